From an optimization exercise on the open Yosys and OpenROAD flow, aimed at small area; shortcuts taken in it are not production practice.
At most, simulation tests tie the RTL to the original design; equivalence was not proved.
The runs stand in the order in which they began. Some may have run side by side, so a run need not build on the results above it, and the first need not be the original design.
Not every run is shown, and edits may drop behaviour that the tests do not exercise.
For run 2, only the layout was checked, not whether the RTL still works.
No activity file was given, so power comes from the tool's default toggle rates.

[config.mk]
export PLATFORM = sky130hd
export DESIGN_NAME = FloatingPointAdder
export DESIGN_NICKNAME = FloatingPointAdder
export VERILOG_FILES = /design/flow/design.v
export SDC_FILE = /design/flow/constraint.sdc
export NUM_CORES = 4
export LEC_CHECK = 0
export CAP_MARGIN = 20
export CORE_MARGIN = 2
export CORE_UTILIZATION = 40
export SLEW_MARGIN = 20
[constraint.sdc]
create_clock -name core_clock -period 5.5 [get_ports {clk_pll}]
set_input_delay 1.1000 -clock core_clock [delete_from_list [all_inputs] [get_ports {clk_pll}]]
set_output_delay 1.1000 -clock core_clock [all_outputs]
set_load 0.01 [all_outputs]
[design.v]
`timescale 1ns / 1ps
module FPExpAdder(
	input wire [7 : 0] in,
	input wire [7 : 0] change,
	output reg [7 : 0] out
    );
	reg [8 : 0] res;
	always @(*)
	begin
		res = in + change;
		out = res[7:0];
		if(in[7] == 1'b0 && change[7] == 1'b0)
		begin
			if(res[7]) 
			begin
				out = 127;
			end
		end
		else if(in[7] == 1'b1 && change[7] == 1'b1)
		begin
			if(!res[7]) 
			begin
				out = -128;
			end
		end
	end
endmodule
`timescale 1ns / 1ps
module ShiftLeft(
	input wire [17 : 0] fraction,
	input wire [7 : 0] shift,
	output reg [17 : 0] out
    );
	always @(*)
	begin
		case (shift)
			0: out = fraction;
			1: out = {fraction[16: 0], 1'b0};
			2: out = {fraction[15: 0], 2'b00};
			3: out = {fraction[14: 0], 3'b000};
			4: out = {fraction[13: 0], 4'b0000};
			5: out = {fraction[12: 0], 5'b00000};
			6: out = {fraction[11: 0], 6'b000000};
			7: out = {fraction[10: 0], 7'b0000000};
			8: out = {fraction[9: 0], 8'b00000000};
			9: out = {fraction[8: 0], 9'b000000000};
			10: out = {fraction[7: 0], 10'b0000000000};
			11: out = {fraction[6: 0], 11'b00000000000};
			12: out = {fraction[5: 0], 12'b000000000000};
			13: out = {fraction[4: 0], 13'b0000000000000};
			14: out = {fraction[3: 0], 14'b00000000000000};
			15: out = {fraction[2: 0], 15'b000000000000000};
			16: out = {fraction[1: 0], 16'b0000000000000000};
			17: out = {fraction[0: 0], 17'b00000000000000000};
			default: out = 18'b000000000000000000;
		endcase
	end
endmodule
`timescale 1ns / 1ps
module ShiftRight(
	input wire [17 : 0] fraction,
	input wire [7 : 0] shift,
	output reg [17 : 0] out
    );
	always @(*)
	begin
		case (shift)
			0: out = fraction;
			1: out = {1'b0, fraction[17: 1]};
			2: out = {2'b00, fraction[17: 2]};
			3: out = {3'b000, fraction[17: 3]};
			4: out = {4'b0000, fraction[17: 4]};
			5: out = {5'b00000, fraction[17: 5]};
			6: out = {6'b000000, fraction[17: 6]};
			7: out = {7'b0000000, fraction[17: 7]};
			8: out = {8'b00000000, fraction[17: 8]};
			9: out = {9'b000000000, fraction[17: 9]};
			10: out = {10'b0000000000, fraction[17: 10]};
			11: out = {11'b00000000000, fraction[17: 11]};
			12: out = {12'b000000000000, fraction[17: 12]};
			13: out = {13'b0000000000000, fraction[17: 13]};
			14: out = {14'b00000000000000, fraction[17: 14]};
			15: out = {15'b000000000000000, fraction[17: 15]};
			16: out = {16'b0000000000000000, fraction[17: 16]};
			17: out = {17'b00000000000000000, fraction[17: 17]};
			default: out = 18'b000000000000000000;
		endcase
	end
endmodule
`timescale 1ns / 1ps
module FPNormal(
	input wire [26 : 0] in_1,
	input wire [26 : 0] in_2,
	output wire [26 : 0] out_1,
	output wire [26 : 0] out_2
    );
	wire in_1_sign;
	wire signed [7 : 0] in_1_exp;
	wire [17 : 0] in_1_fraction;
	wire in_2_sign;
	wire signed [7 : 0] in_2_exp;
	wire [17 : 0] in_2_fraction;
	reg out_1_sign;
	reg out_2_sign;
	reg [7 : 0] out_exp;
	reg [17 : 0] out_1_fraction;
	reg [17 : 0] out_2_fraction;
	assign in_1_sign = in_1[26];
	assign in_1_exp = in_1[25 : 18];
	assign in_1_fraction = in_1[17 : 0];
	assign in_2_sign = in_2[26];
	assign in_2_exp = in_2[25 : 18];
	assign in_2_fraction = in_2[17 : 0];
	assign out_1[26] = out_1_sign;
	assign out_2[26] = out_2_sign;
	assign out_1[25 : 18] = out_exp;
	assign out_2[25 : 18] = out_exp;
	assign out_1[17 : 0] = out_1_fraction;
	assign out_2[17 : 0] = out_2_fraction;
	reg [17 : 0] shifter_fraction;
	reg [7 : 0] shifter_shift;
	wire [17 : 0] shifter_out;
	ShiftRight shifter(.fraction(shifter_fraction), .shift(shifter_shift), .out(shifter_out));
	always @(*)
	begin
		out_1_sign = in_1_sign;
		out_2_sign = in_2_sign;
		if(in_1_exp < in_2_exp)
		begin
			out_exp = in_2_exp;
			out_2_fraction = in_2_fraction;
			shifter_fraction = in_1_fraction;
			shifter_shift = in_2_exp - in_1_exp;
			out_1_fraction = shifter_out;
		end
		else
		begin
			out_exp = in_1_exp;
			out_1_fraction = in_1_fraction;
			shifter_fraction = in_2_fraction;
			shifter_shift = in_1_exp - in_2_exp;
			out_2_fraction = shifter_out;
		end
	end
endmodule
`timescale 1ns / 1ps
module FPSubAdder(
	input wire [26 : 0] in_1,
	input wire [26 : 0] in_2,
	output wire [26 : 0] out,
	output reg carry
    );
	localparam negative = 1'b1;
	localparam possetive = 1'b0;
	wire in_1_sign;
	wire [17 : 0] in_1_fraction;
	wire in_2_sign;
	wire [17 : 0] in_2_fraction;
	wire [7 : 0] in_exp;
	reg out_sign;
	reg [7 : 0] out_exp;
	reg [17 : 0] out_fraction;
	assign in_1_sign = in_1[26];
	assign in_1_fraction = in_1[17 : 0];
	assign in_2_sign = in_2[26];
	assign in_2_fraction = in_2[17 : 0];
	assign in_exp = in_1[25 : 18];
	assign out[26] = out_sign;
	assign out[25 : 18] = out_exp;
	assign out[17 : 0] = out_fraction;
	reg [18 : 0] op_1;
	reg [18 : 0] op_2;
	reg signed [18 : 0] res;
	always @(*)
	begin
		out_exp = in_exp;
		if(in_1_sign == possetive)
		begin
			op_1 = {1'b0, in_1_fraction};
		end
		else
		begin
			op_1 = -{1'b0, in_1_fraction};
		end
		if(in_2_sign == possetive)
		begin
			op_2 = {1'b0, in_2_fraction};
		end
		else
		begin
			op_2 = -{1'b0, in_2_fraction};
		end
		res = op_1 + op_2;
		if(in_1_sign ^ in_2_sign)
		begin
			out_sign = res[18];
			if(out_sign == negative)
			begin
				res = -res;
			end
			out_fraction = res[17:0];
			carry = 0;
		end
		else if(in_1_sign == possetive)
		begin
			out_sign = possetive;
			out_fraction = res[17:0];
			carry = res[18];
		end
		else
		begin
			out_sign = negative;
			res = -res;
			out_fraction = res[17:0];
			carry = res[18];
		end
	end
endmodule
`timescale 1ns / 1ps
module FPShiftNormal(
	input wire [26:0] in,
	input wire carry,
	output wire [26:0] out
    );
	reg out_sign;
	reg [7 : 0] out_exp;
	reg [17 : 0] out_fraction;	
	assign out[26] = out_sign;
	assign out[25 : 18] = out_exp;
	assign out[17 : 0] = out_fraction;
	wire in_sign;
	wire [7 : 0] in_exp;
	wire [17 : 0] in_fraction;
	assign in_sign = in[26];
	assign in_exp = in[25 : 18];
	assign in_fraction = in[17 : 0];
	reg [7 : 0] f_p_exp_adder_in;
	reg [7 : 0] f_p_exp_adder_change;
	wire [7 : 0] f_p_exp_adder_out;
	FPExpAdder f_p_exp_adder (
		.in(f_p_exp_adder_in),
		.change(f_p_exp_adder_change),
		.out(f_p_exp_adder_out)
	);
	reg [17 : 0] shift_left_fraction;
	reg [7 : 0] shift_left_shift;
	wire [17 : 0] shift_left_out;
	ShiftLeft shift_left (
		.fraction(shift_left_fraction),
		.shift(shift_left_shift), 
		.out(shift_left_out)
	);
	reg [5 : 0] highest_set_bit;
	integer i;
	always @(*)
	begin
		out_sign = in_sign;
		f_p_exp_adder_in = in_exp;
		out_exp = f_p_exp_adder_out;
		shift_left_fraction = in_fraction;
		shift_left_shift = 0;
		highest_set_bit = 0;
		if(carry)
		begin
			f_p_exp_adder_change = 1;
			out_fraction = {1'b1, in_fraction[17 : 1]};
		end
		else
		begin
			highest_set_bit = 18;
			for (i=0; i<=17; i=i+1)
			begin
				if (in[i]) highest_set_bit = (17 - i);
			end
			shift_left_shift = highest_set_bit;
			f_p_exp_adder_change = -highest_set_bit;
			out_fraction = shift_left_out | (18'b1000_0000_0000_0000_00);
		end
	end
endmodule
`timescale 1ns / 1ps
module FloatingPointAdder( 
	input wire [26 : 0] in_1,
	input wire [26 : 0] in_2,
	input wire clk_pll,
	output wire [26 : 0] out
    );
	localparam negative = 1'b1;
	localparam possetive = 1'b0;
	wire [26:0] f_p_normal_out_1;
	wire [26:0] f_p_normal_out_2;
	FPNormal f_p_normal (
		.in_1(in_1), 
		.in_2(in_2), 
		.out_1(f_p_normal_out_1), 
		.out_2(f_p_normal_out_2)
	);
	reg [26:0] pipe_1_out_1;
	reg [26:0] pipe_1_out_2;
	always @(posedge clk_pll)
	begin
		pipe_1_out_1 <= f_p_normal_out_1;
		pipe_1_out_2 <= f_p_normal_out_2;
	end
	wire [26:0] f_p_sub_adder_out;
	wire f_p_sub_adder_carry;
	FPSubAdder f_p_sub_adder (
		.in_1(pipe_1_out_1),
		.in_2(pipe_1_out_2),
		.out(f_p_sub_adder_out),
		.carry(f_p_sub_adder_carry)
	);
	reg [26:0] pipe_2_out;
	reg pipe_2_carry;
	always @(posedge clk_pll)
	begin
		pipe_2_out <= f_p_sub_adder_out;
		pipe_2_carry <= f_p_sub_adder_carry;
	end
	FPShiftNormal f_p_shift_normal (
		.in(pipe_2_out),
		.carry(pipe_2_carry),
		.out(out)
	);
endmodule
[run.sh]
#!/bin/bash
# synth_recipe.tcl (not shown) runs the flow's synth.tcl, then flattens the netlist and writes it again
# the make line also repeats each setting of config.mk as NAME=value (left out here)
make -C /OpenROAD-flow-scripts/flow DESIGN_CONFIG=/design/flow/config.mk WORK_HOME=/design/flow/orfs CLKGATE_MAP_FILE= SYNTH_SCRIPT=/design/flow/synth_recipe.tcl finish
==> flow_metrics.env, run 1 <==
export IMPL_synth_seq_area_share_pct=17.1
export IMPL_drive_gt1_share_pct=12.3
export IMPL_routabilityCongestion=1.00
export IMPL_first_global_vias=8889
export IMPL_ios=82
export IMPL_drtAntennaViolNets=0
export IMPL_dp_hpwl_mm=23.0
export IMPL_die_y_um=151
export IMPL_fillCellCount=2162
export IMPL_skew_ps=6.34
export IMPL_final_setup_viol_count=0
export IMPL_avgSynthCellArea_um2=7.24
export IMPL_synth_edf_count=0
export IMPL_portBuffers=80
export IMPL_synthCells=1199
export IMPL_sw_frac_of_total_pct=47.1
export IMPL_core_mm2=0.0212
export IMPL_worstPathRequired_ps=4400
export IMPL_worstHoldEndpoint="pipe_2_out[18]$_DFF_P_"
export IMPL_synthArstFlopShare_pct=0
export IMPL_worst_setup_path_type="flip-flop to output port"
export IMPL_cts_root_buf="clkbuf_16"
export IMPL_endpoint_kind="output port"
export IMPL_path_cells="or4b_4 -> o21ai_2 -> a21oi_1 -> a211o_1 -> inv_1 -> ha_1 -> nor2b_1 -> ha_1 -> a21o_1 -> a21oi_2 -> o21bai_1 -> a21oi_2 -> nor2b_1 -> o21ai_1 -> nand2b_1 -> fa_2 -> nand2_2 -> nand2_1 -> dlygate4sd2_1"
export IMPL_synth_ff_type="dfxtp_1"
export IMPL_cap_viol_max_count=0
export IMPL_outcome="complete, no violations"
export IMPL_place_ws_ps=-140
export IMPL_synth_area_top_cells="dfxtp_1 (17%), ha_1 (6.6%), xnor2_1 (5.7%)"
export IMPL_hold_violations=0
export IMPL_r2r_end="pipe_2_out[1]$_DFF_P_"
export IMPL_clockBufferDepth=2
export IMPL_rsz0062_at_grt="false"
export IMPL_leakagePower_nw=4.25
export IMPL_pwr_share_clk_pct=10.8
export IMPL_max_slew_margin_pct=48.3
export IMPL_drv_slew=0
export IMPL_tightest_slew_ps=774
export IMPL_internal_power_mw=3.02
export IMPL_htree_levels=3
export IMPL_finalPower_mw=5.70
export IMPL_synth_area_mm2=0.00868
export IMPL_insertion_delay_ps=330
export IMPL_ys_ff_latch=74
export IMPL_synth_cell_type_count=86
export IMPL_crit_path_max_fanout=5
export IMPL_wl_mm=29.6
export IMPL_track_usage_pct=25.6
export IMPL_numCtsBuffers=9
export IMPL_yosys_area_top_type_share_pct=17.1
export IMPL_wire_per_inst_um=18.8
export IMPL_r2r_setup_slack_ps=750
export IMPL_seq_power_share_pct=14.3
export IMPL_cp_startpoint="pipe_2_out[12]$_DFF_P_"
export IMPL_ir_drop_mv=0.221
export IMPL_r2r_start="pipe_1_out_2[0]$_DFF_P_"
export IMPL_grt_pass1_wl_mm=46.7
export IMPL_drt_iter0_drc=761
export IMPL_cp_slowest_cell="fa_2"
export IMPL_hold_buffers=0
export IMPL_initial_core_util_pct=41.0
export IMPL_fin_cells=1578
export IMPL_whs_ps=323
export IMPL_clock_sinks=74
export IMPL_clk_pin_slew_worst_paths_ps=60
export IMPL_grt_start_max_net_pins=38
export IMPL_fin_ws_ps=219
export IMPL_finalCritPeriodShare_pct=96.0
export IMPL_clock_fmax_mhz=189
export IMPL_grt_ovfl_total=0
export IMPL_p_switching_mw=2.69
export IMPL_finalCriticalPeriod_ps=5280
export IMPL_viasPerCell=6.08
export IMPL_cts_tree="yes"
export IMPL_nets=1404
export IMPL_synthesis_nets=1305
export IMPL_drcViolationCount=0
export IMPL_fp_dieArea_mm2=0.0229
export IMPL_antenna_found_initial=0
export IMPL_rows=53
export IMPL_holdPathStages=0
export IMPL_diodes=0
export IMPL_synth_largest_area_cell="dfxtp_1"
export IMPL_worstPathArrival_ps=4180
export IMPL_powerDensity_mw_per_mm2=541
export IMPL_reg2regPathDepth=15
export IMPL_cp_start_kind="flip-flop"
export IMPL_hold_path_class="flip-flop to flip-flop"
export IMPL_tns_ps=0
export IMPL_dr_pass1_iters=5
export IMPL_post_place_cells=1555
export IMPL_ys_warn_count=7
export IMPL_die_w_um=151
export IMPL_comb_power_share_pct=74.8
export IMPL_area_growth_pct=21.4
export IMPL_via_count=9593
export IMPL_hold_path_startpoint="pipe_1_out_2[18]$_DFF_P_"
export IMPL_worst_path_largest_cell_delay_ps=590
==> per-layer routing <==
layer  part of all wire (%)  track usage (%)  vias up
met3                    6.5             2.71       83
met1                     43             33.3     4416
met2                     46             43.1      442
met5                      0                0        -
met4                    3.9             10.6        0
li1                       -                -     4652
==> area by class of cell <==
| cell class | instances | area (µm²) | share of cell area, % |
|---|---|---|---|
| Inverter | 47 | 176 | 1.67 |
| Tap cell | 275 | 344 | 3.27 |
| Clock buffer | 10 | 229 | 2.17 |
| Clock inverter | 6 | 88.8 | 0.843 |
| Sequential cell | 74 | 1480 | 14.1 |
| Multi-Input combinational cell | 995 | 6730 | 63.9 |
| Timing Repair Buffer | 171 | 1490 | 14.1 |
==> registers in the layout, indices dropped and copies added, names as in the netlist <==
| signal | cells |
|---|---|
| pipe_2_out | 27 |
| pipe_1_out_1 | 19 |
| pipe_2_carry | 1 |
| pipe_1_out_2 | 27 |
==> placed cells by master, fill, tap and decap left out, types with 8 or more instances in the layout <==
cell             count
clkbuf_16            9
clkdlybuf4s50_1     73
mux2_2              16
a211oi_1            21
a22oi_1             23
nor2b_1             10
nand2b_1            20
nor2_1             100
dfxtp_1             74
a31oi_1             17
inv_1               46
nand2_1            128
a221o_1             12
mux2i_1             39
or4_1               11
o31ai_1             13
or2_2                9
xor2_1              14
a21o_1               9
a21oi_1             81
a221oi_1            19
nand3_1             25
ha_1                46
o21ai_0             73
or3_1               19
xnor2_1             56
nor4_1              21
buf_4               88
and3_1              18
nor3_1              40
o211ai_1             8
==> synth_stat cells, types with 7 or more instances <==
library cell / n
mux2_2: 16
ha_1: 46
o32ai_1: 7
or3_1: 19
nor4_1: 22
a21oi_1: 84
a31oi_1: 17
a221oi_1: 19
dfxtp_1: 74
a21o_1: 9
o211ai_1: 8
xnor2_1: 56
o31ai_1: 13
nor2_1: 101
a221o_1: 12
nor3_1: 40
or2_2: 9
mux2i_1: 39
a22oi_1: 23
xor2_1: 14
clkbuf_1: 71
nand3_1: 25
inv_1: 46
a211oi_1: 22
and3_1: 18
o21ai_0: 76
and2_1: 7
or4_1: 11
nor2b_1: 10
nand2_1: 129
nand2b_1: 20
==> worst max-delay path by stage <==
stage,end
final,out[24]
after global routing,out[22]
after CTS,out[24]
after detailed placement,out[21]
after global placement,out[23]
after floorplan,out[20]
==> through the flow <==
stage	util, %	instance area [µm²]
2_1_floorplan	-	8680
4_1_cts	49.7	10500
5_1_grt	49.8	10500
3_3_place_gp	48.0	10100
6_report	49.8	10500
3_5_place_dp	48.0	10100
==> repair_timing <==
| item | 4_1_cts | 5_1_grt |
|---|---|---|
| gates resized for setup | 32 | 5 |
| pin swaps | 5 | 2 |
| buffers inserted | 7 | 0 |
| setup endpoints to repair | 8 | 8 |
==> power by group through the flow <==
stage | registers, mW | logic [mW] | clock network, mW
floorplan | 0.778 | 2.71 | 0
global placement | 0.825 | 4.15 | 0
detailed placement | 0.827 | 4.16 | 0
CTS | 0.817 | 4.21 | 0.629
global route | 0.839 | 4.66 | 0.655
finish | 0.818 | 4.27 | 0.618
==> critical path, delay by kind of cell (launching register included) <==
| family | cells | cell delay, ps |
|---|---|---|
| AO/OA/AOI/OAI | 8 | 1100 |
| buffers and inverters | 2 | 330 |
| AND/OR/NAND/NOR | 6 | 990 |
| flip-flops | 1 | 310 |
| adder cells (fa/ha/maj) | 3 | 1100 |
==> kinds of logic (layout without fill, tap and decap cells) <==
group	count (synthesis)	in the layout	synth area share (%)
AND/OR/NAND/NOR	440	440	24.9
AO/OA/AOI/OAI	373	373	29.4
buffers and inverters	130	234	5.97
flip-flops	74	74	17.1
XOR/XNOR	71	71	7.25
multiplexers	59	59	7.61
adder cells (fa/ha/maj)	51	51	7.79
other	1	1	0.0432
==> run 2: changes to the inputs <==
==> design.v (replaced) <==
`timescale 1ns / 1ps
module FloatingPointAdder(
	input wire [26 : 0] in_1,
	input wire [26 : 0] in_2,
	input wire clk_pll,
	output wire [26 : 0] out
    );
	wire s1 = in_1[26];
	wire s2 = in_2[26];
	wire [7:0] e1 = in_1[25:18];
	wire [7:0] e2 = in_2[25:18];
	wire [17:0] f1 = in_1[17:0];
	wire [17:0] f2 = in_2[17:0];
	wire [8:0] ediff = {e1[7], e1} - {e2[7], e2};
	wire elt = ediff[8];
	wire eeq = (e1 == e2);
	wire flt = (f1 < f2);
	wire swap = elt | (eeq & flt);
	wire [7:0] d = elt ? (e2 - e1) : ediff[7:0];
	wire sb = swap ? s2 : s1;
	wire [7:0] eb = swap ? e2 : e1;
	wire [17:0] fb = swap ? f2 : f1;
	wire [17:0] fs = swap ? f1 : f2;
	wire [17:0] sh = fs >> d;
	wire sub = s1 ^ s2;
	wire [18:0] sum = {1'b0, fb} + ({19{sub}} ^ {1'b0, sh}) + {18'd0, sub};
	reg p1_sign;
	reg [7:0] p1_exp;
	reg [18:0] p1_sum;
	always @(posedge clk_pll)
	begin
		p1_sign <= sb;
		p1_exp <= eb;
		p1_sum <= sum;
	end
	wire z16 = ~|p1_sum[18:3];
	wire [18:0] n16 = z16 ? {p1_sum[2:0], 16'd0} : p1_sum;
	wire z8 = ~|n16[18:11];
	wire [18:0] n8 = z8 ? {n16[10:0], 8'd0} : n16;
	wire z4 = ~|n8[18:15];
	wire [18:0] n4 = z4 ? {n8[14:0], 4'd0} : n8;
	wire z2 = ~|n4[18:17];
	wire [18:0] n2 = z2 ? {n4[16:0], 2'd0} : n4;
	wire z1 = ~n2[18];
	wire [18:0] n1 = z1 ? {n2[17:0], 1'b0} : n2;
	wire zero = ~|p1_sum;
	wire [4:0] lz = zero ? 5'd19 : {z16, z8, z4, z2, z1};
	wire [9:0] ex = {{2{p1_exp[7]}}, p1_exp} + 10'd1 - {5'd0, lz};
	wire [7:0] exs = (ex[9] & ~&ex[8:7]) ? 8'h80 :
	                 (~ex[9] & |ex[8:7]) ? 8'h7f : ex[7:0];
	reg p2_sign;
	reg [7:0] p2_exp;
	reg [16:0] p2_frac;
	always @(posedge clk_pll)
	begin
		p2_sign <= p1_sign & ~zero;
		p2_exp <= exs;
		p2_frac <= n1[17:1];
	end
	assign out = {p2_sign, p2_exp, 1'b1, p2_frac};
endmodule
==> run 2 against run 1 <==
Effect of this change: now fails the layout checks on negative setup slack; non-clock buffer count up 151; die area down 29%; critical path type is now input pin to flip-flop; cell count down 19%; hold slack better by 150 ps; global-route usage down 3.2 points; critical path depth up 10; synthesized area down 30%; largest power group unchanged; sequential power down 14%; synthesized cell count down 34%; core utilization up 15 points; clock-buffer cell count down 5.
==> flow_metrics.env, run 2 <==
export IMPL_first_global_vias=6496
export IMPL_synth_ff_type="dfxtp_1"
export IMPL_numCtsBuffers=5
export IMPL_dp_hpwl_mm=14.0
export IMPL_synth_cell_type_count=73
export IMPL_area_growth_pct=60.2
export IMPL_diodes=0
export IMPL_finalCriticalPeriod_ps=6160
export IMPL_largest_register="p1_sum"
export IMPL_grt_ovfl_total=0
export IMPL_largest_register_ffs=19
export IMPL_tns_ps=-3250
export IMPL_portBuffers=80
export IMPL_nets=1206
export IMPL_drtAntennaViolNets=0
export IMPL_finalPower_mw=3.51
export IMPL_grt_pass1_wl_mm=30.3
export IMPL_synth_edf_count=0
export IMPL_cp_start_kind="input pin"
export IMPL_rsz0062_at_grt="true"
export IMPL_yosysMostFrequentCell="nand2_1"
export IMPL_hold_path_class="flip-flop to flip-flop"
export IMPL_placedInstanceArea_mm2=0.00846
export IMPL_antenna_found_initial=0
export IMPL_ys_ff_latch=54
export IMPL_avgSynthCellArea_um2=7.69
export IMPL_seq_area_mm2=0.00108
export IMPL_synth_seq_area_share_pct=17.7
export IMPL_routabilityCongestion=0.938
export IMPL_cts_root_buf="clkbuf_16"
export IMPL_worst_setup_path_type="input pin to flip-flop"
export IMPL_htree_levels=2
export IMPL_grt_start_max_net_pins=27
export IMPL_core_mm2=0.0150
export IMPL_final_area_mm2=0.00978
export IMPL_place_ws_ps=-1510
export IMPL_top_regs="p1_sum (19), p2_frac (17)"
export IMPL_cts_tree="yes"
export IMPL_layout_common_cells="buf_4 (210), nand2_1 (91), dfxtp_1 (54)"
export IMPL_synth_largest_area_cell="dfxtp_1"
export IMPL_worstPathArrival_ps=6330
export IMPL_fp_dieArea_mm2=0.0163
export IMPL_clockBufferDepth=2
export IMPL_cap_viol_max_count=0
export IMPL_fin_ws_ps=-662
export IMPL_tightest_slew_ps=621
export IMPL_hold_violations=0
export IMPL_ios=82
export IMPL_track_usage_pct=22.5
export IMPL_drv_slew=0
export IMPL_initial_core_util_pct=40.6
export IMPL_worst_path_largest_cell_delay_ps=460
export IMPL_rows=45
export IMPL_whs_ps=469
export IMPL_drcViolationCount=0
export IMPL_drt_iter0_drc=309
export IMPL_via_count=6673
export IMPL_cp_slowest_cell="mux4_2"
export IMPL_yosys_area_top_type_share_pct=17.7
export IMPL_dr_pass1_iters=4
export IMPL_synthCells=794
export IMPL_powerDensity_mw_per_mm2=359
export IMPL_so_faults="negative setup slack"
export IMPL_crit_path_max_fanout=8
export IMPL_clock_fmax_mhz=162
export IMPL_synth_area_mm2=0.00611
export IMPL_skew_ps=11.7
export IMPL_outcome="failed layout checks"
export IMPL_drive_gt1_share_pct=40.9
export IMPL_viasPerCell=5.24
export IMPL_synthArstFlopShare_pct=0
export IMPL_ir_drop_mv=0.187
export IMPL_fin_cells=1274
export IMPL_postLayoutCoreUtil_pct=65.1
export IMPL_post_place_cells=1213
export IMPL_clock_sinks=54
export IMPL_hold_buffers=0
export IMPL_leakagePower_nw=4.52
export IMPL_fillCellCount=1264
export IMPL_synthesis_nets=914
export IMPL_clk_pin_slew_worst_paths_ps=70
export IMPL_cp_common_cell="o21ai_2"
export IMPL_wire_per_inst_um=14.6
export IMPL_die_w_um=128
export IMPL_synth_area_top_cells="dfxtp_1 (18%), ha_1 (13%), mux2i_1 (9.3%)"
export IMPL_final_common_cell="buf_4"
export IMPL_max_slew_margin_pct=58.6
export IMPL_multiInputGateArea_mm2=0.00530
export IMPL_final_setup_viol_count=9
export IMPL_ys_warn_count=1
export IMPL_synth_cells_most_frequent="nand2_1 (96), a21oi_1 (69), inv_1 (64)"
export IMPL_finalCritPeriodShare_pct=112
export IMPL_wl_mm=18.6
export IMPL_insertion_delay_ps=300
export IMPL_worstPathRequired_ps=5670
export IMPL_endpoint_kind="flip-flop"
export IMPL_die_y_um=128
## run 2: cell types whose count changed after synthesis, moves of 19 or more
cell / change
clkbuf_1: -53
nor2_1: -45
nand2_1: -33
nor3_1: -28
o21ai_0: -23
xnor2_1: -23
dfxtp_1: -20
a22oi_1: -19
nor4_1: -19
## run 2: report_power, final
part	internal [mW]	switching (mW)
logic	1.30	1.20
clock network	0.169	0.136
registers	0.584	0.117
total	2.05	1.46
## run 2: cell families (layout without fill, tap and decap cells)
kind of cell / Yosys count / in the layout / synth area share, %
simple gates: 239 / 239 / 18.2
compound gates: 205 / 205 / 20.9
buf+inv: 102 / 394 / 6.93
mux: 88 / 88 / 16.6
fa+ha+maj: 65 / 65 / 13.8
flops: 54 / 54 / 17.7
xor+xnor: 40 / 40 / 5.74
other cells: 1 / 1 / 0.0614
## run 2: worst max-delay path: cells and delay by family
kind | cells | cell delay, ps
simple gates | 3 | 460
compound gates | 14 | 2010
fa+ha+maj | 3 | 870
buf+inv | 4 | 400
mux | 5 | 1490
## run 2: final cells by class
class	instances	area share, %
multi-input cells	638	54.2
repair buffers	322	28.3
flip-flops and latches	54	11.1
inverters	65	2.62
well taps	188	2.41
clock buffers	5	1.28
clock inverters	2	0.179
## run 2: routing by layer
| layer | vias up | part of all wire (%) | track usage (%) |
|---|---|---|---|
| met2 | 150 | 50 | 40.8 |
| li1 | 3401 | - | - |
| met4 | 0 | 2.7 | 7.56 |
| met3 | 41 | 2.4 | 1.51 |
| met1 | 3081 | 45 | 28.1 |
| met5 | - | 0 | 0 |
## run 2: what timing repair did
| action | 4_1_cts | 5_1_grt |
|---|---|---|
| resized for setup | 141 | 138 |
| endpoints found under the setup margin | 15 | 23 |
| gates cloned | 2 | 0 |
| pin swaps | 57 | 51 |
| setup buffers | 49 | 19 |
## run 2: path summary, 6_finish.rpt
| kind | startpoint | to | slack [ps] | cells past startpoint |
|---|---|---|---|---|
| worst max-delay path | in_1[18] | p1_sum[18]$_DFF_P_ | -660 | 29 |
| worst min-delay path | p1_sign$_DFF_P_ | p2_sign$_DFF_P_ | 470 | 1 |
| worst max register to register | p1_sum[7]$_DFF_P_ | p2_exp[1]$_SDFF_PP0_ | 520 | 22 |
| worst min register to register | p1_sign$_DFF_P_ | p2_sign$_DFF_P_ | 470 | 1 |
==> run 3: changes to the inputs <==
==> design.v (replaced) <==
`timescale 1ns / 1ps
module FloatingPointAdder(
	input wire [26 : 0] in_1,
	input wire [26 : 0] in_2,
	input wire clk_pll,
	output wire [26 : 0] out
    );
	wire s1 = in_1[26];
	wire s2 = in_2[26];
	wire [7:0] e1 = in_1[25:18];
	wire [7:0] e2 = in_2[25:18];
	wire [17:0] f1 = in_1[17:0];
	wire [17:0] f2 = in_2[17:0];
	wire [8:0] ediff = {e1[7], e1} - {e2[7], e2};
	wire elt = ediff[8];
	wire swap = elt | ((e1 == e2) & (f1 < f2));
	wire [7:0] d = elt ? (e2 - e1) : ediff[7:0];
	reg p1_sign;
	reg p1_sub;
	reg [7:0] p1_exp;
	reg [17:0] p1_big;
	reg [17:0] p1_small;
	always @(posedge clk_pll)
	begin
		p1_sign <= swap ? s2 : s1;
		p1_sub <= s1 ^ s2;
		p1_exp <= swap ? e2 : e1;
		p1_big <= swap ? f2 : f1;
		p1_small <= (swap ? f1 : f2) >> d;
	end
	wire [18:0] sum = {1'b0, p1_big} + ({19{p1_sub}} ^ {1'b0, p1_small}) + {18'd0, p1_sub};
	reg [4:0] lz;
	integer i;
	always @(*)
	begin
		lz = 5'd19;
		for (i = 0; i <= 18; i = i + 1)
			if (sum[i]) lz = 18 - i;
	end
	wire zero = ~|sum;
	reg p2_sign;
	reg [7:0] p2_exp;
	reg [17:0] p2_sum;
	reg [4:0] p2_lz;
	always @(posedge clk_pll)
	begin
		p2_sign <= p1_sign & ~zero;
		p2_exp <= p1_exp;
		p2_sum <= sum[17:0];
		p2_lz <= lz;
	end
	wire [18:0] nrm = {1'b0, p2_sum} << p2_lz;
	wire [16:0] frac = nrm[17:1];
	wire [9:0] ex = {{2{p2_exp[7]}}, p2_exp} + 10'd1 - {5'd0, p2_lz};
	wire [7:0] exs = (ex[9] & ~&ex[8:7]) ? 8'h80 :
	                 (~ex[9] & |ex[8:7]) ? 8'h7f : ex[7:0];
	assign out = {p2_sign, exs, 1'b1, frac};
endmodule
==> run 3 against run 2 <==
Effect of this change: the run now finishes clean; synthesized area increased by 15%; sequential power increased by 11%; power grew 5.8%; routed wire length grew 0.52%; clock power rose by 110%; flip-flop and latch count rose by 24; hold slack worse by 140 ps; highest routed layer unchanged.
==> flow_metrics.env, run 3 <==
export IMPL_clk_pin_slew_worst_paths_ps=60
export IMPL_worstPathRequired_ps=5780
export IMPL_holdPathStages=0
export IMPL_rows=48
export IMPL_dp_hpwl_mm=15.2
export IMPL_drt_iter0_drc=350
export IMPL_diodes=0
export IMPL_core_mm2=0.0172
export IMPL_drtAntennaViolNets=0
export IMPL_clockBufferDepth=2
export IMPL_r2r_setup_slack_ps=1770
export IMPL_insertion_delay_ps=340
export IMPL_post_cts_resized=0
export IMPL_clock_sinks=78
export IMPL_fp_dieArea_mm2=0.0187
export IMPL_tightest_slew_ps=753
export IMPL_drive_gt1_share_pct=9.95
export IMPL_portBuffers=80
export IMPL_drv_slew=0
export IMPL_synthCells=842
export IMPL_finalCriticalPeriod_ps=4870
export IMPL_synth_cells_most_frequent="dfxtp_1 (78), nor2_1 (71), inv_1 (70)"
export IMPL_area_growth_pct=20.1
export IMPL_powerDensity_mw_per_mm2=440
export IMPL_worstPathArrival_ps=5150
export IMPL_synthArstFlopShare_pct=0
export IMPL_synth_area_mm2=0.00703
export IMPL_finalCritPeriodShare_pct=88.5
export IMPL_r2r_start="p1_sub$_DFF_P_"
export IMPL_via_count=6336
export IMPL_cts_root_buf="clkbuf_16"
export IMPL_hold_violations=0
export IMPL_synthesis_nets=962
export IMPL_synth_largest_area_cell="dfxtp_1"
export IMPL_ys_ff_latch=78
export IMPL_dr_pass1_iters=5
export IMPL_layout_common_cells="clkdlybuf4s50_1 (80), dfxtp_1 (78), inv_1 (70), nor2_1 (70), nand2_1 (66)"
export IMPL_worst_setup_path_type="input pin to flip-flop"
export IMPL_numCtsBuffers=9
export IMPL_yosys_area_top_type_share_pct=22.2
export IMPL_wl_mm=18.7
export IMPL_synth_edf_count=0
export IMPL_hold_path_startpoint="p1_exp[1]$_DFF_P_"
export IMPL_die_w_um=137
export IMPL_ir_drop_mv=0.298
export IMPL_postLayoutCoreUtil_pct=49.0
export IMPL_nets=1040
export IMPL_skew_ps=5.36
export IMPL_grt_ovfl_total=0
export IMPL_rsz0062_at_grt="false"
export IMPL_synth_cell_type_count=84
export IMPL_clock_fmax_mhz=205
export IMPL_ys_warn_count=1
export IMPL_cts_tree="yes"
export IMPL_grt_start_max_net_pins=53
export IMPL_routabilityCongestion=0.938
export IMPL_ios=82
export IMPL_outcome="complete, no violations"
export IMPL_post_cts_buffers=0
export IMPL_leakagePower_nw=3.67
export IMPL_grt_pass1_wl_mm=30.5
export IMPL_track_usage_pct=20.5
export IMPL_worstHoldEndpoint="p2_exp[1]$_DFF_P_"
export IMPL_max_slew_margin_pct=49.8
export IMPL_r2r_end="p2_sign$_DFF_P_"
export IMPL_yosysMostFrequentCell="dfxtp_1"
export IMPL_top_regs="p1_big (18), p1_small (18), p2_sum (18)"
export IMPL_synth_seq_area_share_pct=22.2
export IMPL_wire_per_inst_um=16.3
export IMPL_reg2regPathDepth=12
export IMPL_cp_start_kind="input pin"
export IMPL_final_setup_viol_count=0
export IMPL_die_y_um=137
export IMPL_hold_buffers=0
export IMPL_antenna_found_initial=0
export IMPL_endpoint_kind="flip-flop"
export IMPL_initial_core_util_pct=40.8
export IMPL_cap_viol_max_count=0
export IMPL_viasPerCell=5.51
export IMPL_drcViolationCount=0
export IMPL_synth_area_top_cells="dfxtp_1 (22%), ha_1 (11%), mux2i_1 (5.7%)"
export IMPL_avgSynthCellArea_um2=8.35
export IMPL_hold_path_class="flip-flop to flip-flop"
export IMPL_crit_path_max_fanout=15
export IMPL_first_global_vias=6047
export IMPL_synth_ff_type="dfxtp_1"
export IMPL_tns_ps=0
export IMPL_htree_levels=3
export IMPL_final_common_cell="clkdlybuf4s50_1"
[run 3: cell count changes after synthesis, sizes merged, moves of 15 or more]
| cell | before | now |
|---|---|---|
| nand2 | 97 | 67 |
| a211oi | 6 | 24 |
| a21oi | 70 | 43 |
| o211ai | 4 | 23 |
| mux2i | 58 | 43 |
| dfxtp | 54 | 78 |
| xnor2 | 33 | 17 |
| xor2 | 7 | 29 |
[run 3: worst max-delay path: stages]
cell	delay, ps
clkdlybuf4s50_1	460
inv_1	80
ha_1	180
inv_1	60
fa_1	440
a211oi_1	400
o31ai_4	110
buf_4	230
o211ai_1	260
a21boi_0	440
nand2_1	130
xnor2_1	570
a211oi_1	200
a311oi_1	300
o311a_1	200
[run 3: logic make-up (layout without fill, tap and decap cells)]
group	after synthesis	count (layout)	share of synthesized area, %
and+or+nand+nor	221	221	15.3
adders and majority gates	65	65	12.0
AOI/OAI and AO/OA	250	250	24.9
muxes	71	71	13.1
buffers and inverters	110	193	6.51
xor gates and xnor gates	46	46	6.00
other	1	1	0.0533
DFF	78	78	22.2
[run 3: routing by layer]
metal	GRT usage, %	share of wire (%)	wire (µm)	vias up
met4	8.10	2.4	442	0
met2	35.2	48	9020	162
li1	-	-	-	3232
met1	26.6	46	8650	2911
met5	0	0	0	-
met3	1.74	3.2	608	31
[run 3: power breakdown]
group	internal, mW	switching [mW]
Clock	0.398	0.230
Sequential	0.706	0.0698
Combinational	1.11	1.20
Total	2.21	1.50
[run 3: cell type report]
class,count,area (µm²)
well taps,225,282
flip-flops and latches,78,1560
fillers,1709,8790
repair buffers,106,996
clock buffers,9,225
clock inverters,7,97.6
multi-input cells,654,5020
inverters,71,267
[run 3: per-stage QoR]
stage	area (µm²)	worst slack, ps	hold slack (ps)	total power [mW]	std cells
after floorplan	7030	1370	310	2.32	842
after global placement	8130	301	313	3.09	1134
after detailed placement	8130	322	312	3.10	1134
after CTS	8450	635	326	3.73	1150
after global routing	8450	370	334	4.01	1150
final	8450	631	325	3.71	1150
[run 3: how the worst max path moves through the flow]
stage                     cells past startpoint           startpoint                endpoint  slack, ps
after floorplan                              14  p2_lz[0]$_SDFF_PP0_                 out[22]       1370
after global placement                       15             in_1[18]  p1_small[0]$_SDFF_PP0_        300
after detailed placement                     15             in_1[18]  p1_small[1]$_SDFF_PP0_        320
after CTS                                    13  p2_lz[2]$_SDFF_PP0_                 out[22]        640
after global routing                         13  p2_lz[4]$_SDFF_PP0_                 out[22]        370
final                                        15             in_1[18]  p1_small[0]$_SDFF_PP0_        630
==> run 4: changes to the inputs <==
==> flow/run.sh (new file) <==
#!/bin/bash
# Standard ORFS layout with two changes: port buffers use the smallest
# buffer cell, and adders are mapped with Yosys's default (Brent-Kung)
# carry network instead of Kogge-Stone.
export BUFFER_PORTS_ARGS="-buffer_cell sky130_fd_sc_hd__buf_1"
export SYNTH_OPERATIONS_ARGS="-nofsm"
bash standard.sh > standard.log 2>&1
==> standard.sh (new file) <==
#!/bin/bash
# synth_recipe.tcl (not shown) runs the flow's synth.tcl, then flattens the netlist and writes it again
# the make line also repeats each setting of config.mk as NAME=value (left out here)
make -C /OpenROAD-flow-scripts/flow DESIGN_CONFIG=/design/flow/config.mk WORK_HOME=/design/flow/orfs CLKGATE_MAP_FILE= SYNTH_SCRIPT=/design/flow/synth_recipe.tcl "${@:-finish}"
removed: run.sh
==> run 4 against run 3 <==
Effect of this change: worst setup slack got worse by 130 ps; power fell by 19%; hold slack hardly changed; first-iteration DRC count is 43% lower; largest power group unchanged; clock-buffer cell count grew 4; largest cell class unchanged; highest routed layer unchanged.
==> flow_metrics.env, run 4 <==
export IMPL_outcome="complete, no violations"
export IMPL_post_cts_resized=0
export IMPL_insertion_delay_ps=330
export IMPL_drive_gt1_share_pct=7.92
export IMPL_cts_root_buf="clkbuf_16"
export IMPL_reg2regPathDepth=17
export IMPL_synth_cells_most_frequent="nand2_1 (85), dfxtp_1 (78), inv_1 (66)"
export IMPL_synth_edf_count=0
export IMPL_htree_levels=3
export IMPL_hold_path_startpoint="p1_exp[3]$_DFF_P_"
export IMPL_powerDensity_mw_per_mm2=432
export IMPL_worstPathRequired_ps=4400
export IMPL_die_y_um=128
export IMPL_ys_ff_latch=78
export IMPL_post_place_cells=942
export IMPL_layout_common_cells="nand2_1 (85), buf_1 (80), dfxtp_1 (78)"
export IMPL_placedInstanceArea_mm2=0.00665
export IMPL_hold_buffers=0
export IMPL_wl_met1_mm=6.76
export IMPL_core_mm2=0.0151
export IMPL_fillCellCount=1490
export IMPL_final_area_mm2=0.00697
export IMPL_worstPathArrival_ps=3900
export IMPL_synthCells=693
export IMPL_ir_drop_mv=0.154
export IMPL_clock_fmax_mhz=200
export IMPL_worst_setup_path_type="flip-flop to output port"
export IMPL_synth_ff_type="dfxtp_1"
export IMPL_track_usage_pct=18.8
export IMPL_initial_core_util_pct=40.7
export IMPL_cp_start_kind="flip-flop"
export IMPL_cap_viol_max_count=0
export IMPL_finalPower_mw=3.01
export IMPL_ios=82
export IMPL_dr_pass1_iters=5
export IMPL_wire_per_inst_um=15.4
export IMPL_wl_mm=14.8
export IMPL_ys_warn_count=1
export IMPL_drtAntennaViolNets=0
export IMPL_grt_ovfl_total=0
export IMPL_synth_area_mm2=0.00615
export IMPL_avgSynthCellArea_um2=8.87
export IMPL_fp_dieArea_mm2=0.0164
export IMPL_dp_hpwl_mm=12.5
export IMPL_first_global_vias=5053
export IMPL_skew_ps=5.19
export IMPL_wl_met2_mm=7.20
export IMPL_finalCriticalPeriod_ps=5000
export IMPL_hold_violations=0
export IMPL_final_setup_viol_count=0
export IMPL_cts_tree="yes"
export IMPL_r2r_start="p1_sub$_DFF_P_"
export IMPL_area_growth_pct=13.3
export IMPL_grt_start_max_net_pins=43
export IMPL_fin_cells=958
export IMPL_max_slew_margin_pct=33.7
export IMPL_synthesis_nets=827
export IMPL_rows=45
export IMPL_rsz0062_at_grt="false"
export IMPL_drcViolationCount=0
export IMPL_r2r_end="p2_sign$_DFF_P_"
export IMPL_clockBufferDepth=2
export IMPL_endpoint_kind="output port"
export IMPL_leakagePower_nw=3.09
export IMPL_portBuffers=80
export IMPL_worstHoldEndpoint="p2_exp[3]$_DFF_P_"
export IMPL_synth_area_top_cells="dfxtp_1 (25%), ha_1 (12%), mux4_2 (8.1%)"
export IMPL_crit_path_max_fanout=17
export IMPL_drv_slew=0
export IMPL_hold_path_class="flip-flop to flip-flop"
export IMPL_clk_pin_slew_worst_paths_ps=50
export IMPL_tns_ps=0
export IMPL_viasPerCell=5.36
export IMPL_synthArstFlopShare_pct=0
export IMPL_clock_sinks=78
export IMPL_grt_pass1_wl_mm=24.7
export IMPL_routabilityCongestion=0.884
export IMPL_antenna_found_initial=0
export IMPL_synth_cell_type_count=58
export IMPL_synth_seq_area_share_pct=25.4
export IMPL_top_regs="p1_big (18), p1_small (18), p2_sum (18)"
export IMPL_synth_largest_area_cell="dfxtp_1"
export IMPL_finalCritPeriodShare_pct=91.0
export IMPL_holdPathStages=0
export IMPL_via_count=5132
export IMPL_final_common_cell="nand2_1"
export IMPL_diodes=0
export IMPL_wl_met3_um=526
export IMPL_yosys_area_top_type_share_pct=25.4
export IMPL_numCtsBuffers=9
export IMPL_die_w_um=128
export IMPL_yosysMostFrequentCell="nand2_1"
export IMPL_nets=899
export IMPL_post_cts_buffers=0
export IMPL_tightest_slew_ps=991
export IMPL_top_layer_used="met4"
export IMPL_drt_iter0_drc=200
export IMPL_r2r_setup_slack_ps=1260
-- run 4: cell count changes after synthesis, moves of 11 or more --
| cell | before | now |
|---|---|---|
| nand2_1 | 66 | 85 |
| a2111oi_0 | 12 | 1 |
| o211ai_1 | 22 | 2 |
| fa_1 | 4 | 20 |
| mux2i_1 | 40 | 28 |
| nor2_1 | 71 | 40 |
| o22ai_1 | 15 | 4 |
| a21oi_1 | 43 | 31 |
-- run 4: power by group --
| part | switching, mW | leakage, nW | internal (mW) |
|---|---|---|---|
| Clock | 0.202 | 0.162 | 0.398 |
| Combinational | 0.964 | 2.28 | 0.682 |
| Sequential | 0.0696 | 0.650 | 0.692 |
-- run 4: cell families (layout without fill, tap and decap cells) --
group                    Yosys count  in the layout  synth area share, %
AO/OA/AOI/OAI                    162            162                 17.3
other                              1              1               0.0610
AND/OR/NAND/NOR                  186            186                 13.7
multiplexers                      56             56                 13.7
adder cells (fa/ha/maj)           79             79                 18.5
XOR/XNOR                          35             35                 4.99
flip-flops                        78             78                 25.4
buffers and inverters             96            173                 6.27
-- run 4: stage by stage --
stage | setup WS, ps | util [%] | hold WS [ps]
global placement | 883 | 44.1 | 315
detailed placement | 815 | 44.1 | 312
finish | 497 | 46.2 | 325
CTS | 505 | 46.2 | 324
global route | 274 | 46.2 | 336
floorplan | 1150 | - | 310
-- run 4: worst max path at each step --
| stage | cells past startpoint | end | start |
|---|---|---|---|
| after floorplan | 14 | out[22] | p2_lz[2]$_SDFF_PP0_ |
| after global placement | 18 | p1_small[3]$_SDFF_PP0_ | in_1[18] |
| after detailed placement | 11 | p1_small[5]$_SDFF_PP0_ | in_1[22] |
| after CTS | 13 | out[21] | p2_lz[2]$_SDFF_PP0_ |
| after global routing | 13 | out[21] | p2_lz[2]$_SDFF_PP0_ |
| final | 13 | out[21] | p2_lz[2]$_SDFF_PP0_ |
-- run 4: layout make-up --
| cell class | instances | area, µm² | share of cell area, % |
|---|---|---|---|
| clock inverter | 3 | 40.0 | 0.575 |
| clock buffer | 13 | 280 | 4.02 |
| tap | 188 | 235 | 3.38 |
| sequential | 78 | 1560 | 22.4 |
| multi-input combinational | 519 | 4210 | 60.4 |
| timing repair buffer | 90 | 388 | 5.57 |
| inverter | 67 | 251 | 3.61 |
-- run 4: layer usage --
layer	global-route usage, %	vias to the layer above
met4	7.05	0
met3	2.05	19
met5	0	-
li1	-	2579
met1	24.5	2411
met2	32.1	123
-- run 4: worst max-delay path, stage by stage (launching register included) --
cell and delay (ps):
dfxtp_1 550, inv_2 250, ha_1 390, ha_1 320, a21o_1 160, a21oi_1 250
nor2b_1 80, o21ai_0 150, nand2b_1 110, fa_1 380, xnor2_1 170, nor2_1 400
o21a_1 200, buf_1 170
==> run 5: changes to the inputs <==
--- a/config.mk
+++ b/config.mk
@@ -8,4 +8,5 @@
 export CAP_MARGIN = 20
 export CORE_MARGIN = 2
-export CORE_UTILIZATION = 40
+export CORE_UTILIZATION = 60
+export CTS_BUF_LIST = sky130_fd_sc_hd__clkbuf_4 sky130_fd_sc_hd__clkbuf_8
 export SLEW_MARGIN = 20
==> run 5 against run 4 <==
Effect of this change: cell count decreased by 5.8%; clock skew up 3.4 ps; largest power group unchanged; hold slack better by 5.5 ps; flip-flop and latch count unchanged; largest cell class unchanged; clock-buffer cell count is 4 lower; via count rose by 0.37%; clock power is 29% lower; first-iteration DRC count rose by 65%; register-to-register slack worse by 30 ps.
==> flow_metrics.env, run 5 <==
export IMPL_dr_pass1_iters=5
export IMPL_top_regs="p1_big (18), p1_small (18), p2_sum (18)"
export IMPL_cp_slowest_cell="dfxtp_1"
export IMPL_yosysMostFrequentCell="nand2_1"
export IMPL_reg2regPathDepth=20
export IMPL_avgSynthCellArea_um2=8.87
export IMPL_tns_ps=0
export IMPL_final_setup_viol_count=0
export IMPL_diodes=0
export IMPL_synth_area_mm2=0.00615
export IMPL_viasPerCell=5.71
export IMPL_synth_area_top_cells="dfxtp_1 (25%), ha_1 (12%), mux4_2 (8.1%)"
export IMPL_synth_cell_type_count=58
export IMPL_ios=82
export IMPL_synth_largest_area_cell="dfxtp_1"
export IMPL_layout_common_cells="nand2_1 (85), buf_1 (80), dfxtp_1 (78)"
export IMPL_grt_start_max_net_pins=43
export IMPL_clockBufferDepth=2
export IMPL_synth_ff_type="dfxtp_1"
export IMPL_powerDensity_mw_per_mm2=415
export IMPL_wl_met2_mm=6.62
export IMPL_crit_cells=13
export IMPL_synthArstFlopShare_pct=0
export IMPL_cts_root_buf="clkbuf_8"
export IMPL_yosys_area_top_type_share_pct=25.4
export IMPL_r2r_start="p1_sub$_DFF_P_"
export IMPL_final_common_cell="nand2_1"
export IMPL_clock_sinks=78
export IMPL_worst_path_largest_cell_delay_ps=580
export IMPL_track_usage_pct=25.0
export IMPL_worst_setup_path_type="flip-flop to output port"
export IMPL_whs_ps=331
export IMPL_portBuffers=80
export IMPL_place_ws_ps=592
export IMPL_drive_gt1_share_pct=7.80
export IMPL_nets=898
export IMPL_die_w_um=105
export IMPL_tightest_slew_ps=1000
export IMPL_ir_drop_mv=0.243
export IMPL_postLayoutCoreUtil_pct=68.7
export IMPL_fp_dieArea_mm2=0.0111
export IMPL_rows=36
export IMPL_finalCriticalPeriod_ps=4990
export IMPL_grt_pass1_wl_mm=22.7
export IMPL_insertion_delay_ps=340
export IMPL_drtAntennaViolNets=0
export IMPL_finalCritPeriodShare_pct=90.7
export IMPL_post_cts_resized=0
export IMPL_numCtsBuffers=9
export IMPL_synthesis_nets=827
export IMPL_cts_tree="yes"
export IMPL_wire_per_inst_um=14.9
export IMPL_crit_path_max_fanout=17
export IMPL_wl_mm=13.5
export IMPL_r2r_setup_slack_ps=1230
export IMPL_via_count=5151
export IMPL_drv_slew=0
export IMPL_top_layer_used="met4"
export IMPL_routabilityCongestion=0.925
export IMPL_cpLargestDelayFamily="adder cells"
export IMPL_hold_buffers=0
export IMPL_clk_pin_slew_worst_paths_ps=80
export IMPL_cap_viol_max_count=0
export IMPL_clock_fmax_mhz=201
export IMPL_drt_iter0_drc=329
export IMPL_drcViolationCount=0
export IMPL_worstPathArrival_ps=3890
export IMPL_antenna_found_initial=0
export IMPL_fin_ws_ps=513
export IMPL_endpoint="out[22]"
export IMPL_post_cts_buffers=0
export IMPL_worstPathRequired_ps=4400
export IMPL_ys_ff_latch=78
export IMPL_ys_warn_count=1
export IMPL_cp_common_cell="ha_1"
export IMPL_hold_violations=0
export IMPL_synthCells=693
export IMPL_max_slew_margin_pct=32.9
export IMPL_synth_edf_count=0
export IMPL_initial_core_util_pct=62.3
export IMPL_synth_seq_area_share_pct=25.4
export IMPL_cp_startpoint="p2_lz[2]$_SDFF_PP0_"
export IMPL_skew_ps=8.57
export IMPL_die_y_um=105
export IMPL_cp_start_kind="flip-flop"
export IMPL_core_mm2=0.00986
export IMPL_leakagePower_nw=3.02
export IMPL_finalPower_mw=2.81
export IMPL_area_growth_pct=10.3
export IMPL_rsz0062_at_grt="false"
export IMPL_wl_met3_um=491
export IMPL_first_global_vias=4962
export IMPL_r2r_end="p2_lz[0]$_SDFF_PP0_"
export IMPL_path_cells="inv_2 -> ha_1 -> ha_1 -> a21o_1 -> a21oi_1 -> nor2b_1 -> o21ai_0 -> nand2b_1 -> fa_1 -> xnor2_1 -> nor2_1 -> or2_2 -> buf_1"
export IMPL_crit_buf_inv=2
export IMPL_endpoint_kind="output port"
export IMPL_htree_levels=3
export IMPL_hold_path_class="flip-flop to flip-flop"
export IMPL_dp_hpwl_mm=11.2
export IMPL_wl_met1_mm=6.05
export IMPL_grt_ovfl_total=0
export IMPL_synth_cells_most_frequent="nand2_1 (85), dfxtp_1 (78), inv_1 (66)"
export IMPL_outcome="complete, no violations"
run 5: cell types whose count changed in the layout (fill, tap and decap cells not counted), sizes merged:
cell / previous run / this run
clkinvlp: 0 / 2
inv: 67 / 69
buf: 90 / 89
clkbuf: 13 / 9
run 5: worst min-delay path by stage:
stage               slack [ps]                end         startpoint  cells after the start
floorplan                  310  p2_exp[0]$_DFF_P_  p1_exp[0]$_DFF_P_                      0
global placement           310  p2_exp[7]$_DFF_P_  p1_exp[7]$_DFF_P_                      0
detailed placement         310  p2_exp[1]$_DFF_P_  p1_exp[1]$_DFF_P_                      0
CTS                        330  p2_exp[2]$_DFF_P_  p1_exp[2]$_DFF_P_                      0
global route               340  p2_exp[1]$_DFF_P_  p1_exp[1]$_DFF_P_                      0
finish                     330  p2_exp[2]$_DFF_P_  p1_exp[2]$_DFF_P_                      0
run 5: per-layer routing:
layer  global-route usage, %  up-vias
li1                        -     2588
met1                    31.8     2392
met2                    44.5      152
met3                    1.92       19
met4                    8.57        0
met5                       0        -
run 5: power by group:
part	internal [mW]	total [mW]	switching, mW
registers	0.690	0.759	0.0691
clock network	0.215	0.427	0.212
logic	0.679	1.63	0.949
total	1.58	2.81	1.23
run 5: through the flow:
step / cells / instance area [µm²]
floorplan: 693 / 6150
global placement: 886 / 6570
detailed placement: 886 / 6570
CTS: 902 / 6780
global route: 902 / 6780
finish: 902 / 6780
run 5: cell type report:
type | instances | area, µm²
Multi-Input combinational cell | 519 | 4210
Fill cell | 826 | 3090
Sequential cell | 78 | 1560
Timing Repair Buffer | 89 | 380
Inverter | 67 | 251
Tap cell | 133 | 166
Clock buffer | 9 | 124
Clock inverter | 7 | 82.6
run 5: kinds of logic (layout without fill, tap and decap cells):
logic type                 Yosys count  after routing  share of synthesized area, %
buffers and inverters               96            172                          6.27
AOI/OAI and AO/OA                  162            162                          17.3
and+or+nand+nor                    186            186                          13.7
xor gates and xnor gates            35             35                          4.99
muxes                               56             56                          13.7
DFF                                 78             78                          25.4
other                                1              1                        0.0610
adders and majority gates           79             79                          18.5
==> run 6: changes to the inputs <==
==> flow/run.sh (replaced) <==
#!/bin/bash
# Standard ORFS layout with these changes:
#  - port buffers use the smallest buffer cell (buf_1);
#  - adders use Yosys's default Brent-Kung carry network, not Kogge-Stone;
#  - ABC maps with the area-oriented script flow/area.abc.
# Synthesis is the standard flow's own script (synth_recipe.tcl) with only the ABC call
# changed; registers are unchanged.
set -e
W=$PWD
sed 's|^  log_cmd abc {\*}\$abc_args$|  log_cmd abc -script $::env(MY_ABC_SCRIPT) {*}[lrange $abc_args 2 end]|' \
  $FLOW_HOME/scripts/synth.tcl > $W/synth_mod.tcl
grep -q MY_ABC_SCRIPT $W/synth_mod.tcl
sed "s|source \$::env(SCRIPTS_DIR)/synth.tcl|source $W/synth_mod.tcl|" synth_recipe.tcl > $W/flow_synth.tcl
grep -q synth_mod.tcl $W/flow_synth.tcl
sed "s|SYNTH_SCRIPT=[^ ]*|SYNTH_SCRIPT=$W/flow_synth.tcl|" standard.sh > $W/flow_standard.sh
grep -q flow_synth.tcl $W/flow_standard.sh
export MY_ABC_SCRIPT=$W/flow/area.abc
export BUFFER_PORTS_ARGS="-buffer_cell sky130_fd_sc_hd__buf_1"
export SYNTH_OPERATIONS_ARGS="-nofsm"
bash $W/flow_standard.sh > $W/standard.log 2>&1
==> flow/area.abc (new file) <==
strash
&get -n
&fraig -x
&put
scorr
dc2
strash
&get -n
&dch -f
&nf
&put
topo
stime -c
==> run 6 against run 5 <==
Effect of this change: still clean; maximum frequency decreased by 1.7%; synthesized cell count increased by 1.0%; clock skew increased by 0.75 ps; synthesized area decreased by 6.0%; sequential share of layout area increased by 0.74 points; non-clock buffer count increased by 6; largest cell class unchanged; highest routed layer unchanged.
==> flow_metrics.env, run 6 <==
export IMPL_clk_pin_slew_worst_paths_ps=80
export IMPL_post_cts_resized=0
export IMPL_drt_iter0_drc=212
export IMPL_synthCells=700
export IMPL_cts_tree="yes"
export IMPL_fp_dieArea_mm2=0.0104
export IMPL_yosys_area_top_type_share_pct=27.0
export IMPL_ios=82
export IMPL_cts_root_buf="clkbuf_8"
export IMPL_place_ws_ps=141
export IMPL_drtAntennaViolNets=0
export IMPL_drcViolationCount=0
export IMPL_routabilityCongestion=0.922
export IMPL_ir_drop_mv=0.234
export IMPL_yosysMostFrequentCell="dfxtp_1"
export IMPL_grt_start_max_net_pins=40
export IMPL_outcome="complete, no violations"
export IMPL_synthesis_nets=834
export IMPL_rsz0062_at_grt="false"
export IMPL_dr_pass1_iters=5
export IMPL_synthArstFlopShare_pct=0
export IMPL_worstPathArrival_ps=5330
export IMPL_max_slew_margin_pct=45.5
export IMPL_final_setup_viol_count=0
export IMPL_layout_common_cells="buf_1 (80), dfxtp_1 (78), o21ai_0 (75)"
export IMPL_insertion_delay_ps=340
export IMPL_diodes=0
export IMPL_fillCellCount=814
export IMPL_sw_frac_of_total_pct=44.9
export IMPL_wire_per_inst_um=14.0
export IMPL_via_count=5287
export IMPL_path_cells="buf_1 -> clkinv_1 -> ha_1 -> and2_0 -> a221oi_1 -> o21ai_0 -> fa_1 -> xor2_1 -> nor2_1 -> o221ai_1 -> a21oi_1 -> clkinv_1 -> a211oi_1 -> o21ai_0 -> mux2_1 -> mux2_1 -> o22ai_1"
export IMPL_seq_power_share_pct=25.6
export IMPL_leakagePower_nw=2.72
export IMPL_synth_seq_area_share_pct=27.0
export IMPL_cap_viol_max_count=0
export IMPL_powerDensity_mw_per_mm2=466
export IMPL_drv_slew=0
export IMPL_hold_violations=0
export IMPL_endpoint_kind="flip-flop"
export IMPL_die_y_um=102
export IMPL_synth_cell_type_count=49
export IMPL_hold_buffers=0
export IMPL_first_global_vias=4995
export IMPL_post_cts_buffers=0
export IMPL_avgSynthCellArea_um2=8.26
export IMPL_finalCritPeriodShare_pct=92.2
export IMPL_synth_ff_type="dfxtp_1"
export IMPL_drive_gt1_share_pct=3.84
export IMPL_htree_levels=3
export IMPL_finalCriticalPeriod_ps=5070
export IMPL_area_growth_pct=13.6
export IMPL_comb_power_share_pct=59.5
export IMPL_p_switching_mw=1.37
export IMPL_clock_sinks=78
export IMPL_tns_ps=0
export IMPL_worst_setup_path_type="input pin to flip-flop"
export IMPL_synth_cells_most_frequent="dfxtp_1 (78), o21ai_0 (77), nand2_1 (70)"
export IMPL_internal_power_mw=1.69
export IMPL_synth_area_top_cells="dfxtp_1 (27%), ha_1 (13%), fa_1 (6.9%)"
export IMPL_tightest_slew_ps=817
export IMPL_top_regs="p1_big (18), p1_small (18), p2_sum (18)"
export IMPL_ys_warn_count=1
export IMPL_worst_path_largest_cell_delay_ps=420
export IMPL_track_usage_pct=26.2
export IMPL_rows=35
export IMPL_grt_pass1_wl_mm=21.9
export IMPL_viasPerCell=5.64
export IMPL_synth_edf_count=0
export IMPL_synth_largest_area_cell="dfxtp_1"
export IMPL_final_common_cell="buf_1"
export IMPL_cp_start_kind="input pin"
export IMPL_pwr_share_clk_pct=14.9
export IMPL_synth_area_mm2=0.00578
export IMPL_numCtsBuffers=9
export IMPL_portBuffers=80
export IMPL_nets=938
export IMPL_core_mm2=0.00928
export IMPL_antenna_found_initial=0
export IMPL_initial_core_util_pct=62.3
export IMPL_skew_ps=9.32
export IMPL_die_w_um=102
export IMPL_hold_path_class="flip-flop to flip-flop"
export IMPL_grt_ovfl_total=0
export IMPL_crit_path_max_fanout=8
export IMPL_clock_fmax_mhz=197
export IMPL_fin_ws_ps=428
export IMPL_dp_hpwl_mm=10.8
export IMPL_ys_ff_latch=78
export IMPL_clockBufferDepth=2
export IMPL_wl_mm=13.1
export IMPL_worstPathRequired_ps=5760
export IMPL_cp_slowest_cell="a221oi_1"
==> run 6: path summary, 6_finish.rpt <==
check / cells after the start / from / endpoint / slack (ps)
hold / removal: 0 / p1_exp[7]$_DFF_P_ / p2_exp[7]$_DFF_P_ / 330
setup / recovery: 17 / in_1[20] / p1_small[2]$_SDFF_PP0_ / 430
hold reg to reg: 0 / p1_exp[7]$_DFF_P_ / p2_exp[7]$_DFF_P_ / 330
setup reg to reg: 18 / p1_sub$_DFF_P_ / p2_sign$_DFF_P_ / 660
==> run 6: area by class of cell <==
cell class	instances	area, µm²	share of cell area (%)
Inverter	60	225	3.43
Clock buffer	10	138	2.10
Clock inverter	5	83.8	1.28
Tap cell	129	161	2.46
Timing Repair Buffer	95	413	6.29
Multi-Input combinational cell	560	3990	60.7
Sequential cell	78	1560	23.8
==> run 6: routing by layer <==
layer	share of wire (%)	vias up	global-route usage (%)	wire, µm
li1	-	2713	-	-
met1	45	2383	31.4	5850
met2	48	155	46.3	6310
met3	4.1	36	3.42	542
met4	3.0	0	12.7	392
met5	0	-	0	0
==> run 6: through the flow <==
step	std cells	hold slack, ps	utilization (%)	area (µm²)	total power [mW]
3_5_place_dp	922	313	68.4	6350	2.60
6_report	937	332	70.7	6570	3.06
3_3_place_gp	922	314	68.4	6350	2.55
5_1_grt	937	347	70.7	6570	3.35
2_1_floorplan	700	310	-	5780	2.10
4_1_cts	937	331	70.7	6570	3.07
==> run 6: critical path: cells and delay by family <==
kind / cells / cell delay [ps]
buffers and inverters: 3 / 650
AND/OR/NAND/NOR: 2 / 290
adder cells (fa/ha/maj): 2 / 730
XOR/XNOR: 1 / 180
AO/OA/AOI/OAI: 7 / 1690
multiplexers: 2 / 680
==> run 6: cells by family (layout without fill, tap and decap cells) <==
group,after synthesis,after routing,synth area share [%]
compound gates,231,231,24.4
fa+ha+maj,79,79,19.7
xor+xnor,35,35,5.30
flops,78,78,27.0
buf+inv,62,170,4.16
mux,29,29,5.33
simple gates,185,185,14.0
other cells,1,1,0.0649
==> run 6: power by group through the flow <==
stage	sequential, mW	clock [mW]	combinational, mW
global route	0.800	0.489	2.06
finish	0.784	0.457	1.82
detailed placement	0.800	0	1.80
floorplan	0.821	0	1.28
global placement	0.796	0	1.76
CTS	0.787	0.465	1.81
==> run 7: changes to the inputs <==
==> flow/area.abc (replaced) <==
strash
balance -l
resub -K 6 -l
rewrite -l
resub -K 6 -N 2 -l
refactor -l
resub -K 8 -l
balance -l
resub -K 8 -N 2 -l
rewrite -l
resub -K 10 -l
rewrite -z -l
resub -K 10 -N 2 -l
balance -l
resub -K 12 -l
refactor -z -l
resub -K 12 -N 2 -l
rewrite -z -l
balance -l
dch -f
amap
topo
stime -c
==> run 7 against run 6 <==
Effect of this change: hold slack got worse by 1.5 ps; sequential power grew 2%; via count rose by 2.2%; flip-flop and latch count stayed put; routed wire length increased by 4.9%; synthesized cell count fell by 0.29%; maximum frequency decreased by 1.3%; still clean on timing, DRC and antenna; sequential share of layout area rose by 1.1 points; power fell by 8.9%; worst setup slack worse by 69 ps; global-route usage grew 1.9 points; critical path depth shrank 4.
==> flow_metrics.env, run 7 <==
export IMPL_routabilityCongestion=0.973
export IMPL_cp_start_kind="flip-flop"
export IMPL_synth_mux_area_share_pct=0
export IMPL_fp_dieArea_mm2=0.0100
export IMPL_diodes=0
export IMPL_hold_path_class="flip-flop to flip-flop"
export IMPL_top_regs="p1_big (18), p1_small (18), p2_sum (18)"
export IMPL_layout_common_cells="nor2_1 (107), clkinv_1 (80), a21oi_1 (80), buf_1 (80), dfxtp_1 (78)"
export IMPL_synthCells=698
export IMPL_numCtsBuffers=9
export IMPL_grt_ovfl_total=0
export IMPL_synthArstFlopShare_pct=0
export IMPL_cts_tree="yes"
export IMPL_hold_violations=0
export IMPL_crit_path_max_fanout=18
export IMPL_outcome="complete, no violations"
export IMPL_via_count=5403
export IMPL_worstPathRequired_ps=4400
export IMPL_max_slew_margin_pct=57.5
export IMPL_synth_cell_type_count=39
export IMPL_final_common_cell="nor2_1"
export IMPL_rows=35
export IMPL_synth_largest_area_cell="dfxtp_1"
export IMPL_cap_viol_max_count=0
export IMPL_fin_cells=917
export IMPL_ios=82
export IMPL_avgSynthCellArea_um2=7.96
export IMPL_final_setup_viol_count=0
export IMPL_drtAntennaViolNets=0
export IMPL_clock_sinks=78
export IMPL_hold_buffers=0
export IMPL_dr_pass1_iters=4
export IMPL_insertion_delay_ps=350
export IMPL_wl_mm=13.7
export IMPL_dp_hpwl_mm=11.2
export IMPL_finalCriticalPeriod_ps=5140
export IMPL_nets=935
export IMPL_skew_ps=18.7
export IMPL_synth_ff_type="dfxtp_1"
export IMPL_cts_root_buf="clkbuf_8"
export IMPL_endpoint_kind="output port"
export IMPL_wire_per_inst_um=15.0
export IMPL_clockBufferDepth=2
export IMPL_antenna_found_initial=0
export IMPL_powerDensity_mw_per_mm2=444
export IMPL_synth_cells_most_frequent="nor2_1 (108), clkinv_1 (82), a21oi_1 (80)"
export IMPL_ys_ff_latch=78
export IMPL_drcViolationCount=0
export IMPL_fillCellCount=808
export IMPL_die_w_um=100
export IMPL_grt_pass1_wl_mm=22.6
export IMPL_synth_xor_area_share_pct=0
export IMPL_yosys_area_top_type_share_pct=28.1
export IMPL_synth_area_mm2=0.00555
export IMPL_yosys_area_share_simple_pct=15.7
export IMPL_drive_gt1_share_pct=4.09
export IMPL_synth_compound_area_share_pct=29.8
export IMPL_clock_fmax_mhz=195
export IMPL_drv_slew=0
export IMPL_synth_top_family_by_area="compound AO/OA/AOI/OAI gates"
export IMPL_htree_levels=3
export IMPL_track_usage_pct=28.1
export IMPL_synthesis_nets=832
export IMPL_initial_core_util_pct=61.0
export IMPL_post_cts_buffers=0
export IMPL_tightest_slew_ps=636
export IMPL_synth_area_top_cells="dfxtp_1 (28%), ha_1 (13%), nor2_1 (7.3%)"
export IMPL_drt_iter0_drc=149
export IMPL_die_y_um=100
export IMPL_leakagePower_nw=2.42
export IMPL_ys_warn_count=1
export IMPL_synth_seq_area_share_pct=28.1
export IMPL_yosysMostFrequentCell="nor2_1"
export IMPL_synthAdderAreaFrac_pct=20.5
export IMPL_ir_drop_mv=0.173
export IMPL_finalCritPeriodShare_pct=93.5
export IMPL_synth_edf_count=0
export IMPL_post_place_cells=901
export IMPL_worst_setup_path_type="flip-flop to output port"
export IMPL_grt_start_max_net_pins=43
export IMPL_viasPerCell=5.89
export IMPL_tns_ps=0
export IMPL_rsz0062_at_grt="false"
export IMPL_portBuffers=80
export IMPL_core_mm2=0.00911
export IMPL_worstPathArrival_ps=4040
export IMPL_clk_pin_slew_worst_paths_ps=80
export IMPL_area_growth_pct=13.2
export IMPL_first_global_vias=4916
## run 7: worst paths after layout
check / startpoint / to / slack [ps] / cells after the start
min: p1_exp[2]$_DFF_P_ / p2_exp[2]$_DFF_P_ / 330 / 0
max reg2reg: p1_sub$_DFF_P_ / p2_lz[4]$_SDFF_PP0_ / 650 / 27
min reg2reg: p1_exp[2]$_DFF_P_ / p2_exp[2]$_DFF_P_ / 330 / 0
max: p2_lz[2]$_SDFF_PP0_ / out[22] / 360 / 13
## run 7: cell families after synthesis
family,after synthesis
other,1
buffers and inverters,84
adder cells (fa/ha/maj),79
flip-flops,78
AND/OR/NAND/NOR,197
AO/OA/AOI/OAI,259
## run 7: metal layers
metal	vias up	global-route usage (%)	share of wire, %
li1	2762	-	-
met1	2501	33.7	42
met2	121	51.2	51
met3	19	3.97	4.4
met4	0	9.38	2.2
met5	-	0	0
## run 7: repair_timing
| item | in CTS | in global routing |
|---|---|---|
| endpoints found under the setup margin | 0 | 1 |
| endpoints found under the hold margin | 0 | 0 |
| resized for setup | 0 | 1 |
## run 7: layout make-up
class | instances | area [µm²] | area share (%)
Multi-Input combinational cell | 536 | 3670 | 58.4
Timing Repair Buffer | 94 | 418 | 6.65
Inverter | 82 | 309 | 4.92
Tap cell | 111 | 139 | 2.21
Sequential cell | 78 | 1560 | 24.9
Clock inverter | 3 | 18.8 | 0.299
Clock buffer | 13 | 166 | 2.65
## run 7: per-stage QoR
step	power [mW]	util (%)	setup WS, ps	hold WS, ps	instance area (µm²)
floorplan	1.93	-	4.47	310	5560
detailed placement	2.39	67.0	299	312	6100
finish	2.79	69.0	359	331	6280
CTS	2.79	69.0	293	331	6280
global placement	2.35	67.0	505	311	6100
global route	3.03	69.0	35.6	337	6280
## run 7: critical path, cell delays in order, from the launching register on
cell	delay (ps)
dfxtp_1	690
clkinv_1	210
ha_1	360
ha_1	300
a21o_1	160
a21oi_1	290
clkinv_1	110
a21oi_1	160
o21bai_1	120
fa_1	390
o21ai_0	280
and2_0	380
o22ai_1	120
buf_1	140
## run 7: where the power goes
group          internal (mW)  switching (mW)  leakage [nW]
clock                  0.198           0.202         0.100
combinational          0.640           0.948          1.67
sequential             0.694           0.108         0.651
==> run 8: changes to the inputs <==
--- a/flow/run.sh
+++ b/flow/run.sh
@@ -3,5 +3,6 @@
 #  - port buffers use the smallest buffer cell (buf_1);
 #  - adders use Yosys's default Brent-Kung carry network, not Kogge-Stone;
-#  - ABC maps with the area-oriented script flow/area.abc.
+#  - no full/half-adder cell extraction; ABC maps all logic with the
+#    area-oriented script flow/area.abc.
 # Synthesis is the standard flow's own script (synth_recipe.tcl) with only the ABC call
 # changed; registers are unchanged.
@@ -18,3 +19,4 @@
 export BUFFER_PORTS_ARGS="-buffer_cell sky130_fd_sc_hd__buf_1"
 export SYNTH_OPERATIONS_ARGS="-nofsm"
+export ADDER_MAP_FILE=
 bash $W/flow_standard.sh > $W/standard.log 2>&1
==> run 8 against run 7 <==
Effect of this change: via count rose by 2.4%; global-route usage rose by 0.65 points; critical path depth rose by 33; hold slack got worse by 8.0 ps; die area fell by 11%; design area fell by 6.7%; combinational power fell by 17%; largest power group unchanged.
==> flow_metrics.env, run 8 <==
export IMPL_outcome="complete, no violations"
export IMPL_finalCritPeriodShare_pct=93.0
export IMPL_htree_levels=3
export IMPL_fin_ws_ps=387
export IMPL_worst_path_largest_cell_delay_ps=360
export IMPL_top_regs="p1_big (18), p1_small (18), p2_sum (18)"
export IMPL_seq_area_mm2=0.00157
export IMPL_whs_ps=323
export IMPL_busiest_layer="met2"
export IMPL_worstPathRequired_ps=5730
export IMPL_endpoint_kind="flip-flop"
export IMPL_synth_cells_most_frequent="nor2_1 (129), clkinv_1 (91), o22ai_1 (84)"
export IMPL_worst_setup_path_type="flip-flop to flip-flop"
export IMPL_crit_path_max_fanout=5
export IMPL_ir_drop_mv=0.165
export IMPL_antenna_found_initial=0
export IMPL_hold_buffers=0
export IMPL_track_usage_pct=28.7
export IMPL_tightest_slew_ps=607
export IMPL_synth_area_mm2=0.00492
export IMPL_core_mm2=0.00809
export IMPL_synth_ff_type="dfxtp_1"
export IMPL_clock_fmax_mhz=196
export IMPL_synth_seq_area_share_pct=31.7
export IMPL_synthArstFlopShare_pct=0
export IMPL_numCtsBuffers=9
export IMPL_area_growth_pct=19.0
export IMPL_portBuffers=80
export IMPL_drive_gt1_share_pct=7.74
export IMPL_finalCriticalPeriod_ps=5110
export IMPL_grtUsageMet1_pct=34.9
export IMPL_rows=33
export IMPL_diodes=0
export IMPL_place_ws_ps=19.5
export IMPL_via_count=5533
export IMPL_leakagePower_nw=2.12
export IMPL_initial_core_util_pct=60.9
export IMPL_hold_violations=0
export IMPL_worstPathArrival_ps=5340
export IMPL_cts_root_buf="clkbuf_8"
export IMPL_synthCells=727
export IMPL_grt_ovfl_total=0
export IMPL_synth_area_top_cells="dfxtp_1 (32%), o22ai_1 (11%), nor2_1 (9.8%)"
export IMPL_yosys_area_top_type_share_pct=31.7
export IMPL_cp_common_cell="nand2_1"
export IMPL_die_w_um=94.6
export IMPL_yosysMostFrequentCell="nor2_1"
export IMPL_synth_cell_type_count=34
export IMPL_drtAntennaViolNets=0
export IMPL_synth_edf_count=0
export IMPL_multiInputGateArea_mm2=0.00311
export IMPL_clk_pin_slew_worst_paths_ps=80
export IMPL_r2r_setup_slack_ps=390
export IMPL_avgSynthCellArea_um2=6.77
export IMPL_drcViolationCount=0
export IMPL_cp_slowest_cell="dfxtp_4"
export IMPL_synthesis_nets=782
export IMPL_nets=891
export IMPL_routabilityCongestion=0.942
export IMPL_hold_path_class="flip-flop to flip-flop"
export IMPL_wl_mm=12.8
export IMPL_clock_sinks=78
export IMPL_cts_tree="yes"
export IMPL_powerDensity_mw_per_mm2=443
export IMPL_tns_ps=0
export IMPL_fillCellCount=701
export IMPL_insertion_delay_ps=350
export IMPL_drv_slew=0
export IMPL_skew_ps=8.62
export IMPL_ys_warn_count=1
export IMPL_viasPerCell=5.86
export IMPL_first_global_vias=4820
export IMPL_final_setup_viol_count=0
export IMPL_cp_start_kind="flip-flop"
export IMPL_max_slew_margin_pct=59.2
export IMPL_ys_ff_latch=78
export IMPL_fp_dieArea_mm2=0.00895
export IMPL_layout_common_cells="nor2_1 (127), clkinv_1 (89), o22ai_1 (84)"
export IMPL_dr_pass1_iters=5
export IMPL_dp_hpwl_mm=9.89
export IMPL_reg2regPathDepth=46
export IMPL_wire_per_inst_um=13.5
export IMPL_clockBufferDepth=2
export IMPL_cap_viol_max_count=0
export IMPL_grt_pass1_wl_mm=20.7
export IMPL_grt_use_met3_pct=4.79
export IMPL_synth_largest_area_cell="dfxtp_1"
export IMPL_met2_usage_pct=51.5
export IMPL_final_common_cell="nor2_1"
export IMPL_die_y_um=94.6
export IMPL_ios=82
export IMPL_grt_start_max_net_pins=43
export IMPL_drt_iter0_drc=285
export IMPL_holdPathStages=0
## run 8: stage by stage
stage                     std cells  instance area [µm²]  power, mW  util [%]
after global placement          925                 5490       1.99      67.8
after CTS                       942                 5760       2.54      71.2
after global routing            945                 5860       2.80      72.4
after floorplan                 727                 4940       1.68         -
final                           945                 5860       2.59      72.4
after detailed placement        925                 5490       2.01      67.8
## run 8: power by group
part	total, mW	switching, mW	internal [mW]	leakage [nW]
clock	0.510	0.197	0.313	0.119
combinational	1.32	0.792	0.530	1.35
sequential	0.762	0.0797	0.682	0.652
## run 8: per-layer routing
| layer | up-vias | wire (µm) |
|---|---|---|
| met4 | 0 | 291 |
| li1 | 2870 | - |
| met5 | - | 0 |
| met1 | 2464 | 5720 |
| met2 | 171 | 6110 |
| met3 | 28 | 643 |
## run 8: kinds of logic (layout without fill, tap and decap cells)
family / count (synthesis) / count (layout) / share of synthesized area [%]
AOI/OAI and AO/OA: 304 / 304 / 38.8
xor gates and xnor gates: 1 / 1 / 0.178
buffers and inverters: 93 / 206 / 7.24
DFF: 78 / 78 / 31.7
other: 1 / 1 / 0.0761
and+or+nand+nor: 250 / 250 / 22.0
## run 8: final timing paths
path / start / end
max: p1_sub$_DFF_P_ / p2_sign$_DFF_P_
min reg2reg: p1_exp[7]$_DFF_P_ / p2_exp[7]$_DFF_P_
max reg2reg: p1_sub$_DFF_P_ / p2_sign$_DFF_P_
min: p1_exp[7]$_DFF_P_ / p2_exp[7]$_DFF_P_
## run 8: critical path, delay by kind of cell, from the launching register on
kind	cells	cell delay (ps)
AND/OR/NAND/NOR	24	2520
AO/OA/AOI/OAI	22	2090
flip-flops	1	360
## run 8: cell type report
| class | instances | area share (%) |
|---|---|---|
| Clock inverter | 5 | 1.81 |
| Multi-Input combinational cell | 556 | 53.1 |
| Timing Repair Buffer | 100 | 7.90 |
| Tap cell | 105 | 2.24 |
| Sequential cell | 78 | 26.7 |
| Inverter | 91 | 5.91 |
| Clock buffer | 10 | 2.35 |
## run 8: repair_timing
item	in CTS	in global routing
pin swaps	2	6
buffers inserted	2	3
cloned	0	0
endpoints found under the setup margin	1	14
gates resized for setup	7	38
==> run 9: changes to the inputs <==
--- a/config.mk
+++ b/config.mk
@@ -8,5 +8,8 @@
 export CAP_MARGIN = 20
 export CORE_MARGIN = 2
-export CORE_UTILIZATION = 60
-export CTS_BUF_LIST = sky130_fd_sc_hd__clkbuf_4 sky130_fd_sc_hd__clkbuf_8
+export CORE_UTILIZATION = 70
+export CTS_BUF_LIST = sky130_fd_sc_hd__clkbuf_8
+export CTS_CLUSTER_DIAMETER = 100
+export CTS_CLUSTER_SIZE = 40
+export PLACE_DENSITY = 0.75
 export SLEW_MARGIN = 20
==> run 9 against run 8 <==
Effect of this change: the layout now fails its checks (negative setup slack); sequential share of layout area is essentially flat; largest power group unchanged; sequential power rose by 2%; synthesized cell count unchanged; flip-flop and latch count unchanged; combinational power increased by 8%; clock power decreased by 16%; register-to-register slack got worse by 560 ps; critical path depth is the same; non-clock buffer count fell by 1; die area decreased by 14%.
==> flow_metrics.env, run 9 <==
export IMPL_track_usage_pct=37.8
export IMPL_viasPerCell=6.58
export IMPL_max_slew_margin_pct=49.0
export IMPL_final_setup_viol_count=2
export IMPL_fillCellCount=394
export IMPL_drcViolationCount=0
export IMPL_die_w_um=87.9
export IMPL_initial_core_util_pct=72.5
export IMPL_crit_buf_inv=0
export IMPL_synthArstFlopShare_pct=0
export IMPL_hold_path_class="flip-flop to flip-flop"
export IMPL_dp_hpwl_mm=9.92
export IMPL_dr_pass1_iters=12
export IMPL_drv_slew=0
export IMPL_synth_cells_most_frequent="nor2_1 (129), clkinv_1 (91), o22ai_1 (84)"
export IMPL_cts_tree="yes"
export IMPL_area_growth_pct=19.2
export IMPL_synth_largest_area_cell="dfxtp_1"
export IMPL_wl_mm=15.7
export IMPL_ios=82
export IMPL_ys_warn_count=1
export IMPL_layout_common_cells="nor2_1 (126), clkinv_1 (88), o22ai_1 (84)"
export IMPL_first_global_vias=5145
export IMPL_via_count=6158
export IMPL_htree_levels=3
export IMPL_post_place_cells=914
export IMPL_endpoint_kind="flip-flop"
export IMPL_die_y_um=87.9
export IMPL_wire_per_inst_um=16.8
export IMPL_top_regs="p1_big (18), p1_small (18), p2_sum (18)"
export IMPL_clock_sinks=78
export IMPL_leakagePower_nw=2.12
export IMPL_synth_seq_area_share_pct=31.7
export IMPL_outcome="failed layout checks"
export IMPL_crit_path_max_fanout=7
export IMPL_diodes=0
export IMPL_cpLargestDelayFamily="simple AND/OR/NAND/NOR gates"
export IMPL_worst_setup_path_type="flip-flop to flip-flop"
export IMPL_cp_slowest_cell="dfxtp_4"
export IMPL_rows=30
export IMPL_grt_ovfl_total=0
export IMPL_finalPower_mw=2.64
export IMPL_drt_iter0_drc=823
export IMPL_yosysMostFrequentCell="nor2_1"
export IMPL_worstPathRequired_ps=5730
export IMPL_drive_gt1_share_pct=9.40
export IMPL_skew_ps=16.0
export IMPL_cts_root_buf="clkbuf_8"
export IMPL_hold_violations=0
export IMPL_tightest_slew_ps=760
export IMPL_core_mm2=0.00679
export IMPL_cp_common_cell="o21ai_2"
export IMPL_placedInstanceArea_mm2=0.00546
export IMPL_fin_ws_ps=-173
export IMPL_synth_cell_type_count=34
export IMPL_clockBufferDepth=2
export IMPL_avgSynthCellArea_um2=6.77
export IMPL_so_faults="negative setup slack"
export IMPL_synth_ff_type="dfxtp_1"
export IMPL_grt_pass1_wl_mm=23.1
export IMPL_nets=890
export IMPL_yosys_area_top_type_share_pct=31.7
export IMPL_numCtsBuffers=9
export IMPL_ir_drop_mv=0.225
export IMPL_worstPathArrival_ps=5900
export IMPL_hold_buffers=0
export IMPL_postLayoutCoreUtil_pct=86.4
export IMPL_ys_ff_latch=78
export IMPL_grt_start_max_net_pins=43
export IMPL_powerDensity_mw_per_mm2=450
export IMPL_clock_fmax_mhz=176
export IMPL_fin_cells=936
export IMPL_routabilityCongestion=0.977
export IMPL_insertion_delay_ps=370
export IMPL_cp_start_kind="flip-flop"
export IMPL_antenna_found_initial=0
export IMPL_cap_viol_max_count=0
export IMPL_final_common_cell="nor2_1"
export IMPL_fp_dieArea_mm2=0.00772
export IMPL_clk_pin_slew_worst_paths_ps=90
export IMPL_finalCritPeriodShare_pct=103
export IMPL_tns_ps=-184
export IMPL_synthesis_nets=782
export IMPL_portBuffers=80
export IMPL_finalCriticalPeriod_ps=5670
export IMPL_drtAntennaViolNets=0
export IMPL_final_area_mm2=0.00587
export IMPL_synthCells=727
export IMPL_synth_edf_count=0
export IMPL_worst_path_largest_cell_delay_ps=390
export IMPL_synth_area_top_cells="dfxtp_1 (32%), o22ai_1 (11%), nor2_1 (9.8%)"
export IMPL_synth_area_mm2=0.00492
-- run 9: layout make-up --
class | count | area, µm² | area share [%]
clock buffers | 9 | 124 | 2.11
clock inverters | 7 | 75.1 | 1.28
inverters | 91 | 348 | 5.93
multi-input cells | 556 | 3170 | 54.1
flip-flops and latches | 78 | 1570 | 26.7
well taps | 96 | 120 | 2.05
repair buffers | 99 | 463 | 7.89
-- run 9: final timing paths --
check / cells past startpoint / startpoint / endpoint / slack, ps
min: 0 / p1_exp[3]$_DFF_P_ / p2_exp[3]$_DFF_P_ / 330
min reg2reg: 0 / p1_exp[3]$_DFF_P_ / p2_exp[3]$_DFF_P_ / 330
max: 46 / p1_sub$_DFF_P_ / p2_sign$_DFF_P_ / -170
max reg2reg: 46 / p1_sub$_DFF_P_ / p2_sign$_DFF_P_ / -170
-- run 9: what timing repair did --
action	4_1_cts	5_1_grt
setup buffers	3	3
cloned	0	0
gates resized for setup	22	43
endpoints found under the setup margin	5	19
pin swaps	3	5
-- run 9: worst register-to-register path, delay by kind of cell (launching register included) --
kind / cells / cell delay [ps]
simple gates: 24 / 2850
compound gates: 22 / 2280
flops: 1 / 390
-- run 9: logic make-up after synthesis --
kind of cell | Yosys count | synth area share, %
other | 1 | 0.0761
AOI/OAI and AO/OA | 304 | 38.8
buffers and inverters | 93 | 7.24
xor gates and xnor gates | 1 | 0.178
DFF | 78 | 31.7
and+or+nand+nor | 250 | 22.0
-- run 9: report_power, final --
part / internal [mW] / switching, mW
clock network: 0.211 / 0.217
logic: 0.543 / 0.891
registers: 0.682 / 0.0948
-- run 9: metal layers --
metal	track usage, %	routed length (µm)
met3	7.07	1500
met1	42.9	5840
met4	20.3	1150
met2	67.1	7240
met5	0	0
-- run 9: metrics by stage --
step,setup WS (ps),hold WS (ps)
global route,-363,342
detailed placement,-422,313
finish,-173,331
global placement,285,314
CTS,13.4,332
floorplan,22.7,310
==> run 10: changes to the inputs <==
--- a/config.mk
+++ b/config.mk
@@ -8,8 +8,7 @@
 export CAP_MARGIN = 20
 export CORE_MARGIN = 2
-export CORE_UTILIZATION = 70
+export CORE_UTILIZATION = 60
 export CTS_BUF_LIST = sky130_fd_sc_hd__clkbuf_8
-export CTS_CLUSTER_DIAMETER = 100
-export CTS_CLUSTER_SIZE = 40
-export PLACE_DENSITY = 0.75
+export CTS_CLUSTER_DIAMETER = 60
+export CTS_CLUSTER_SIZE = 30
 export SLEW_MARGIN = 20
==> run 10 against run 9 <==
Effect of this change: now clean on timing, DRC and antenna; clock-buffer cell count rose by 1; design area down 0.13%; synthesized area unchanged; core utilization decreased by 14 points; non-clock buffer count up 1; power fell by 1.7%; critical path type unchanged; largest power group unchanged; highest routed layer unchanged.
==> flow_metrics.env, run 10 <==
export IMPL_synth_area_top_cells="dfxtp_1 (32%), o22ai_1 (11%), nor2_1 (9.8%)"
export IMPL_grt_ovfl_total=0
export IMPL_core_mm2=0.00809
export IMPL_synth_cell_type_count=34
export IMPL_top_regs="p1_big (18), p1_small (18), p2_sum (18)"
export IMPL_endpoint_kind="flip-flop"
export IMPL_portBuffers=80
export IMPL_via_count=5533
export IMPL_ios=82
export IMPL_final_common_cell="nor2_1"
export IMPL_worstPathArrival_ps=5340
export IMPL_synth_cells_most_frequent="nor2_1 (129), clkinv_1 (91), o22ai_1 (84)"
export IMPL_post_place_cells=925
export IMPL_finalCriticalPeriod_ps=5110
export IMPL_antenna_found_initial=0
export IMPL_die_w_um=94.6
export IMPL_wl_met3_um=643
export IMPL_insertion_delay_ps=350
export IMPL_cp_slowest_cell="dfxtp_4"
export IMPL_wl_mm=12.8
export IMPL_cp_start_kind="flip-flop"
export IMPL_clk_pin_slew_worst_paths_ps=80
export IMPL_cap_viol_max_count=0
export IMPL_worst_path_largest_cell_delay_ps=360
export IMPL_nets=891
export IMPL_synthArstFlopShare_pct=0
export IMPL_synth_edf_count=0
export IMPL_track_usage_pct=28.7
export IMPL_crit_path_max_fanout=5
export IMPL_area_growth_pct=19.0
export IMPL_hold_path_class="flip-flop to flip-flop"
export IMPL_fp_dieArea_mm2=0.00895
export IMPL_initial_core_util_pct=60.9
export IMPL_first_global_vias=4820
export IMPL_viasPerCell=5.86
export IMPL_cp_common_cell="nand2_1"
export IMPL_powerDensity_mw_per_mm2=443
export IMPL_placedInstanceArea_mm2=0.00549
export IMPL_drcViolationCount=0
export IMPL_skew_ps=8.62
export IMPL_synthCells=727
export IMPL_dr_pass1_iters=5
export IMPL_synthesis_nets=782
export IMPL_die_y_um=94.6
export IMPL_numCtsBuffers=9
export IMPL_tightest_slew_ps=607
export IMPL_cts_tree="yes"
export IMPL_synth_seq_area_share_pct=31.7
export IMPL_synth_ff_type="dfxtp_1"
export IMPL_hold_violations=0
export IMPL_drt_iter0_drc=285
export IMPL_fin_cells=945
export IMPL_htree_levels=3
export IMPL_hold_buffers=0
export IMPL_synth_largest_area_cell="dfxtp_1"
export IMPL_final_setup_viol_count=0
export IMPL_grt_pass1_wl_mm=20.7
export IMPL_leakagePower_nw=2.12
export IMPL_layout_common_cells="nor2_1 (127), clkinv_1 (89), o22ai_1 (84)"
export IMPL_wl_met2_mm=6.11
export IMPL_wire_per_inst_um=13.5
export IMPL_avgSynthCellArea_um2=6.77
export IMPL_finalCritPeriodShare_pct=93.0
export IMPL_cts_root_buf="clkbuf_8"
export IMPL_yosys_area_top_type_share_pct=31.7
export IMPL_fillCellCount=701
export IMPL_fin_ws_ps=387
export IMPL_drive_gt1_share_pct=7.74
export IMPL_drtAntennaViolNets=0
export IMPL_clock_sinks=78
export IMPL_final_area_mm2=0.00586
export IMPL_drv_slew=0
export IMPL_ys_ff_latch=78
export IMPL_outcome="complete, no violations"
export IMPL_worstPathRequired_ps=5730
export IMPL_worst_setup_path_type="flip-flop to flip-flop"
export IMPL_top_layer_used="met4"
export IMPL_clockBufferDepth=2
export IMPL_ys_warn_count=1
export IMPL_clock_fmax_mhz=196
export IMPL_diodes=0
export IMPL_max_slew_margin_pct=59.2
export IMPL_place_ws_ps=19.5
export IMPL_dp_hpwl_mm=9.89
export IMPL_yosysMostFrequentCell="nor2_1"
export IMPL_wl_met1_mm=5.72
export IMPL_synth_area_mm2=0.00492
export IMPL_ir_drop_mv=0.165
export IMPL_grt_start_max_net_pins=43
export IMPL_rows=33
export IMPL_routabilityCongestion=0.942
==> run 10: cell counts after synthesis <==
No cell type changed its count.
==> run 10: layout make-up <==
type                            count  area [µm²]  share of cell area [%]
Multi-Input combinational cell    556        3110                    53.1
Sequential cell                    78        1570                    26.7
Timing Repair Buffer              100         463                    7.90
Inverter                           91         347                    5.91
Clock buffer                       10         138                    2.35
Tap cell                          105         131                    2.24
Clock inverter                      5         106                    1.81
==> run 10: final timing paths <==
path | start | to | slack (ps) | cells past startpoint
max reg2reg | p1_sub$_DFF_P_ | p2_sign$_DFF_P_ | 390 | 46
min reg2reg | p1_exp[7]$_DFF_P_ | p2_exp[7]$_DFF_P_ | 320 | 0
min | p1_exp[7]$_DFF_P_ | p2_exp[7]$_DFF_P_ | 320 | 0
max | p1_sub$_DFF_P_ | p2_sign$_DFF_P_ | 390 | 46
==> run 10: cell families after synthesis <==
kind of cell,after synthesis,share of synthesized area [%]
xor+xnor,1,0.178
other cells,1,0.0761
buf+inv,93,7.24
flops,78,31.7
compound gates,304,38.8
simple gates,250,22.0
==> run 10: through the flow <==
stage          total power, mW  utilization (%)  setup TNS [ps]  hold slack (ps)
2_1_floorplan             1.68                -               0              310
3_3_place_gp              1.99             67.8               0              313
3_5_place_dp              2.01             67.8               0              313
4_1_cts                   2.54             71.2               0              325
5_1_grt                   2.80             72.4            -345              334
6_report                  2.59             72.4               0              323
==> run 10: critical path: cells and delay by family (launching register included) <==
kind            cells  cell delay [ps]
simple gates       24             2520
flops               1              360
compound gates     22             2090
==> run 10: where the power goes <==
group / internal, mW / total, mW / leakage [nW] / switching [mW]
Clock: 0.313 / 0.510 / 0.119 / 0.197
Combinational: 0.530 / 1.32 / 1.35 / 0.792
Sequential: 0.682 / 0.762 / 0.652 / 0.0797
==> run 10: what timing repair did <==
action | 4_1_cts | 5_1_grt
cloned | 0 | 0
setup endpoints to repair | 1 | 14
endpoints found under the hold margin | 0 | 0
pin swaps | 2 | 6
resized for setup | 7 | 38
setup buffers | 2 | 3
==> run 10: routing by layer <==
layer  track usage [%]  vias up
met1              34.9     2464
met3              4.79       28
li1                  -     2870
met2              51.5      171
met4              9.54        0
met5                 0        -
==> run 11: changes to the inputs <==
--- a/config.mk
+++ b/config.mk
@@ -9,6 +9,4 @@
 export CORE_MARGIN = 2
 export CORE_UTILIZATION = 60
-export CTS_BUF_LIST = sky130_fd_sc_hd__clkbuf_8
-export CTS_CLUSTER_DIAMETER = 60
-export CTS_CLUSTER_SIZE = 30
+export CTS_BUF_LIST = sky130_fd_sc_hd__clkbuf_4
 export SLEW_MARGIN = 20
==> run 11 against run 10 <==
Effect of this change: hold slack improved by 6.1 ps; via count rose by 0.47%; die area did not move; clock-buffer cell count fell by 1; cell count fell by 0.21%; power fell by 4.2%; synthesized area did not move; first-iteration DRC count fell by 10%; design area fell by 1.4%; flip-flop and latch count did not move; global-route usage fell by 0.40 points.
==> flow_metrics.env, run 11 <==
export IMPL_routabilityCongestion=0.942
export IMPL_drcViolationCount=0
export IMPL_synth_area_mm2=0.00492
export IMPL_ys_warn_count=1
export IMPL_numCtsBuffers=9
export IMPL_wire_per_inst_um=13.3
export IMPL_whs_ps=329
export IMPL_clockBufferDepth=2
export IMPL_hold_violations=0
export IMPL_endpoint_kind="flip-flop"
export IMPL_fin_ws_ps=415
export IMPL_ir_drop_mv=0.143
export IMPL_first_global_vias=4772
export IMPL_initial_core_util_pct=60.9
export IMPL_clock_fmax_mhz=197
export IMPL_clock_sinks=78
export IMPL_synth_seq_area_share_pct=31.7
export IMPL_die_y_um=94.6
export IMPL_skew_ps=14.3
export IMPL_cp_common_cell="nand2_1"
export IMPL_ys_ff_latch=78
export IMPL_synth_largest_area_cell="dfxtp_1"
export IMPL_worstPathArrival_ps=5400
export IMPL_synthCells=727
export IMPL_area_growth_pct=17.4
export IMPL_insertion_delay_ps=420
export IMPL_top_regs="p1_big (18), p1_small (18), p2_sum (18)"
export IMPL_leakagePower_nw=2.08
export IMPL_finalCritPeriodShare_pct=92.5
export IMPL_outcome="complete, no violations"
export IMPL_yosys_area_top_type_share_pct=31.7
export IMPL_finalCriticalPeriod_ps=5080
export IMPL_nets=889
export IMPL_powerDensity_mw_per_mm2=430
export IMPL_crit_path_max_fanout=5
export IMPL_grt_ovfl_total=0
export IMPL_synthesis_nets=782
export IMPL_worst_setup_path_type="flip-flop to flip-flop"
export IMPL_dr_pass1_iters=5
export IMPL_clk_pin_slew_worst_paths_ps=110
export IMPL_drtAntennaViolNets=0
export IMPL_cts_root_buf="clkbuf_4"
export IMPL_final_setup_viol_count=0
export IMPL_hold_path_class="flip-flop to flip-flop"
export IMPL_ios=82
export IMPL_drive_gt1_share_pct=7.28
export IMPL_finalPower_mw=2.49
export IMPL_synthArstFlopShare_pct=0
export IMPL_viasPerCell=5.90
export IMPL_core_mm2=0.00809
export IMPL_die_w_um=94.6
export IMPL_cap_viol_max_count=0
export IMPL_antenna_found_initial=0
export IMPL_max_slew_margin_pct=59.2
export IMPL_worst_path_largest_cell_delay_ps=360
export IMPL_htree_levels=3
export IMPL_rows=33
export IMPL_yosysMostFrequentCell="nor2_1"
export IMPL_avgSynthCellArea_um2=6.77
export IMPL_via_count=5559
export IMPL_worstPathRequired_ps=5810
export IMPL_track_usage_pct=28.3
export IMPL_hold_buffers=0
export IMPL_cp_start_kind="flip-flop"
export IMPL_portBuffers=80
export IMPL_synth_cell_type_count=34
export IMPL_wl_mm=12.5
export IMPL_tightest_slew_ps=607
export IMPL_synth_edf_count=0
export IMPL_diodes=0
export IMPL_dp_hpwl_mm=9.89
export IMPL_synth_cells_most_frequent="nor2_1 (129), clkinv_1 (91), o22ai_1 (84)"
export IMPL_grt_pass1_wl_mm=20.4
export IMPL_layout_common_cells="nor2_1 (128), clkinv_1 (90), o22ai_1 (84)"
export IMPL_cts_tree="yes"
export IMPL_drv_slew=0
export IMPL_final_common_cell="nor2_1"
export IMPL_drt_iter0_drc=256
export IMPL_synth_area_top_cells="dfxtp_1 (32%), o22ai_1 (11%), nor2_1 (9.8%)"
export IMPL_fp_dieArea_mm2=0.00895
export IMPL_cp_slowest_cell="dfxtp_2"
export IMPL_synth_ff_type="dfxtp_1"
export IMPL_place_ws_ps=19.5
export IMPL_grt_start_max_net_pins=43
run 11: power by group:
part           total (mW)  internal (mW)  switching [mW]  leakage, nW
Clock               0.410          0.228           0.183       0.0901
Combinational        1.31          0.526           0.788         1.34
Sequential          0.761          0.682          0.0791        0.652
run 11: worst max-delay path: cells and delay by family, from the launching register on:
kind | cells | cell delay (ps)
and+or+nand+nor | 22 | 2580
AOI/OAI and AO/OA | 20 | 1890
DFF | 1 | 360
buffers and inverters | 1 | 150
run 11: repair_timing:
action	CTS	global route
setup buffers	0	3
endpoints found under the setup margin	1	8
resized for setup	2	38
pin swaps	0	6
run 11: layout make-up:
cell class / count / area (µm²)
tap: 105 / 131
fill: 720 / 2310
timing repair buffer: 98 / 448
multi-input combinational: 556 / 3110
clock buffer: 9 / 67.6
inverter: 91 / 347
clock inverter: 6 / 110
sequential: 78 / 1560
run 11: metrics by stage:
step           TNS (ps)  cells  instance area, µm²  util [%]
3_5_place_dp          0    925                5490      67.8
5_1_grt            -315    943                5780      71.4
6_report              0    943                5780      71.4
3_3_place_gp          0    925                5490      67.8
2_1_floorplan         0    727                4940         -
4_1_cts               0    940                5670      70.0
run 11: layer usage:
layer / vias to the layer above / global-route usage (%) / wire length (µm)
met2: 191 / 51.0 / 6090
met3: 21 / 4.23 / 676
li1: 2872 / - / -
met4: 0 / 9.54 / 223
met1: 2475 / 34.4 / 5540
met5: - / 0 / 0
run 11: logic make-up (layout without fill, tap and decap cells):
| logic type | Yosys count | after routing | share of synthesized area (%) |
|---|---|---|---|
| AND/OR/NAND/NOR | 250 | 250 | 22.0 |
| XOR/XNOR | 1 | 1 | 0.178 |
| AO/OA/AOI/OAI | 304 | 304 | 38.8 |
| flip-flops | 78 | 78 | 31.7 |
| buffers and inverters | 93 | 204 | 7.24 |
| other | 1 | 1 | 0.0761 |
run 11: final timing paths:
path,slack (ps),startpoint,depth (start not counted),to
worst max-delay path,420,p1_sub$_DFF_P_,43,p2_sign$_DFF_P_
worst min-delay path,330,p1_exp[7]$_DFF_P_,0,p2_exp[7]$_DFF_P_
worst max register to register,420,p1_sub$_DFF_P_,43,p2_sign$_DFF_P_
worst min register to register,330,p1_exp[7]$_DFF_P_,0,p2_exp[7]$_DFF_P_
==> run 12: changes to the inputs <==
--- a/flow/run.sh
+++ b/flow/run.sh
@@ -20,3 +20,4 @@
 export SYNTH_OPERATIONS_ARGS="-nofsm"
 export ADDER_MAP_FILE=
+export CTS_ARGS="-sink_clustering_enable -repair_clock_nets -buf_list sky130_fd_sc_hd__clkbuf_8 -dont_use_dummy_load"
 bash $W/flow_standard.sh > $W/standard.log 2>&1
--- a/config.mk
+++ b/config.mk
@@ -9,4 +9,4 @@
 export CORE_MARGIN = 2
 export CORE_UTILIZATION = 60
-export CTS_BUF_LIST = sky130_fd_sc_hd__clkbuf_4
+export CTS_BUF_LIST = sky130_fd_sc_hd__clkbuf_8
 export SLEW_MARGIN = 20
==> run 12 against run 11 <==
Effect of this change: critical path type unchanged; clock power shrank 25%; hold slack got worse by 31 ps; power is 3.9% lower; maximum frequency is 1.0% lower.
==> flow_metrics.env, run 12 <==
export IMPL_ios=82
export IMPL_synthArstFlopShare_pct=0
export IMPL_die_y_um=94.6
export IMPL_skew_ps=25.2
export IMPL_drive_gt1_share_pct=6.96
export IMPL_routabilityCongestion=0.942
export IMPL_ys_warn_count=1
export IMPL_grt_use_met3_pct=3.83
export IMPL_drt_iter0_drc=237
export IMPL_holdPathStages=0
export IMPL_drv_slew=0
export IMPL_insertion_delay_ps=340
export IMPL_clock_sinks=78
export IMPL_numCtsBuffers=9
export IMPL_clockBufferDepth=2
export IMPL_multiInputGateArea_mm2=0.00312
export IMPL_dr_pass1_iters=6
export IMPL_synth_cell_type_count=34
export IMPL_first_global_vias=4747
export IMPL_cp_start_kind="flip-flop"
export IMPL_finalPower_mw=2.39
export IMPL_hold_violations=0
export IMPL_ys_ff_latch=78
export IMPL_via_count=5540
export IMPL_layout_common_cells="nor2_1 (127), clkinv_1 (89), o22ai_1 (84)"
export IMPL_dp_hpwl_mm=9.89
export IMPL_synth_largest_area_cell="dfxtp_1"
export IMPL_synth_top_family_by_area="compound AO/OA/AOI/OAI gates"
export IMPL_grt_ovfl_total=0
export IMPL_r2r_start="p1_sub$_DFF_P_"
export IMPL_worstPathArrival_ps=5350
export IMPL_synthCells=727
export IMPL_core_mm2=0.00809
export IMPL_synth_compound_area_share_pct=38.8
export IMPL_drtAntennaViolNets=0
export IMPL_final_common_cell="nor2_1"
export IMPL_yosysMostFrequentCell="nor2_1"
export IMPL_synth_area_mm2=0.00492
export IMPL_clk_pin_slew_worst_paths_ps=70
export IMPL_fp_dieArea_mm2=0.00895
export IMPL_finalCritPeriodShare_pct=93.4
export IMPL_viasPerCell=5.91
export IMPL_synth_seq_area_share_pct=31.7
export IMPL_busiest_layer="met2"
export IMPL_crit_path_max_fanout=5
export IMPL_cts_root_buf="clkbuf_8"
export IMPL_synth_mux_area_share_pct=0
export IMPL_grt_pass1_wl_mm=20.3
export IMPL_r2r_setup_slack_ps=360
export IMPL_synthesis_nets=782
export IMPL_rows=33
export IMPL_ir_drop_mv=0.158
export IMPL_synth_edf_count=0
export IMPL_hold_path_class="flip-flop to flip-flop"
export IMPL_grtUsageMet1_pct=34.5
export IMPL_place_ws_ps=19.5
export IMPL_reg2regPathDepth=46
export IMPL_synthAdderAreaFrac_pct=0
export IMPL_diodes=0
export IMPL_cap_viol_max_count=0
export IMPL_finalCriticalPeriod_ps=5140
export IMPL_seq_area_mm2=0.00156
export IMPL_track_usage_pct=28.2
export IMPL_nets=890
export IMPL_top_regs="p1_big (18), p1_small (18), p2_sum (18)"
export IMPL_worstPathRequired_ps=5710
export IMPL_endpoint_kind="flip-flop"
export IMPL_met2_usage_pct=50.5
export IMPL_initial_core_util_pct=60.9
export IMPL_area_growth_pct=16.5
export IMPL_avgSynthCellArea_um2=6.77
export IMPL_fin_ws_ps=361
export IMPL_cts_tree="yes"
export IMPL_worst_setup_path_type="flip-flop to flip-flop"
export IMPL_max_slew_margin_pct=56.3
export IMPL_cp_common_cell="nand2_1"
export IMPL_yosys_area_share_simple_pct=22.0
export IMPL_antenna_found_initial=0
export IMPL_synth_xor_area_share_pct=0.178
export IMPL_r2r_end="p2_sign$_DFF_P_"
export IMPL_tightest_slew_ps=650
export IMPL_grt_start_max_net_pins=43
export IMPL_hold_path_startpoint="p1_exp[7]$_DFF_P_"
export IMPL_powerDensity_mw_per_mm2=416
export IMPL_htree_levels=3
export IMPL_worstHoldEndpoint="p2_exp[7]$_DFF_P_"
export IMPL_outcome="complete, no violations"
export IMPL_worst_path_largest_cell_delay_ps=350
export IMPL_synth_ff_type="dfxtp_1"
export IMPL_synth_cells_most_frequent="nor2_1 (129), clkinv_1 (91), o22ai_1 (84)"
export IMPL_wire_per_inst_um=13.4
export IMPL_clock_fmax_mhz=195
export IMPL_synth_area_top_cells="dfxtp_1 (32%), o22ai_1 (11%), nor2_1 (9.8%)"
export IMPL_fillCellCount=727
export IMPL_wl_mm=12.6
export IMPL_drcViolationCount=0
export IMPL_leakagePower_nw=2.06
export IMPL_die_w_um=94.6
export IMPL_yosys_area_top_type_share_pct=31.7
export IMPL_final_setup_viol_count=0
export IMPL_portBuffers=80
export IMPL_cp_slowest_cell="dfxtp_2"
[run 12: cells by family (layout without fill, tap and decap cells)]
group / count (synthesis) / in the layout
and+or+nand+nor: 250 / 250
DFF: 78 / 78
xor gates and xnor gates: 1 / 1
buffers and inverters: 93 / 199
AOI/OAI and AO/OA: 304 / 304
other: 1 / 1
[run 12: critical path, delay by kind of cell, from the launching register on]
family           cells  cell delay, ps
AO/OA/AOI/OAI       22            2070
flip-flops           1             350
AND/OR/NAND/NOR     24            2600
[run 12: through the flow]
stage | utilization (%) | setup TNS, ps | hold slack (ps) | cell area (µm²) | std cells
finish | 70.9 | 0 | 298 | 5740 | 938
global route | 70.9 | -629 | 311 | 5740 | 938
CTS | 69.4 | 0 | 298 | 5620 | 934
detailed placement | 67.8 | 0 | 313 | 5490 | 925
global placement | 67.8 | 0 | 313 | 5490 | 925
floorplan | - | 0 | 310 | 4940 | 727
[run 12: final cells by class]
type,count,area share [%]
Sequential cell,78,27.3
Timing Repair Buffer,99,7.94
Tap cell,105,2.29
Inverter,91,6.04
Clock buffer,9,2.16
Multi-Input combinational cell,556,54.3
[run 12: timing repair]
item                                    in CTS  in global routing
setup buffers                                0                  4
gates resized for setup                      3                 38
pin swaps                                    0                  6
hold endpoints to repair                     0                  0
hold buffers                                 0                  0
endpoints found under the setup margin       1                 12
[run 12: how the worst max path moves through the flow]
| stage | depth (start not counted) | startpoint | slack (ps) | endpoint |
|---|---|---|---|---|
| 2_1_floorplan | 22 | in_1[19] | 20 | p1_small[1]$_SDFF_PP0_ |
| 3_3_place_gp | 45 | p1_sub$_DFF_P_ | 280 | p2_sign$_DFF_P_ |
| 3_5_place_dp | 45 | p1_sub$_DFF_P_ | 20 | p2_sign$_DFF_P_ |
| 4_1_cts | 45 | p1_small[1]$_SDFF_PP0_ | 7 | p2_sign$_DFF_P_ |
| 5_1_grt | 46 | p1_sub$_DFF_P_ | -320 | p2_sign$_DFF_P_ |
| 6_report | 46 | p1_sub$_DFF_P_ | 360 | p2_sign$_DFF_P_ |
[run 12: report_power, final]
part           internal (mW)  switching, mW
clock                  0.146          0.162
combinational          0.528          0.790
sequential             0.683         0.0795
total                   1.36           1.03
[run 12: per-layer routing]
metal / vias up / wire, µm
li1: 2863 / -
met1: 2488 / 5650
met2: 165 / 6080
met3: 24 / 614
met4: 0 / 244
met5: - / 0
==> run 13: changes to the inputs <==
--- a/flow/run.sh
+++ b/flow/run.sh
@@ -20,4 +20,4 @@
 export SYNTH_OPERATIONS_ARGS="-nofsm"
 export ADDER_MAP_FILE=
-export CTS_ARGS="-sink_clustering_enable -repair_clock_nets -buf_list sky130_fd_sc_hd__clkbuf_8 -dont_use_dummy_load"
+export CTS_ARGS="-sink_clustering_enable -repair_clock_nets -buf_list sky130_fd_sc_hd__clkbuf_4 -dont_use_dummy_load"
 bash $W/flow_standard.sh > $W/standard.log 2>&1
--- a/config.mk
+++ b/config.mk
@@ -9,4 +9,4 @@
 export CORE_MARGIN = 2
 export CORE_UTILIZATION = 60
-export CTS_BUF_LIST = sky130_fd_sc_hd__clkbuf_8
+export CTS_BUF_LIST = sky130_fd_sc_hd__clkbuf_4
 export SLEW_MARGIN = 20
==> run 13 against run 12 <==
Effect of this change: still clean on timing, DRC and antenna; routed wire length decreased by 0.75%; clock power decreased by 24%; combinational power about the same; flip-flop and latch count unchanged; synthesized area unchanged; via count decreased by 0.36%; clock skew increased by 16 ps; cell count decreased by 0.11%; first-iteration DRC count decreased by 3.0%; non-clock buffer count decreased by 1; register-to-register slack improved by 70 ps; maximum frequency increased by 1.4%; largest cell class unchanged.
==> flow_metrics.env, run 13 <==
export IMPL_outcome="complete, no violations"
export IMPL_cts_root_buf="clkbuf_4"
export IMPL_yosys_area_share_simple_pct=22.0
export IMPL_multiInputGateArea_mm2=0.00311
export IMPL_finalCritPeriodShare_pct=92.1
export IMPL_internal_power_mw=1.28
export IMPL_pwr_share_clk_pct=10.1
export IMPL_clockBufferDepth=2
export IMPL_wire_per_inst_um=13.3
export IMPL_skew_ps=41.2
export IMPL_layout_common_cells="nor2_1 (128), clkinv_1 (89), o22ai_1 (84)"
export IMPL_via_count=5520
export IMPL_r2r_setup_slack_ps=430
export IMPL_clock_fmax_mhz=197
export IMPL_grt_use_met3_pct=4.47
export IMPL_synth_mux_area_share_pct=0
export IMPL_endpoint_kind="flip-flop"
export IMPL_top_regs="p1_big (18), p1_small (18), p2_sum (18)"
export IMPL_fillCellCount=735
export IMPL_synth_ff_type="dfxtp_1"
export IMPL_synth_cells_most_frequent="nor2_1 (129), clkinv_1 (91), o22ai_1 (84)"
export IMPL_dr_pass1_iters=4
export IMPL_insertion_delay_ps=420
export IMPL_synth_seq_area_share_pct=31.7
export IMPL_seq_power_share_pct=33.0
export IMPL_synthAdderAreaFrac_pct=0
export IMPL_final_common_cell="nor2_1"
export IMPL_grt_ovfl_total=0
export IMPL_first_global_vias=4743
export IMPL_final_setup_viol_count=0
export IMPL_wl_mm=12.5
export IMPL_synth_edf_count=0
export IMPL_met2_usage_pct=50.2
export IMPL_core_mm2=0.00809
export IMPL_cap_viol_max_count=0
export IMPL_p_switching_mw=1.02
export IMPL_cts_tree="yes"
export IMPL_nets=889
export IMPL_synthCells=727
export IMPL_avgSynthCellArea_um2=6.77
export IMPL_crit_path_max_fanout=5
export IMPL_clock_sinks=78
export IMPL_hold_path_class="flip-flop to flip-flop"
export IMPL_tightest_slew_ps=623
export IMPL_cp_start_kind="flip-flop"
export IMPL_die_y_um=94.6
export IMPL_hold_buffers=0
export IMPL_grtUsageMet1_pct=34.9
export IMPL_area_growth_pct=15.1
export IMPL_synthArstFlopShare_pct=0
export IMPL_worst_setup_path_type="flip-flop to flip-flop"
export IMPL_seq_area_mm2=0.00156
export IMPL_synth_xor_area_share_pct=0.178
export IMPL_rows=33
export IMPL_dp_hpwl_mm=9.89
export IMPL_die_w_um=94.6
export IMPL_cpLargestDelayFamily="simple AND/OR/NAND/NOR gates"
export IMPL_ios=82
export IMPL_drive_gt1_share_pct=6.73
export IMPL_synth_cell_type_count=34
export IMPL_hold_violations=0
export IMPL_clk_pin_slew_worst_paths_ps=120
export IMPL_postLayoutCoreUtil_pct=70.1
export IMPL_portBuffers=80
export IMPL_powerDensity_mw_per_mm2=407
export IMPL_crit_buf_inv=1
export IMPL_cp_slowest_cell="dfxtp_2"
export IMPL_placedInstanceArea_mm2=0.00549
export IMPL_synth_top_family_by_area="compound AO/OA/AOI/OAI gates"
export IMPL_drtAntennaViolNets=0
export IMPL_fp_dieArea_mm2=0.00895
export IMPL_track_usage_pct=28.3
export IMPL_viasPerCell=5.89
export IMPL_routabilityCongestion=0.942
export IMPL_synthesis_nets=782
export IMPL_synth_area_mm2=0.00492
export IMPL_cp_common_cell="nand2_1"
export IMPL_sw_frac_of_total_pct=44.4
export IMPL_drcViolationCount=0
export IMPL_ys_ff_latch=78
export IMPL_drt_iter0_drc=230
export IMPL_leakagePower_nw=2.03
export IMPL_synth_compound_area_share_pct=38.8
export IMPL_synth_largest_area_cell="dfxtp_1"
export IMPL_grt_pass1_wl_mm=20.4
export IMPL_finalCriticalPeriod_ps=5070
export IMPL_worst_path_largest_cell_delay_ps=350
export IMPL_yosysMostFrequentCell="nor2_1"
export IMPL_synth_area_top_cells="dfxtp_1 (32%), o22ai_1 (11%), nor2_1 (9.8%)"
export IMPL_worstPathArrival_ps=5350
export IMPL_htree_levels=3
export IMPL_max_slew_margin_pct=58.1
export IMPL_drv_slew=0
export IMPL_diodes=0
export IMPL_ys_warn_count=1
export IMPL_comb_power_share_pct=56.9
export IMPL_numCtsBuffers=9
export IMPL_final_area_mm2=0.00567
export IMPL_grt_start_max_net_pins=43
export IMPL_worstPathRequired_ps=5790
export IMPL_yosys_area_top_type_share_pct=31.7
export IMPL_initial_core_util_pct=60.9
export IMPL_ir_drop_mv=0.136
export IMPL_antenna_found_initial=0
export IMPL_busiest_layer="met2"
==> run 13: cell counts after synthesis <==
Identical to the previous run, type by type.
==> run 13: worst register-to-register path, delay by kind of cell (launching register included) <==
kind                   cells  cell delay [ps]
AOI/OAI and AO/OA         20             1870
buffers and inverters      1              150
DFF                        1              350
and+or+nand+nor           22             2580
==> run 13: power groups by stage <==
stage	Combinational, mW	Sequential [mW]	Clock, mW
2_1_floorplan	0.920	0.759	0
3_3_place_gp	1.22	0.768	0
3_5_place_dp	1.24	0.771	0
4_1_cts	1.25	0.758	0.235
5_1_grt	1.48	0.776	0.257
6_report	1.31	0.761	0.233
==> run 13: final timing paths <==
| kind | from | end | cells past startpoint |
|---|---|---|---|
| worst max-delay path | p1_sub$_DFF_P_ | p2_sign$_DFF_P_ | 43 |
| worst min-delay path | p1_exp[7]$_DFF_P_ | p2_exp[7]$_DFF_P_ | 0 |
| worst max register to register | p1_sub$_DFF_P_ | p2_sign$_DFF_P_ | 43 |
| worst min register to register | p1_exp[7]$_DFF_P_ | p2_exp[7]$_DFF_P_ | 0 |
==> run 13: what timing repair did <==
action,in CTS,in global routing
pin swaps,0,6
gates cloned,0,0
buffers inserted,0,3
setup endpoints to repair,1,8
resized for setup,1,39
==> run 13: cells by family (layout without fill, tap and decap cells) <==
group | count (synthesis) | after routing
compound gates | 304 | 304
xor+xnor | 1 | 1
buf+inv | 93 | 198
flops | 78 | 78
other cells | 1 | 1
simple gates | 250 | 250
==> run 13: cell type report <==
type                            instances  area share (%)
Clock buffer                            9            1.19
Tap cell                              105            2.32
Inverter                               91            6.11
Sequential cell                        78            27.6
Timing Repair Buffer                   98            7.90
Multi-Input combinational cell        556            54.9
==> run 13: layer usage <==
layer / wire (µm) / vias to the layer above
li1: - / 2862
met3: 626 / 30
met1: 5610 / 2451
met4: 303 / 0
met5: 0 / -
met2: 5960 / 177
==> run 13: per-stage QoR <==
stage / power [mW] / setup WS, ps / setup TNS, ps / hold WS (ps) / cells
floorplan: 1.68 / 22.7 / 0 / 310 / 727
global placement: 1.99 / 283 / 0 / 313 / 925
detailed placement: 2.01 / 19.5 / 0 / 313 / 925
CTS: 2.25 / 5.04 / 0 / 286 / 934
global route: 2.51 / -203 / -273 / 293 / 937
finish: 2.31 / 433 / 0 / 284 / 937
==> run 14: changes to the inputs <==
--- a/flow/run.sh
+++ b/flow/run.sh
@@ -2,4 +2,5 @@
 # Standard ORFS layout with these changes:
 #  - port buffers use the smallest buffer cell (buf_1);
+#  - clock tree of clkbuf_4 cells, without dummy balancing loads;
 #  - adders use Yosys's default Brent-Kung carry network, not Kogge-Stone;
 #  - no full/half-adder cell extraction; ABC maps all logic with the
==> run 14 against run 13 <==
Effect of this change: flip-flop and latch count did not move; first-iteration DRC count unchanged; clock-buffer cell count unchanged; global-route usage stayed put; maximum frequency unchanged; design area is the same; via count is the same; routed wire length stayed put; clock power barely moved; die area unchanged; critical endpoint unchanged.
==> flow_metrics.env, run 14 <==
export IMPL_synth_area_top_cells="dfxtp_1 (32%), o22ai_1 (11%), nor2_1 (9.8%)"
export IMPL_synth_area_mm2=0.00492
export IMPL_first_global_vias=4743
export IMPL_numCtsBuffers=9
export IMPL_top_layer_used="met4"
export IMPL_finalPower_mw=2.31
export IMPL_worstPathArrival_ps=5350
export IMPL_skew_ps=41.2
export IMPL_synthesis_nets=782
export IMPL_cp_common_cell="nand2_1"
export IMPL_fillCellCount=735
export IMPL_dp_hpwl_mm=9.89
export IMPL_die_y_um=94.6
export IMPL_worstPathRequired_ps=5790
export IMPL_r2r_start="p1_sub$_DFF_P_"
export IMPL_synth_largest_area_cell="dfxtp_1"
export IMPL_wl_met2_mm=5.96
export IMPL_drt_iter0_drc=230
export IMPL_viasPerCell=5.89
export IMPL_seq_area_mm2=0.00156
export IMPL_area_growth_pct=15.1
export IMPL_r2r_end="p2_sign$_DFF_P_"
export IMPL_ys_warn_count=1
export IMPL_finalCriticalPeriod_ps=5070
export IMPL_drive_gt1_share_pct=6.73
export IMPL_ir_drop_mv=0.136
export IMPL_synth_ff_type="dfxtp_1"
export IMPL_hold_buffers=0
export IMPL_worst_setup_path_type="flip-flop to flip-flop"
export IMPL_clockBufferDepth=2
export IMPL_grt_ovfl_total=0
export IMPL_drcViolationCount=0
export IMPL_cap_viol_max_count=0
export IMPL_synth_cells_most_frequent="nor2_1 (129), clkinv_1 (91), o22ai_1 (84)"
export IMPL_fin_cells=937
export IMPL_synth_seq_area_share_pct=31.7
export IMPL_fin_ws_ps=433
export IMPL_routabilityCongestion=0.942
export IMPL_synth_edf_count=0
export IMPL_synthCells=727
export IMPL_grt_pass1_wl_mm=20.4
export IMPL_outcome="complete, no violations"
export IMPL_grt_start_max_net_pins=43
export IMPL_cts_tree="yes"
export IMPL_antenna_found_initial=0
export IMPL_wire_per_inst_um=13.3
export IMPL_post_place_cells=925
export IMPL_multiInputGateArea_mm2=0.00311
export IMPL_crit_cells=43
export IMPL_place_ws_ps=19.5
export IMPL_insertion_delay_ps=420
export IMPL_r2r_setup_slack_ps=430
export IMPL_drtAntennaViolNets=0
export IMPL_hold_violations=0
export IMPL_track_usage_pct=28.3
export IMPL_powerDensity_mw_per_mm2=407
export IMPL_core_mm2=0.00809
export IMPL_yosys_area_top_type_share_pct=31.7
export IMPL_drv_slew=0
export IMPL_endpoint="p2_sign$_DFF_P_"
export IMPL_reg2regPathDepth=43
export IMPL_htree_levels=3
export IMPL_avgSynthCellArea_um2=6.77
export IMPL_cp_startpoint="p1_sub$_DFF_P_"
export IMPL_final_common_cell="nor2_1"
export IMPL_cpLargestDelayFamily="simple AND/OR/NAND/NOR gates"
export IMPL_top_regs="p1_big (18), p1_small (18), p2_sum (18)"
export IMPL_crit_buf_inv=1
export IMPL_leakagePower_nw=2.03
export IMPL_endpoint_kind="flip-flop"
export IMPL_dr_pass1_iters=4
export IMPL_initial_core_util_pct=60.9
export IMPL_via_count=5520
export IMPL_synth_cell_type_count=34
export IMPL_ios=82
export IMPL_diodes=0
export IMPL_yosysMostFrequentCell="nor2_1"
export IMPL_layout_common_cells="nor2_1 (128), clkinv_1 (89), o22ai_1 (84)"
export IMPL_wl_met1_mm=5.61
export IMPL_ys_ff_latch=78
export IMPL_crit_path_max_fanout=5
export IMPL_whs_ps=284
export IMPL_postLayoutCoreUtil_pct=70.1
export IMPL_wl_met3_um=626
export IMPL_portBuffers=80
export IMPL_worst_path_largest_cell_delay_ps=350
export IMPL_cp_start_kind="flip-flop"
export IMPL_rows=33
export IMPL_final_setup_viol_count=0
export IMPL_cp_slowest_cell="dfxtp_2"
export IMPL_synthArstFlopShare_pct=0
export IMPL_clock_fmax_mhz=197
export IMPL_die_w_um=94.6
export IMPL_hold_path_class="flip-flop to flip-flop"
export IMPL_clock_sinks=78
export IMPL_tightest_slew_ps=623
export IMPL_finalCritPeriodShare_pct=92.1
export IMPL_clk_pin_slew_worst_paths_ps=120
export IMPL_max_slew_margin_pct=58.1
export IMPL_nets=889
export IMPL_wl_mm=12.5
export IMPL_fp_dieArea_mm2=0.00895
export IMPL_cts_root_buf="clkbuf_4"
run 14: worst register-to-register path: cells and delay by family, from the launching register on:
| family | cells | cell delay, ps |
|---|---|---|
| AO/OA/AOI/OAI | 20 | 1870 |
| buffers and inverters | 1 | 150 |
| flip-flops | 1 | 350 |
| AND/OR/NAND/NOR | 22 | 2580 |
run 14: logic make-up after synthesis:
| family | after synthesis | synth area share (%) |
|---|---|---|
| flops | 78 | 31.7 |
| buf+inv | 93 | 7.24 |
| simple gates | 250 | 22.0 |
| xor+xnor | 1 | 0.178 |
| other cells | 1 | 0.0761 |
| compound gates | 304 | 38.8 |
run 14: layer usage:
metal | vias up | track usage (%)
met1 | 2451 | 34.9
met4 | 0 | 9.90
met3 | 30 | 4.47
met2 | 177 | 50.2
li1 | 2862 | -
met5 | - | 0
run 14: worst min path at each step:
stage                           start           endpoint  slack, ps  depth (start not counted)
CTS                 p1_exp[7]$_DFF_P_  p2_exp[7]$_DFF_P_        290                          0
finish              p1_exp[7]$_DFF_P_  p2_exp[7]$_DFF_P_        280                          0
global route        p1_exp[7]$_DFF_P_  p2_exp[7]$_DFF_P_        290                          0
floorplan           p1_exp[0]$_DFF_P_  p2_exp[0]$_DFF_P_        310                          0
detailed placement  p1_exp[2]$_DFF_P_  p2_exp[2]$_DFF_P_        310                          0
global placement    p1_exp[4]$_DFF_P_  p2_exp[4]$_DFF_P_        310                          0
run 14: final cells by class:
type | count | area share (%)
Inverter | 91 | 6.11
Multi-Input combinational cell | 556 | 54.9
Sequential cell | 78 | 27.6
Timing Repair Buffer | 98 | 7.90
Clock buffer | 9 | 1.19
Tap cell | 105 | 2.32
run 14: repair_timing:
action / 4_1_cts / 5_1_grt
resized for setup: 1 / 39
buffers inserted: 0 / 3
cloned: 0 / 0
setup endpoints to repair: 1 / 8
pin swaps: 0 / 6
run 14: metrics by stage:
step | setup TNS [ps] | area [µm²]
CTS | 0 | 5560
global placement | 0 | 5490
global route | -273 | 5670
detailed placement | 0 | 5490
finish | 0 | 5670
floorplan | 0 | 4940
run 14: report_power, final:
part | switching (mW) | internal, mW | total, mW | leakage, nW
clock network | 0.157 | 0.0761 | 0.233 | 0.0414
logic | 0.787 | 0.526 | 1.31 | 1.34
registers | 0.0791 | 0.682 | 0.761 | 0.652
total | 1.02 | 1.28 | 2.31 | 2.03
==> run 15: changes to the inputs <==
--- a/flow/run.sh
+++ b/flow/run.sh
@@ -21,4 +21,4 @@
 export SYNTH_OPERATIONS_ARGS="-nofsm"
 export ADDER_MAP_FILE=
-export CTS_ARGS="-sink_clustering_enable -repair_clock_nets -buf_list sky130_fd_sc_hd__clkbuf_4 -dont_use_dummy_load"
+export CTS_ARGS='-sink_clustering_enable -repair_clock_nets -buf_list {sky130_fd_sc_hd__clkbuf_4 sky130_fd_sc_hd__clkbuf_8} -root_buf sky130_fd_sc_hd__clkbuf_8 -dont_use_dummy_load'
 bash $W/flow_standard.sh > $W/standard.log 2>&1
==> run 15 against run 14 <==
Effect of this change: worst setup slack lost 72 ps; design area grew 1.2%; routed wire length up 0.76%; clock skew shrank 16 ps; combinational power hardly changed; core utilization up 0.82 points; hold slack better by 15 ps; register-to-register slack got worse by 70 ps; sequential share of layout area down 0.32 points; critical path type unchanged; largest cell class unchanged; highest routed layer unchanged.
==> flow_metrics.env, run 15 <==
export IMPL_antenna_found_initial=0
export IMPL_synth_cell_type_count=34
export IMPL_synth_largest_area_cell="dfxtp_1"
export IMPL_area_growth_pct=16.5
export IMPL_crit_path_max_fanout=5
export IMPL_first_global_vias=4747
export IMPL_viasPerCell=5.91
export IMPL_fillCellCount=727
export IMPL_cap_viol_max_count=0
export IMPL_core_mm2=0.00809
export IMPL_diodes=0
export IMPL_leakagePower_nw=2.06
export IMPL_synthesis_nets=782
export IMPL_clk_pin_slew_worst_paths_ps=70
export IMPL_worstPathRequired_ps=5710
export IMPL_via_count=5540
export IMPL_synth_edf_count=0
export IMPL_worst_path_largest_cell_delay_ps=350
export IMPL_drcViolationCount=0
export IMPL_finalCritPeriodShare_pct=93.4
export IMPL_synth_area_top_cells="dfxtp_1 (32%), o22ai_1 (11%), nor2_1 (9.8%)"
export IMPL_nets=890
export IMPL_ys_ff_latch=78
export IMPL_portBuffers=80
export IMPL_clock_fmax_mhz=195
export IMPL_grt_ovfl_total=0
export IMPL_fin_cells=938
export IMPL_placedInstanceArea_mm2=0.00549
export IMPL_synth_ff_type="dfxtp_1"
export IMPL_wl_mm=12.6
export IMPL_drt_iter0_drc=237
export IMPL_synth_cells_most_frequent="nor2_1 (129), clkinv_1 (91), o22ai_1 (84)"
export IMPL_dr_pass1_iters=6
export IMPL_clock_sinks=78
export IMPL_die_y_um=94.6
export IMPL_cts_tree="yes"
export IMPL_finalCriticalPeriod_ps=5140
export IMPL_outcome="complete, no violations"
export IMPL_drtAntennaViolNets=0
export IMPL_ir_drop_mv=0.158
export IMPL_hold_buffers=0
export IMPL_wire_per_inst_um=13.4
export IMPL_avgSynthCellArea_um2=6.77
export IMPL_dp_hpwl_mm=9.89
export IMPL_seq_area_mm2=0.00156
export IMPL_place_ws_ps=19.5
export IMPL_skew_ps=25.2
export IMPL_synth_area_mm2=0.00492
export IMPL_cts_root_buf="clkbuf_8"
export IMPL_ios=82
export IMPL_drv_slew=0
export IMPL_synth_seq_area_share_pct=31.7
export IMPL_synthArstFlopShare_pct=0
export IMPL_synthCells=727
export IMPL_top_regs="p1_big (18), p1_small (18), p2_sum (18)"
export IMPL_track_usage_pct=28.2
export IMPL_cp_start_kind="flip-flop"
export IMPL_routabilityCongestion=0.942
export IMPL_yosysMostFrequentCell="nor2_1"
export IMPL_ys_warn_count=1
export IMPL_endpoint_kind="flip-flop"
export IMPL_initial_core_util_pct=60.9
export IMPL_multiInputGateArea_mm2=0.00312
export IMPL_whs_ps=298
export IMPL_final_common_cell="nor2_1"
export IMPL_numCtsBuffers=9
export IMPL_fin_ws_ps=361
export IMPL_final_setup_viol_count=0
export IMPL_grt_start_max_net_pins=43
export IMPL_finalPower_mw=2.39
export IMPL_post_place_cells=925
export IMPL_final_area_mm2=0.00574
export IMPL_grt_pass1_wl_mm=20.3
export IMPL_cp_common_cell="nand2_1"
export IMPL_yosys_area_top_type_share_pct=31.7
export IMPL_worstPathArrival_ps=5350
export IMPL_tightest_slew_ps=650
export IMPL_fp_dieArea_mm2=0.00895
export IMPL_die_w_um=94.6
export IMPL_insertion_delay_ps=340
export IMPL_htree_levels=3
export IMPL_clockBufferDepth=2
export IMPL_drive_gt1_share_pct=6.96
export IMPL_layout_common_cells="nor2_1 (127), clkinv_1 (89), o22ai_1 (84)"
export IMPL_hold_violations=0
export IMPL_cp_slowest_cell="dfxtp_2"
export IMPL_rows=33
export IMPL_hold_path_class="flip-flop to flip-flop"
export IMPL_max_slew_margin_pct=56.3
export IMPL_worst_setup_path_type="flip-flop to flip-flop"
export IMPL_powerDensity_mw_per_mm2=416
run 15: layer usage:
layer	routed length (µm)	global-route usage [%]	part of all wire [%]	vias to the layer above
met5	0	0	0	-
met4	244	10.1	1.9	0
met3	614	3.83	4.9	24
met2	6080	50.5	48	165
met1	5650	34.5	45	2488
li1	-	-	-	2863
run 15: what timing repair did:
| action | 4_1_cts | 5_1_grt |
|---|---|---|
| setup buffers | 0 | 4 |
| setup endpoints to repair | 1 | 12 |
| gates cloned | 0 | 0 |
| gates resized for setup | 3 | 38 |
| pin swaps | 0 | 6 |
run 15: area by class of cell:
cell class | count | share of cell area (%)
sequential | 78 | 27.3
tap | 105 | 2.29
timing repair buffer | 99 | 7.94
clock buffer | 9 | 2.16
inverter | 91 | 6.04
multi-input combinational | 556 | 54.3
run 15: path summary, 6_finish.rpt:
path | startpoint | endpoint | slack [ps] | cells past startpoint
hold reg to reg | p1_exp[7]$_DFF_P_ | p2_exp[7]$_DFF_P_ | 300 | 0
setup / recovery | p1_sub$_DFF_P_ | p2_sign$_DFF_P_ | 360 | 46
setup reg to reg | p1_sub$_DFF_P_ | p2_sign$_DFF_P_ | 360 | 46
hold / removal | p1_exp[7]$_DFF_P_ | p2_exp[7]$_DFF_P_ | 300 | 0
run 15: worst max-delay path, delay by kind of cell (launching register included):
family | cells | cell delay [ps]
AO/OA/AOI/OAI | 22 | 2070
flip-flops | 1 | 350
AND/OR/NAND/NOR | 24 | 2600
run 15: report_power, final:
part           switching (mW)  internal (mW)  leakage (nW)
Combinational           0.790          0.528          1.35
Clock                   0.162          0.146        0.0647
Sequential             0.0795          0.683         0.652
Total                    1.03           1.36          2.06
run 15: per-stage QoR:
stage          util (%)  TNS (ps)
6_report           70.9         0
5_1_grt            70.9      -629
4_1_cts            69.4         0
3_5_place_dp       67.8         0
3_3_place_gp       67.8         0
2_1_floorplan         -         0
run 15: kinds of logic (layout without fill, tap and decap cells):
kind of cell              count (synthesis)  count (layout)  synth area share, %
buffers and inverters                    93             199                 7.24
AOI/OAI and AO/OA                       304             304                 38.8
and+or+nand+nor                         250             250                 22.0
xor gates and xnor gates                  1               1                0.178
other                                     1               1               0.0761
DFF                                      78              78                 31.7
==> run 16: changes to the inputs <==
--- a/flow/run.sh
+++ b/flow/run.sh
@@ -21,4 +21,4 @@
 export SYNTH_OPERATIONS_ARGS="-nofsm"
 export ADDER_MAP_FILE=
-export CTS_ARGS='-sink_clustering_enable -repair_clock_nets -buf_list {sky130_fd_sc_hd__clkbuf_4 sky130_fd_sc_hd__clkbuf_8} -root_buf sky130_fd_sc_hd__clkbuf_8 -dont_use_dummy_load'
+export CTS_ARGS="-sink_clustering_enable -repair_clock_nets -buf_list sky130_fd_sc_hd__clkbuf_4 -dont_use_dummy_load"
 bash $W/flow_standard.sh > $W/standard.log 2>&1
--- a/config.mk
+++ b/config.mk
@@ -10,3 +10,4 @@
 export CORE_UTILIZATION = 60
 export CTS_BUF_LIST = sky130_fd_sc_hd__clkbuf_4
+export GPL_TIMING_DRIVEN = 0
 export SLEW_MARGIN = 20
==> run 16 against run 15 <==
Effect of this change: via count is 0.58% lower; die area stayed put; sequential share of layout area is 0.18 points higher; largest power group unchanged; non-clock buffer count is 2 lower; maximum frequency is 1.2% higher; design area is 0.48% lower; clock skew is 11 ps higher; clock-buffer cell count stayed put; clock power is 26% lower; core utilization is 0.34 points lower; largest cell class unchanged; power is 3.8% lower; synthesized cell count stayed put.
==> flow_metrics.env, run 16 <==
export IMPL_outcome="complete, no violations"
export IMPL_ir_drop_mv=0.142
export IMPL_wire_per_inst_um=13.3
export IMPL_cts_root_buf="clkbuf_4"
export IMPL_synth_area_mm2=0.00492
export IMPL_worstPathRequired_ps=5780
export IMPL_ys_warn_count=1
export IMPL_cap_viol_max_count=0
export IMPL_drt_iter0_drc=297
export IMPL_numCtsBuffers=9
export IMPL_insertion_delay_ps=400
export IMPL_grt_start_max_net_pins=37
export IMPL_core_mm2=0.00809
export IMPL_synthArstFlopShare_pct=0
export IMPL_worst_path_largest_cell_delay_ps=370
export IMPL_die_y_um=94.6
export IMPL_postLayoutCoreUtil_pct=70.5
export IMPL_drive_gt1_share_pct=8.16
export IMPL_yosys_area_top_type_share_pct=31.7
export IMPL_skew_ps=35.9
export IMPL_clock_sinks=78
export IMPL_ys_ff_latch=78
export IMPL_fp_dieArea_mm2=0.00895
export IMPL_hold_buffers=0
export IMPL_fillCellCount=745
export IMPL_final_setup_viol_count=0
export IMPL_cp_startpoint="p1_sub$_DFF_P_"
export IMPL_synth_seq_area_share_pct=31.7
export IMPL_final_area_mm2=0.00571
export IMPL_layout_common_cells="nor2_1 (126), clkinv_1 (85), o22ai_1 (81)"
export IMPL_endpoint_kind="flip-flop"
export IMPL_crit_path_max_fanout=7
export IMPL_cp_start_kind="flip-flop"
export IMPL_multiInputGateArea_mm2=0.00316
export IMPL_finalPower_mw=2.30
export IMPL_yosysMostFrequentCell="nor2_1"
export IMPL_tns_ps=0
export IMPL_wl_mm=12.5
export IMPL_cpLargestDelayFamily="simple AND/OR/NAND/NOR gates"
export IMPL_rows=33
export IMPL_diodes=0
export IMPL_cts_tree="yes"
export IMPL_worstPathArrival_ps=5360
export IMPL_drv_slew=0
export IMPL_via_count=5508
export IMPL_hold_violations=0
export IMPL_grt_pass1_wl_mm=20.0
export IMPL_synthCells=727
export IMPL_crit_buf_inv=0
export IMPL_powerDensity_mw_per_mm2=402
export IMPL_place_ws_ps=-1210
export IMPL_initial_core_util_pct=60.9
export IMPL_placedInstanceArea_mm2=0.00539
export IMPL_worst_setup_path_type="flip-flop to flip-flop"
export IMPL_fin_ws_ps=422
export IMPL_final_common_cell="nor2_1"
export IMPL_track_usage_pct=27.8
export IMPL_ios=82
export IMPL_finalCriticalPeriod_ps=5080
export IMPL_antenna_found_initial=0
export IMPL_drtAntennaViolNets=0
export IMPL_hold_path_class="flip-flop to flip-flop"
export IMPL_synth_edf_count=0
export IMPL_tightest_slew_ps=1090
export IMPL_synth_area_top_cells="dfxtp_1 (32%), o22ai_1 (11%), nor2_1 (9.8%)"
export IMPL_synthesis_nets=782
export IMPL_area_growth_pct=15.9
export IMPL_top_regs="p1_big (18), p1_small (18), p2_sum (18)"
export IMPL_synth_largest_area_cell="dfxtp_1"
export IMPL_cp_slowest_cell="dfxtp_4"
export IMPL_hold_path_startpoint="p1_exp[7]$_DFF_P_"
export IMPL_seq_area_mm2=0.00157
export IMPL_drcViolationCount=0
export IMPL_leakagePower_nw=2.05
export IMPL_r2r_start="p1_sub$_DFF_P_"
export IMPL_synth_ff_type="dfxtp_1"
export IMPL_cp_common_cell="nand2_1"
export IMPL_clockBufferDepth=2
export IMPL_portBuffers=80
export IMPL_clock_fmax_mhz=197
export IMPL_synth_cell_type_count=34
export IMPL_dp_hpwl_mm=9.33
export IMPL_htree_levels=3
export IMPL_die_w_um=94.6
export IMPL_nets=890
export IMPL_synth_cells_most_frequent="nor2_1 (129), clkinv_1 (91), o22ai_1 (84)"
export IMPL_clk_pin_slew_worst_paths_ps=110
export IMPL_max_slew_margin_pct=27.4
export IMPL_grt_ovfl_total=0
export IMPL_dr_pass1_iters=6
export IMPL_first_global_vias=4585
export IMPL_viasPerCell=5.87
export IMPL_routabilityCongestion=0.906
export IMPL_avgSynthCellArea_um2=6.77
export IMPL_finalCritPeriodShare_pct=92.3
==> run 16: cell types whose count changed in the layout (fill, tap and decap cells not counted), moves of 4 or more <==
cell	before	now
clkbuf_4	0	9
clkbuf_8	9	0
clkinv_1	89	85
buf_4	18	14
==> run 16: layer usage <==
metal | vias up | part of all wire, % | GRT usage [%] | routed length [µm]
met1 | 2427 | 45 | 35.7 | 5640
met5 | - | 0 | 0 | 0
met3 | 20 | 5.6 | 2.95 | 695
met2 | 195 | 47 | 48.3 | 5940
li1 | 2866 | - | - | -
met4 | 0 | 1.8 | 10.1 | 230
==> run 16: cell families after synthesis <==
family	count (synthesis)	synth area share (%)
compound gates	304	38.8
simple gates	250	22.0
buf+inv	93	7.24
flops	78	31.7
xor+xnor	1	0.178
other cells	1	0.0761
==> run 16: report_power, final <==
group / leakage (nW) / internal (mW) / switching, mW
logic: 1.35 / 0.522 / 0.776
clock network: 0.0414 / 0.0762 / 0.153
registers: 0.652 / 0.682 / 0.0878
==> run 16: worst register-to-register path: cells and delay by family, from the launching register on <==
family           cells  cell delay (ps)
AO/OA/AOI/OAI       22             2040
AND/OR/NAND/NOR     24             2570
flip-flops           1              370
==> run 16: repair_timing <==
| action | in CTS | in global routing |
|---|---|---|
| resized for setup | 17 | 38 |
| setup buffers | 5 | 8 |
| setup endpoints to repair | 25 | 31 |
| hold endpoints to repair | 0 | 0 |
| gates cloned | 2 | 0 |
| pin swaps | 3 | 4 |
==> run 16: worst paths after layout <==
| kind | end | slack (ps) | depth (start not counted) |
|---|---|---|---|
| max | p2_sign$_DFF_P_ | 420 | 46 |
| min reg2reg | p2_exp[7]$_DFF_P_ | 300 | 0 |
| min | p2_exp[7]$_DFF_P_ | 300 | 0 |
| max reg2reg | p2_sign$_DFF_P_ | 420 | 46 |
==> run 16: through the flow <==
stage,hold slack [ps],std cells
floorplan,310,727
global placement,313,912
detailed placement,313,914
CTS,292,930
global route,286,938
finish,299,938
==> run 16: cell type report <==
cell class / instances / area share (%)
plain buffers: 2 / 0.263
clock buffers: 9 / 1.18
inverters: 91 / 6.27
multi-input cells: 558 / 55.3
flip-flops and latches: 78 / 27.4
well taps: 105 / 2.30
repair buffers: 95 / 7.21
==> run 17: changes to the inputs <==
--- a/config.mk
+++ b/config.mk
@@ -10,4 +10,4 @@
 export CORE_UTILIZATION = 60
 export CTS_BUF_LIST = sky130_fd_sc_hd__clkbuf_4
-export GPL_TIMING_DRIVEN = 0
+export PLACE_DENSITY = 0.7
 export SLEW_MARGIN = 20
==> run 17 against run 16 <==
Effect of this change: routed wire length is 0.10% lower; non-clock buffer count is 1 higher; flip-flop and latch count stayed put; sequential share of layout area is 0.14 points higher; register-to-register slack hardly changed; global-route usage is 0.56 points higher; critical path depth is 3 lower; power is 0.44% higher; critical path type unchanged; largest cell class unchanged; largest power group unchanged; highest routed layer unchanged.
==> flow_metrics.env, run 17 <==
export IMPL_clk_pin_slew_worst_paths_ps=120
export IMPL_fp_dieArea_mm2=0.00895
export IMPL_viasPerCell=5.89
export IMPL_finalCriticalPeriod_ps=5070
export IMPL_sw_frac_of_total_pct=44.4
export IMPL_drive_gt1_share_pct=6.73
export IMPL_synth_compound_area_share_pct=38.8
export IMPL_yosys_area_share_simple_pct=22.0
export IMPL_yosysMostFrequentCell="nor2_1"
export IMPL_synth_area_top_cells="dfxtp_1 (32%), o22ai_1 (11%), nor2_1 (9.8%)"
export IMPL_whs_ps=284
export IMPL_pwr_share_clk_pct=10.1
export IMPL_rows=33
export IMPL_numCtsBuffers=9
export IMPL_synth_xor_area_share_pct=0.178
export IMPL_cts_tree="yes"
export IMPL_first_global_vias=4743
export IMPL_final_setup_viol_count=0
export IMPL_track_usage_pct=28.3
export IMPL_seq_power_share_pct=33.0
export IMPL_clock_fmax_mhz=197
export IMPL_synth_edf_count=0
export IMPL_post_place_cells=925
export IMPL_dp_hpwl_mm=9.89
export IMPL_synthCells=727
export IMPL_hold_violations=0
export IMPL_grt_pass1_wl_mm=20.4
export IMPL_yosys_area_top_type_share_pct=31.7
export IMPL_grt_start_max_net_pins=43
export IMPL_synth_top_family_by_area="compound AO/OA/AOI/OAI gates"
export IMPL_diodes=0
export IMPL_powerDensity_mw_per_mm2=407
export IMPL_synth_cell_type_count=34
export IMPL_clock_sinks=78
export IMPL_drt_iter0_drc=230
export IMPL_synthesis_nets=782
export IMPL_layout_common_cells="nor2_1 (128), clkinv_1 (89), o22ai_1 (84)"
export IMPL_ys_ff_latch=78
export IMPL_synth_seq_area_share_pct=31.7
export IMPL_comb_power_share_pct=56.9
export IMPL_antenna_found_initial=0
export IMPL_seq_area_mm2=0.00156
export IMPL_cp_common_cell="nand2_1"
export IMPL_final_common_cell="nor2_1"
export IMPL_htree_levels=3
export IMPL_area_growth_pct=15.1
export IMPL_synthArstFlopShare_pct=0
export IMPL_synth_largest_area_cell="dfxtp_1"
export IMPL_top_regs="p1_big (18), p1_small (18), p2_sum (18)"
export IMPL_crit_path_max_fanout=5
export IMPL_fin_ws_ps=433
export IMPL_tightest_slew_ps=623
export IMPL_routabilityCongestion=0.942
export IMPL_skew_ps=41.2
export IMPL_outcome="complete, no violations"
export IMPL_initial_core_util_pct=60.9
export IMPL_avgSynthCellArea_um2=6.77
export IMPL_ios=82
export IMPL_die_y_um=94.6
export IMPL_dr_pass1_iters=4
export IMPL_synth_mux_area_share_pct=0
export IMPL_worst_path_largest_cell_delay_ps=350
export IMPL_drtAntennaViolNets=0
export IMPL_cp_start_kind="flip-flop"
export IMPL_p_switching_mw=1.02
export IMPL_synth_area_mm2=0.00492
export IMPL_die_w_um=94.6
export IMPL_place_ws_ps=19.5
export IMPL_worstPathRequired_ps=5790
export IMPL_clockBufferDepth=2
export IMPL_finalCritPeriodShare_pct=92.1
export IMPL_multiInputGateArea_mm2=0.00311
export IMPL_leakagePower_nw=2.03
export IMPL_cts_root_buf="clkbuf_4"
export IMPL_wl_mm=12.5
export IMPL_insertion_delay_ps=420
export IMPL_ir_drop_mv=0.136
export IMPL_drv_slew=0
export IMPL_worstPathArrival_ps=5350
export IMPL_drcViolationCount=0
export IMPL_max_slew_margin_pct=58.1
export IMPL_tns_ps=0
export IMPL_via_count=5520
export IMPL_core_mm2=0.00809
export IMPL_synth_ff_type="dfxtp_1"
export IMPL_cp_slowest_cell="dfxtp_2"
export IMPL_synthAdderAreaFrac_pct=0
export IMPL_worst_setup_path_type="flip-flop to flip-flop"
export IMPL_placedInstanceArea_mm2=0.00549
export IMPL_fillCellCount=735
export IMPL_portBuffers=80
export IMPL_fin_cells=937
export IMPL_endpoint_kind="flip-flop"
export IMPL_internal_power_mw=1.28
export IMPL_grt_ovfl_total=0
export IMPL_nets=889
export IMPL_cap_viol_max_count=0
export IMPL_final_area_mm2=0.00567
export IMPL_synth_cells_most_frequent="nor2_1 (129), clkinv_1 (91), o22ai_1 (84)"
export IMPL_ys_warn_count=1
export IMPL_hold_path_class="flip-flop to flip-flop"
export IMPL_wire_per_inst_um=13.3
## run 17: routing by layer
layer / vias to the layer above / part of all wire (%) / global-route usage (%)
li1: 2862 / - / -
met1: 2451 / 45 / 34.9
met2: 177 / 48 / 50.2
met3: 30 / 5.0 / 4.47
met4: 0 / 2.4 / 9.90
met5: - / 0 / 0
## run 17: cell type report
class	count	share of cell area, %
multi-input cells	556	54.9
flip-flops and latches	78	27.6
repair buffers	98	7.90
inverters	91	6.11
well taps	105	2.32
clock buffers	9	1.19
## run 17: worst max-delay path, delay by kind of cell, from the launching register on
family / cells / cell delay, ps
flops: 1 / 350
buf+inv: 1 / 150
compound gates: 20 / 1870
simple gates: 22 / 2580
## run 17: final timing paths
check | from | end | slack [ps] | cells after the start
min | p1_exp[7]$_DFF_P_ | p2_exp[7]$_DFF_P_ | 280 | 0
max reg2reg | p1_sub$_DFF_P_ | p2_sign$_DFF_P_ | 430 | 43
max | p1_sub$_DFF_P_ | p2_sign$_DFF_P_ | 430 | 43
min reg2reg | p1_exp[7]$_DFF_P_ | p2_exp[7]$_DFF_P_ | 280 | 0
## run 17: repair_timing
action,4_1_cts,5_1_grt
cloned,0,0
setup buffers,0,3
pin swaps,0,6
setup endpoints to repair,1,8
hold buffers,0,0
resized for setup,1,39
## run 17: cell families after synthesis
kind of cell | after synthesis
other | 1
AO/OA/AOI/OAI | 304
XOR/XNOR | 1
flip-flops | 78
buffers and inverters | 93
AND/OR/NAND/NOR | 250
## run 17: power by group through the flow
stage / sequential [mW] / combinational, mW / clock [mW]
3_5_place_dp: 0.771 / 1.24 / 0
6_report: 0.761 / 1.31 / 0.233
2_1_floorplan: 0.759 / 0.920 / 0
4_1_cts: 0.758 / 1.25 / 0.235
5_1_grt: 0.776 / 1.48 / 0.257
3_3_place_gp: 0.768 / 1.22 / 0
## run 17: metrics by stage
step           utilization [%]  total power [mW]
6_report                  70.1              2.31
5_1_grt                   70.1              2.51
4_1_cts                   68.7              2.25
3_5_place_dp              67.8              2.01
3_3_place_gp              67.8              1.99
2_1_floorplan                -              1.68
==> run 18: changes to the inputs <==
--- a/flow/run.sh
+++ b/flow/run.sh
@@ -21,4 +21,4 @@
 export SYNTH_OPERATIONS_ARGS="-nofsm"
 export ADDER_MAP_FILE=
-export CTS_ARGS="-sink_clustering_enable -repair_clock_nets -buf_list sky130_fd_sc_hd__clkbuf_4 -dont_use_dummy_load"
+export CTS_ARGS='-sink_clustering_enable -repair_clock_nets -buf_list sky130_fd_sc_hd__clkbuf_4 -sink_buffer_max_cap_derate 0.6 -dont_use_dummy_load'
 bash $W/flow_standard.sh > $W/standard.log 2>&1
--- a/config.mk
+++ b/config.mk
@@ -10,4 +10,3 @@
 export CORE_UTILIZATION = 60
 export CTS_BUF_LIST = sky130_fd_sc_hd__clkbuf_4
-export PLACE_DENSITY = 0.7
 export SLEW_MARGIN = 20
==> run 18 against run 17 <==
Effect of this change: still clean; synthesized cell count unchanged; die area unchanged; clock skew unchanged; combinational power about the same; flip-flop and latch count unchanged; global-route usage unchanged; register-to-register slack about the same; via count unchanged; largest cell class unchanged.
==> flow_metrics.env, run 18 <==
export IMPL_outcome="complete, no violations"
export IMPL_r2r_start="p1_sub$_DFF_P_"
export IMPL_synth_edf_count=0
export IMPL_synth_largest_area_cell="dfxtp_1"
export IMPL_drtAntennaViolNets=0
export IMPL_r2r_setup_slack_ps=430
export IMPL_layout_common_cells="nor2_1 (128), clkinv_1 (89), o22ai_1 (84)"
export IMPL_max_slew_margin_pct=58.1
export IMPL_finalCritPeriodShare_pct=92.1
export IMPL_clk_pin_slew_worst_paths_ps=120
export IMPL_post_place_cells=925
export IMPL_finalCriticalPeriod_ps=5070
export IMPL_drive_gt1_share_pct=6.73
export IMPL_whs_ps=284
export IMPL_synth_ff_type="dfxtp_1"
export IMPL_dr_pass1_iters=4
export IMPL_diodes=0
export IMPL_final_common_cell="nor2_1"
export IMPL_drcViolationCount=0
export IMPL_synthCells=727
export IMPL_wire_per_inst_um=13.3
export IMPL_grt_ovfl_total=0
export IMPL_drv_slew=0
export IMPL_worst_setup_path_type="flip-flop to flip-flop"
export IMPL_fin_ws_ps=433
export IMPL_tns_ps=0
export IMPL_reg2regPathDepth=43
export IMPL_synth_area_top_cells="dfxtp_1 (32%), o22ai_1 (11%), nor2_1 (9.8%)"
export IMPL_final_setup_viol_count=0
export IMPL_insertion_delay_ps=420
export IMPL_crit_path_max_fanout=5
export IMPL_worstHoldEndpoint="p2_exp[7]$_DFF_P_"
export IMPL_holdPathStages=0
export IMPL_die_y_um=94.6
export IMPL_leakagePower_nw=2.03
export IMPL_yosysMostFrequentCell="nor2_1"
export IMPL_synth_cells_most_frequent="nor2_1 (129), clkinv_1 (91), o22ai_1 (84)"
export IMPL_initial_core_util_pct=60.9
export IMPL_area_growth_pct=15.1
export IMPL_worst_path_largest_cell_delay_ps=350
export IMPL_die_w_um=94.6
export IMPL_hold_buffers=0
export IMPL_avgSynthCellArea_um2=6.77
export IMPL_hold_violations=0
export IMPL_antenna_found_initial=0
export IMPL_ios=82
export IMPL_clock_sinks=78
export IMPL_grt_pass1_wl_mm=20.4
export IMPL_cp_slowest_cell="dfxtp_2"
export IMPL_synth_area_mm2=0.00492
export IMPL_powerDensity_mw_per_mm2=407
export IMPL_htree_levels=3
export IMPL_worstPathArrival_ps=5350
export IMPL_drt_iter0_drc=230
export IMPL_nets=889
export IMPL_synth_seq_area_share_pct=31.7
export IMPL_cp_start_kind="flip-flop"
export IMPL_placedInstanceArea_mm2=0.00549
export IMPL_dp_hpwl_mm=9.89
export IMPL_skew_ps=41.2
export IMPL_core_mm2=0.00809
export IMPL_routabilityCongestion=0.942
export IMPL_place_ws_ps=19.5
export IMPL_hold_path_class="flip-flop to flip-flop"
export IMPL_clock_fmax_mhz=197
export IMPL_first_global_vias=4743
export IMPL_clockBufferDepth=2
export IMPL_portBuffers=80
export IMPL_fp_dieArea_mm2=0.00895
export IMPL_endpoint_kind="flip-flop"
export IMPL_via_count=5520
export IMPL_final_area_mm2=0.00567
export IMPL_ys_warn_count=1
export IMPL_fin_cells=937
export IMPL_hold_path_startpoint="p1_exp[7]$_DFF_P_"
export IMPL_synthArstFlopShare_pct=0
export IMPL_cts_tree="yes"
export IMPL_synthesis_nets=782
export IMPL_cap_viol_max_count=0
export IMPL_track_usage_pct=28.3
export IMPL_viasPerCell=5.89
export IMPL_r2r_end="p2_sign$_DFF_P_"
export IMPL_worstPathRequired_ps=5790
export IMPL_grt_start_max_net_pins=43
export IMPL_ir_drop_mv=0.136
export IMPL_ys_ff_latch=78
export IMPL_rows=33
export IMPL_wl_mm=12.5
export IMPL_cts_root_buf="clkbuf_4"
export IMPL_top_regs="p1_big (18), p1_small (18), p2_sum (18)"
export IMPL_yosys_area_top_type_share_pct=31.7
export IMPL_tightest_slew_ps=623
export IMPL_numCtsBuffers=9
export IMPL_synth_cell_type_count=34
export IMPL_cp_common_cell="nand2_1"
[run 18: cell counts in the layout (fill, tap and decap cells not counted)]
Identical to the previous run, type by type.
[run 18: report_power, final]
part | total (mW) | leakage [nW] | switching, mW | internal (mW)
clock | 0.233 | 0.0414 | 0.157 | 0.0761
sequential | 0.761 | 0.652 | 0.0791 | 0.682
combinational | 1.31 | 1.34 | 0.787 | 0.526
total | 2.31 | 2.03 | 1.02 | 1.28
[run 18: cell type report]
cell class                      count  area (µm²)
Sequential cell                    78        1560
Timing Repair Buffer               98         448
Fill cell                         735        2420
Tap cell                          105         131
Clock buffer                        9        67.6
Multi-Input combinational cell    556        3110
Inverter                           91         347
[run 18: cell families (layout without fill, tap and decap cells)]
| family | count (synthesis) | count (layout) | synth area share, % |
|---|---|---|---|
| other | 1 | 1 | 0.0761 |
| and+or+nand+nor | 250 | 250 | 22.0 |
| AOI/OAI and AO/OA | 304 | 304 | 38.8 |
| buffers and inverters | 93 | 198 | 7.24 |
| DFF | 78 | 78 | 31.7 |
| xor gates and xnor gates | 1 | 1 | 0.178 |
[run 18: how the worst max path moves through the flow]
stage | start | end
2_1_floorplan | in_1[19] | p1_small[1]$_SDFF_PP0_
3_3_place_gp | p1_sub$_DFF_P_ | p2_sign$_DFF_P_
3_5_place_dp | p1_sub$_DFF_P_ | p2_sign$_DFF_P_
4_1_cts | p1_sub$_DFF_P_ | p2_sign$_DFF_P_
5_1_grt | p1_sub$_DFF_P_ | p2_sign$_DFF_P_
6_report | p1_sub$_DFF_P_ | p2_sign$_DFF_P_
[run 18: through the flow]
step | power, mW | util (%)
after floorplan | 1.68 | -
after global placement | 1.99 | 67.8
after detailed placement | 2.01 | 67.8
after CTS | 2.25 | 68.7
after global routing | 2.51 | 70.1
final | 2.31 | 70.1
[run 18: routing by layer]
| metal | vias to the layer above | track usage (%) | part of all wire [%] |
|---|---|---|---|
| met5 | - | 0 | 0 |
| met4 | 0 | 9.90 | 2.4 |
| met3 | 30 | 4.47 | 5.0 |
| met2 | 177 | 50.2 | 48 |
| met1 | 2451 | 34.9 | 45 |
| li1 | 2862 | - | - |
[run 18: worst max-delay path: cells and delay by family (launching register included)]
| kind | cells | cell delay (ps) |
|---|---|---|
| compound gates | 20 | 1870 |
| flops | 1 | 350 |
| simple gates | 22 | 2580 |
| buf+inv | 1 | 150 |
[run 18: what timing repair did]
| item | in CTS | in global routing |
|---|---|---|
| pin swaps | 0 | 6 |
| gates cloned | 0 | 0 |
| setup endpoints to repair | 1 | 8 |
| buffers inserted | 0 | 3 |
| resized for setup | 1 | 39 |
==> run 19: changes to the inputs <==
--- a/design.v
+++ b/design.v
@@ -30,4 +30,13 @@
 	end
 	wire [18:0] sum = {1'b0, p1_big} + ({19{p1_sub}} ^ {1'b0, p1_small}) + {18'd0, p1_sub};
+	reg p2_sign;
+	reg [7:0] p2_exp;
+	reg [18:0] p2_sum;
+	always @(posedge clk_pll)
+	begin
+		p2_sign <= p1_sign;
+		p2_exp <= p1_exp;
+		p2_sum <= sum;
+	end
 	reg [4:0] lz;
 	integer i;
@@ -36,23 +45,12 @@
 		lz = 5'd19;
 		for (i = 0; i <= 18; i = i + 1)
-			if (sum[i]) lz = 18 - i;
+			if (p2_sum[i]) lz = 18 - i;
 	end
-	wire zero = ~|sum;
-	reg p2_sign;
-	reg [7:0] p2_exp;
-	reg [17:0] p2_sum;
-	reg [4:0] p2_lz;
-	always @(posedge clk_pll)
-	begin
-		p2_sign <= p1_sign & ~zero;
-		p2_exp <= p1_exp;
-		p2_sum <= sum[17:0];
-		p2_lz <= lz;
-	end
-	wire [18:0] nrm = {1'b0, p2_sum} << p2_lz;
+	wire [18:0] nrm = p2_sum << lz;
 	wire [16:0] frac = nrm[17:1];
-	wire [9:0] ex = {{2{p2_exp[7]}}, p2_exp} + 10'd1 - {5'd0, p2_lz};
+	wire [9:0] ex = {{2{p2_exp[7]}}, p2_exp} + 10'd1 - {5'd0, lz};
 	wire [7:0] exs = (ex[9] & ~&ex[8:7]) ? 8'h80 :
 	                 (~ex[9] & |ex[8:7]) ? 8'h7f : ex[7:0];
-	assign out = {p2_sign, exs, 1'b1, frac};
+	wire zero = lz[4] & lz[1] & lz[0];
+	assign out = {p2_sign & ~zero, exs, 1'b1, frac};
 endmodule
--- a/flow/run.sh
+++ b/flow/run.sh
@@ -21,4 +21,4 @@
 export SYNTH_OPERATIONS_ARGS="-nofsm"
 export ADDER_MAP_FILE=
-export CTS_ARGS='-sink_clustering_enable -repair_clock_nets -buf_list sky130_fd_sc_hd__clkbuf_4 -sink_buffer_max_cap_derate 0.6 -dont_use_dummy_load'
+export CTS_ARGS='-sink_clustering_enable -repair_clock_nets -buf_list sky130_fd_sc_hd__clkbuf_8 -dont_use_dummy_load'
 bash $W/flow_standard.sh > $W/standard.log 2>&1
--- a/config.mk
+++ b/config.mk
@@ -9,4 +9,4 @@
 export CORE_MARGIN = 2
 export CORE_UTILIZATION = 60
-export CTS_BUF_LIST = sky130_fd_sc_hd__clkbuf_4
+export CTS_BUF_LIST = sky130_fd_sc_hd__clkbuf_8
 export SLEW_MARGIN = 20
==> run 19 against run 18 <==
Effect of this change: global-route usage up 1.6 points; critical path depth fell by 21; combinational power shrank 15%; register-to-register slack improved by 280 ps; non-clock buffer count is 1 lower; hold slack gained 30 ps; synthesized cell count is 1.5% lower; cell count is 1.5% lower; clock power rose by about 30%; highest routed layer unchanged; still clean.
==> flow_metrics.env, run 19 <==
export IMPL_leakagePower_nw=1.99
export IMPL_endpoint_kind="output port"
export IMPL_multiInputGateArea_mm2=0.00301
export IMPL_synth_mux_area_share_pct=0
export IMPL_dr_pass1_iters=5
export IMPL_synth_edf_count=0
export IMPL_ios=82
export IMPL_reg2regPathDepth=39
export IMPL_seq_area_mm2=0.00149
export IMPL_drive_gt1_share_pct=4.87
export IMPL_antenna_found_initial=0
export IMPL_hold_path_class="flip-flop to flip-flop"
export IMPL_htree_levels=3
export IMPL_die_w_um=93.5
export IMPL_drv_slew=0
export IMPL_grt_ovfl_total=0
export IMPL_cts_root_buf="clkbuf_8"
export IMPL_cap_viol_max_count=0
export IMPL_synth_xor_area_share_pct=0.182
export IMPL_core_mm2=0.00773
export IMPL_yosys_area_share_simple_pct=20.7
export IMPL_synth_seq_area_share_pct=30.8
export IMPL_ys_warn_count=1
export IMPL_finalCritPeriodShare_pct=91.2
export IMPL_cts_tree="yes"
export IMPL_drt_iter0_drc=326
export IMPL_clock_fmax_mhz=199
export IMPL_worstPathArrival_ps=3920
export IMPL_worst_setup_path_type="flip-flop to output port"
export IMPL_synth_cell_type_count=38
export IMPL_fp_dieArea_mm2=0.00875
export IMPL_wl_mm=12.7
export IMPL_synth_area_top_cells="dfxtp_1 (31%), nor2_1 (11%), o22ai_1 (9.9%)"
export IMPL_r2r_end="p2_sum[18]$_DFF_P_"
export IMPL_diodes=0
export IMPL_max_slew_margin_pct=64.8
export IMPL_insertion_delay_ps=340
export IMPL_die_y_um=93.5
export IMPL_synth_largest_area_cell="dfxtp_1"
export IMPL_place_ws_ps=216
export IMPL_layout_common_cells="nor2_1 (138), clkinv_1 (92), buf_1 (80)"
export IMPL_numCtsBuffers=9
export IMPL_viasPerCell=5.97
export IMPL_synth_ff_type="dfxtp_1"
export IMPL_initial_core_util_pct=62.2
export IMPL_synthCells=716
export IMPL_wire_per_inst_um=13.8
export IMPL_final_setup_viol_count=0
export IMPL_synth_cells_most_frequent="nor2_1 (140), clkinv_1 (93), o22ai_1 (76)"
export IMPL_crit_path_max_fanout=16
export IMPL_fin_cells=923
export IMPL_track_usage_pct=29.9
export IMPL_portBuffers=80
export IMPL_powerDensity_mw_per_mm2=385
export IMPL_clk_pin_slew_worst_paths_ps=80
export IMPL_clockBufferDepth=2
export IMPL_drtAntennaViolNets=0
export IMPL_largest_register_ffs=19
export IMPL_cp_start_kind="flip-flop"
export IMPL_synth_area_mm2=0.00481
export IMPL_fillCellCount=667
export IMPL_dp_hpwl_mm=9.99
export IMPL_r2r_setup_slack_ps=710
export IMPL_top_regs="p2_sum (19), p1_big (18), p1_small (18)"
export IMPL_largest_register="p2_sum"
export IMPL_synth_compound_area_share_pct=40.9
export IMPL_avgSynthCellArea_um2=6.72
export IMPL_grt_pass1_wl_mm=21.2
export IMPL_synthArstFlopShare_pct=0
export IMPL_via_count=5514
export IMPL_first_global_vias=4869
export IMPL_finalCriticalPeriod_ps=5020
export IMPL_drcViolationCount=0
export IMPL_worstPathRequired_ps=4400
export IMPL_hold_path_startpoint="p1_exp[7]$_DFF_P_"
export IMPL_worstHoldEndpoint="p2_exp[7]$_DFF_P_"
export IMPL_grt_start_max_net_pins=35
export IMPL_synthAdderAreaFrac_pct=0
export IMPL_ys_ff_latch=74
export IMPL_fin_ws_ps=483
export IMPL_area_growth_pct=15.2
export IMPL_routabilityCongestion=0.937
export IMPL_final_common_cell="nor2_1"
export IMPL_clock_sinks=74
export IMPL_ir_drop_mv=0.143
export IMPL_outcome="complete, no violations"
export IMPL_skew_ps=23.1
export IMPL_yosys_area_top_type_share_pct=30.8
export IMPL_hold_violations=0
export IMPL_nets=878
export IMPL_synth_top_family_by_area="compound AO/OA/AOI/OAI gates"
export IMPL_synthesis_nets=771
export IMPL_yosysMostFrequentCell="nor2_1"
export IMPL_post_place_cells=913
export IMPL_tightest_slew_ps=526
export IMPL_holdPathStages=0
export IMPL_r2r_start="p1_sub$_DFF_P_"
export IMPL_rows=32
run 19: cell types whose count changed after synthesis, sizes merged, moves of 5 or more:
cell,change
nor2,+11
o22ai,-8
a221oi,-5
nor2b,-5
o22a,+5
o32ai,-5
or2,-5
run 19: layout make-up:
| cell class | count | area share, % |
|---|---|---|
| multi-input combinational | 548 | 54.4 |
| timing repair buffer | 97 | 7.95 |
| inverter | 93 | 6.32 |
| clock buffer | 9 | 2.24 |
| tap | 102 | 2.30 |
| sequential | 74 | 26.8 |
run 19: worst max path at each step:
stage	cells past startpoint	to	startpoint
global placement	27	p1_small[0]$_SDFF_PP0_	in_1[1]
CTS	21	out[18]	p2_sum[16]$_DFF_P_
global route	32	out[23]	p2_sum[1]$_DFF_P_
finish	22	out[18]	p2_sum[7]$_DFF_P_
detailed placement	25	p1_small[0]$_SDFF_PP0_	in_1[18]
floorplan	21	p1_small[0]$_SDFF_PP0_	in_1[18]
run 19: report_power, final:
| part | switching (mW) | internal [mW] | leakage [nW] |
|---|---|---|---|
| Combinational | 0.687 | 0.434 | 1.31 |
| Clock | 0.159 | 0.146 | 0.0647 |
| Sequential | 0.0737 | 0.634 | 0.619 |
| Total | 0.920 | 1.21 | 1.99 |
run 19: repair_timing:
item / 4_1_cts / 5_1_grt
gates resized for setup: 0 / 23
setup endpoints to repair: 0 / 15
hold buffers: 0 / 0
setup buffers: 0 / 1
run 19: critical path: stages (launching register included):
cell and delay [ps]:
dfxtp_1 330, or2_0 240, or3_1 390, a31oi_1 170, o21ai_0 90, buf_4 220
o21ai_0 270, nor2_1 70, a21oi_1 180, nand2_1 110, o21ai_0 120, nand2_1 100
o21ai_0 120, nand2_1 100, o21ai_0 100, nand2_1 90, o21ai_0 120, nand2_1 130
nor3_1 160, buf_4 180, nor2_1 50, nor2_1 80, buf_1 150
run 19: cells by family (layout without fill, tap and decap cells):
group / count (synthesis) / after routing
other cells: 1 / 1
simple gates: 238 / 238
xor+xnor: 1 / 1
flops: 74 / 74
buf+inv: 94 / 199
compound gates: 308 / 308
run 19: per-layer routing:
layer  wire length (µm)  up-vias  track usage [%]
li1                   -     2826                -
met1               5640     2452             36.3
met2               6080      211             52.6
met3                703       25             4.27
met4                293        0             12.9
met5                  0        -                0
run 19: metrics by stage:
| stage | hold WS (ps) | setup TNS, ps | power, mW | area (µm²) | util, % |
|---|---|---|---|---|---|
| 2_1_floorplan | 310 | 0 | 1.49 | 4820 | - |
| 3_3_place_gp | 311 | 0 | 1.77 | 5370 | 69.5 |
| 3_5_place_dp | 313 | 0 | 1.80 | 5370 | 69.5 |
| 4_1_cts | 316 | 0 | 2.11 | 5500 | 71.1 |
| 5_1_grt | 321 | -25.7 | 2.31 | 5540 | 71.7 |
| 6_report | 314 | 0 | 2.13 | 5540 | 71.7 |
==> run 20: changes to the inputs <==
--- a/flow/run.sh
+++ b/flow/run.sh
@@ -2,5 +2,5 @@
 # Standard ORFS layout with these changes:
 #  - port buffers use the smallest buffer cell (buf_1);
-#  - clock tree of clkbuf_4 cells, without dummy balancing loads;
+#  - clock tree of clkbuf_8 cells, without dummy balancing loads;
 #  - adders use Yosys's default Brent-Kung carry network, not Kogge-Stone;
 #  - no full/half-adder cell extraction; ABC maps all logic with the
==> run 20 against run 19 <==
Effect of this change: still clean on timing, DRC and antenna; first-iteration DRC count did not move; register-to-register slack about the same; power stayed put; synthesized area is the same; design area unchanged; die area unchanged; routed wire length unchanged; global-route usage is the same; largest cell class unchanged; largest power group unchanged.
==> flow_metrics.env, run 20 <==
export IMPL_outcome="complete, no violations"
export IMPL_dr_pass1_iters=5
export IMPL_final_setup_viol_count=0
export IMPL_initial_core_util_pct=62.2
export IMPL_synth_largest_area_cell="dfxtp_1"
export IMPL_antenna_found_initial=0
export IMPL_drive_gt1_share_pct=4.87
export IMPL_synthArstFlopShare_pct=0
export IMPL_diodes=0
export IMPL_cts_root_buf="clkbuf_8"
export IMPL_fin_cells=923
export IMPL_ys_ff_latch=74
export IMPL_crit_path_max_fanout=16
export IMPL_synth_area_top_cells="dfxtp_1 (31%), nor2_1 (11%), o22ai_1 (9.9%)"
export IMPL_cap_viol_max_count=0
export IMPL_synth_cell_type_count=38
export IMPL_viasPerCell=5.97
export IMPL_grt_pass1_wl_mm=21.2
export IMPL_postLayoutCoreUtil_pct=71.7
export IMPL_rows=32
export IMPL_yosys_area_top_type_share_pct=30.8
export IMPL_synth_area_mm2=0.00481
export IMPL_yosysMostFrequentCell="nor2_1"
export IMPL_track_usage_pct=29.9
export IMPL_final_common_cell="nor2_1"
export IMPL_worstPathArrival_ps=3920
export IMPL_synthCells=716
export IMPL_die_y_um=93.5
export IMPL_synth_cells_most_frequent="nor2_1 (140), clkinv_1 (93), o22ai_1 (76)"
export IMPL_insertion_delay_ps=340
export IMPL_fillCellCount=667
export IMPL_die_w_um=93.5
export IMPL_endpoint_kind="output port"
export IMPL_hold_path_startpoint="p1_exp[7]$_DFF_P_"
export IMPL_hold_buffers=0
export IMPL_cp_start_kind="flip-flop"
export IMPL_fp_dieArea_mm2=0.00875
export IMPL_r2r_end="p2_sum[18]$_DFF_P_"
export IMPL_dp_hpwl_mm=9.99
export IMPL_numCtsBuffers=9
export IMPL_max_slew_margin_pct=64.8
export IMPL_hold_violations=0
export IMPL_routabilityCongestion=0.937
export IMPL_largest_register_ffs=19
export IMPL_area_growth_pct=15.2
export IMPL_worst_path_largest_cell_delay_ps=390
export IMPL_via_count=5514
export IMPL_r2r_start="p1_sub$_DFF_P_"
export IMPL_synth_seq_area_share_pct=30.8
export IMPL_clk_pin_slew_worst_paths_ps=80
export IMPL_wire_per_inst_um=13.8
export IMPL_grt_ovfl_total=0
export IMPL_fin_ws_ps=483
export IMPL_largest_register="p2_sum"
export IMPL_ys_warn_count=1
export IMPL_worstHoldEndpoint="p2_exp[7]$_DFF_P_"
export IMPL_cts_tree="yes"
export IMPL_hold_path_class="flip-flop to flip-flop"
export IMPL_reg2regPathDepth=39
export IMPL_portBuffers=80
export IMPL_clock_sinks=74
export IMPL_top_regs="p2_sum (19), p1_big (18), p1_small (18)"
export IMPL_tightest_slew_ps=526
export IMPL_ir_drop_mv=0.143
export IMPL_clockBufferDepth=2
export IMPL_finalCritPeriodShare_pct=91.2
export IMPL_path_cells="or2_0 -> or3_1 -> a31oi_1 -> o21ai_0 -> buf_4 -> o21ai_0 -> nor2_1 -> a21oi_1 -> nand2_1 -> o21ai_0 -> nand2_1 -> o21ai_0 -> nand2_1 -> o21ai_0 -> nand2_1 -> o21ai_0 -> nand2_1 -> nor3_1 -> buf_4 -> nor2_1 -> nor2_1 -> buf_1"
export IMPL_cp_slowest_cell="or3_1"
export IMPL_post_place_cells=913
export IMPL_drt_iter0_drc=326
export IMPL_drtAntennaViolNets=0
export IMPL_finalPower_mw=2.13
export IMPL_synthesis_nets=771
export IMPL_worstPathRequired_ps=4400
export IMPL_r2r_setup_slack_ps=710
export IMPL_whs_ps=314
export IMPL_grt_start_max_net_pins=35
export IMPL_worst_setup_path_type="flip-flop to output port"
export IMPL_drcViolationCount=0
export IMPL_skew_ps=23.1
export IMPL_synth_ff_type="dfxtp_1"
export IMPL_holdPathStages=0
export IMPL_layout_common_cells="nor2_1 (138), clkinv_1 (92), buf_1 (80)"
export IMPL_core_mm2=0.00773
export IMPL_place_ws_ps=216
export IMPL_first_global_vias=4869
export IMPL_cp_common_cell="o21ai_0"
export IMPL_synth_edf_count=0
export IMPL_powerDensity_mw_per_mm2=385
export IMPL_avgSynthCellArea_um2=6.72
export IMPL_leakagePower_nw=1.99
export IMPL_clock_fmax_mhz=199
export IMPL_htree_levels=3
export IMPL_ios=82
export IMPL_drv_slew=0
export IMPL_nets=878
export IMPL_wl_mm=12.7
export IMPL_finalCriticalPeriod_ps=5020
[run 20: cell counts after synthesis]
No cell type changed its count.
[run 20: how the worst max path moves through the flow]
stage,startpoint,end,slack (ps),depth (start not counted)
after detailed placement,in_1[18],p1_small[0]$_SDFF_PP0_,220,25
after global routing,p2_sum[1]$_DFF_P_,out[23],-10,32
final,p2_sum[7]$_DFF_P_,out[18],480,22
after floorplan,in_1[18],p1_small[0]$_SDFF_PP0_,60,21
after CTS,p2_sum[16]$_DFF_P_,out[18],210,21
after global placement,in_1[1],p1_small[0]$_SDFF_PP0_,320,27
[run 20: worst max-delay path: cells and delay by family, from the launching register on]
family                 cells  cell delay [ps]
buffers and inverters      3              550
AND/OR/NAND/NOR           11             1520
flip-flops                 1              330
AO/OA/AOI/OAI              8             1170
[run 20: area by class of cell]
class	instances	area, µm²	share of cell area (%)
well taps	102	128	2.30
inverters	93	350	6.32
flip-flops and latches	74	1490	26.8
clock buffers	9	124	2.24
multi-input cells	548	3010	54.4
repair buffers	97	440	7.95
[run 20: layer usage]
layer  track usage (%)  part of all wire, %
met1              36.3                   44
met3              4.27                  5.5
met5                 0                    0
met2              52.6                   48
met4              12.9                  2.3
[run 20: stage by stage]
step	setup TNS (ps)	area [µm²]
2_1_floorplan	0	4820
3_3_place_gp	0	5370
3_5_place_dp	0	5370
4_1_cts	0	5500
5_1_grt	-25.7	5540
6_report	0	5540
[run 20: cell families after synthesis]
| family | synth area share [%] |
|---|---|
| compound gates | 40.9 |
| xor+xnor | 0.182 |
| buf+inv | 7.41 |
| flops | 30.8 |
| other cells | 0.0780 |
| simple gates | 20.7 |
[run 20: power by group]
group / switching, mW / internal [mW] / leakage, nW
Combinational: 0.687 / 0.434 / 1.31
Sequential: 0.0737 / 0.634 / 0.619
Clock: 0.159 / 0.146 / 0.0647
Total: 0.920 / 1.21 / 1.99
[run 20: repair_timing]
item / in CTS / in global routing
gates resized for setup: 0 / 23
endpoints found under the setup margin: 0 / 15
buffers inserted: 0 / 1
==> run 21: changes to the inputs <==
--- a/flow/area.abc
+++ b/flow/area.abc
@@ -20,4 +20,28 @@
 dch -f
 amap
+strash
+balance -l
+resub -K 6 -l
+rewrite -l
+resub -K 6 -N 2 -l
+refactor -l
+resub -K 8 -l
+balance -l
+resub -K 8 -N 2 -l
+rewrite -l
+resub -K 10 -l
+rewrite -z -l
+resub -K 10 -N 2 -l
+balance -l
+resub -K 12 -l
+refactor -z -l
+resub -K 12 -N 2 -l
+rewrite -z -l
+balance -l
+dch -f
+amap
+strash
+dch -f
+amap
 topo
 stime -c
==> run 21 against run 20 <==
Effect of this change: now fails the layout checks on negative setup slack; clock power rose by 2%; global-route usage rose by 2.1 points; hold slack improved by 1.4 ps; power rose by 16%; synthesized cell count fell by 1.4%; core utilization rose by 12 points; design area rose by 15%; sequential power rose by 2%; sequential share of layout area fell by 3.6 points; synthesized area fell by 2.2%; critical path type is now input pin to flip-flop.
==> flow_metrics.env, run 21 <==
export IMPL_area_growth_pct=35.8
export IMPL_crit_path_max_fanout=12
export IMPL_grt_ovfl_total=0
export IMPL_finalPower_mw=2.48
export IMPL_synth_largest_area_cell="dfxtp_1"
export IMPL_rows=32
export IMPL_hold_path_class="flip-flop to flip-flop"
export IMPL_outcome="failed layout checks"
export IMPL_htree_levels=3
export IMPL_dp_hpwl_mm=10.6
export IMPL_so_faults="negative setup slack"
export IMPL_grt_start_max_net_pins=37
export IMPL_cap_viol_max_count=0
export IMPL_clk_pin_slew_worst_paths_ps=80
export IMPL_nets=913
export IMPL_synthCells=706
export IMPL_drive_gt1_share_pct=19.0
export IMPL_drv_slew=0
export IMPL_die_y_um=92.5
export IMPL_cts_root_buf="clkbuf_8"
export IMPL_endpoint_kind="flip-flop"
export IMPL_numCtsBuffers=9
export IMPL_yosysMostFrequentCell="nor2_1"
export IMPL_drcViolationCount=0
export IMPL_largest_register="p2_sum"
export IMPL_avgSynthCellArea_um2=6.66
export IMPL_r2r_end="p2_sum[18]$_DFF_P_"
export IMPL_worstPathRequired_ps=5770
export IMPL_via_count=6093
export IMPL_routabilityCongestion=0.945
export IMPL_synthArstFlopShare_pct=0
export IMPL_yosys_area_top_type_share_pct=31.5
export IMPL_wire_per_inst_um=17.3
export IMPL_clock_sinks=74
export IMPL_insertion_delay_ps=350
export IMPL_final_common_cell="nor2_1"
export IMPL_worst_setup_path_type="input pin to flip-flop"
export IMPL_max_slew_margin_pct=14.9
export IMPL_ys_ff_latch=74
export IMPL_synth_cell_type_count=35
export IMPL_dr_pass1_iters=5
export IMPL_top_regs="p2_sum (19), p1_big (18), p1_small (18)"
export IMPL_worstHoldEndpoint="p2_exp[7]$_DFF_P_"
export IMPL_diodes=0
export IMPL_wl_mm=16.6
export IMPL_holdPathStages=0
export IMPL_grt_pass1_wl_mm=22.3
export IMPL_viasPerCell=6.36
export IMPL_ir_drop_mv=0.146
export IMPL_ios=82
export IMPL_initial_core_util_pct=61.5
export IMPL_synth_cells_most_frequent="nor2_1 (146), o22ai_1 (101), clkinv_1 (94)"
export IMPL_drt_iter0_drc=491
export IMPL_cp_slowest_cell="or3_1"
export IMPL_hold_violations=0
export IMPL_cp_common_cell="nor2_1"
export IMPL_hold_buffers=0
export IMPL_ys_warn_count=1
export IMPL_leakagePower_nw=2.34
export IMPL_clockBufferDepth=2
export IMPL_skew_ps=20.0
export IMPL_track_usage_pct=32.0
export IMPL_drtAntennaViolNets=0
export IMPL_finalCriticalPeriod_ps=5950
export IMPL_finalCritPeriodShare_pct=108
export IMPL_fin_ws_ps=-447
export IMPL_worst_path_largest_cell_delay_ps=360
export IMPL_die_w_um=92.5
export IMPL_clock_fmax_mhz=168
export IMPL_portBuffers=80
export IMPL_largest_register_ffs=19
export IMPL_fp_dieArea_mm2=0.00856
export IMPL_synth_area_mm2=0.00470
export IMPL_core_mm2=0.00765
export IMPL_r2r_setup_slack_ps=660
export IMPL_antenna_found_initial=0
export IMPL_final_setup_viol_count=16
export IMPL_synth_seq_area_share_pct=31.5
export IMPL_whs_ps=315
export IMPL_layout_common_cells="nor2_1 (136), clkinv_1 (86), buf_1 (73)"
export IMPL_reg2regPathDepth=41
export IMPL_cp_start_kind="input pin"
export IMPL_synthesis_nets=761
export IMPL_cts_tree="yes"
export IMPL_synth_edf_count=0
export IMPL_rsz0062_at_grt="true"
export IMPL_worstPathArrival_ps=6220
export IMPL_tightest_slew_ps=1280
export IMPL_synth_area_top_cells="dfxtp_1 (32%), o22ai_1 (13%), nor2_1 (12%)"
export IMPL_first_global_vias=5266
export IMPL_hold_path_startpoint="p1_exp[7]$_DFF_P_"
export IMPL_synth_ff_type="dfxtp_1"
export IMPL_powerDensity_mw_per_mm2=388
export IMPL_r2r_start="p1_sub$_DFF_P_"
## run 21: changes by cell type after synthesis, sizes merged, moves of 4 or more
cell    previous run  this run
o22a              22        27
o221ai             7         3
o21ai             59        52
a221oi             1         7
or2               18        12
a31oi             10         6
nor2             140       146
a22oi             20         2
nor2b              6         1
o22ai             76       101
## run 21: cells by family (layout without fill, tap and decap cells)
kind of cell | after synthesis | after routing | share of synthesized area, %
compound gates | 303 | 303 | 40.8
simple gates | 233 | 233 | 20.0
buf+inv | 95 | 245 | 7.66
flops | 74 | 74 | 31.5
other cells | 1 | 1 | 0.0798
## run 21: final cells by class
class / instances / area (µm²)
timing repair buffer: 140 / 846
timing repair inverter: 2 / 17.5
multi-input combinational: 537 / 3390
fill: 495 / 1260
tap: 102 / 128
inverter: 94 / 395
clock buffer: 9 / 124
sequential: 74 / 1490
## run 21: stage by stage
step           setup TNS (ps)  utilization, %  instance area [µm²]  cells  worst slack (ps)
2_1_floorplan            -393               -                 4810    706              -190
3_3_place_gp            -2890            73.0                 5590    934              -294
3_5_place_dp            -5180            73.0                 5590    934              -448
4_1_cts                     0            75.2                 5750    943             0.897
5_1_grt                 -8140            83.5                 6380    958              -700
6_report                -2830            83.5                 6380    958              -447
## run 21: how the worst max path moves through the flow
stage | start | endpoint | slack, ps
finish | in_1[0] | p1_small[1]$_SDFF_PP0_ | -450
global route | in_1[0] | p1_small[1]$_SDFF_PP0_ | -700
CTS | p2_sum[4]$_DFF_P_ | out[20] | 0.9
detailed placement | in_1[0] | p1_small[0]$_SDFF_PP0_ | -450
global placement | in_1[0] | p1_small[1]$_SDFF_PP0_ | -290
floorplan | in_1[2] | p1_small[0]$_SDFF_PP0_ | -190
## run 21: repair_timing
action                     in CTS  in global routing
gates resized for setup        11                121
cloned                          0                  3
buffers inserted                0                 12
pin swaps                       2                 26
setup endpoints to repair       7                 31
hold endpoints to repair        0                  0
## run 21: per-layer routing
layer	vias to the layer above	track usage [%]	share of wire, %
met5	-	0	0
met4	0	14.9	6.3
met3	108	4.80	7.3
met2	374	59.4	49
met1	2740	35.6	37
li1	2871	-	-
## run 21: worst max-delay path: cells and delay by family
kind	cells	cell delay, ps
AO/OA/AOI/OAI	19	2980
buffers and inverters	5	640
AND/OR/NAND/NOR	11	1520
## run 21: power breakdown
group	switching (mW)	internal, mW
logic	0.862	0.584
registers	0.0789	0.640
clock network	0.165	0.146
total	1.11	1.37
==> run 22: changes to the inputs <==
--- a/flow/run.sh
+++ b/flow/run.sh
@@ -2,5 +2,5 @@
 # Standard ORFS layout with these changes:
 #  - port buffers use the smallest buffer cell (buf_1);
-#  - clock tree of clkbuf_8 cells, without dummy balancing loads;
+#  - clock tree of clkbuf_4 cells, without dummy balancing loads;
 #  - adders use Yosys's default Brent-Kung carry network, not Kogge-Stone;
 #  - no full/half-adder cell extraction; ABC maps all logic with the
@@ -21,4 +21,4 @@
 export SYNTH_OPERATIONS_ARGS="-nofsm"
 export ADDER_MAP_FILE=
-export CTS_ARGS='-sink_clustering_enable -repair_clock_nets -buf_list sky130_fd_sc_hd__clkbuf_8 -dont_use_dummy_load'
+export CTS_ARGS='-sink_clustering_enable -repair_clock_nets -buf_list sky130_fd_sc_hd__clkbuf_4 -dont_use_dummy_load'
 bash $W/flow_standard.sh > $W/standard.log 2>&1
==> flow/area.abc (replaced) <==
strash
balance -l
resub -K 6 -l
rewrite -l
resub -K 6 -N 2 -l
refactor -l
resub -K 8 -l
balance -l
resub -K 8 -N 2 -l
rewrite -l
resub -K 10 -l
rewrite -z -l
resub -K 10 -N 2 -l
balance -l
resub -K 12 -l
refactor -z -l
resub -K 12 -N 2 -l
rewrite -z -l
balance -l
dch -f
amap
topo
stime -c
--- a/config.mk
+++ b/config.mk
@@ -9,4 +9,4 @@
 export CORE_MARGIN = 2
 export CORE_UTILIZATION = 60
-export CTS_BUF_LIST = sky130_fd_sc_hd__clkbuf_8
+export CTS_BUF_LIST = sky130_fd_sc_hd__clkbuf_4
 export SLEW_MARGIN = 20
==> run 22 against run 21 <==
Effect of this change: now clean on timing, DRC and antenna; core utilization down 12 points; worst setup slack improved by 930 ps; register-to-register slack gained 110 ps; design area fell by 14%; synthesized cell count grew 1.4%; largest power group unchanged; non-clock buffer count fell by 43; flip-flop and latch count unchanged; largest cell class unchanged.
==> flow_metrics.env, run 22 <==
export IMPL_htree_levels=3
export IMPL_grt_pass1_wl_mm=21.1
export IMPL_initial_core_util_pct=62.2
export IMPL_leakagePower_nw=1.97
export IMPL_viasPerCell=5.96
export IMPL_synth_seq_area_share_pct=30.8
export IMPL_cp_start_kind="flip-flop"
export IMPL_grt_ovfl_total=0
export IMPL_nets=878
export IMPL_final_common_cell="nor2_1"
export IMPL_ios=82
export IMPL_drv_slew=0
export IMPL_final_setup_viol_count=0
export IMPL_drive_gt1_share_pct=4.99
export IMPL_r2r_start="p1_sub$_DFF_P_"
export IMPL_pwr_share_clk_pct=10.7
export IMPL_die_w_um=93.5
export IMPL_clock_sinks=74
export IMPL_ir_drop_mv=0.123
export IMPL_outcome="complete, no violations"
export IMPL_routabilityCongestion=0.937
export IMPL_r2r_end="p2_sum[18]$_DFF_P_"
export IMPL_finalCritPeriodShare_pct=91.3
export IMPL_synth_area_top_cells="dfxtp_1 (31%), nor2_1 (11%), o22ai_1 (9.9%)"
export IMPL_first_global_vias=4869
export IMPL_synthesis_nets=771
export IMPL_cap_viol_max_count=0
export IMPL_top_regs="p2_sum (19), p1_big (18), p1_small (18)"
export IMPL_die_y_um=93.5
export IMPL_hold_path_class="flip-flop to flip-flop"
export IMPL_layout_common_cells="nor2_1 (137), clkinv_1 (92), buf_1 (80)"
export IMPL_portBuffers=80
export IMPL_internal_power_mw=1.14
export IMPL_avgSynthCellArea_um2=6.72
export IMPL_yosysMostFrequentCell="nor2_1"
export IMPL_fin_cells=924
export IMPL_dr_pass1_iters=5
export IMPL_grt_start_max_net_pins=35
export IMPL_endpoint_kind="output port"
export IMPL_ys_warn_count=1
export IMPL_clockBufferDepth=2
export IMPL_largest_register="p2_sum"
export IMPL_rows=32
export IMPL_yosys_area_top_type_share_pct=30.8
export IMPL_largest_register_ffs=19
export IMPL_core_mm2=0.00773
export IMPL_clk_pin_slew_worst_paths_ps=120
export IMPL_ys_ff_latch=74
export IMPL_worst_setup_path_type="flip-flop to output port"
export IMPL_dp_hpwl_mm=9.99
export IMPL_drtAntennaViolNets=0
export IMPL_worstPathArrival_ps=3920
export IMPL_p_switching_mw=0.904
export IMPL_drcViolationCount=0
export IMPL_r2r_setup_slack_ps=770
export IMPL_synth_cells_most_frequent="nor2_1 (140), clkinv_1 (93), o22ai_1 (76)"
export IMPL_fp_dieArea_mm2=0.00875
export IMPL_numCtsBuffers=9
export IMPL_multiInputGateArea_mm2=0.00302
export IMPL_reg2regPathDepth=39
export IMPL_area_growth_pct=14.3
export IMPL_comb_power_share_pct=54.7
export IMPL_max_slew_margin_pct=65.5
export IMPL_fillCellCount=667
export IMPL_track_usage_pct=29.6
export IMPL_cts_root_buf="clkbuf_4"
export IMPL_crit_path_max_fanout=10
export IMPL_endpoint="out[18]"
export IMPL_via_count=5506
export IMPL_sw_frac_of_total_pct=44.1
export IMPL_synth_area_mm2=0.00481
export IMPL_tightest_slew_ps=516
export IMPL_synth_ff_type="dfxtp_1"
export IMPL_place_ws_ps=216
export IMPL_skew_ps=39.0
export IMPL_whs_ps=309
export IMPL_fin_ws_ps=479
export IMPL_insertion_delay_ps=390
export IMPL_seq_area_mm2=0.00149
export IMPL_drt_iter0_drc=367
export IMPL_synth_edf_count=0
export IMPL_cts_tree="yes"
export IMPL_worstPathRequired_ps=4400
export IMPL_tns_ps=0
export IMPL_rsz0062_at_grt="false"
export IMPL_synthArstFlopShare_pct=0
export IMPL_clock_fmax_mhz=199
export IMPL_synthCells=716
export IMPL_post_place_cells=913
export IMPL_antenna_found_initial=1
export IMPL_wire_per_inst_um=13.5
export IMPL_cp_startpoint="p2_sum[11]$_DFF_P_"
export IMPL_wl_mm=12.5
export IMPL_powerDensity_mw_per_mm2=373
export IMPL_hold_path_startpoint="p1_exp[7]$_DFF_P_"
export IMPL_hold_violations=0
export IMPL_synth_largest_area_cell="dfxtp_1"
export IMPL_synth_cell_type_count=38
export IMPL_seq_power_share_pct=34.5
export IMPL_finalCriticalPeriod_ps=5020
==> run 22: cell count changes after synthesis, sizes merged, moves of 6 or more <==
cell / change
o22ai: -25
nor2: -6
a22oi: +18
o21ai: +7
a221oi: -6
or2: +6
==> run 22: power by group through the flow <==
stage | combinational, mW | clock [mW] | sequential (mW)
after floorplan | 0.790 | 0 | 0.700
after global placement | 1.06 | 0 | 0.712
after detailed placement | 1.08 | 0 | 0.717
after CTS | 1.09 | 0.227 | 0.704
after global routing | 1.25 | 0.249 | 0.720
final | 1.12 | 0.220 | 0.707
==> run 22: final cells by class <==
class | count | share of cell area, %
Timing Repair Buffer | 97 | 8.01
Antenna cell | 1 | 0.0455
Tap cell | 102 | 2.32
Inverter | 93 | 6.38
Clock buffer | 9 | 1.23
Multi-Input combinational cell | 548 | 55.0
Sequential cell | 74 | 27.0
==> run 22: worst min-delay path by stage <==
stage,end,cells after the start
2_1_floorplan,p2_exp[0]$_DFF_P_,0
3_3_place_gp,p2_exp[2]$_DFF_P_,0
3_5_place_dp,p2_exp[4]$_DFF_P_,0
4_1_cts,p2_exp[7]$_DFF_P_,0
5_1_grt,p2_exp[7]$_DFF_P_,0
6_report,p2_exp[7]$_DFF_P_,0
==> run 22: routing by layer <==
metal  part of all wire [%]  GRT usage (%)
met5                      0              0
met2                     47           52.5
met3                    5.7           3.79
met1                     44           36.2
met4                    2.7           11.5
==> run 22: cells by family (layout without fill, tap and decap cells) <==
logic type | Yosys count | in the layout | share of synthesized area [%]
AOI/OAI and AO/OA | 308 | 308 | 40.9
xor gates and xnor gates | 1 | 1 | 0.182
buffers and inverters | 94 | 199 | 7.41
DFF | 74 | 74 | 30.8
other | 1 | 2 | 0.0780
and+or+nand+nor | 238 | 238 | 20.7
==> run 22: metrics by stage <==
stage / total power, mW / area [µm²] / utilization (%)
4_1_cts: 2.02 / 5440 / 70.4
3_5_place_dp: 1.80 / 5370 / 69.5
2_1_floorplan: 1.49 / 4820 / -
6_report: 2.05 / 5500 / 71.1
5_1_grt: 2.22 / 5500 / 71.1
3_3_place_gp: 1.77 / 5370 / 69.5
==> run 22: worst max-delay path: stages, from the launching register on <==
cell	delay, ps
dfxtp_1	340
or2_0	250
nor3_1	260
nand2_1	220
nor2_1	210
clkinv_1	300
nand2_1	220
o21ai_1	120
a21oi_1	230
nand2_1	100
o21ai_0	120
nand2_1	100
o21ai_0	100
nand2_1	90
o21ai_0	120
nand2_1	130
nor3_1	160
buf_4	180
nor2_1	50
nor2_1	80
buf_1	150
==> run 22: repair_timing <==
item | CTS | global route
hold buffers | 0 | 0
resized for setup | 0 | 25
buffers inserted | 0 | 1
setup endpoints to repair | 0 | 15
endpoints found under the hold margin | 0 | 0
==> run 23: changes to the inputs <==
--- a/config.mk
+++ b/config.mk
@@ -8,5 +8,5 @@
 export CAP_MARGIN = 20
 export CORE_MARGIN = 2
-export CORE_UTILIZATION = 60
+export CORE_UTILIZATION = 50
 export CTS_BUF_LIST = sky130_fd_sc_hd__clkbuf_4
 export SLEW_MARGIN = 20
==> run 23 against run 22 <==
Effect of this change: synthesized area unchanged; critical endpoint is now out[24]; synthesized cell count is the same; still clean on timing, DRC and antenna; design area grew 1.0%; largest cell class unchanged; global-route usage shrank 4.9 points; routed wire length rose by 0.86%; power grew 0.53%; hold slack better by 2.6 ps; die area rose by 19%; clock skew is 9.4 ps lower; register-to-register slack hardly changed.
==> flow_metrics.env, run 23 <==
export IMPL_endpoint_kind="output port"
export IMPL_synthCells=716
export IMPL_final_area_mm2=0.00555
export IMPL_initial_core_util_pct=51.8
export IMPL_numCtsBuffers=9
export IMPL_final_common_cell="nor2_1"
export IMPL_largest_register="p2_sum"
export IMPL_drtAntennaViolNets=0
export IMPL_synth_area_mm2=0.00481
export IMPL_routabilityCongestion=0.948
export IMPL_first_global_vias=4754
export IMPL_r2r_end="p2_sum[18]$_DFF_P_"
export IMPL_cp_slowest_cell="dfxtp_2"
export IMPL_cts_root_buf="clkbuf_4"
export IMPL_finalCriticalPeriod_ps=5090
export IMPL_whs_ps=311
export IMPL_dp_hpwl_mm=10.0
export IMPL_synth_mux_area_share_pct=0
export IMPL_hold_violations=0
export IMPL_grt_pass1_wl_mm=20.7
export IMPL_outcome="complete, no violations"
export IMPL_hold_buffers=0
export IMPL_placedInstanceArea_mm2=0.00542
export IMPL_max_slew_margin_pct=49.5
export IMPL_seq_area_mm2=0.00149
export IMPL_ys_warn_count=1
export IMPL_wire_per_inst_um=13.2
export IMPL_yosysMostFrequentCell="nor2_1"
export IMPL_worst_setup_path_type="flip-flop to output port"
export IMPL_diodes=0
export IMPL_ir_drop_mv=0.126
export IMPL_yosys_area_top_type_share_pct=30.8
export IMPL_synth_seq_area_share_pct=30.8
export IMPL_skew_ps=29.7
export IMPL_crit_path_max_fanout=7
export IMPL_r2r_start="p1_sub$_DFF_P_"
export IMPL_final_setup_viol_count=0
export IMPL_nets=883
export IMPL_drcViolationCount=0
export IMPL_synth_largest_area_cell="dfxtp_1"
export IMPL_synth_top_family_by_area="compound AO/OA/AOI/OAI gates"
export IMPL_finalCritPeriodShare_pct=92.6
export IMPL_clk_pin_slew_worst_paths_ps=120
export IMPL_portBuffers=80
export IMPL_layout_common_cells="nor2_1 (138), clkinv_1 (92), buf_1 (80)"
export IMPL_via_count=5392
export IMPL_worst_path_largest_cell_delay_ps=370
export IMPL_r2r_setup_slack_ps=770
export IMPL_synthesis_nets=771
export IMPL_cp_startpoint="p2_sum[1]$_DFF_P_"
export IMPL_clock_sinks=74
export IMPL_wl_mm=12.6
export IMPL_top_regs="p2_sum (19), p1_big (18), p1_small (18)"
export IMPL_cp_start_kind="flip-flop"
export IMPL_cts_tree="yes"
export IMPL_avgSynthCellArea_um2=6.72
export IMPL_synthArstFlopShare_pct=0
export IMPL_antenna_found_initial=0
export IMPL_synth_cell_type_count=38
export IMPL_synth_edf_count=0
export IMPL_core_mm2=0.00928
export IMPL_clock_fmax_mhz=196
export IMPL_yosys_area_share_simple_pct=20.7
export IMPL_powerDensity_mw_per_mm2=371
export IMPL_largest_register_ffs=19
export IMPL_clockBufferDepth=2
export IMPL_synth_cells_most_frequent="nor2_1 (140), clkinv_1 (93), o22ai_1 (76)"
export IMPL_dr_pass1_iters=5
export IMPL_synth_ff_type="dfxtp_1"
export IMPL_hold_path_class="flip-flop to flip-flop"
export IMPL_grt_start_max_net_pins=38
export IMPL_synthAdderAreaFrac_pct=0
export IMPL_synth_area_top_cells="dfxtp_1 (31%), nor2_1 (11%), o22ai_1 (9.9%)"
export IMPL_synth_compound_area_share_pct=40.9
export IMPL_grt_ovfl_total=0
export IMPL_ios=82
export IMPL_htree_levels=3
export IMPL_die_w_um=102
export IMPL_track_usage_pct=24.6
export IMPL_leakagePower_nw=1.99
export IMPL_cap_viol_max_count=0
export IMPL_ys_ff_latch=74
export IMPL_worstPathArrival_ps=3990
export IMPL_die_y_um=102
export IMPL_holdPathStages=0
export IMPL_rows=35
export IMPL_tightest_slew_ps=758
export IMPL_reg2regPathDepth=40
export IMPL_cp_common_cell="nor2_1"
export IMPL_drv_slew=0
export IMPL_drive_gt1_share_pct=5.21
export IMPL_synth_xor_area_share_pct=0.182
export IMPL_fp_dieArea_mm2=0.0104
export IMPL_fillCellCount=937
export IMPL_multiInputGateArea_mm2=0.00300
export IMPL_insertion_delay_ps=410
export IMPL_area_growth_pct=15.4
export IMPL_tns_ps=0
export IMPL_drt_iter0_drc=232
export IMPL_worstPathRequired_ps=4400
export IMPL_worstHoldEndpoint="p2_exp[0]$_DFF_P_"
export IMPL_viasPerCell=5.65
export IMPL_hold_path_startpoint="p1_exp[0]$_DFF_P_"
run 23: cell counts after synthesis:
No cell type changed its count.
run 23: cells by family after synthesis:
kind of cell | after synthesis
AOI/OAI and AO/OA | 308
other | 1
DFF | 74
and+or+nand+nor | 238
xor gates and xnor gates | 1
buffers and inverters | 94
run 23: timing repair:
| action | CTS | global route |
|---|---|---|
| resized for setup | 0 | 16 |
| endpoints found under the setup margin | 0 | 11 |
| buffers inserted | 0 | 4 |
run 23: power breakdown:
part	internal, mW	total (mW)	switching [mW]
sequential	0.633	0.706	0.0731
combinational	0.442	1.13	0.685
clock	0.0761	0.226	0.150
total	1.15	2.06	0.908
run 23: worst max path at each step:
stage,end,slack (ps)
after floorplan,p1_small[0]$_SDFF_PP0_,60
after global placement,p1_small[0]$_SDFF_PP0_,200
after detailed placement,p1_small[0]$_SDFF_PP0_,110
after CTS,out[24],140
after global routing,out[21],-30
final,out[24],410
run 23: critical path, delay by kind of cell, from the launching register on:
kind                   cells  cell delay [ps]
buffers and inverters      4              370
flip-flops                 1              370
AO/OA/AOI/OAI              8              920
AND/OR/NAND/NOR           21             1940
run 23: area by class of cell:
cell class	count	area share (%)
flip-flops and latches	74	26.8
clock buffers	9	1.22
multi-input cells	548	54.1
inverters	93	6.31
well taps	129	2.91
repair buffers	102	8.68
run 23: routing by layer:
layer	up-vias	track usage, %	part of all wire [%]
li1	2844	-	-
met1	2371	31.6	47
met2	158	42.4	46
met3	19	3.63	4.5
met4	0	8.41	2.3
met5	-	0	0
run 23: metrics by stage:
stage / setup WS (ps) / cells / utilization, % / power (mW)
2_1_floorplan: 62.5 / 716 / - / 1.49
3_3_place_gp: 203 / 942 / 58.4 / 1.79
3_5_place_dp: 107 / 942 / 58.4 / 1.80
4_1_cts: 142 / 951 / 59.1 / 2.04
5_1_grt: -31.5 / 955 / 59.8 / 2.24
6_report: 409 / 955 / 59.8 / 2.06
==> run 24: changes to the inputs <==
--- a/config.mk
+++ b/config.mk
@@ -8,5 +8,5 @@
 export CAP_MARGIN = 20
 export CORE_MARGIN = 2
-export CORE_UTILIZATION = 50
+export CORE_UTILIZATION = 70
 export CTS_BUF_LIST = sky130_fd_sc_hd__clkbuf_4
 export SLEW_MARGIN = 20
==> run 24 against run 23 <==
Effect of this change: critical endpoint is now out[20]; worst setup slack lost 3.7 ps; cell count shrank 5.5%; largest power group unchanged; largest cell class unchanged; critical path type unchanged; clock skew grew 12 ps.
==> flow_metrics.env, run 24 <==
export IMPL_leakagePower_nw=1.98
export IMPL_drt_iter0_drc=446
export IMPL_numCtsBuffers=9
export IMPL_core_mm2=0.00672
export IMPL_ys_warn_count=1
export IMPL_drcViolationCount=0
export IMPL_worstPathRequired_ps=4400
export IMPL_fillCellCount=481
export IMPL_worst_setup_path_type="flip-flop to output port"
export IMPL_worstPathArrival_ps=4000
export IMPL_antenna_found_initial=0
export IMPL_fp_dieArea_mm2=0.00755
export IMPL_insertion_delay_ps=420
export IMPL_r2r_setup_slack_ps=620
export IMPL_synth_edf_count=0
export IMPL_ios=82
export IMPL_final_setup_viol_count=0
export IMPL_drive_gt1_share_pct=5.84
export IMPL_via_count=5709
export IMPL_tns_ps=0
export IMPL_synthesis_nets=771
export IMPL_track_usage_pct=33.0
export IMPL_htree_levels=3
export IMPL_hold_buffers=0
export IMPL_outcome="complete, no violations"
export IMPL_seq_area_mm2=0.00149
export IMPL_synth_largest_area_cell="dfxtp_1"
export IMPL_r2r_start="p1_sub$_DFF_P_"
export IMPL_dr_pass1_iters=6
export IMPL_hold_violations=0
export IMPL_cts_root_buf="clkbuf_4"
export IMPL_nets=879
export IMPL_synth_cells_most_frequent="nor2_1 (140), clkinv_1 (93), o22ai_1 (76)"
export IMPL_cp_startpoint="p2_sum[16]$_DFF_P_"
export IMPL_ir_drop_mv=0.140
export IMPL_yosysMostFrequentCell="nor2_1"
export IMPL_finalCritPeriodShare_pct=92.6
export IMPL_drtAntennaViolNets=0
export IMPL_clock_fmax_mhz=196
export IMPL_ys_ff_latch=74
export IMPL_largest_register="p2_sum"
export IMPL_cts_tree="yes"
export IMPL_finalCriticalPeriod_ps=5100
export IMPL_synth_ff_type="dfxtp_1"
export IMPL_clk_pin_slew_worst_paths_ps=120
export IMPL_die_w_um=86.9
export IMPL_synth_cell_type_count=38
export IMPL_initial_core_util_pct=71.6
export IMPL_multiInputGateArea_mm2=0.00304
export IMPL_skew_ps=41.7
export IMPL_area_growth_pct=14.3
export IMPL_crit_path_max_fanout=10
export IMPL_wl_mm=13.0
export IMPL_endpoint_kind="output port"
export IMPL_routabilityCongestion=1.06
export IMPL_die_y_um=86.9
export IMPL_hold_path_startpoint="p1_exp[6]$_DFF_P_"
export IMPL_grt_pass1_wl_mm=20.1
export IMPL_first_global_vias=4751
export IMPL_rows=30
export IMPL_clock_sinks=74
export IMPL_hold_path_class="flip-flop to flip-flop"
export IMPL_layout_common_cells="nor2_1 (137), clkinv_1 (92), buf_1 (80)"
export IMPL_yosys_area_top_type_share_pct=30.8
export IMPL_wire_per_inst_um=14.4
export IMPL_powerDensity_mw_per_mm2=379
export IMPL_fin_cells=902
export IMPL_synth_area_top_cells="dfxtp_1 (31%), nor2_1 (11%), o22ai_1 (9.9%)"
export IMPL_grt_start_max_net_pins=38
export IMPL_synth_area_mm2=0.00481
export IMPL_diodes=0
export IMPL_dp_hpwl_mm=9.80
export IMPL_portBuffers=80
export IMPL_synthCells=716
export IMPL_final_common_cell="nor2_1"
export IMPL_viasPerCell=6.33
export IMPL_synth_seq_area_share_pct=30.8
export IMPL_drv_slew=0
export IMPL_avgSynthCellArea_um2=6.72
export IMPL_largest_register_ffs=19
export IMPL_top_regs="p2_sum (19), p1_big (18), p1_small (18)"
export IMPL_clockBufferDepth=2
export IMPL_whs_ps=307
export IMPL_synthArstFlopShare_pct=0
export IMPL_cap_viol_max_count=0
export IMPL_grt_ovfl_total=0
export IMPL_cp_start_kind="flip-flop"
export IMPL_post_place_cells=889
run 24: layout make-up:
| class | count | area share, % |
|---|---|---|
| well taps | 80 | 1.82 |
| inverters | 93 | 6.38 |
| flip-flops and latches | 74 | 27.0 |
| multi-input cells | 548 | 55.3 |
| repair buffers | 98 | 8.22 |
| clock buffers | 9 | 1.23 |
run 24: metal layers:
layer	track usage [%]	up-vias	share of wire (%)
li1	-	2830	-
met1	40.6	2542	41
met2	58.0	296	49
met3	4.83	41	7.6
met4	12.6	0	2.6
met5	0	-	0
run 24: metrics by stage:
| step | total power, mW | cell area, µm² | util [%] | setup slack, ps |
|---|---|---|---|---|
| 3_3_place_gp | 1.75 | 5330 | 79.3 | 324 |
| 2_1_floorplan | 1.49 | 4820 | - | 62.5 |
| 6_report | 2.08 | 5500 | 81.8 | 405 |
| 5_1_grt | 2.24 | 5500 | 81.8 | -28.6 |
| 4_1_cts | 2.02 | 5400 | 80.4 | 29.2 |
| 3_5_place_dp | 1.79 | 5330 | 79.3 | 148 |
run 24: report_power, final:
group / internal [mW] / switching, mW / leakage (nW) / total (mW)
clock network: 0.0760 / 0.153 / 0.0414 / 0.229
logic: 0.445 / 0.697 / 1.32 / 1.14
registers: 0.633 / 0.0781 / 0.619 / 0.712
run 24: kinds of logic (layout without fill, tap and decap cells):
family | count (synthesis) | count (layout) | synth area share [%]
other | 1 | 1 | 0.0780
xor gates and xnor gates | 1 | 1 | 0.182
and+or+nand+nor | 238 | 238 | 20.7
DFF | 74 | 74 | 30.8
AOI/OAI and AO/OA | 308 | 308 | 40.9
buffers and inverters | 94 | 200 | 7.41
run 24: path summary, 6_finish.rpt:
| check | to | cells past startpoint |
|---|---|---|
| worst min register to register | p2_exp[6]$_DFF_P_ | 0 |
| worst max register to register | p2_sum[18]$_DFF_P_ | 41 |
| worst min-delay path | p2_exp[6]$_DFF_P_ | 0 |
| worst max-delay path | out[20] | 21 |
run 24: critical path: stages (launching register included):
cell and delay (ps):
dfxtp_1 340, clkinv_1 70, nand2_1 80, nor3_2 340, nand2_1 240, nor2_1 190, clkinv_1 260, nand2_1 230
o21ai_0 160, a21oi_1 220, nand2_1 90, o21ai_0 120, nand2_1 100, o21ai_0 120, nand2_1 110, o21ai_1 110
nand2_1 90, buf_4 150, nor3_4 200, nor2_1 80, nor2_1 90, buf_1 150
run 24: what timing repair did:
item                       in CTS  in global routing
pin swaps                       0                  7
resized for setup               1                 34
setup endpoints to repair       3                 17
buffers inserted                0                  4
==> run 25: changes to the inputs <==
--- a/flow/area.abc
+++ b/flow/area.abc
@@ -18,5 +18,5 @@
 rewrite -z -l
 balance -l
-dch -f
+dch
 amap
 topo
--- a/config.mk
+++ b/config.mk
@@ -8,5 +8,5 @@
 export CAP_MARGIN = 20
 export CORE_MARGIN = 2
-export CORE_UTILIZATION = 70
+export CORE_UTILIZATION = 60
 export CTS_BUF_LIST = sky130_fd_sc_hd__clkbuf_4
 export SLEW_MARGIN = 20
==> run 25 against run 24 <==
Effect of this change: largest cell class unchanged; clock-buffer cell count stayed put; critical endpoint is now p1_small[0]$_SDFF_PP0_; synthesized cell count is 2.1% lower; still clean on timing, DRC and antenna; routed wire length is 0.34% lower; highest routed layer unchanged; largest power group unchanged; sequential share of layout area is 0.54 points higher; die area is 14% higher; core utilization is 12 points lower; global-route usage is 2.4 points lower; design area is 1.9% lower.
==> flow_metrics.env, run 25 <==
export IMPL_outcome="complete, no violations"
export IMPL_ios=82
export IMPL_wire_per_inst_um=14.2
export IMPL_worst_setup_path_type="input pin to flip-flop"
export IMPL_numCtsBuffers=9
export IMPL_area_growth_pct=14.4
export IMPL_fin_cells=907
export IMPL_nets=862
export IMPL_r2r_setup_slack_ps=540
export IMPL_powerDensity_mw_per_mm2=366
export IMPL_yosys_area_top_type_share_pct=31.4
export IMPL_clock_fmax_mhz=196
export IMPL_die_y_um=92.6
export IMPL_insertion_delay_ps=390
export IMPL_ys_warn_count=1
export IMPL_fp_dieArea_mm2=0.00858
export IMPL_worstPathRequired_ps=5820
export IMPL_r2r_end="p2_sum[18]$_DFF_P_"
export IMPL_synth_cell_type_count=32
export IMPL_drcViolationCount=0
export IMPL_largest_register_ffs=19
export IMPL_die_w_um=92.6
export IMPL_worstPathArrival_ps=5430
export IMPL_synthesis_nets=756
export IMPL_largest_register="p2_sum"
export IMPL_placedInstanceArea_mm2=0.00525
export IMPL_yosysMostFrequentCell="nor2_1"
export IMPL_cp_slowest_cell="o32a_1"
export IMPL_synth_cells_most_frequent="nor2_1 (116), clkinv_1 (103), o22ai_1 (94)"
export IMPL_hold_path_class="flip-flop to flip-flop"
export IMPL_synth_area_mm2=0.00471
export IMPL_synthCells=701
export IMPL_finalCritPeriodShare_pct=92.9
export IMPL_layout_common_cells="nor2_1 (112), clkinv_1 (101), o22ai_1 (94)"
export IMPL_synth_area_top_cells="dfxtp_1 (31%), o22ai_1 (12%), nor2_1 (9.2%)"
export IMPL_worst_path_largest_cell_delay_ps=320
export IMPL_endpoint="p1_small[0]$_SDFF_PP0_"
export IMPL_htree_levels=3
export IMPL_reg2regPathDepth=41
export IMPL_cp_common_cell="a21oi_1"
export IMPL_rsz0062_at_grt="true"
export IMPL_synthArstFlopShare_pct=0
export IMPL_grt_ovfl_total=0
export IMPL_endpoint_kind="flip-flop"
export IMPL_avgSynthCellArea_um2=6.73
export IMPL_dp_hpwl_mm=10.2
export IMPL_post_place_cells=896
export IMPL_antenna_found_initial=0
export IMPL_postLayoutCoreUtil_pct=70.1
export IMPL_portBuffers=80
export IMPL_synth_edf_count=0
export IMPL_wl_mm=12.9
export IMPL_ys_ff_latch=74
export IMPL_finalCriticalPeriod_ps=5110
export IMPL_hold_violations=0
export IMPL_grt_pass1_wl_mm=21.6
export IMPL_clock_sinks=74
export IMPL_final_area_mm2=0.00539
export IMPL_r2r_start="p1_sub$_DFF_P_"
export IMPL_drive_gt1_share_pct=5.84
export IMPL_leakagePower_nw=1.89
export IMPL_viasPerCell=6.12
export IMPL_track_usage_pct=30.6
export IMPL_cp_startpoint="in_1[2]"
export IMPL_skew_ps=29.3
export IMPL_cp_start_kind="input pin"
export IMPL_final_common_cell="nor2_1"
export IMPL_routabilityCongestion=0.991
export IMPL_max_slew_margin_pct=48.4
export IMPL_first_global_vias=5006
export IMPL_clockBufferDepth=2
export IMPL_drv_slew=0
export IMPL_ir_drop_mv=0.155
export IMPL_diodes=0
export IMPL_rows=32
export IMPL_cap_viol_max_count=0
export IMPL_synth_ff_type="dfxtp_1"
export IMPL_drt_iter0_drc=332
export IMPL_top_regs="p2_sum (19), p1_big (18), p1_small (18)"
export IMPL_fillCellCount=668
export IMPL_grt_start_max_net_pins=34
export IMPL_via_count=5549
export IMPL_dr_pass1_iters=5
export IMPL_tightest_slew_ps=774
export IMPL_cts_root_buf="clkbuf_4"
export IMPL_core_mm2=0.00769
export IMPL_crit_path_max_fanout=28
export IMPL_final_setup_viol_count=0
export IMPL_synth_largest_area_cell="dfxtp_1"
export IMPL_cts_tree="yes"
export IMPL_initial_core_util_pct=61.3
export IMPL_clk_pin_slew_worst_paths_ps=110
export IMPL_synth_seq_area_share_pct=31.4
export IMPL_drtAntennaViolNets=0
==> run 25: power by group <==
part | switching (mW) | total [mW] | internal, mW
combinational | 0.669 | 1.06 | 0.395
sequential | 0.0652 | 0.691 | 0.626
clock | 0.143 | 0.219 | 0.0761
total | 0.878 | 1.97 | 1.10
==> run 25: critical path, delay by kind of cell <==
| family | cells | cell delay [ps] |
|---|---|---|
| AO/OA/AOI/OAI | 16 | 2790 |
| AND/OR/NAND/NOR | 8 | 990 |
| buffers and inverters | 3 | 540 |
==> run 25: cell families (layout without fill, tap and decap cells) <==
| kind of cell | after synthesis | after routing | share of synthesized area [%] |
|---|---|---|---|
| simple gates | 211 | 211 | 18.1 |
| compound gates | 311 | 311 | 42.0 |
| other cells | 1 | 1 | 0.0795 |
| buf+inv | 104 | 208 | 8.36 |
| flops | 74 | 74 | 31.4 |
==> run 25: worst min path at each step <==
stage / slack, ps / start / cells past startpoint / end
global route: 290 / p1_exp[7]$_DFF_P_ / 0 / p2_exp[7]$_DFF_P_
detailed placement: 310 / p1_exp[2]$_DFF_P_ / 0 / p2_exp[2]$_DFF_P_
CTS: 300 / p1_exp[6]$_DFF_P_ / 0 / p2_exp[6]$_DFF_P_
floorplan: 310 / p1_exp[0]$_DFF_P_ / 0 / p2_exp[0]$_DFF_P_
global placement: 310 / p1_exp[1]$_DFF_P_ / 0 / p2_exp[1]$_DFF_P_
finish: 290 / p1_exp[6]$_DFF_P_ / 0 / p2_exp[6]$_DFF_P_
==> run 25: what timing repair did <==
| action | CTS | global route |
|---|---|---|
| resized for setup | 0 | 30 |
| hold buffers | 0 | 0 |
| endpoints found under the setup margin | 0 | 11 |
| setup buffers | 0 | 2 |
==> run 25: final cells by class <==
type	instances	area (µm²)	share of cell area [%]
multi-input cells	523	2900	53.7
flip-flops and latches	74	1490	27.6
repair buffers	96	424	7.87
inverters	103	388	7.19
well taps	102	128	2.37
clock buffers	9	67.6	1.25
==> run 25: metrics by stage <==
step                      TNS, ps  hold slack (ps)  total power, mW  worst slack (ps)
after floorplan             -45.5              310             1.42             -45.5
after global placement          0              312             1.69               333
after detailed placement        0              312             1.71               133
after CTS                       0              298             1.93              72.7
after global routing        -88.6              289             2.13             -88.6
final                           0              295             1.97               388
==> run 25: per-layer routing <==
layer / vias to the layer above / routed length (µm) / GRT usage (%) / part of all wire (%)
met3: 24 / 801 / 4.80 / 6.2
met1: 2498 / 5570 / 37.4 / 43
met4: 0 / 293 / 12.0 / 2.3
met5: - / 0 / 0 / 0
li1: 2788 / - / - / -
met2: 239 / 6250 / 53.9 / 48
==> run 26: changes to the inputs <==
--- a/flow/area.abc
+++ b/flow/area.abc
@@ -18,6 +18,6 @@
 rewrite -z -l
 balance -l
-dch
-amap
+dch -f
+amap -F 2
 topo
 stime -c
==> run 26 against run 25 <==
Effect of this change: critical endpoint is now p1_small[4]$_SDFF_PP0_; combinational power is essentially flat; die area is 1.8% lower; highest routed layer unchanged; largest cell class unchanged; synthesized area fell by 1.9%; non-clock buffer count grew 2.
==> flow_metrics.env, run 26 <==
export IMPL_outcome="complete, no violations"
export IMPL_dr_pass1_iters=5
export IMPL_grt_start_max_net_pins=36
export IMPL_viasPerCell=6.03
export IMPL_cp_common_cell="o22ai_1"
export IMPL_yosysMostFrequentCell="nor2_1"
export IMPL_finalCriticalPeriod_ps=5060
export IMPL_drtAntennaViolNets=0
export IMPL_endpoint="p1_small[4]$_SDFF_PP0_"
export IMPL_synth_area_top_cells="dfxtp_1 (32%), nor2_1 (12%), o22ai_1 (11%)"
export IMPL_drive_gt1_share_pct=6.20
export IMPL_antenna_found_initial=0
export IMPL_synth_area_mm2=0.00462
export IMPL_cp_startpoint="in_2[19]"
export IMPL_initial_core_util_pct=60.8
export IMPL_fillCellCount=685
export IMPL_final_common_cell="nor2_1"
export IMPL_clock_sinks=74
export IMPL_place_ws_ps=84.1
export IMPL_worst_path_largest_cell_delay_ps=450
export IMPL_synthCells=684
export IMPL_synthArstFlopShare_pct=0
export IMPL_worstPathRequired_ps=5750
export IMPL_first_global_vias=4623
export IMPL_final_setup_viol_count=0
export IMPL_top_regs="p2_sum (19), p1_big (18), p1_small (18)"
export IMPL_cpLargestDelayFamily="compound AO/OA/AOI/OAI gates"
export IMPL_fp_dieArea_mm2=0.00843
export IMPL_postLayoutCoreUtil_pct=70.1
export IMPL_r2r_end="p2_sum[18]$_DFF_P_"
export IMPL_clk_pin_slew_worst_paths_ps=110
export IMPL_fin_cells=892
export IMPL_finalCritPeriodShare_pct=92.0
export IMPL_layout_common_cells="nor2_1 (148), o22ai_1 (83), buf_1 (80)"
export IMPL_crit_path_max_fanout=15
export IMPL_tightest_slew_ps=549
export IMPL_largest_register="p2_sum"
export IMPL_synth_cells_most_frequent="nor2_1 (151), a21oi_1 (93), o22ai_1 (84)"
export IMPL_die_y_um=91.8
export IMPL_cp_slowest_cell="a2111oi_0"
export IMPL_post_place_cells=883
export IMPL_drcViolationCount=0
export IMPL_multiInputGateArea_mm2=0.00297
export IMPL_cts_root_buf="clkbuf_4"
export IMPL_leakagePower_nw=1.95
export IMPL_ys_ff_latch=74
export IMPL_rows=32
export IMPL_wl_mm=12.4
export IMPL_htree_levels=3
export IMPL_final_area_mm2=0.00533
export IMPL_hold_violations=0
export IMPL_routabilityCongestion=0.921
export IMPL_fin_ws_ps=441
export IMPL_placedInstanceArea_mm2=0.00519
export IMPL_cap_viol_max_count=0
export IMPL_clockBufferDepth=2
export IMPL_hold_buffers=0
export IMPL_insertion_delay_ps=400
export IMPL_reg2regPathDepth=39
export IMPL_clock_fmax_mhz=198
export IMPL_synth_ff_type="dfxtp_1"
export IMPL_ios=82
export IMPL_ys_warn_count=1
export IMPL_path_cells="buf_1 -> clkinv_1 -> nor2_1 -> o21ai_0 -> nand2_1 -> nand2_1 -> a21oi_1 -> o22ai_1 -> a21oi_1 -> o21ai_0 -> a22oi_1 -> clkinv_1 -> o22ai_1 -> a21oi_1 -> a311oi_1 -> buf_4 -> o21ai_0 -> buf_4 -> o22ai_1 -> o22ai_1 -> o221a_1 -> a2111oi_0"
export IMPL_crit_buf_inv=5
export IMPL_ir_drop_mv=0.122
export IMPL_worstPathArrival_ps=5310
export IMPL_dp_hpwl_mm=9.75
export IMPL_cp_start_kind="input pin"
export IMPL_synth_largest_area_cell="dfxtp_1"
export IMPL_powerDensity_mw_per_mm2=380
export IMPL_die_w_um=91.8
export IMPL_drv_slew=0
export IMPL_skew_ps=28.8
export IMPL_worst_setup_path_type="input pin to flip-flop"
export IMPL_core_mm2=0.00761
export IMPL_synthesis_nets=739
export IMPL_endpoint_kind="flip-flop"
export IMPL_finalPower_mw=2.03
export IMPL_r2r_setup_slack_ps=520
export IMPL_numCtsBuffers=9
export IMPL_grt_pass1_wl_mm=20.1
export IMPL_synth_seq_area_share_pct=32.0
export IMPL_wire_per_inst_um=13.9
export IMPL_area_growth_pct=15.3
export IMPL_seq_area_mm2=0.00148
export IMPL_crit_cells=22
export IMPL_avgSynthCellArea_um2=6.76
export IMPL_drt_iter0_drc=283
export IMPL_diodes=0
export IMPL_yosys_area_top_type_share_pct=32.0
export IMPL_track_usage_pct=28.9
export IMPL_grt_ovfl_total=0
export IMPL_cts_tree="yes"
export IMPL_max_slew_margin_pct=62.4
export IMPL_via_count=5379
export IMPL_nets=847
export IMPL_synth_edf_count=0
export IMPL_r2r_start="p1_sub$_DFF_P_"
export IMPL_portBuffers=80
export IMPL_largest_register_ffs=19
export IMPL_synth_cell_type_count=40
export IMPL_hold_path_class="flip-flop to flip-flop"
-- run 26: cell types whose count changed in the layout (fill, tap and decap cells not counted), sizes merged, moves of 7 or more --
cell	delta
o22ai	-10
nor3	+11
a21oi	+42
clkinv	-36
a22oi	-13
o21ai	-18
nor2	+35
nand2	-11
nand3	-7
o21a	-19
-- run 26: kinds of logic (layout without fill, tap and decap cells) --
| group | count (synthesis) | in the layout | share of synthesized area [%] |
|---|---|---|---|
| XOR/XNOR | 1 | 1 | 0.189 |
| other | 1 | 1 | 0.0811 |
| AND/OR/NAND/NOR | 236 | 236 | 20.5 |
| AO/OA/AOI/OAI | 305 | 305 | 41.7 |
| buffers and inverters | 67 | 173 | 5.52 |
| flip-flops | 74 | 74 | 32.0 |
-- run 26: report_power, final --
group / internal [mW] / switching [mW]
Combinational: 0.421 / 0.665
Clock: 0.0761 / 0.146
Sequential: 0.632 / 0.0881
Total: 1.13 / 0.899
-- run 26: stage by stage --
stage / hold slack, ps / TNS, ps
2_1_floorplan: 310 / 0
3_3_place_gp: 311 / 0
3_5_place_dp: 312 / 0
4_1_cts: 303 / 0
5_1_grt: 313 / -99.2
6_report: 303 / 0
-- run 26: worst reg2reg max path, delay by kind of cell, from the launching register on --
kind / cells / cell delay [ps]
compound gates: 21 / 3010
buf+inv: 1 / 150
flops: 1 / 350
simple gates: 17 / 1350
-- run 26: cell type report --
type	count	area share (%)
Inverter	66	4.67
Sequential cell	74	27.8
Timing Repair Buffer	98	8.24
Multi-Input combinational cell	543	55.6
Clock buffer	9	1.27
Tap cell	102	2.39
-- run 26: what timing repair did --
item                       4_1_cts  5_1_grt
buffers inserted                 0        0
gates resized for setup          0       20
setup endpoints to repair        0        7
-- run 26: metal layers --
layer / vias to the layer above / share of wire, % / global-route usage [%]
met5: - / 0 / 0
met4: 0 / 2.1 / 9.95
met3: 31 / 5.4 / 4.44
met2: 191 / 49 / 49.6
met1: 2390 / 44 / 37.0
li1: 2767 / - / -
-- run 26: worst min path at each step --
stage	from	end	slack [ps]	depth (start not counted)
2_1_floorplan	p1_exp[0]$_DFF_P_	p2_exp[0]$_DFF_P_	310	0
3_3_place_gp	p1_exp[0]$_DFF_P_	p2_exp[0]$_DFF_P_	310	0
3_5_place_dp	p1_exp[7]$_DFF_P_	p2_exp[7]$_DFF_P_	310	0
4_1_cts	p1_exp[0]$_DFF_P_	p2_exp[0]$_DFF_P_	300	0
5_1_grt	p1_exp[0]$_DFF_P_	p2_exp[0]$_DFF_P_	310	0
6_report	p1_exp[0]$_DFF_P_	p2_exp[0]$_DFF_P_	300	0
==> run 27: changes to the inputs <==
--- a/flow/area.abc
+++ b/flow/area.abc
@@ -18,6 +18,6 @@
 rewrite -z -l
 balance -l
-dch -f
-amap -F 2
+dch
+amap -F 2 -m
 topo
 stime -c
==> run 27 against run 26 <==
Effect of this change: still clean on timing, DRC and antenna; routed wire length increased by 4.5%; power decreased by 2.8%; sequential share of layout area about the same; maximum frequency decreased by 1.1%; synthesized area decreased by 1.3%; cell count decreased by 0.34%; hold slack got worse by 4.1 ps; critical path type is now flip-flop to output port; critical endpoint is now out[22]; largest power group unchanged.
==> flow_metrics.env, run 27 <==
export IMPL_leakagePower_nw=1.85
export IMPL_fin_ws_ps=387
export IMPL_grt_pass1_wl_mm=21.0
export IMPL_final_area_mm2=0.00533
export IMPL_yosys_area_share_simple_pct=19.9
export IMPL_cts_tree="yes"
export IMPL_clockBufferDepth=2
export IMPL_crit_path_max_fanout=7
export IMPL_drt_iter0_drc=277
export IMPL_die_y_um=91.2
export IMPL_drtAntennaViolNets=0
export IMPL_r2r_end="p2_sum[18]$_DFF_P_"
export IMPL_avgSynthCellArea_um2=6.68
export IMPL_worstPathRequired_ps=4400
export IMPL_wl_mm=13.0
export IMPL_fp_dieArea_mm2=0.00832
export IMPL_grtUsageMet1_pct=37.7
export IMPL_busiest_layer="met2"
export IMPL_synth_edf_count=0
export IMPL_hold_path_class="flip-flop to flip-flop"
export IMPL_worstPathArrival_ps=4010
export IMPL_synth_area_mm2=0.00456
export IMPL_met2_usage_pct=54.3
export IMPL_r2r_start="p1_sub$_DFF_P_"
export IMPL_yosysMostFrequentCell="nor2_1"
export IMPL_ys_ff_latch=74
export IMPL_cp_startpoint="p2_sum[2]$_DFF_P_"
export IMPL_r2r_setup_slack_ps=410
export IMPL_top_regs="p2_sum (19), p1_big (18), p1_small (18)"
export IMPL_htree_levels=3
export IMPL_yosys_area_top_type_share_pct=32.5
export IMPL_endpoint_kind="output port"
export IMPL_wire_per_inst_um=14.6
export IMPL_clk_pin_slew_worst_paths_ps=120
export IMPL_core_mm2=0.00729
export IMPL_outcome="complete, no violations"
export IMPL_place_ws_ps=20.7
export IMPL_worst_setup_path_type="flip-flop to output port"
export IMPL_reg2regPathDepth=39
export IMPL_dp_hpwl_mm=10.1
export IMPL_grt_ovfl_total=0
export IMPL_synth_ff_type="dfxtp_1"
export IMPL_viasPerCell=6.14
export IMPL_finalCriticalPeriod_ps=5110
export IMPL_synth_mux_area_share_pct=0
export IMPL_synthCells=683
export IMPL_ir_drop_mv=0.123
export IMPL_ys_warn_count=1
export IMPL_whs_ps=299
export IMPL_synth_compound_area_share_pct=41.5
export IMPL_via_count=5460
export IMPL_synth_cell_type_count=34
export IMPL_hold_path_startpoint="p1_exp[6]$_DFF_P_"
export IMPL_finalCritPeriodShare_pct=93.0
export IMPL_final_common_cell="nor2_1"
export IMPL_cts_root_buf="clkbuf_4"
export IMPL_insertion_delay_ps=400
export IMPL_die_w_um=91.2
export IMPL_placedInstanceArea_mm2=0.00514
export IMPL_synth_cells_most_frequent="nor2_1 (146), o22ai_1 (104), a21oi_1 (82)"
export IMPL_area_growth_pct=16.8
export IMPL_cap_viol_max_count=0
export IMPL_nets=847
export IMPL_routabilityCongestion=1.03
export IMPL_dr_pass1_iters=5
export IMPL_initial_core_util_pct=62.6
export IMPL_track_usage_pct=30.9
export IMPL_synth_area_top_cells="dfxtp_1 (32%), o22ai_1 (14%), nor2_1 (12%)"
export IMPL_synthAdderAreaFrac_pct=0
export IMPL_layout_common_cells="nor2_1 (143), o22ai_1 (103), buf_1 (80)"
export IMPL_drv_slew=0
export IMPL_max_slew_margin_pct=61.3
export IMPL_antenna_found_initial=0
export IMPL_synth_seq_area_share_pct=32.5
export IMPL_clock_sinks=74
export IMPL_portBuffers=80
export IMPL_hold_violations=0
export IMPL_clock_fmax_mhz=196
export IMPL_synth_largest_area_cell="dfxtp_1"
export IMPL_skew_ps=32.8
export IMPL_grt_use_met3_pct=5.06
export IMPL_fin_cells=889
export IMPL_powerDensity_mw_per_mm2=369
export IMPL_synthArstFlopShare_pct=0
export IMPL_ios=82
export IMPL_synthesis_nets=738
export IMPL_rows=31
export IMPL_first_global_vias=4721
export IMPL_largest_register="p2_sum"
export IMPL_synth_top_family_by_area="compound AO/OA/AOI/OAI gates"
export IMPL_drive_gt1_share_pct=7.09
export IMPL_numCtsBuffers=9
export IMPL_synth_xor_area_share_pct=0
export IMPL_drcViolationCount=0
export IMPL_largest_register_ffs=19
export IMPL_worstHoldEndpoint="p2_exp[6]$_DFF_P_"
export IMPL_cp_start_kind="flip-flop"
export IMPL_grt_start_max_net_pins=36
export IMPL_final_setup_viol_count=0
export IMPL_post_place_cells=878
export IMPL_diodes=0
export IMPL_holdPathStages=0
export IMPL_tightest_slew_ps=575
-- run 27: cell types whose count changed in the layout (fill, tap and decap cells not counted), sizes merged, moves of 5 or more --
| cell | delta |
|---|---|
| a21oi | -11 |
| clkinv | +5 |
| nor2 | -5 |
| o211a | -5 |
| o21ai | +8 |
| o22a | -7 |
| o22ai | +20 |
-- run 27: worst max-delay path, cell delays in order, from the launching register on --
cell and delay (ps):
dfxtp_1 350, nor2_1 110, nor3_1 50, nor3_1 130, nor3_1 60, nor3_1 160, nor3_1 70, nor3_1 180
nor3_1 100, nor3_2 160, clkinv_1 130, nor2_1 240, nor2_1 140, a21oi_2 220, a21oi_2 90, nor2_1 140
nor2_1 70, nor2_1 170, nor2_2 70, o22ai_1 150, nand2_1 150, o21ai_1 160, nor3_2 70, buf_4 160
nor2_1 120, buf_1 160
-- run 27: kinds of logic (layout without fill, tap and decap cells) --
group	Yosys count	in the layout
AOI/OAI and AO/OA	307	307
buffers and inverters	73	180
DFF	74	74
other	1	1
and+or+nand+nor	228	228
-- run 27: final cells by class --
class	count	area, µm²
sequential	74	1480
multi-input combinational	536	2920
tap	99	124
inverter	72	278
fill	619	1960
clock buffer	9	67.6
timing repair buffer	99	463
-- run 27: metal layers --
metal,routed length [µm],up-vias
met3,720,32
li1,-,2755
met4,324,0
met2,6320,221
met1,5640,2452
met5,0,-
-- run 27: worst max path at each step --
stage                                        end  slack [ps]  cells after the start
after global placement    p1_small[1]$_SDFF_PP0_         180                     31
after CTS                     p2_sum[18]$_DFF_P_          50                     39
after global routing          p2_sum[18]$_DFF_P_        -100                     38
after detailed placement  p1_small[0]$_SDFF_PP0_          20                     31
after floorplan           p1_small[0]$_SDFF_PP0_          50                     30
final                                    out[22]         390                     25
-- run 27: repair_timing --
| action | CTS | global route |
|---|---|---|
| hold buffers | 0 | 0 |
| buffers inserted | 0 | 2 |
| pin swaps | 0 | 3 |
| resized for setup | 2 | 29 |
| setup endpoints to repair | 7 | 17 |
-- run 27: report_power, final --
part / switching, mW / total, mW / internal, mW
sequential: 0.0843 / 0.710 / 0.625
clock: 0.143 / 0.219 / 0.0760
combinational: 0.649 / 1.04 / 0.392
total: 0.876 / 1.97 / 1.09
-- run 27: stage by stage --
stage | total power, mW | TNS, ps | util (%)
final | 1.97 | 0 | 73.1
after global routing | 2.12 | -184 | 73.1
after CTS | 1.92 | 0 | 71.6
after detailed placement | 1.70 | 0 | 70.5
after global placement | 1.67 | 0 | 70.5
after floorplan | 1.41 | 0 | -
==> run 28: changes to the inputs <==
--- a/flow/area.abc
+++ b/flow/area.abc
@@ -19,5 +19,5 @@
 balance -l
 dch
-amap -F 2 -m
+amap -F 3
 topo
 stime -c
==> run 28 against run 27 <==
Effect of this change: global-route usage stayed put; routed wire length increased by 2.4%; worst setup slack worse by 110 ps; clock-buffer cell count unchanged; via count about the same; non-clock buffer count decreased by 1; clock skew grew 5.6 ps; core utilization fell by 0.18 points; power grew 1.0%; largest power group unchanged; first-iteration DRC count up 27%.
==> flow_metrics.env, run 28 <==
export IMPL_fp_dieArea_mm2=0.00833
export IMPL_nets=836
export IMPL_synth_cells_most_frequent="nor2_1 (127), o22ai_1 (96), a21oi_1 (78)"
export IMPL_synthCells=673
export IMPL_final_area_mm2=0.00535
export IMPL_cap_viol_max_count=0
export IMPL_placedInstanceArea_mm2=0.00512
export IMPL_synth_cell_type_count=34
export IMPL_endpoint="out[24]"
export IMPL_largest_register_ffs=19
export IMPL_outcome="complete, no violations"
export IMPL_viasPerCell=6.22
export IMPL_area_growth_pct=17.1
export IMPL_final_common_cell="nor2_1"
export IMPL_largest_register="p2_sum"
export IMPL_fillCellCount=616
export IMPL_die_y_um=91.2
export IMPL_drtAntennaViolNets=0
export IMPL_cp_startpoint="p2_sum[0]$_DFF_P_"
export IMPL_wire_per_inst_um=15.2
export IMPL_worst_path_largest_cell_delay_ps=390
export IMPL_clockBufferDepth=2
export IMPL_cpLargestDelayFamily="simple AND/OR/NAND/NOR gates"
export IMPL_cp_common_cell="nor2_1"
export IMPL_whs_ps=326
export IMPL_r2r_start="p1_sub$_DFF_P_"
export IMPL_worst_setup_path_type="flip-flop to output port"
export IMPL_hold_violations=0
export IMPL_worstPathArrival_ps=4120
export IMPL_htree_levels=3
export IMPL_powerDensity_mw_per_mm2=372
export IMPL_first_global_vias=4923
export IMPL_clk_pin_slew_worst_paths_ps=120
export IMPL_drt_iter0_drc=353
export IMPL_insertion_delay_ps=400
export IMPL_hold_buffers=0
export IMPL_via_count=5463
export IMPL_antenna_found_initial=0
export IMPL_ys_warn_count=1
export IMPL_wl_mm=13.3
export IMPL_final_setup_viol_count=0
export IMPL_avgSynthCellArea_um2=6.79
export IMPL_yosys_area_top_type_share_pct=32.4
export IMPL_dp_hpwl_mm=9.92
export IMPL_r2r_setup_slack_ps=490
export IMPL_core_mm2=0.00733
export IMPL_synth_largest_area_cell="dfxtp_1"
export IMPL_synth_area_mm2=0.00457
export IMPL_clock_fmax_mhz=192
export IMPL_tns_ps=0
export IMPL_postLayoutCoreUtil_pct=72.9
export IMPL_cp_slowest_cell="or3_4"
export IMPL_reg2regPathDepth=39
export IMPL_synth_area_top_cells="dfxtp_1 (32%), o22ai_1 (13%), nor2_1 (10%)"
export IMPL_fin_cells=878
export IMPL_grt_start_max_net_pins=47
export IMPL_routabilityCongestion=0.937
export IMPL_leakagePower_nw=1.86
export IMPL_crit_path_max_fanout=7
export IMPL_cts_tree="yes"
export IMPL_ir_drop_mv=0.153
export IMPL_portBuffers=80
export IMPL_layout_common_cells="nor2_1 (126), o22ai_1 (91), buf_1 (80)"
export IMPL_top_regs="p2_sum (19), p1_big (18), p1_small (18)"
export IMPL_die_w_um=91.2
export IMPL_post_place_cells=867
export IMPL_synth_ff_type="dfxtp_1"
export IMPL_r2r_end="p2_sum[18]$_DFF_P_"
export IMPL_grt_ovfl_total=0
export IMPL_track_usage_pct=30.9
export IMPL_crit_buf_inv=2
export IMPL_tightest_slew_ps=620
export IMPL_yosysMostFrequentCell="nor2_1"
export IMPL_dr_pass1_iters=5
export IMPL_clock_sinks=74
export IMPL_hold_path_class="flip-flop to flip-flop"
export IMPL_initial_core_util_pct=62.3
export IMPL_worstPathRequired_ps=4400
export IMPL_synthArstFlopShare_pct=0
export IMPL_endpoint_kind="output port"
export IMPL_finalCritPeriodShare_pct=94.9
export IMPL_synthesis_nets=728
export IMPL_ios=82
export IMPL_drcViolationCount=0
export IMPL_finalCriticalPeriod_ps=5220
export IMPL_grt_pass1_wl_mm=21.3
export IMPL_diodes=0
export IMPL_max_slew_margin_pct=58.3
export IMPL_drv_slew=0
export IMPL_skew_ps=38.4
export IMPL_rows=31
export IMPL_crit_cells=33
export IMPL_synth_seq_area_share_pct=32.4
export IMPL_synth_edf_count=0
export IMPL_cp_start_kind="flip-flop"
export IMPL_drive_gt1_share_pct=7.70
export IMPL_cts_root_buf="clkbuf_4"
export IMPL_ys_ff_latch=74
export IMPL_numCtsBuffers=9
-- run 28: changes by cell type after synthesis, sizes merged, moves of 4 or more --
cell and delta:
o22ai -8, nand2 +6, nor2 -19, o21a +6, o22a +5, clkinv -5, a21oi -4
-- run 28: layer usage --
metal	part of all wire (%)	up-vias	GRT usage [%]	wire length [µm]
li1	-	2737	-	-
met1	41	2473	37.7	5510
met2	49	214	53.7	6560
met3	5.7	39	4.23	759
met4	3.7	0	14.4	488
met5	0	-	0	0
-- run 28: through the flow --
stage	worst slack, ps	power, mW
2_1_floorplan	46.3	1.41
3_3_place_gp	140	1.68
3_5_place_dp	-15.7	1.70
4_1_cts	69.0	1.92
5_1_grt	-68.2	2.13
6_report	279	1.99
-- run 28: logic make-up after synthesis --
logic type | count (synthesis) | synth area share, %
DFF | 74 | 32.4
AOI/OAI and AO/OA | 309 | 42.3
other | 1 | 0.0821
buffers and inverters | 68 | 5.67
and+or+nand+nor | 221 | 19.5
-- run 28: area by class of cell --
cell class              count  area (µm²)  share of cell area, %
repair buffers             98         460                   8.61
inverters                  67         258                   4.82
flip-flops and latches     74        1490                   27.8
well taps                  99         124                   2.32
multi-input cells         531        2950                   55.2
clock buffers               9        67.6                   1.26
-- run 28: timing repair --
action / CTS / global route
hold endpoints to repair: 0 / 0
buffers inserted: 0 / 2
resized for setup: 0 / 37
endpoints found under the setup margin: 0 / 17
-- run 28: how the worst min path moves through the flow --
stage                      start           endpoint  slack (ps)  cells past startpoint
2_1_floorplan  p1_exp[0]$_DFF_P_  p2_exp[0]$_DFF_P_         310                      0
3_3_place_gp   p1_exp[2]$_DFF_P_  p2_exp[2]$_DFF_P_         310                      0
3_5_place_dp   p1_exp[6]$_DFF_P_  p2_exp[6]$_DFF_P_         320                      0
4_1_cts        p1_exp[6]$_DFF_P_  p2_exp[6]$_DFF_P_         320                      0
5_1_grt        p1_exp[6]$_DFF_P_  p2_exp[6]$_DFF_P_         320                      0
6_report       p1_exp[6]$_DFF_P_  p2_exp[6]$_DFF_P_         330                      0
-- run 28: worst reg2reg max path: cells and delay by family, from the launching register on --
| kind | cells | cell delay (ps) |
|---|---|---|
| flip-flops | 1 | 400 |
| AO/OA/AOI/OAI | 21 | 3060 |
| AND/OR/NAND/NOR | 18 | 1460 |
-- run 28: power breakdown --
group	internal, mW	switching, mW	total, mW
logic	0.399	0.651	1.05
clock network	0.0762	0.152	0.228
registers	0.625	0.0875	0.712
total	1.10	0.890	1.99
==> run 29: changes to the inputs <==
--- a/flow/area.abc
+++ b/flow/area.abc
@@ -18,6 +18,6 @@
 rewrite -z -l
 balance -l
-dch
-amap -F 3
+dch -f
+amap -F 2
 topo
 stime -c
--- a/config.mk
+++ b/config.mk
@@ -8,5 +8,5 @@
 export CAP_MARGIN = 20
 export CORE_MARGIN = 2
-export CORE_UTILIZATION = 60
+export CORE_UTILIZATION = 65
 export CTS_BUF_LIST = sky130_fd_sc_hd__clkbuf_4
 export SLEW_MARGIN = 20
==> run 29 against run 28 <==
Effect of this change: die area is 6.3% lower; design area decreased by 0.54%; cell count is 0.80% higher; critical path type is now flip-flop to flip-flop; clock skew fell by 4.8 ps; sequential power increased by 1%; maximum frequency rose by 4.2%; hold slack lost 29 ps.
==> flow_metrics.env, run 29 <==
export IMPL_clk_pin_slew_worst_paths_ps=120
export IMPL_wl_mm=12.3
export IMPL_grt_ovfl_total=0
export IMPL_skew_ps=33.6
export IMPL_yosys_area_top_type_share_pct=32.0
export IMPL_met2_usage_pct=53.9
export IMPL_crit_path_max_fanout=27
export IMPL_cp_start_kind="flip-flop"
export IMPL_final_area_mm2=0.00532
export IMPL_clock_fmax_mhz=199
export IMPL_dp_hpwl_mm=9.45
export IMPL_first_global_vias=4609
export IMPL_viasPerCell=6.20
export IMPL_final_common_cell="nor2_1"
export IMPL_hold_path_class="flip-flop to flip-flop"
export IMPL_grt_use_met3_pct=4.48
export IMPL_drt_iter0_drc=407
export IMPL_placedInstanceArea_mm2=0.00517
export IMPL_top_regs="p2_sum (19), p1_big (18), p1_small (18)"
export IMPL_finalCritPeriodShare_pct=91.1
export IMPL_drtAntennaViolNets=0
export IMPL_antenna_found_initial=0
export IMPL_diodes=0
export IMPL_initial_core_util_pct=67.7
export IMPL_drive_gt1_share_pct=6.08
export IMPL_track_usage_pct=31.5
export IMPL_cp_common_cell="nor2_1"
export IMPL_clock_sinks=74
export IMPL_multiInputGateArea_mm2=0.00296
export IMPL_area_growth_pct=15.0
export IMPL_nets=846
export IMPL_ys_warn_count=1
export IMPL_via_count=5488
export IMPL_routabilityCongestion=1.01
export IMPL_worstPathRequired_ps=5780
export IMPL_synth_cells_most_frequent="nor2_1 (151), a21oi_1 (93), o22ai_1 (84)"
export IMPL_ir_drop_mv=0.145
export IMPL_synth_area_top_cells="dfxtp_1 (32%), nor2_1 (12%), o22ai_1 (11%)"
export IMPL_worstPathArrival_ps=5290
export IMPL_powerDensity_mw_per_mm2=381
export IMPL_finalCriticalPeriod_ps=5010
export IMPL_die_y_um=88.3
export IMPL_finalPower_mw=2.03
export IMPL_synth_seq_area_share_pct=32.0
export IMPL_synthArstFlopShare_pct=0
export IMPL_worst_setup_path_type="flip-flop to flip-flop"
export IMPL_synth_edf_count=0
export IMPL_max_slew_margin_pct=64.6
export IMPL_seq_area_mm2=0.00149
export IMPL_largest_register_ffs=19
export IMPL_clockBufferDepth=2
export IMPL_tns_ps=0
export IMPL_grt_start_max_net_pins=47
export IMPL_fillCellCount=558
export IMPL_numCtsBuffers=9
export IMPL_portBuffers=80
export IMPL_ios=82
export IMPL_endpoint_kind="flip-flop"
export IMPL_place_ws_ps=99.4
export IMPL_yosysMostFrequentCell="nor2_1"
export IMPL_synthCells=684
export IMPL_hold_buffers=0
export IMPL_synth_largest_area_cell="dfxtp_1"
export IMPL_die_w_um=88.3
export IMPL_dr_pass1_iters=6
export IMPL_cts_root_buf="clkbuf_4"
export IMPL_synthesis_nets=739
export IMPL_wire_per_inst_um=13.9
export IMPL_grtUsageMet1_pct=40.0
export IMPL_fin_cells=885
export IMPL_post_place_cells=875
export IMPL_drv_slew=0
export IMPL_worst_path_largest_cell_delay_ps=410
export IMPL_htree_levels=3
export IMPL_synth_ff_type="dfxtp_1"
export IMPL_cts_tree="yes"
export IMPL_cp_slowest_cell="dfxtp_4"
export IMPL_tightest_slew_ps=528
export IMPL_synth_area_mm2=0.00462
export IMPL_synth_cell_type_count=40
export IMPL_grt_pass1_wl_mm=19.8
export IMPL_drcViolationCount=0
export IMPL_avgSynthCellArea_um2=6.76
export IMPL_insertion_delay_ps=400
export IMPL_fin_ws_ps=487
export IMPL_largest_register="p2_sum"
export IMPL_busiest_layer="met2"
export IMPL_rows=30
export IMPL_cap_viol_max_count=0
export IMPL_fp_dieArea_mm2=0.00780
export IMPL_final_setup_viol_count=0
export IMPL_leakagePower_nw=1.94
export IMPL_ys_ff_latch=74
export IMPL_outcome="complete, no violations"
export IMPL_hold_violations=0
export IMPL_layout_common_cells="nor2_1 (147), o22ai_1 (83), a21oi_1 (80), buf_1 (80), dfxtp_1 (72)"
export IMPL_core_mm2=0.00683
run 29: worst max-delay path, delay by kind of cell, from the launching register on:
kind | cells | cell delay (ps)
buffers and inverters | 2 | 490
AND/OR/NAND/NOR | 15 | 2460
AO/OA/AOI/OAI | 19 | 1540
flip-flops | 1 | 410
run 29: logic make-up (layout without fill, tap and decap cells):
family,Yosys count,in the layout,synth area share (%)
AO/OA/AOI/OAI,305,305,41.7
AND/OR/NAND/NOR,236,236,20.5
flip-flops,74,74,32.0
buffers and inverters,67,172,5.52
other,1,1,0.0811
XOR/XNOR,1,1,0.189
run 29: power by group:
part	switching, mW	internal [mW]	total (mW)
logic	0.662	0.423	1.08
registers	0.0892	0.632	0.721
clock network	0.145	0.0761	0.221
run 29: stage by stage:
stage	hold WS, ps	utilization (%)
after floorplan	310	-
after global placement	313	75.7
after detailed placement	314	75.7
after CTS	293	76.7
after global routing	294	77.8
final	297	77.8
run 29: final timing paths:
kind	startpoint	endpoint	slack [ps]	cells after the start
min reg2reg	p1_exp[3]$_DFF_P_	p2_exp[3]$_DFF_P_	300	0
max reg2reg	p1_sub$_DFF_P_	p2_sum[18]$_DFF_P_	490	36
min	p1_exp[3]$_DFF_P_	p2_exp[3]$_DFF_P_	300	0
max	p1_sub$_DFF_P_	p2_sum[18]$_DFF_P_	490	36
run 29: final cells by class:
class | count | share of cell area, %
Multi-Input combinational cell | 543 | 55.7
Sequential cell | 74 | 28.0
Timing Repair Buffer | 97 | 8.12
Inverter | 66 | 4.68
Tap cell | 96 | 2.26
Clock buffer | 9 | 1.27
run 29: repair_timing:
action / in CTS / in global routing
resized for setup: 0 / 21
buffers inserted: 0 / 1
endpoints found under the setup margin: 0 / 11
run 29: metal layers:
metal  part of all wire (%)  wire (µm)
met5                      0          0
met1                     42       5210
met4                    3.6        439
met3                    7.1        869
met2                     47       5780
==> run 30: changes to the inputs <==
--- a/config.mk
+++ b/config.mk
@@ -8,5 +8,5 @@
 export CAP_MARGIN = 20
 export CORE_MARGIN = 2
-export CORE_UTILIZATION = 65
+export CORE_UTILIZATION = 55
 export CTS_BUF_LIST = sky130_fd_sc_hd__clkbuf_4
 export SLEW_MARGIN = 20
==> run 30 against run 29 <==
Effect of this change: first-iteration DRC count shrank 37%; clock-buffer cell count is the same; critical endpoint is now p1_small[4]$_SDFF_PP0_; largest cell class unchanged; still clean on timing, DRC and antenna; critical path type is now input pin to flip-flop; routed wire length shrank 2.9%.
==> flow_metrics.env, run 30 <==
export IMPL_synth_edf_count=0
export IMPL_clock_fmax_mhz=198
export IMPL_wl_mm=11.9
export IMPL_dr_pass1_iters=5
export IMPL_post_cts_resized=0
export IMPL_synth_area_top_cells="dfxtp_1 (32%), nor2_1 (12%), o22ai_1 (11%)"
export IMPL_hold_path_startpoint="p1_exp[6]$_DFF_P_"
export IMPL_routabilityCongestion=0.927
export IMPL_largest_register_ffs=19
export IMPL_synth_seq_area_share_pct=32.0
export IMPL_yosys_area_top_type_share_pct=32.0
export IMPL_die_w_um=95.7
export IMPL_rsz0062_at_grt="false"
export IMPL_top_regs="p2_sum (19), p1_big (18), p1_small (18)"
export IMPL_tns_ps=0
export IMPL_worstPathRequired_ps=5760
export IMPL_cp_start_kind="input pin"
export IMPL_final_setup_viol_count=0
export IMPL_track_usage_pct=25.9
export IMPL_clk_pin_slew_worst_paths_ps=120
export IMPL_outcome="complete, no violations"
export IMPL_final_common_cell="nor2_1"
export IMPL_endpoint_kind="flip-flop"
export IMPL_clockBufferDepth=2
export IMPL_hold_path_class="flip-flop to flip-flop"
export IMPL_fin_cells=897
export IMPL_antenna_found_initial=0
export IMPL_ys_ff_latch=74
export IMPL_fin_ws_ps=461
export IMPL_viasPerCell=5.88
export IMPL_finalPower_mw=2.00
export IMPL_insertion_delay_ps=420
export IMPL_ys_warn_count=1
export IMPL_hold_violations=0
export IMPL_htree_levels=3
export IMPL_numCtsBuffers=9
export IMPL_max_slew_margin_pct=61.1
export IMPL_grt_pass1_wl_mm=18.8
export IMPL_cts_tree="yes"
export IMPL_synthArstFlopShare_pct=0
export IMPL_cp_startpoint="in_2[19]"
export IMPL_rows=33
export IMPL_cap_viol_max_count=0
export IMPL_hold_buffers=0
export IMPL_post_place_cells=887
export IMPL_cts_root_buf="clkbuf_4"
export IMPL_ios=82
export IMPL_worstPathArrival_ps=5300
export IMPL_portBuffers=80
export IMPL_synthesis_nets=739
export IMPL_leakagePower_nw=1.95
export IMPL_core_mm2=0.00818
export IMPL_synth_area_mm2=0.00462
export IMPL_powerDensity_mw_per_mm2=376
export IMPL_place_ws_ps=-36.3
export IMPL_drv_slew=0
export IMPL_drcViolationCount=0
export IMPL_skew_ps=37.9
export IMPL_reg2regPathDepth=39
export IMPL_finalCriticalPeriod_ps=5040
export IMPL_r2r_start="p1_sub$_DFF_P_"
export IMPL_via_count=5278
export IMPL_fillCellCount=778
export IMPL_grt_start_max_net_pins=35
export IMPL_synthCells=684
export IMPL_wire_per_inst_um=13.3
export IMPL_endpoint="p1_small[4]$_SDFF_PP0_"
export IMPL_initial_core_util_pct=56.6
export IMPL_layout_common_cells="nor2_1 (150), o22ai_1 (84), a21oi_1 (80), buf_1 (80), dfxtp_1 (73)"
export IMPL_grt_ovfl_total=0
export IMPL_finalCritPeriodShare_pct=91.6
export IMPL_first_global_vias=4245
export IMPL_crit_path_max_fanout=16
export IMPL_tightest_slew_ps=582
export IMPL_area_growth_pct=15.2
export IMPL_drt_iter0_drc=258
export IMPL_synth_largest_area_cell="dfxtp_1"
export IMPL_avgSynthCellArea_um2=6.76
export IMPL_yosysMostFrequentCell="nor2_1"
export IMPL_drive_gt1_share_pct=5.69
export IMPL_dp_hpwl_mm=9.50
export IMPL_synth_ff_type="dfxtp_1"
export IMPL_synth_cell_type_count=40
export IMPL_drtAntennaViolNets=0
export IMPL_post_cts_buffers=0
export IMPL_worst_setup_path_type="input pin to flip-flop"
export IMPL_nets=848
export IMPL_ir_drop_mv=0.123
export IMPL_fp_dieArea_mm2=0.00916
export IMPL_synth_cells_most_frequent="nor2_1 (151), a21oi_1 (93), o22ai_1 (84)"
export IMPL_r2r_setup_slack_ps=650
export IMPL_r2r_end="p2_sum[18]$_DFF_P_"
export IMPL_clock_sinks=74
export IMPL_postLayoutCoreUtil_pct=65.2
export IMPL_die_y_um=95.7
export IMPL_largest_register="p2_sum"
-- run 30: cell count changes in the layout (fill, tap and decap cells not counted), sizes merged --
cell,delta
diode,+1
buf,+2
-- run 30: cell type report --
cell class / instances / area [µm²] / area share (%)
repair buffers: 99 / 443 / 8.32
diodes: 1 / 2.50 / 0.0470
inverters: 66 / 249 / 4.67
clock buffers: 9 / 67.6 / 1.27
multi-input cells: 543 / 2950 / 55.4
well taps: 105 / 131 / 2.47
flip-flops and latches: 74 / 1480 / 27.8
-- run 30: kinds of logic after synthesis --
kind of cell | count (synthesis) | share of synthesized area (%)
xor gates and xnor gates | 1 | 0.189
other | 1 | 0.0811
and+or+nand+nor | 236 | 20.5
DFF | 74 | 32.0
buffers and inverters | 67 | 5.52
AOI/OAI and AO/OA | 305 | 41.7
-- run 30: worst min path at each step --
stage,end,slack [ps],depth (start not counted)
2_1_floorplan,p2_exp[0]$_DFF_P_,310,0
3_3_place_gp,p2_exp[6]$_DFF_P_,310,0
3_5_place_dp,p2_exp[1]$_DFF_P_,310,0
4_1_cts,p2_exp[6]$_DFF_P_,290,0
5_1_grt,p2_exp[4]$_DFF_P_,300,0
6_report,p2_exp[6]$_DFF_P_,290,0
-- run 30: worst max-delay path, cell delays in order --
cell,delay [ps]
buf_1,80
clkinv_1,110
nor2_1,150
o21ai_0,130
nand2_1,120
nand2_1,80
a21oi_1,230
o22ai_1,140
a21oi_1,260
o21ai_0,140
a22oi_1,240
clkinv_1,200
o22ai_1,270
a21oi_1,110
a311oi_1,230
buf_4,190
nand2_1,290
o22ai_1,310
o22ai_1,160
o221a_1,280
a2111oi_1,460
-- run 30: routing by layer --
layer | GRT usage, % | part of all wire [%] | up-vias
met2 | 44.2 | 47 | 181
met4 | 6.90 | 1.2 | 0
li1 | - | - | 2773
met3 | 3.76 | 6.2 | 14
met5 | 0 | 0 | -
met1 | 34.2 | 46 | 2310
-- run 30: power breakdown --
part | leakage, nW | internal (mW) | switching [mW]
clock | 0.0414 | 0.0759 | 0.140
sequential | 0.618 | 0.632 | 0.0851
combinational | 1.29 | 0.419 | 0.652
-- run 30: per-stage QoR --
stage / cell area [µm²] / hold WS, ps
final: 5330 / 294
after global routing: 5320 / 297
after CTS: 5270 / 293
after detailed placement: 5200 / 312
after global placement: 5200 / 312
after floorplan: 4640 / 310

-- what the ideal ports hide --
How much do the figures lean on ideal ports? The routed layouts below were timed once more, with nothing changed but the port constraints. Step 1: set_driving_cell puts a clkbuf_16 on clk_pll and a buf_2 on each other input, an assumption about the parent block. Step 2 adds t to the input delays and takes it off the output delays; t is the mean of the earliest and latest rising clock arrival at the registers after step 1. Input paths then give back, and output paths get back, about the clock's delay inside the block. Three values: ideal, step 1, step 2; two values: the first two.
run	shift t [ns]	setup slack, ns	hold WS [ns]	clock arrival spread, ns	pins driven straight from the clock port
run 1	0.370	0.219 / 0.179 / 0.189	0.323 / 0.323 / 0.323	0.008 / 0.008	1
run 2	0.325	-0.662 / -0.688 / -1.013	0.469 / 0.469 / 0.469	0.011 / 0.012	1
run 3	0.371	0.631 / 0.604 / 0.276	0.325 / 0.325 / 0.325	0.005 / 0.006	1
run 4	0.362	0.497 / 0.459 / 0.795	0.325 / 0.325 / 0.325	0.006 / 0.006	1
run 5	0.367	0.513 / 0.484 / 0.525	0.331 / 0.331 / 0.331	0.008 / 0.009	1
run 6	0.365	0.428 / 0.422 / 0.056	0.332 / 0.332 / 0.332	0.010 / 0.009	1
run 7	0.369	0.359 / 0.326 / 0.355	0.331 / 0.331 / 0.331	0.018 / 0.019	1
run 8	0.371	0.387 / 0.387 / 0.103	0.323 / 0.323 / 0.323	0.009 / 0.009	1
run 9	0.392	-0.173 / -0.173 / -0.173	0.331 / 0.331 / 0.331	0.016 / 0.016	1
run 10	0.371	0.387 / 0.387 / 0.103	0.323 / 0.323 / 0.323	0.009 / 0.009	1
run 11	0.440	0.415 / 0.415 / 0.088	0.329 / 0.329 / 0.329	0.015 / 0.016	1
run 12	0.359	0.361 / 0.361 / 0.097	0.298 / 0.298 / 0.298	0.027 / 0.027	1
run 13	0.427	0.433 / 0.433 / 0.099	0.284 / 0.284 / 0.284	0.043 / 0.043	1
run 14	0.427	0.433 / 0.433 / 0.099	0.284 / 0.284 / 0.284	0.043 / 0.043	1
run 15	0.359	0.361 / 0.361 / 0.097	0.298 / 0.298 / 0.298	0.027 / 0.027	1
run 16	0.412	0.422 / 0.422 / 0.036	0.299 / 0.299 / 0.299	0.038 / 0.037	1
run 17	0.427	0.433 / 0.433 / 0.099	0.284 / 0.284 / 0.284	0.043 / 0.043	1
run 18	0.427	0.433 / 0.433 / 0.099	0.284 / 0.284 / 0.284	0.043 / 0.043	1
run 19	0.358	0.483 / 0.452 / 0.171	0.314 / 0.314 / 0.314	0.023 / 0.024	1
run 20	0.358	0.483 / 0.452 / 0.171	0.314 / 0.314 / 0.314	0.023 / 0.024	1
run 21	0.367	-0.447 / -0.470 / -0.838	0.315 / 0.315 / 0.315	0.020 / 0.021	1
run 22	0.405	0.479 / 0.449 / 0.199	0.309 / 0.309 / 0.309	0.039 / 0.039	1
run 23	0.425	0.409 / 0.380 / 0.064	0.311 / 0.311 / 0.311	0.031 / 0.031	1
run 24	0.431	0.405 / 0.377 / 0.048	0.307 / 0.307 / 0.307	0.042 / 0.042	1
run 25	0.405	0.388 / 0.395 / -0.010	0.295 / 0.295 / 0.295	0.032 / 0.032	1
run 26	0.409	0.441 / 0.447 / 0.038	0.303 / 0.303 / 0.303	0.041 / 0.041	1
run 27	0.419	0.387 / 0.357 / 0.034	0.299 / 0.299 / 0.299	0.033 / 0.034	1
run 28	0.413	0.279 / 0.251 / -0.005	0.326 / 0.326 / 0.326	0.038 / 0.039	1
run 29	0.411	0.487 / 0.487 / 0.118	0.297 / 0.297 / 0.297	0.034 / 0.034	1
run 30	0.425	0.461 / 0.471 / 0.046	0.294 / 0.294 / 0.294	0.044 / 0.044	1
With both steps, setup timing fails in run 25 and run 28, where it was met with ideal ports. For run 30, which loses most, drivers alone change the setup slack by +0.010 ns; drivers and shift together by -0.415 ns.
